What follows belongs to an exercise in optimizing a design on an open flow for small area; a production flow would make more cautious choices. The RTL was checked by simulation tests, not by an equivalence proof against the original design. Order is by start time. A run may have started before the one above it ended, and the first run may already hold edits. The series may have gaps, and a smaller design here may also do less where the tests do not look. No activity file was given, so power comes from the tool's default toggle rates.

$ cat design/flow/config.mk
export PLATFORM = sky130hd
export DESIGN_NAME = rpi
export DESIGN_NICKNAME = rpi
export VERILOG_FILES = /design/flow/design.v
export SDC_FILE = /design/flow/constraint.sdc
export NUM_CORES = 4
export LEC_CHECK = 0
export CAP_MARGIN = 20
export CORE_MARGIN = 2
export CORE_UTILIZATION = 40
export SLEW_MARGIN = 20
$ cat design/flow/run.sh
#!/bin/bash
# synth_recipe.tcl (not shown) runs the flow's synth.tcl, then flattens the netlist and writes it again
# the make line also repeats each setting of config.mk as NAME=value (left out here)
make -C /OpenROAD-flow-scripts/flow DESIGN_CONFIG=/design/flow/config.mk WORK_HOME=/design/flow/orfs CLKGATE_MAP_FILE= SYNTH_SCRIPT=/design/flow/synth_recipe.tcl finish
$ cat design/flow/constraint.sdc
create_clock -name core_clock -period 10.0 [get_ports {clk_100mhz}]
set_input_delay 2.0000 -clock core_clock [delete_from_list [all_inputs] [get_ports {clk_100mhz}]]
set_output_delay 2.0000 -clock core_clock [all_outputs]
set_load 0.01 [all_outputs]
$ cat design/flow/design.v
module INV (input I, output O);
  assign O = ~I;
endmodule
module AND2 (input I0, input I1, output O);
  assign O = I0 & I1;
endmodule
module AND3 (input I0, input I1, input I2, output O);
  assign O = I0 & I1 & I2;
endmodule
module AND4 (input I0, input I1, input I2, input I3, output O);
  assign O = I0 & I1 & I2 & I3;
endmodule
module OR2 (input I0, input I1, output O);
  assign O = I0 | I1;
endmodule
module OR3 (input I0, input I1, input I2, output O);
  assign O = I0 | I1 | I2;
endmodule
module OR4 (input I0, input I1, input I2, input I3, output O);
  assign O = I0 | I1 | I2 | I3;
endmodule
`timescale 1ns / 1ps
module MC14495_ZJU(D0, 
                   D1, 
                   D2, 
                   D3, 
                   LE, 
                   point, 
                   a, 
                   b, 
                   c, 
                   d, 
                   e, 
                   f, 
                   g, 
                   p);
    input D0;
    input D1;
    input D2;
    input D3;
    input LE;
    input point;
   output a;
   output b;
   output c;
   output d;
   output e;
   output f;
   output g;
   output p;
   wire XLXN_14;
   wire XLXN_24;
   wire XLXN_26;
   wire XLXN_27;
   wire XLXN_28;
   wire XLXN_61;
   wire XLXN_62;
   wire XLXN_72;
   wire XLXN_73;
   wire XLXN_74;
   wire XLXN_75;
   wire XLXN_111;
   wire XLXN_115;
   wire XLXN_119;
   wire XLXN_140;
   wire XLXN_141;
   wire XLXN_170;
   wire XLXN_171;
   wire XLXN_172;
   wire XLXN_184;
   wire XLXN_185;
   wire XLXN_186;
   wire XLXN_200;
   wire XLXN_201;
   wire XLXN_202;
   wire XLXN_208;
   wire XLXN_209;
   wire XLXN_210;
   wire XLXN_211;
   wire XLXN_212;
   wire XLXN_213;
   wire XLXN_214;
   INV  XLXI_1 (.I(D3), 
               .O(XLXN_14));
   INV  XLXI_2 (.I(D2), 
               .O(XLXN_61));
   INV  XLXI_3 (.I(D1), 
               .O(XLXN_62));
   INV  XLXI_4 (.I(D0), 
               .O(XLXN_24));
   AND4  XLXI_5 (.I0(D0), 
                .I1(XLXN_61), 
                .I2(XLXN_62), 
                .I3(XLXN_14), 
                .O(XLXN_119));
   AND4  XLXI_6 (.I0(XLXN_24), 
                .I1(XLXN_62), 
                .I2(D2), 
                .I3(XLXN_14), 
                .O(XLXN_26));
   AND4  XLXI_7 (.I0(D0), 
                .I1(XLXN_62), 
                .I2(D2), 
                .I3(D3), 
                .O(XLXN_27));
   AND4  XLXI_8 (.I0(D0), 
                .I1(D1), 
                .I2(XLXN_61), 
                .I3(D3), 
                .O(XLXN_28));
   OR4  XLXI_17 (.I0(XLXN_28), 
                .I1(XLXN_27), 
                .I2(XLXN_26), 
                .I3(XLXN_119), 
                .O(XLXN_208));
   AND4  XLXI_18 (.I0(D0), 
                 .I1(XLXN_62), 
                 .I2(D2), 
                 .I3(XLXN_14), 
                 .O(XLXN_72));
   AND3  XLXI_19 (.I0(XLXN_24), 
                 .I1(D1), 
                 .I2(D2), 
                 .O(XLXN_73));
   AND3  XLXI_20 (.I0(XLXN_24), 
                 .I1(D2), 
                 .I2(D3), 
                 .O(XLXN_74));
   AND3  XLXI_21 (.I0(D0), 
                 .I1(D1), 
                 .I2(D3), 
                 .O(XLXN_75));
   OR4  XLXI_22 (.I0(XLXN_75), 
                .I1(XLXN_74), 
                .I2(XLXN_73), 
                .I3(XLXN_72), 
                .O(XLXN_209));
   AND4  XLXI_23 (.I0(XLXN_24), 
                 .I1(D1), 
                 .I2(XLXN_61), 
                 .I3(XLXN_14), 
                 .O(XLXN_111));
   AND3  XLXI_24 (.I0(D1), 
                 .I1(D2), 
                 .I2(D3), 
                 .O(XLXN_115));
   OR3  XLXI_26 (.I0(XLXN_115), 
                .I1(XLXN_111), 
                .I2(XLXN_74), 
                .O(XLXN_210));
   AND3  XLXI_27 (.I0(D0), 
                 .I1(D1), 
                 .I2(D2), 
                 .O(XLXN_140));
   AND4  XLXI_28 (.I0(XLXN_24), 
                 .I1(D1), 
                 .I2(XLXN_61), 
                 .I3(D3), 
                 .O(XLXN_141));
   OR4  XLXI_29 (.I0(XLXN_141), 
                .I1(XLXN_140), 
                .I2(XLXN_26), 
                .I3(XLXN_119), 
                .O(XLXN_211));
   AND3  XLXI_30 (.I0(XLXN_62), 
                 .I1(D2), 
                 .I2(XLXN_14), 
                 .O(XLXN_171));
   AND2  XLXI_32 (.I0(D0), 
                 .I1(XLXN_14), 
                 .O(XLXN_170));
   AND3  XLXI_35 (.I0(D0), 
                 .I1(XLXN_62), 
                 .I2(XLXN_61), 
                 .O(XLXN_172));
   OR3  XLXI_36 (.I0(XLXN_172), 
                .I1(XLXN_171), 
                .I2(XLXN_170), 
                .O(XLXN_212));
   AND3  XLXI_37 (.I0(D0), 
                 .I1(XLXN_61), 
                 .I2(XLXN_14), 
                 .O(XLXN_184));
   AND3  XLXI_38 (.I0(D1), 
                 .I1(XLXN_61), 
                 .I2(XLXN_14), 
                 .O(XLXN_185));
   AND3  XLXI_39 (.I0(D0), 
                 .I1(D1), 
                 .I2(XLXN_14), 
                 .O(XLXN_186));
   OR4  XLXI_41 (.I0(XLXN_186), 
                .I1(XLXN_185), 
                .I2(XLXN_184), 
                .I3(XLXN_27), 
                .O(XLXN_213));
   AND3  XLXI_42 (.I0(XLXN_62), 
                 .I1(XLXN_61), 
                 .I2(XLXN_14), 
                 .O(XLXN_200));
   AND4  XLXI_43 (.I0(D0), 
                 .I1(D1), 
                 .I2(D2), 
                 .I3(XLXN_14), 
                 .O(XLXN_201));
   AND4  XLXI_44 (.I0(XLXN_24), 
                 .I1(XLXN_62), 
                 .I2(D2), 
                 .I3(D3), 
                 .O(XLXN_202));
   OR3  XLXI_46 (.I0(XLXN_202), 
                .I1(XLXN_201), 
                .I2(XLXN_200), 
                .O(XLXN_214));
   OR2  XLXI_47 (.I0(LE), 
                .I1(XLXN_208), 
                .O(a));
   OR2  XLXI_48 (.I0(LE), 
                .I1(XLXN_209), 
                .O(b));
   OR2  XLXI_49 (.I0(LE), 
                .I1(XLXN_210), 
                .O(c));
   OR2  XLXI_50 (.I0(LE), 
                .I1(XLXN_211), 
                .O(d));
   OR2  XLXI_51 (.I0(LE), 
                .I1(XLXN_212), 
                .O(e));
   OR2  XLXI_52 (.I0(LE), 
                .I1(XLXN_213), 
                .O(f));
   OR2  XLXI_53 (.I0(LE), 
                .I1(XLXN_214), 
                .O(g));
   INV  XLXI_57 (.I(point), 
                .O(p));
endmodule
`timescale 1ns / 1ps
module  HexTo8SEG(input [31:0] Hexs,		
						input [7:0] points,
						input [7:0] LES,
						input flash,
						output[63:0] SEG_TXT
						);
	Hex2Seg HTS0(Hexs[31:28],LES[7],points[7],flash,SEG_TXT[63:56]);  
	Hex2Seg HTS1(Hexs[27:24],LES[6],points[6],flash,SEG_TXT[55:48]); 
	Hex2Seg HTS2(Hexs[23:20],LES[5],points[5],flash,SEG_TXT[47:40]);  
	Hex2Seg HTS3(Hexs[19:16],LES[4],points[4],flash,SEG_TXT[39:32]);
	Hex2Seg HTS4(Hexs[15:12],LES[3],points[3],flash,SEG_TXT[31:24]);
	Hex2Seg HTS5(Hexs[11:8], LES[2],points[2],flash,SEG_TXT[23:16]);
	Hex2Seg HTS6(Hexs[7:4],  LES[1],points[1],flash,SEG_TXT[15:8]);
	Hex2Seg HTS7(Hexs[3:0],  LES[0],points[0],flash,SEG_TXT[7:0]);
endmodule
module	 Hex2Seg(input[3:0]Hex,
						input LE,
						input point, 
						input flash,
						output[7:0]Segment
						);
		wire en = LE & flash;	
		MC14495_ZJU  MSEG(.D3(Hex[3]),.D2(Hex[2]),.D1(Hex[1]),.D0(Hex[0]),.LE(en),.point(point),
								.a(a),.b(b),.c(c),.d(d),.e(e),.f(f),.g(g),.p(p));
		assign Segment = {p,g,f,e,d,c,b,a};	 
endmodule
`timescale 1ns / 1ps
module SSeg_map(input[63:0]Disp_num, 
                output[63:0]Seg_map
                     );
    assign Seg_map = {
                    Disp_num[30], Disp_num[15], Disp_num[11],Disp_num[23], Disp_num[31], Disp_num[22],  Disp_num[10], Disp_num[3],
                    Disp_num[28], Disp_num[14], Disp_num[9], Disp_num[21], Disp_num[29], Disp_num[20],  Disp_num[8],  Disp_num[2],
                    Disp_num[26], Disp_num[13], Disp_num[7], Disp_num[19], Disp_num[27], Disp_num[18],  Disp_num[6],  Disp_num[1],
                    Disp_num[24], Disp_num[12], Disp_num[5], Disp_num[17], Disp_num[25], Disp_num[16],  Disp_num[4],  Disp_num[0],							 
                    Disp_num[30], Disp_num[15], Disp_num[11],Disp_num[23], Disp_num[31], Disp_num[22],  Disp_num[10], Disp_num[3],
                    Disp_num[28], Disp_num[14], Disp_num[9], Disp_num[21], Disp_num[29], Disp_num[20],  Disp_num[8],  Disp_num[2],
                    Disp_num[26], Disp_num[13], Disp_num[7], Disp_num[19], Disp_num[27], Disp_num[18],  Disp_num[6],  Disp_num[1],
                    Disp_num[24], Disp_num[12], Disp_num[5], Disp_num[17], Disp_num[25], Disp_num[16],  Disp_num[4],  Disp_num[0]};
endmodule
`timescale 1ns / 1ps
module        P2S(input wire clk,						 
						input wire rst,
						input wire Start,
						input wire[DATA_BITS-1:0] PData,
						output wire s_clk,
						output wire s_clrn,
						output wire sout,
						output reg  EN
						);
parameter
	DATA_BITS = 32,  											 
	DATA_COUNT_BITS = 5,										 
	DIR = 0;														 
localparam
		S_IDLE = 0,   
		S_TRAN = 1;   
wire S1,S0,SL,SR;
reg [DATA_BITS:0] Q;
reg sh_clk;
reg [1:0]Go, S, state;
reg       en_n, sh_n;
reg [1:0] s_n, state_n;
reg       s1_n, s0_n;
	assign {SR,SL} = 2'b11;
	assign s_clk = sh_clk;
	assign s_clrn = 1;
	assign sout    = DIR ? Q[0] : Q[DATA_BITS];
	assign {S1,S0} = DIR ? {S[0],S[1]} : S;
	wire finish    = DIR ? &Q[DATA_BITS:2] : &Q[DATA_BITS-2:0];
	always @(posedge clk) begin
		if (rst) Go <= 2'b00;
		else     Go <= {Go[0],Start};
	end
	always @* begin
		en_n = EN; s_n = S; state_n = state; sh_n = sh_clk;
		case(state)
			S_IDLE: if(Go == 2'b01)begin
						  en_n = 0;
						  s_n = 2'b10;
						  state_n = S_TRAN;
						  sh_n = ~sh_clk;
					  end
					  else begin
						  en_n = 1;
						  s_n = 2'b11;
						  sh_n = 0;
						  state_n = S_IDLE;
					  end
			S_TRAN: begin if(finish)begin
								  sh_n = ~sh_clk;
								  en_n = 1;
								  s_n = 2'b11;
								  state_n = S_IDLE;
							  end
							  else begin sh_n = ~sh_clk;
									 state_n = S_TRAN;
							  end
					  end
			default: state_n = S_IDLE;
		endcase
		{s1_n,s0_n} = DIR ? {s_n[0],s_n[1]} : s_n;
	end
	always @(posedge clk) begin
		if (rst) begin
			sh_clk <= 0;
			EN     <= 1;
			S      <= 2'b11;
			state  <= S_IDLE;
			Q      <= 0;
		end
		else begin
			sh_clk <= sh_n;
			EN     <= en_n;
			S      <= s_n;
			state  <= state_n;
			if (sh_clk & ~sh_n)
				case({s1_n,s0_n})
				2'b00: Q <= Q;
				2'b01: Q <= {SR,Q[DATA_BITS:1]};
				2'b10: Q <= {Q[DATA_BITS-1:0],SL};
				2'b11: if(DIR)Q <= {1'b0,PData};
						 else   Q <= {PData,1'b0};
				endcase
		end
	end
endmodule
`timescale 1ns / 1ps
module Display(input clk,
					input rst,
					input Start,
					input Tex,
					input flash,
					input [31:0]Hexs,
					input [7:0]point,
					input [7:0]LES,
					output seg_clk,
					output seg_sout,
					output SEG_PEN,
					output seg_clrn,
					output [63:0] seg64
					);
wire [63:0]a,b,o;
	assign o = Tex ? ~a : ~b;
	assign seg64 = o;
	HexTo8SEG		SM1(.Hexs(Hexs),
							 .points(point),
							 .LES(LES),
							 .flash(flash),
							 .SEG_TXT(a)
							 );
	SSeg_map			SM3(.Disp_num({Hexs,Hexs}),
                      .Seg_map(b)
							 );
	P2S 				#(.DATA_BITS(64),.DATA_COUNT_BITS(6),.DIR(1))
						  P7SEG (.clk(clk),
									.rst(rst),
									.Start(Start),
									.PData(o),
									.s_clk(seg_clk),
									.s_clrn(seg_clrn),
									.sout(seg_sout),
									.EN(SEG_PEN)
									);
endmodule
`timescale 1ns / 1ps
module 		 GPIO(input clk,
						input rst,
						input Start,
						input EN,
						input [15:0] P_Data,
						output wire led_clk,
						output wire led_sout,
						output wire led_clrn,
						output wire LED_PEN,
						output reg[15:0] GPIOf0
						);
	always @(posedge clk)
		if(rst) GPIOf0 <= 16'hFFFF;
		else if(EN)  GPIOf0 <= P_Data;
			  else    GPIOf0 <= GPIOf0;
	P2S 	#(.DATA_BITS(16),.DATA_COUNT_BITS(4),.DIR(1))
		  PLED (.clk(clk),
				.rst(rst),
				.Start(Start),
				.PData(GPIOf0),
				.s_clk(led_clk),
				.s_clrn(led_clrn),
				.sout(led_sout),
				.EN(LED_PEN)
				);
endmodule
`timescale 1ns / 1ps
module  clkdiv(input clk,
					input rst,
					output reg[31:0]clkdiv
					);
	always @ (posedge clk) begin
		if (rst) clkdiv <= 0;
		else clkdiv <= clkdiv + 1'b1;
	end
endmodule
`timescale 1ns / 1ps
module   SAnti_jitter(input wire clk,
							 input wire reset,
							 input wire RSTN,
							 input wire readn,
							 input wire [4:0]Key_y,
							 output reg [4:0] Key_x,
							 input wire [15:0]SW,
							 output reg [4:0] Key_out,
							 output reg      Key_ready,
							 output reg [4:0] pulse_out,
							 output reg [4:0] BTN_OK,
							 output reg [15:0]SW_OK,
							 output reg 	  CR,
							 output reg 	  rst
							);
localparam KEY_DEBOUNCE = 200;    
localparam ROW_DWELL    = 25;     
localparam SW_DEBOUNCE  = 200;    
localparam RST_HOLD     = 1000;   
reg [31:0] counterState;		 
reg [31:0] counter, counter1, rst_counter;
reg [4:0]  btn_temp;
reg [15:0] sw_temp;
reg [2:0]  clk1;
wire [4:0] Keyy;
reg scan, RSTN_temp;
	assign Keyy = ~Key_y;
	always@(posedge clk)
		if (reset) clk1 <= 0;
		else       clk1 <= clk1+1;
	wire tick = (clk1 == 3'b011);
	always @(posedge clk) begin
	if (reset) begin
		btn_temp <= 0; Key_ready <= 0; Key_out <= 0; counter <= 0;
		scan <= 0; counterState <= 0; pulse_out <= 0; BTN_OK <= 0;
		Key_x <= 0;
	end
	else if (tick) begin
		btn_temp <= Keyy;
		if(!readn )begin Key_ready <= 0;	Key_out <= 0;end
		if((btn_temp != Keyy ) && !scan) begin
			counter <= 32'h00000000;
			scan  <= 1;
			end
		else if(counter < KEY_DEBOUNCE)begin
				counter <= counter+1;
				counterState <= 32'b0; 
				end
				else begin
					if(~|Key_x)begin pulse_out <= Keyy; BTN_OK <= Keyy;  end
					if(~|Key_x && ~|Keyy )begin pulse_out <= 0; BTN_OK <= Keyy; end
					if(scan)	begin
						case(Key_x)
							  5'b00000:
											begin
												if(counterState < ROW_DWELL)
													counterState <= counterState + 32'b1;
												else begin
													Key_x <= 5'b11101;
													counterState <= 32'b0;
												end
											end
							  5'b11101: begin
												if(counterState < ROW_DWELL)
													counterState <= counterState + 32'b1;
												else begin
													if(~|Keyy) Key_x <= 5'b11011;
													else begin
													Key_out <= {Keyy[4],3'h0,Keyy[4]}+Keyy_num(Keyy)+0;
													scan <= 0;
													Key_x <= 5'b00000;
													Key_ready <=1;
													end
													counterState <= 32'b0;
												end
											end
							  5'b11011: begin
												if(counterState < ROW_DWELL)
													counterState <= counterState + 32'b1;
												else begin
													if(~|Keyy)Key_x <= 5'b10111;
													else begin
													Key_out <= {1'b0, {3{Keyy[4]}},1'b0}+Keyy_num(Keyy)+4;
													scan <= 0;
													Key_x <= 5'b00000;
													Key_ready <=1;
													end
													counterState <= 32'b0;
												end
											end
							  5'b10111: begin
												if(counterState < ROW_DWELL)
													counterState <= counterState + 32'b1;
												else begin
													if(~|Keyy) Key_x <= 5'b01111;
													else begin
													Key_out <= {1'b0,Keyy[4],1'b0,{2{Keyy[4]}}}+Keyy_num(Keyy)+8;
													scan <= 0;
													Key_x <= 5'b00000;
													Key_ready <=1;
													end
													counterState <= 32'b0;
												end
											end
							  5'b01111: begin
												if(counterState < ROW_DWELL)
													counterState <= counterState + 32'b1;
												else begin
													if(~|Keyy) Key_x <= 5'b11110;
													else begin
													Key_out <= {1'b0, Keyy[4],3'b000}+ Keyy_num(Keyy)+12;
													scan <= 0;
													Key_x <= 5'b00000;
													Key_ready <=1;
													end
													counterState <= 32'b0;
												end
											end
							  5'b11110: begin
												if(counterState < ROW_DWELL)
													counterState <= counterState + 32'b1;
												else begin
													if(~|Keyy) Key_x <= 5'b11111;
													else begin
													Key_out <= Keyy_num(Keyy)+16;
													scan <= 0;
													Key_x <= 5'b00000;
													Key_ready <=1;
													end
													counterState <= 32'b0;
												end
											end
								default: begin Key_out <= Key_out;
											Key_x <= 5'b00000;
											scan <= 0;
											end
						endcase
				end
			end
	 end
	 end
	always @(posedge clk) begin
	if (reset) begin
		RSTN_temp <= 1; sw_temp <= 0; counter1 <= 0; rst_counter <= 0;
		CR <= 0; SW_OK <= 0; rst <= 0;
	end
	else begin
		RSTN_temp <= RSTN;
		sw_temp <= SW;
		if(RSTN_temp !=RSTN || sw_temp !=SW) begin
			counter1 <= 32'h00000000;
			rst_counter<=0;
			end
		else if(counter1<SW_DEBOUNCE)
				counter1<=counter1+1;
				else begin
					CR <= ~RSTN;
					SW_OK <= SW;
					if(!RSTN && rst_counter<RST_HOLD)begin
						rst_counter <= rst_counter + 1;
					end
					else begin
						rst <= ~RSTN;
					end
				end
	 end
	 end
	function [4:0] Keyy_num;
		input [4:0] Keyy;
		begin
		case (Keyy)
				5'b00000 : Keyy_num = 5'b00000;		
				5'b00001 : Keyy_num = 5'b00000;		 
				5'b00010 : Keyy_num = 5'b00001;		 
				5'b00100 : Keyy_num = 5'b00010;		 
				5'b01000 : Keyy_num = 5'b00011;		 
				5'b10000 : Keyy_num = 5'b00100;		 
				default  : Keyy_num = 5'b00000;		 
		endcase
		end
	endfunction
endmodule
`timescale 1ns / 1ps
module ps2(
    input clk,
	input rst,
	input ps2_clk,
	input ps2_data,
	output [9:0] ps2_code,
	output ps2_ready
    );
    reg ps2_clk_flag0, ps2_clk_flag1, ps2_clk_flag2;
    wire negedge_ps2_clk;
	always @ (posedge clk) begin
	   if (rst) begin
            ps2_clk_flag0 <= 1'b0;
			ps2_clk_flag1 <= 1'b0;
			ps2_clk_flag2 <= 1'b0;
		end
		else begin
            ps2_clk_flag0 <= ps2_clk;
			ps2_clk_flag1 <= ps2_clk_flag0;
			ps2_clk_flag2 <= ps2_clk_flag1;
		end
	end
	assign negedge_ps2_clk = !ps2_clk_flag1 & ps2_clk_flag2;
	reg [3:0] num;
	always @ (posedge clk) begin
	    if (rst)
            num <= 4'd0;
		else if (num == 4'd11)
            num <= 4'd0;
		else if (negedge_ps2_clk) begin
            num <= num + 1'b1;
        end
	end
	reg negedge_ps2_clk_shift;
	always @ (posedge clk) begin
	   if (rst) negedge_ps2_clk_shift <= 1'b0;
	   else     negedge_ps2_clk_shift <= negedge_ps2_clk;
	end
	reg [7:0] temp_data;
    always @ (posedge clk) begin
        temp_data <= temp_data;
        if (rst)
		   temp_data <= 8'd0;
		else if (negedge_ps2_clk_shift) begin
		   case (num)
				4'd2 : temp_data[0] <= ps2_data;
				4'd3 : temp_data[1] <= ps2_data;
				4'd4 : temp_data[2] <= ps2_data;
				4'd5 : temp_data[3] <= ps2_data;
				4'd6 : temp_data[4] <= ps2_data;
				4'd7 : temp_data[5] <= ps2_data;
				4'd8 : temp_data[6] <= ps2_data;
				4'd9 : temp_data[7] <= ps2_data;
				default : temp_data <= temp_data;
			endcase
		end
	end
	reg [9:0] data;
	reg data_break, data_done, data_expand;
	always @ (posedge clk) begin
	   if (rst) begin
            data_done <= 1'b0;
            data_expand <= 1'b0;
            data_break <= 1'b0;
			data <= 10'd0;
		end
		else if (num == 4'd11) begin
		   if (temp_data == 8'hE0) begin
			   data_expand <= 1'b1;
			end
			else if(temp_data == 8'hF0) begin
			   data_break <= 1'b1;
			end
			else begin
                data <= {data_expand, data_break, temp_data};
				data_done <= 1'b1;
				data_expand <= 1'b0;
				data_break <= 1'b0;
			end
		end
		else begin
		    data <= data;
			data_done <= 1'b0;
			data_expand <= data_expand;
			data_break <= data_break;
		end
	end
	assign ps2_code = data;
	assign ps2_ready = data_done;
endmodule
`timescale 1ns / 1ps
module dataReader(
    input clk_100mhz,
    input rst,
    input clk,
    input [63:0] seg,
    input [15:0] led,
    output [4:0] data,
    output [3:0] s
    );
    localparam IDLE_LIMIT = 32'd1000;   
    reg [31:0] count;
    reg busy;
    reg [1:0] clk_reg;
    always @(posedge clk_100mhz) begin
        if (rst) clk_reg <= 2'b00;
        else     clk_reg <= {clk_reg[0], clk};
    end
    always @(posedge clk_100mhz) begin
        if (rst) begin
            count <= 32'b0;
            busy  <= 1'b0;
        end else if(clk_reg == 2'b01) begin
            count <= 32'b0;
            busy  <= 1'b1;
        end else begin
            if(count<IDLE_LIMIT)
                count <= count+32'b01;
            else
                busy <= 1'b0;
        end
    end
    reg [63:0] segR;
    reg [15:0] ledR;
    reg [15:0] dataR;
    reg [3:0]  state;
    always @(posedge clk_100mhz) begin
        if (rst) begin
            state <= 4'h0;
            segR  <= 64'b0;
            ledR  <= 16'b0;
            dataR <= 16'b0;
        end else if(clk_reg == 2'b01) begin
            if(busy == 1'b0) begin
                state <= 4'h0;
                segR <= seg;
                ledR <= led;
            end else begin
                dataR <= {segR[63:60], ledR[15:15]};
                segR  <= {segR[59:0], 4'b0};
                ledR  <= {ledR[14:0], 1'b0};
                state <= state + 4'h1;
            end
        end
    end
    assign data = dataR[4:0];
    assign s = state;
endmodule
`timescale 1ns / 1ps
module rpi(
	input clk_100mhz,
	input reset,
	input RSTN,
	input [15:0] SW,
	input [3:0] BTN_IN,
	input ps2_clk,
	input ps2_data,
	output [3:0] BTN_OUT,
	output LEDCLK,
	output LEDDT,
	output LEDEN,
	output SEGCLK,
	output SEGDT,
	output SEGEN,
	input SegLedClk,
	output [4:0] SegLedData
 );
	reg[31:0] data;
	wire[4:0] KCode;
	wire[4:0] K_ROW;
	wire[31:0] clkdiv;
	wire[15:0] SW_OK;
	wire rst_db;
	wire [63:0] seg64;
	wire [15:0] led16;
	wire sub_rst = reset | rst_db;
	assign BTN_OUT = K_ROW[4:1];
	clkdiv M1 (.clk(clk_100mhz),
	           .rst(sub_rst),
			   .clkdiv(clkdiv));
   SAnti_jitter  M2 (.clk(clk_100mhz),
                    .reset(reset),
                    .Key_y({1'b1, BTN_IN}),
                    .readn(1'b1),
                    .RSTN(RSTN),
                    .SW(SW),
                    .BTN_OK(),
                    .CR(),
                    .Key_out(KCode[4:0]),
                    .Key_ready(),
                    .Key_x(K_ROW[4:0]),
                    .pulse_out(),
                    .rst(rst_db),
                    .SW_OK(SW_OK[15:0]));
    wire [9:0] ps2_code;
    wire ps2_ready;
    ps2 M3(.clk(clk_100mhz),
            .rst(reset | SW_OK[0]),
            .ps2_clk(ps2_clk),
            .ps2_data(ps2_data),
            .ps2_code(ps2_code),
            .ps2_ready(ps2_ready));
   Display  M4 (.clk(clk_100mhz),
               .flash(clkdiv[15]),
               .Hexs(data),
               .LES(8'h04),
               .point(data[15:8]),
               .rst(sub_rst),
               .Start(clkdiv[10]),
               .Tex(SW_OK[15]),
               .seg_clk(SEGCLK),
               .seg_clrn(),
               .SEG_PEN(SEGEN),
               .seg_sout(SEGDT),
               .seg64(seg64));
   GPIO  M6 (.clk(clk_100mhz),
            .EN(1'b1),
            .P_Data(data[15:0]),
            .rst(sub_rst),
            .Start(clkdiv[10]),
            .GPIOf0(led16),
            .led_clk(LEDCLK),
            .led_clrn(),
            .LED_PEN(LEDEN),
            .led_sout(LEDDT));
    dataReader M7(
            .clk_100mhz(clk_100mhz),
            .rst(reset),
            .clk(SegLedClk),
            .seg(seg64),
            .led(led16),
            .data(SegLedData),
            .s());
	always @(posedge clk_100mhz) begin
	   if (reset)
			data <= 32'b0;
	   else if(KCode != 5'b0000)
			data <= {KCode[3:0], 2'b0, ps2_code, SW_OK[15:0]};
	end
endmodule
==> results of run 1 <==
-- through the flow --
step,setup slack (ns),util,hold slack [ns],cells
2_1_floorplan,6.42,-,0.399,2558
3_3_place_gp,5.27,0.416,0.409,3113
3_5_place_dp,5.22,0.416,0.413,3113
4_1_cts,5.87,0.451,0.427,3211
5_1_grt,5.68,0.452,0.463,3211
6_report,5.91,0.452,0.424,3211
-- cells in the mapped netlist, types with 6 or more instances --
master and instances:
sky130_fd_sc_hd__dfxtp_1 484, sky130_fd_sc_hd__nand2_1 267, sky130_fd_sc_hd__a21oi_1 249, sky130_fd_sc_hd__nor2_1 217, sky130_fd_sc_hd__clkbuf_1 149, sky130_fd_sc_hd__o21ai_0 144, sky130_fd_sc_hd__and2_1 89, sky130_fd_sc_hd__nand2b_1 67
sky130_fd_sc_hd__mux2i_1 61, sky130_fd_sc_hd__xor2_1 56, sky130_fd_sc_hd__nand3_1 55, sky130_fd_sc_hd__nand4_1 51, sky130_fd_sc_hd__o211ai_1 46, sky130_fd_sc_hd__nor2b_1 40, sky130_fd_sc_hd__a211oi_1 39, sky130_fd_sc_hd__nor4_1 39
sky130_fd_sc_hd__o21a_1 36, sky130_fd_sc_hd__inv_1 32, sky130_fd_sc_hd__a31oi_1 30, sky130_fd_sc_hd__nor3_1 29, sky130_fd_sc_hd__or3_1 27, sky130_fd_sc_hd__a221oi_1 26, sky130_fd_sc_hd__o21ai_1 25, sky130_fd_sc_hd__buf_2 24
sky130_fd_sc_hd__and3_1 22, sky130_fd_sc_hd__a221oi_2 20, sky130_fd_sc_hd__xnor2_1 20, sky130_fd_sc_hd__a222oi_1 15, sky130_fd_sc_hd__a22oi_1 15, sky130_fd_sc_hd__buf_1 15, sky130_fd_sc_hd__ha_1 13, sky130_fd_sc_hd__o22ai_1 13
sky130_fd_sc_hd__buf_4 12, sky130_fd_sc_hd__and4_1 11, sky130_fd_sc_hd__o221ai_1 8, sky130_fd_sc_hd__or2_2 7, sky130_fd_sc_hd__a21o_1 6, sky130_fd_sc_hd__nor3b_1 6, sky130_fd_sc_hd__nor4_2 6, sky130_fd_sc_hd__o31ai_1 6
-- report_power, final --
part,switching (mW),internal [mW]
sequential,0.0263,1.96
combinational,0.0905,0.0579
clock,0.829,1.24
-- critical path, stage by stage --
cell,delay (ns)
sky130_fd_sc_hd__clkdlybuf4s50_1,0.45
sky130_fd_sc_hd__xor2_1,0.18
sky130_fd_sc_hd__nor4_2,0.36
sky130_fd_sc_hd__nand4_2,0.23
sky130_fd_sc_hd__nor3_4,0.87
sky130_fd_sc_hd__or3b_1,0.41
sky130_fd_sc_hd__a21oi_1,0.12
-- final cells by class --
class | count | share of cell area
Timing Repair Buffer | 62 | 0.0234
Inverter | 34 | 0.00526
Tap cell | 696 | 0.0359
Clock inverter | 22 | 0.0120
Sequential cell | 484 | 0.400
Multi-Input combinational cell | 1837 | 0.459
Clock buffer | 76 | 0.0653
-- per-layer routing --
metal	global-route usage	wire (um)	part of all wire
met5	0	0	0
met1	0.278	26900	0.48
met2	0.308	25000	0.44
met4	0.0643	1300	0.023
met3	0.0289	3020	0.054
-- cell families after synthesis --
logic type,after synthesis,synth area share
AO/OA/AOI/OAI,732,0.220
XOR/XNOR,76,0.0306
adder cells (fa/ha/maj),13,0.00749
buffers and inverters,237,0.0455
flip-flops,484,0.446
multiplexers,63,0.0291
AND/OR/NAND/NOR,953,0.221
-- path summary, 6_finish.rpt --
| kind | from | endpoint | slack (ns) | cells after the start |
|---|---|---|---|---|
| max | SW[4] | M2.rst$_SDFFE_PP0P_ | 5.91 | 7 |
| min | M2.clk1[0]$_SDFF_PP0_ | M2.clk1[0]$_SDFF_PP0_ | 0.42 | 1 |
| max reg2reg | M4.P7SEG.Q[49]$_SDFFE_PP0P_ | M4.P7SEG.Q[57]$_SDFFE_PP0P_ | 6.68 | 7 |
| min reg2reg | M2.clk1[0]$_SDFF_PP0_ | M2.clk1[0]$_SDFF_PP0_ | 0.42 | 1 |
==> flow_summary.html, run 1 <==
<table>
<tr><th>Metric</th><th>Value</th></tr>
<tr><th colspan="2">Finish</th></tr>
<tr><td>Leading cell type in the layout, fill and taps excluded</td><td>sky130_fd_sc_hd__dfxtp_1</td></tr>
<tr><td>Largest reg by FF count</td><td>M4.P7SEG.Q</td></tr>
<tr><td>Commonest cells after routing, fill and taps aside</td><td>sky130_fd_sc_hd__dfxtp_1, sky130_fd_sc_hd__nand2_1, sky130_fd_sc_hd__a21oi_1, sky130_fd_sc_hd__nor2_1, sky130_fd_sc_hd__o21ai_0</td></tr>
<tr><td>Largest registers in the final layout</td><td>M4.P7SEG.Q: 65 flops, M7.segR: 64 flops</td></tr>
<tr><td>Share of final-layout standard cells stronger than drive strength 1</td><td>0.0763</td></tr>
<tr><td>Flip-flop count of the largest register, all copies and words added</td><td>65</td></tr>
<tr><td>Syn-to-layout area delta</td><td>11.7%</td></tr>
<tr><td>Storage cell area</td><td>around 9700 sq um</td></tr>
<tr><td>Final-layout fill cell count</td><td>5202</td></tr>
<tr><td>Net total in the final layout</td><td>2512</td></tr>
<tr><td>Area of the multi-input gates</td><td>approximately 11000 sq um</td></tr>
<tr><td>Cell area after layout</td><td>~24000 sq um</td></tr>
<tr><td>Antenna Diode Count</td><td>0</td></tr>
<tr><th colspan="2">GRT</th></tr>
<tr><td>Largest net degree at the start of global routing</td><td>about 110</td></tr>
<tr><td>Combined global-route utilization of all metal layers</td><td>0.197</td></tr>
<tr><td>Number of antenna violations at the first check in global routing</td><td>0</td></tr>
<tr><td>Congestion Overflow GR</td><td>0</td></tr>
<tr><td>Via count of the first global-routing pass</td><td>~17000</td></tr>
<tr><td>First-pass GRT wire length</td><td>about 92000 um</td></tr>
<tr><th colspan="2">Clocking</th></tr>
<tr><td>Count of cells resized by post-cts repair</td><td>0</td></tr>
<tr><td>Clock tree root driver cell</td><td>sky130_fd_sc_hd__clkbuf_16</td></tr>
<tr><td>Level count of the clock H-tree</td><td>2</td></tr>
<tr><td>Number of hold-repair buffers added at the cts stage</td><td>0</td></tr>
<tr><td>Number of clock buffers inserted by TritonCTS</td><td>54</td></tr>
<tr><td>Clock Latency Late Sink</td><td>0.62 ns</td></tr>
<tr><td>Clock tree from TritonCTS</td><td>built</td></tr>
<tr><td>Post-CTS repair timing setup buffer count</td><td>0</td></tr>
<tr><td>Worst-path clk slew</td><td>~0.060 ns</td></tr>
<tr><td>Count of clock tree sinks</td><td>484</td></tr>
<tr><td>CTS Buffer Depth</td><td>3</td></tr>
<tr><th colspan="2">Timing</th></tr>
<tr><td>Tcrit/Tclk final</td><td>0.410</td></tr>
<tr><td>Crit path time final</td><td>about 4.1 ns</td></tr>
<tr><td>Setup violations, final</td><td>0</td></tr>
<tr><td>Upper clock frequency limit</td><td>244 MHz</td></tr>
<tr><td>Fin Clk Skew</td><td>roughly 0.013 ns</td></tr>
<tr><td>Final number of hold-violating endpoints</td><td>0</td></tr>
<tr><td>Relative slew slack</td><td>0.296</td></tr>
<tr><td>Max-slew violation count</td><td>0</td></tr>
<tr><td>Transition time at the pin with the least slew margin</td><td>roughly 1.1 ns</td></tr>
<tr><td>Setup repair after global routing missed its margin</td><td>false</td></tr>
<tr><td>Final total negative setup slack</td><td>0 ns</td></tr>
<tr><th colspan="2">Synthesis</th></tr>
<tr><td>Ys flop type</td><td>sky130_fd_sc_hd__dfxtp_1</td></tr>
<tr><td>Post-Synthesis Cells</td><td>between 2000 and 3000</td></tr>
<tr><td>Cell accounting for the most synthesized area</td><td>sky130_fd_sc_hd__dfxtp_1</td></tr>
<tr><td>Net count after synthesis</td><td>between 2000 and 3000</td></tr>
<tr><td>Netlist area before placement</td><td>about 22000 sq um</td></tr>
<tr><td>Number of library cell types mapped by synthesis</td><td>a little under 90</td></tr>
<tr><td>Yosys warns</td><td>16</td></tr>
<tr><td>Number of enable flip-flop cells after synthesis</td><td>0</td></tr>
<tr><td>Synth area leaders</td><td>sky130_fd_sc_hd__dfxtp_1, sky130_fd_sc_hd__a21oi_1, sky130_fd_sc_hd__nand2_1</td></tr>
<tr><td>Syn avg cell area</td><td>approximately 8.5 sq um</td></tr>
<tr><td>Number of synthesized register bits</td><td>484</td></tr>
<tr><td>Top-area cell type share of the netlist area</td><td>0.446</td></tr>
<tr><td>Sequential-to-total area share from yosys stat</td><td>0.446</td></tr>
<tr><td>Async set-reset flop share out of synthesis</td><td>0</td></tr>
<tr><th colspan="2">Setup path</th></tr>
<tr><td>Crit path capture type</td><td>register</td></tr>
<tr><td>Startpoint type of the worst setup path</td><td>primary input</td></tr>
<tr><td>Required time of the critical path</td><td>10.54 ns</td></tr>
<tr><td>Arrival @ worst endpoint</td><td>between 4 and 5 ns</td></tr>
<tr><td>Max Fanout on Critical Path</td><td>17</td></tr>
<tr><td>Type of the worst setup path</td><td>primary input to register</td></tr>
<tr><th colspan="2">Detailed routing</th></tr>
<tr><td>DRC violations left</td><td>0</td></tr>
<tr><td>Post-route ant nets</td><td>0</td></tr>
<tr><td>Violation count after the first detailed-routing iteration</td><td>1464</td></tr>
<tr><td>Detail-routed via count per cell</td><td>~5.7</td></tr>
<tr><td>Vias</td><td>18400</td></tr>
<tr><td>DR pass1 iterations</td><td>8</td></tr>
<tr><td>Wire length per cell after detailed routing</td><td>roughly 18 um</td></tr>
<tr><td>Final wirelength</td><td>56200 um</td></tr>
<tr><th colspan="2">Die</th></tr>
<tr><td>Area of the core region</td><td>around 54000 sq um</td></tr>
<tr><td>Horizontal die dimension</td><td>237 um</td></tr>
<tr><td>Initial Utilization</td><td>0.404</td></tr>
<tr><td>Core Rows</td><td>between 80 and 90</td></tr>
<tr><td>Die Ht</td><td>about 240 um</td></tr>
<tr><td>Die Area</td><td>around 56000 sq um</td></tr>
<tr><td>I/O Pins</td><td>41</td></tr>
<tr><th colspan="2">Place</th></tr>
<tr><td>RePlAce Congestion</td><td>between 0.8 and 0.9</td></tr>
<tr><td>Detail Placement HPWL</td><td>36000 um</td></tr>
<tr><td>PortBufs</td><td>40</td></tr>
<tr><td>Placed Area</td><td>22400 sq um</td></tr>
<tr><th colspan="2">Power and ir drop</th></tr>
<tr><td>Leakage power</td><td>8.26 nW</td></tr>
<tr><td>Max IR drop VDD</td><td>around 0.15 mV</td></tr>
<tr><td>Total power density per cell area</td><td>173 nW/um^2</td></tr>
<tr><td>Design Power</td><td>4.20 mW</td></tr>
<tr><th colspan="2">Status</th></tr>
<tr><td>Run status</td><td>no timing/DRC/antenna violations</td></tr>
<tr><th colspan="2">Hold path</th></tr>
<tr><td>Class of the tightest hold or removal check</td><td>register to register</td></tr>
<tr><th colspan="2">Flow run</th></tr>
<tr><td>Number of max-cap violations</td><td>0</td></tr>
</table>
==> inputs of run 2 (changes only) <==
==> design/flow/design.v (replaced) <==
`timescale 1ns / 1ps
module rpi(
	input clk_100mhz,
	input reset,
	input RSTN,
	input [15:0] SW,
	input [3:0] BTN_IN,
	input ps2_clk,
	input ps2_data,
	output [3:0] BTN_OUT,
	output LEDCLK,
	output LEDDT,
	output LEDEN,
	output SEGCLK,
	output SEGDT,
	output SEGEN,
	input SegLedClk,
	output [4:0] SegLedData
 );
	wire clk = clk_100mhz;
	function img;
		input [31:0] d;
		input tex;
		input fl;
		input [5:0] k;
		reg [3:0] h;
		reg [6:0] lit;
		reg [4:0] m;
		reg [4:0] src;
		begin
			h = d[{k[5:3], 2'b00} +: 4];
			case (h)
				4'h0: lit = 7'b0111111;
				4'h1: lit = 7'b0000110;
				4'h2: lit = 7'b1011011;
				4'h3: lit = 7'b1001111;
				4'h4: lit = 7'b1100110;
				4'h5: lit = 7'b1101101;
				4'h6: lit = 7'b1111101;
				4'h7: lit = 7'b0000111;
				4'h8: lit = 7'b1111111;
				4'h9: lit = 7'b1101111;
				4'ha: lit = 7'b1110111;
				4'hb: lit = 7'b1111100;
				4'hc: lit = 7'b0111001;
				4'hd: lit = 7'b1011110;
				4'he: lit = 7'b1111001;
				default: lit = 7'b1110001;
			endcase
			m = k[4:0];
			case (m[2:0])
				3'd0: src = {3'b000, m[4:3]};
				3'd1: src = 5'd4  + {m[4:3], 1'b0};
				3'd2: src = 5'd16 + {m[4:3], 1'b0};
				3'd3: src = 5'd25 + {m[4:3], 1'b0};
				3'd4: src = 5'd17 + {m[4:3], 1'b0};
				3'd5: src = 5'd5  + {m[4:3], 1'b0};
				3'd6: src = 5'd12 + {3'b000, m[4:3]};
				default: src = 5'd24 + {m[4:3], 1'b0};
			endcase
			if (tex) begin
				if (k[2:0] == 3'd7) img = d[{2'b01, k[5:3]}];
				else img = lit[k[2:0]] & ~(fl & (k[5:3] == 3'd2));
			end else
				img = ~d[src];
		end
	endfunction
	reg        RSTN_temp;
	reg [15:0] sw_temp;
	reg [10:0] dcnt;       
	reg [15:0] SW_OK;
	reg        rst_db;
	wire chg  = (RSTN_temp != RSTN) || (sw_temp != SW);
	wire d_ok = dcnt >= 11'd200;
	always @(posedge clk) begin
		if (reset) begin
			RSTN_temp <= 1'b1; sw_temp <= 16'd0; dcnt <= 11'd0;
			SW_OK <= 16'd0; rst_db <= 1'b0;
		end else begin
			RSTN_temp <= RSTN;
			sw_temp <= SW;
			if (chg) dcnt <= 11'd0;
			else if (!d_ok) dcnt <= dcnt + 11'd1;
			else begin
				SW_OK <= SW;
				if (!RSTN && dcnt < 11'd1200) dcnt <= dcnt + 11'd1;
				else rst_db <= ~RSTN;
			end
		end
	end
	wire sub_rst = reset | rst_db;
	reg [15:0] cc;
	always @(posedge clk)
		if (sub_rst) cc <= 16'hFFFF;
		else         cc <= cc + 16'd1;
	wire flash_now = cc[15] ^ (&cc[14:0]);           
	localparam [2:0] S_R5 = 3'd4, S_END = 3'd5, S_IDLE = 3'd7;
	reg [2:0] clk1;
	always @(posedge clk)
		if (reset) clk1 <= 3'd0;
		else       clk1 <= clk1 + 3'd1;
	wire tick = clk1 == 3'd3;
	wire [3:0] Keyy = ~BTN_IN;
	reg  [3:0] btn_temp;
	reg        scan, deb;      
	reg  [7:0] kcnt;           
	reg  [2:0] krow;           
	reg  [4:0] Key_out;
	wire [1:0] num = (Keyy == 4'b0010) ? 2'd1 :
	                 (Keyy == 4'b0100) ? 2'd2 :
	                 (Keyy == 4'b1000) ? 2'd3 : 2'd0;
	always @(posedge clk) begin
		if (reset) begin
			btn_temp <= 4'd0; scan <= 1'b0; deb <= 1'b0; kcnt <= 8'd0;
			krow <= S_IDLE; Key_out <= 5'd0;
		end else if (tick) begin
			btn_temp <= Keyy;
			if ((btn_temp != Keyy) && !scan) begin
				kcnt <= 8'd0; deb <= 1'b0; scan <= 1'b1;
			end else if (!deb) begin
				if (kcnt == 8'd199) begin deb <= 1'b1; kcnt <= 8'd0; end
				else kcnt <= kcnt + 8'd1;
			end else if (scan) begin
				if (krow == S_END) begin
					krow <= S_IDLE; scan <= 1'b0;
				end else if (kcnt < 8'd25)
					kcnt <= kcnt + 8'd1;
				else begin
					kcnt <= 8'd0;
					if (krow == S_IDLE || ~|Keyy) krow <= krow + 3'd1;
					else begin
						Key_out <= {krow, num};
						scan <= 1'b0;
						krow <= S_IDLE;
					end
				end
			end
		end
	end
	assign BTN_OUT[0] = (krow != S_IDLE) && (krow != 3'd0);
	assign BTN_OUT[1] = (krow != S_IDLE) && (krow != 3'd1);
	assign BTN_OUT[2] = (krow != S_IDLE) && (krow != 3'd2);
	assign BTN_OUT[3] = (krow != S_IDLE) && (krow != 3'd3);
	wire prst = reset | SW_OK[0];
	reg ps2_clk_flag0, ps2_clk_flag1, ps2_clk_flag2, neg_sh;
	reg [3:0] pnum;
	reg [7:0] temp_data;
	reg [9:0] ps2_code;
	reg data_expand, data_break;
	wire neg = !ps2_clk_flag1 & ps2_clk_flag2;
	always @(posedge clk) begin
		if (prst) begin
			ps2_clk_flag0 <= 1'b0; ps2_clk_flag1 <= 1'b0; ps2_clk_flag2 <= 1'b0;
			neg_sh <= 1'b0; pnum <= 4'd0; ps2_code <= 10'd0;
			data_expand <= 1'b0; data_break <= 1'b0;
		end else begin
			ps2_clk_flag0 <= ps2_clk;
			ps2_clk_flag1 <= ps2_clk_flag0;
			ps2_clk_flag2 <= ps2_clk_flag1;
			neg_sh <= neg;
			if (pnum == 4'd11) pnum <= 4'd0;
			else if (neg) pnum <= pnum + 4'd1;
			if (pnum == 4'd11) begin
				if (temp_data == 8'hE0) data_expand <= 1'b1;
				else if (temp_data == 8'hF0) data_break <= 1'b1;
				else begin
					ps2_code <= {data_expand, data_break, temp_data};
					data_expand <= 1'b0;
					data_break <= 1'b0;
				end
			end
		end
	end
	always @(posedge clk)
		if (neg_sh && pnum >= 4'd2 && pnum <= 4'd9)
			temp_data <= {ps2_data, temp_data[7:1]};
	reg [29:0] data;
	always @(posedge clk)
		if (reset) data <= 30'd0;
		else if (Key_out != 5'd0) data <= {Key_out[3:0], ps2_code, SW_OK};
	wire [31:0] data32 = {data[29:26], 2'b00, data[25:0]};
	wire seg_win = cc[10:7] == 4'b1000;
	wire seg_ld  = seg_win & (&cc[6:0]);
	reg  [29:0] sdata;
	reg         stex, svalid;
	always @(posedge clk) begin
		if (seg_ld) begin sdata <= data; stex <= SW_OK[15]; end
		if (sub_rst) svalid <= 1'b0;
		else if (seg_ld) svalid <= 1'b1;
	end
	wire [5:0] sk = seg_win ? cc[6:1] : 6'd0;
	wire sflash = cc[15] ^ (cc[14:11] == 4'd0);
	assign SEGDT  = svalid & img({sdata[29:26], 2'b00, sdata[25:0]}, stex, sflash, sk);
	assign SEGCLK = seg_win & cc[0];
	assign SEGEN  = ~(seg_win & (|cc[6:0]) & ~(&cc[6:0]));
	wire led_win = cc[10:5] == 6'b100000;
	wire led_ld  = led_win & (cc[4:0] == 5'd30);
	reg [15:0] ldata;
	reg        llast;
	always @(posedge clk) begin
		if (sub_rst) ldata <= 16'd0;
		else if (led_ld) ldata <= data[15:0];
		llast <= ldata[15];
	end
	wire [3:0] lk = led_win ? cc[4:1] : 4'd0;
	assign LEDDT  = (led_win & (&cc[4:0])) ? llast : ldata[lk];
	assign LEDCLK = led_win & cc[0];
	assign LEDEN  = ~(led_win & (|cc[4:0]) & ~(&cc[4:0]));
	reg  [1:0] clk_reg;
	reg  [9:0] rcnt;           
	wire redge = clk_reg == 2'b01;
	wire busy  = ~(&rcnt[9:5] & rcnt[3] & rcnt[0]);
	wire busy_next = ~reset & (redge | (busy & (rcnt != 10'd1000)));
	always @(posedge clk) begin
		if (reset) begin
			clk_reg <= 2'b00;
			rcnt <= 10'd1001;
		end else begin
			clk_reg <= {clk_reg[0], SegLedClk};
			if (redge) rcnt <= 10'd0;
			else if (busy) rcnt <= rcnt + 10'd1;
		end
	end
	reg [15:0] rled;
	reg        rled_ones;
	always @(posedge clk)
		if (!busy_next) begin rled <= data[15:0]; rled_ones <= sub_rst; end
	reg [29:0] rdata;
	reg        rtex, rflash;
	reg [4:0]  ri;
	reg [4:0]  dataR;
	wire [3:0] rk = ~ri[3:0];
	wire [4:0] rout = ri[4] ? 5'd0 : {
		img({rdata[29:26], 2'b00, rdata[25:0]}, rtex, rflash, {rk, 2'd3}),
		img({rdata[29:26], 2'b00, rdata[25:0]}, rtex, rflash, {rk, 2'd2}),
		img({rdata[29:26], 2'b00, rdata[25:0]}, rtex, rflash, {rk, 2'd1}),
		img({rdata[29:26], 2'b00, rdata[25:0]}, rtex, rflash, {rk, 2'd0}),
		rled_ones | rled[rk]};
	always @(posedge clk) begin
		if (reset) dataR <= 5'd0;
		else if (redge & busy) dataR <= rout;
		if (redge) begin
			if (!busy) begin
				rdata <= data; rtex <= SW_OK[15]; rflash <= flash_now;
				ri <= 5'd0;
			end else if (!ri[4])
				ri <= ri + 5'd1;
		end
	end
	assign SegLedData = dataR;
endmodule
==> run 2 against run 1 <==
Net effect:
- still clean on timing, DRC and antenna
- die area is 43% lower
- via count is 53% lower
- clock power is 53% lower
- synthesized cell count is 54% lower
- combinational power is about 70% higher
- non-clock buffer count is 11 lower
- worst setup slack worse by 2.3 ns
- cell count is 50% lower
- sequential power is about 40% lower
- count of clock-buffer cells in the layout is 34 lower
- critical path depth is 6 higher
- final area is 43% lower
- critical path type is now register to output pin
- highest routed layer unchanged
==> flow_summary.html, run 2 <==
<table>
<tr><th>Metric</th><th>Value</th></tr>
<tr><th colspan="2">Finish</th></tr>
<tr><td>Commonest cells after routing, fill and taps aside</td><td>sky130_fd_sc_hd__dfxtp_1, sky130_fd_sc_hd__nand2_1, sky130_fd_sc_hd__nor2_1, sky130_fd_sc_hd__edfxtp_1, sky130_fd_sc_hd__a21oi_1 (was sky130_fd_sc_hd__dfxtp_1, sky130_fd_sc_hd__nand2_1, sky130_fd_sc_hd__a21oi_1, sky130_fd_sc_hd__nor2_1, sky130_fd_sc_hd__o21ai_0)</td></tr>
<tr><td>Share of final-layout standard cells stronger than drive strength 1</td><td>0.0891 (was 0.0763)</td></tr>
<tr><td>Cell area after layout</td><td>13900 sq um (was 24300 sq um)</td></tr>
<tr><td>Largest registers in the final layout</td><td>data: 30 flops, rdata: 30 flops, sdata: 30 flops (was M4.P7SEG.Q: 65 flops, M7.segR: 64 flops)</td></tr>
<tr><td>Antenna Diode Count</td><td>0 (unchanged)</td></tr>
<tr><td>Finished Core Util</td><td>0.455 (was 0.452)</td></tr>
<tr><td>Number of cells in the finished layout apart from fillers</td><td>1619 (was 3211)</td></tr>
<tr><td>Leading cell type in the layout, fill and taps excluded</td><td>sky130_fd_sc_hd__dfxtp_1 (unchanged)</td></tr>
<tr><td>Final-layout fill cell count</td><td>2876 (was 5202)</td></tr>
<tr><td>Syn-to-layout area delta</td><td>12.5% (was 11.7%)</td></tr>
<tr><td>Net total in the final layout</td><td>1261 (was 2512)</td></tr>
<tr><th colspan="2">Synthesis</th></tr>
<tr><td>Net count after synthesis</td><td>1244 (was 2597)</td></tr>
<tr><td>Syn avg cell area</td><td>10.4 sq um (was 8.49 sq um)</td></tr>
<tr><td>Post-Synthesis Cells</td><td>1184 (was 2558)</td></tr>
<tr><td>Number of enable flip-flop cells after synthesis</td><td>93 (was 0)</td></tr>
<tr><td>Synth area leaders</td><td>sky130_fd_sc_hd__dfxtp_1, sky130_fd_sc_hd__edfxtp_1, sky130_fd_sc_hd__mux2i_1 (was sky130_fd_sc_hd__dfxtp_1, sky130_fd_sc_hd__a21oi_1, sky130_fd_sc_hd__nand2_1)</td></tr>
<tr><td>Yosys warns</td><td>1 (was 16)</td></tr>
<tr><td>Number of library cell types mapped by synthesis</td><td>73 (was 89)</td></tr>
<tr><td>Sequential-to-total area share from yosys stat</td><td>0.505 (was 0.446)</td></tr>
<tr><td>Number of synthesized register bits</td><td>264 (was 484)</td></tr>
<tr><td>Netlist area before placement</td><td>12300 sq um (was 21700 sq um)</td></tr>
<tr><td>Async set-reset flop share out of synthesis</td><td>0 (unchanged)</td></tr>
<tr><td>Top-area cell type share of the netlist area</td><td>0.278 (was 0.446)</td></tr>
<tr><td>Cell with the most instances after synthesis</td><td>sky130_fd_sc_hd__dfxtp_1 (unchanged)</td></tr>
<tr><td>Ys flop type</td><td>sky130_fd_sc_hd__dfxtp_1 (unchanged)</td></tr>
<tr><td>Cell accounting for the most synthesized area</td><td>sky130_fd_sc_hd__dfxtp_1 (unchanged)</td></tr>
<tr><td>Commonest cells in the netlist</td><td>sky130_fd_sc_hd__dfxtp_1, sky130_fd_sc_hd__nand2_1, sky130_fd_sc_hd__nor2_1 (was sky130_fd_sc_hd__dfxtp_1, sky130_fd_sc_hd__nand2_1, sky130_fd_sc_hd__a21oi_1)</td></tr>
<tr><th colspan="2">Setup path</th></tr>
<tr><td>Max Fanout on Critical Path</td><td>26 (was 17)</td></tr>
<tr><td>Most frequent CP cell</td><td>sky130_fd_sc_hd__a2111oi_0</td></tr>
<tr><td>Cell family with the largest share of critical-path delay</td><td>compound AO/OA/AOI/OAI gates (was simple AND/OR/NAND/NOR gates)</td></tr>
<tr><td>Startpoint type of the worst setup path</td><td>register (was primary input)</td></tr>
<tr><td>Crit-path cells</td><td>nor4b_4 &gt; buf_4 &gt; nand3_1 &gt; a22o_1 &gt; a311oi_1 &gt; inv_1 &gt; ha_1 &gt; nand2_1 &gt; o211a_1 &gt; a2111oi_0 &gt; a2111oi_0 &gt; o32ai_1 &gt; clkdlybuf4s50_1 (was clkdlybuf4s50_1 &gt; xor2_1 &gt; nor4_2 &gt; nand4_2 &gt; nor3_4 &gt; or3b_1 &gt; a21oi_1)</td></tr>
<tr><td>Delay of the slowest cell on the worst path</td><td>0.69 ns (was 0.87 ns)</td></tr>
<tr><td>Required time of the critical path</td><td>8.00 ns (was 10.54 ns)</td></tr>
<tr><td>Crit-path slowest cell</td><td>sky130_fd_sc_hd__a311oi_1 (was sky130_fd_sc_hd__nor3_4)</td></tr>
<tr><td>Arrival @ worst endpoint</td><td>4.43 ns (was 4.64 ns)</td></tr>
<tr><td>Count of buffering cells on the critical path with inverters included</td><td>3 (was 1)</td></tr>
<tr><td>Type of the worst setup path</td><td>register to output pin (was primary input to register)</td></tr>
<tr><td>Crit path capture type</td><td>output pin (was register)</td></tr>
<tr><th colspan="2">Clocking</th></tr>
<tr><td>Clock tree root driver cell</td><td>sky130_fd_sc_hd__clkbuf_16 (unchanged)</td></tr>
<tr><td>Count of cells resized by post-cts repair</td><td>0 (unchanged)</td></tr>
<tr><td>Count of clock tree sinks</td><td>264 (was 484)</td></tr>
<tr><td>Clock tree from TritonCTS</td><td>built (unchanged)</td></tr>
<tr><td>Post-CTS repair timing setup buffer count</td><td>0 (unchanged)</td></tr>
<tr><td>Number of hold-repair buffers added at the cts stage</td><td>0 (unchanged)</td></tr>
<tr><td>CTS Buffer Depth</td><td>3 (unchanged)</td></tr>
<tr><td>Level count of the clock H-tree</td><td>1 (was 2)</td></tr>
<tr><td>Worst-path clk slew</td><td>0.06 ns (about the same)</td></tr>
<tr><td>Number of clock buffers inserted by TritonCTS</td><td>29 (was 54)</td></tr>
<tr><td>Clock Latency Late Sink</td><td>0.53 ns (was 0.62 ns)</td></tr>
<tr><th colspan="2">Power and ir drop</th></tr>
<tr><td>Max IR drop VDD</td><td>0.122 mV (was 0.154 mV)</td></tr>
<tr><td>Switching share of power</td><td>0.244 (was 0.225)</td></tr>
<tr><td>Design Power</td><td>2.44 mW (was 4.20 mW)</td></tr>
<tr><td>Leakage power</td><td>5.14 nW (was 8.26 nW)</td></tr>
<tr><td>Relative contribution of combinational cells to total power</td><td>0.103 (was 0.035)</td></tr>
<tr><td>Reported net switching power</td><td>0.594 mW (was 0.945 mW)</td></tr>
<tr><td>Share of power burned in the clock network</td><td>0.403 (was 0.491)</td></tr>
<tr><td>Fraction of power consumed by sequential logic</td><td>0.494 (was 0.473)</td></tr>
<tr><td>Internal power of the cells</td><td>1.84 mW (was 3.26 mW)</td></tr>
<tr><td>Total power density per cell area</td><td>176 nW/um^2 (was 173 nW/um^2)</td></tr>
<tr><th colspan="2">Timing</th></tr>
<tr><td>Final total negative setup slack</td><td>0 ns (unchanged)</td></tr>
<tr><td>Setup repair after global routing missed its margin</td><td>false (unchanged)</td></tr>
<tr><td>Fin Clk Skew</td><td>0.0132 ns (was 0.0133 ns)</td></tr>
<tr><td>Relative slew slack</td><td>0.297 (was 0.296)</td></tr>
<tr><td>Final critical-path setup slack</td><td>3.57 ns (was 5.91 ns)</td></tr>
<tr><td>Crit path time final</td><td>6.43 ns (was 4.10 ns)</td></tr>
<tr><td>Max-slew violation count</td><td>0 (unchanged)</td></tr>
<tr><td>Transition time at the pin with the least slew margin</td><td>1.06 ns (about the same)</td></tr>
<tr><td>Upper clock frequency limit</td><td>156 MHz (was 244 MHz)</td></tr>
<tr><td>Tcrit/Tclk final</td><td>0.643 (was 0.410)</td></tr>
<tr><td>Final hold slack</td><td>0.372 ns (was 0.424 ns)</td></tr>
<tr><td>Final number of hold-violating endpoints</td><td>0 (unchanged)</td></tr>
<tr><td>Setup violations, final</td><td>0 (unchanged)</td></tr>
<tr><th colspan="2">Detailed routing</th></tr>
<tr><td>Wire length per cell after detailed routing</td><td>16.5 um (was 17.5 um)</td></tr>
<tr><td>DRC violations left</td><td>0 (unchanged)</td></tr>
<tr><td>Vias</td><td>8631 (was 18400)</td></tr>
<tr><td>DR pass1 iterations</td><td>5 (was 8)</td></tr>
<tr><td>Detail-routed via count per cell</td><td>5.33 (was 5.73)</td></tr>
<tr><td>Violation count after the first detailed-routing iteration</td><td>541 (was 1464)</td></tr>
<tr><td>Final wirelength</td><td>26800 um (was 56200 um)</td></tr>
<tr><td>Post-route ant nets</td><td>0 (unchanged)</td></tr>
<tr><th colspan="2">Die</th></tr>
<tr><td>Die Ht</td><td>179 um (was 237 um)</td></tr>
<tr><td>Horizontal die dimension</td><td>179 um (was 237 um)</td></tr>
<tr><td>Core Rows</td><td>64 (was 85)</td></tr>
<tr><td>Area of the core region</td><td>30400 sq um (was 53700 sq um)</td></tr>
<tr><td>Die Area</td><td>32200 sq um (was 56200 sq um)</td></tr>
<tr><td>I/O Pins</td><td>41 (unchanged)</td></tr>
<tr><td>Initial Utilization</td><td>0.405 (was 0.404)</td></tr>
<tr><th colspan="2">GRT</th></tr>
<tr><td>Combined global-route utilization of all metal layers</td><td>0.164 (was 0.197)</td></tr>
<tr><td>Number of antenna violations at the first check in global routing</td><td>0 (unchanged)</td></tr>
<tr><td>First-pass GRT wire length</td><td>43900 um (was 91800 um)</td></tr>
<tr><td>Largest net degree at the start of global routing</td><td>70 (was 106)</td></tr>
<tr><td>Via count of the first global-routing pass</td><td>8257 (was 17200)</td></tr>
<tr><td>Congestion Overflow GR</td><td>0 (unchanged)</td></tr>
<tr><th colspan="2">Place</th></tr>
<tr><td>Detail Placement HPWL</td><td>18700 um (was 36000 um)</td></tr>
<tr><td>PortBufs</td><td>40 (unchanged)</td></tr>
<tr><td>Placed cell count</td><td>1566 (was 3113)</td></tr>
<tr><td>Post-Place Setup Slack</td><td>4.16 ns (was 5.22 ns)</td></tr>
<tr><td>Placed Area</td><td>13000 sq um (was 22400 sq um)</td></tr>
<tr><td>RePlAce Congestion</td><td>0.874 (was 0.840)</td></tr>
<tr><th colspan="2">Flow run</th></tr>
<tr><td>Number of max-cap violations</td><td>0 (unchanged)</td></tr>
<tr><th colspan="2">Status</th></tr>
<tr><td>Run status</td><td>no timing/DRC/antenna violations (unchanged)</td></tr>
<tr><th colspan="2">Hold path</th></tr>
<tr><td>Class of the tightest hold or removal check</td><td>register to register (unchanged)</td></tr>
</table>
-- run 2: changes by cell type after synthesis, sizes merged, moves of 38 or more --
cell,previous run,this run
dfxtp,484,171
a21oi,252,89
o21ai,170,17
nand2,267,157
nor2,217,109
clkbuf,149,50
edfxtp,0,93
and2,90,13
nand2b,67,14
a221oi,46,4
o211ai,48,7
buf,54,15
nand4,53,15
-- run 2: layout make-up --
class	count	area [sq um]	area share
inverters	33	124	0.00894
multi-input cells	822	5650	0.408
clock buffers	42	805	0.0581
well taps	396	495	0.0358
clock inverters	11	81.3	0.00587
repair buffers	51	480	0.0347
flip-flops and latches	264	6220	0.449
-- run 2: cell families after synthesis --
logic type / synth area share
xor+xnor: 0.0434
mux: 0.108
simple gates: 0.162
buf+inv: 0.0376
compound gates: 0.110
flops: 0.505
fa+ha+maj: 0.0345
-- run 2: power groups by stage --
stage	combinational, mW	clock (mW)	sequential [mW]
after floorplan	0.221	0	1.19
after global placement	0.246	0	1.22
after detailed placement	0.250	0	1.23
after CTS	0.251	1.01	1.20
after global routing	0.282	1.06	1.21
final	0.251	0.982	1.20
-- run 2: path summary, 6_finish.rpt --
check,startpoint,endpoint,slack (ns),cells after the start
max reg2reg,ri[2]$_SDFFCE_PP0P_,dataR[4]$_SDFFE_PP0P_,6.83,9
min,ldata[15]$_SDFFE_PP0P_,llast$_DFF_P_,0.37,0
max,cc[8]$_SDFF_PP1_,SEGDT,3.57,13
min reg2reg,ldata[15]$_SDFFE_PP0P_,llast$_DFF_P_,0.37,0
-- run 2: metal layers --
metal / GRT usage / routed length, um / vias to the layer above
met5: 0 / 0 / -
met4: 0.0377 / 444 / 0
met3: 0.0265 / 1060 / 34
met2: 0.264 / 12500 / 171
met1: 0.232 / 12800 / 4156
li1: - / - / 4270
==> inputs of run 3 (changes only) <==
==> design/flow/flow/run.sh (new file) <==
#!/bin/bash
# Own layout flow: the standard synthesis, then its combinational logic
# re-mapped for area with ABC (the registers are left exactly as synthesised),
# then the standard layout steps with small port buffers and a clock tree
# without dummy loads. Each tool's output goes to a log file in this folder.
set -euo pipefail
W=$(pwd)
R=$W/orfs/results/$FLOW_PLATFORM/rpi/base
LIB=$FLOW_HOME/platforms/$FLOW_PLATFORM/lib/sky130_fd_sc_hd__tt_025C_1v80.lib
YOSYS=$(command -v yosys || true)
[ -n "$YOSYS" ] || YOSYS=$FLOW_HOME/../tools/install/yosys/bin/yosys

bash standard.sh synth > "$W/log_1_standard_synth.log" 2>&1

cp "$R/1_2_yosys.v" "$W/standard_synth.v"
sed -e "s#@LIB@#$LIB#g" -e "s#@IN@#$W/standard_synth.v#g" -e "s#@OUT@#$R/1_2_yosys.v#g" \
    "$W/flow/remap.ys" > "$W/remap.ys"
"$YOSYS" -q -l "$W/log_2_remap.log" "$W/remap.ys" > /dev/null 2>&1
sed -e "s#@LIB@#$LIB#g" -e "s#@OUT@#$R/1_2_yosys.v#g" "$W/flow/check.ys" > "$W/check.ys"
"$YOSYS" -q -l "$W/log_2_check.log" "$W/check.ys" > /dev/null 2>&1
# the registers must be exactly those of the standard synthesis
flops() { grep -oE 'sky130_fd_sc_hd__[a-z]*df[a-z0-9_]* +[^ ]+' "$1" | sort; }
if ! diff <(flops "$W/standard_synth.v") <(flops "$R/1_2_yosys.v") > "$W/log_2_flops.log"; then
    echo "register set changed" >&2; exit 1
fi

bash standard.sh \
    "CTS_ARGS=-sink_clustering_enable -repair_clock_nets -dont_use_dummy_load" \
    "BUFFER_PORTS_ARGS=-buffer_cell sky130_fd_sc_hd__buf_1" \
    finish > "$W/log_3_layout.log" 2>&1
==> design/flow/flow/check.ys (new file) <==
# Sanity check of the re-mapped netlist: every net driven, no loops.
read_liberty -lib @LIB@
read_verilog @OUT@
hierarchy -check -top rpi
check -assert
stat -liberty @LIB@
==> design/flow/flow/remap.ys (new file) <==
# Re-map the combinational logic of the standard synthesis netlist for area.
# Sequential and special cells stay black boxes, so every register keeps its
# name and cell type.
read_liberty -ignore_miss_func @LIB@
blackbox sky130_fd_sc_hd__*df* sky130_fd_sc_hd__*dl* sky130_fd_sc_hd__conb_1 sky130_fd_sc_hd__*tap* sky130_fd_sc_hd__decap* sky130_fd_sc_hd__*lpflow* sky130_fd_sc_hd__*probe* sky130_fd_sc_hd__diode* sky130_fd_sc_hd__macro*
read_verilog @IN@
hierarchy -check -top rpi
flatten
opt_clean
abc -script +strash;dch,-f;amap;strash;dch,-f;amap;strash;dch,-f;amap;topo -liberty @LIB@ -dont_use *lpflow* -dont_use *probe* -dont_use *clk* -dont_use *dly* -dont_use *bleeder*
opt_clean -purge
setundef -zero
splitnets
opt_clean -purge
stat -liberty @LIB@
write_verilog -noattr -noexpr -nohex -nodec @OUT@
==> design/flow/standard.sh (new file) <==
#!/bin/bash
# synth_recipe.tcl (not shown) runs the flow's synth.tcl, then flattens the netlist and writes it again
# the make line also repeats each setting of config.mk as NAME=value (left out here)
make -C /OpenROAD-flow-scripts/flow DESIGN_CONFIG=/design/flow/config.mk WORK_HOME=/design/flow/orfs CLKGATE_MAP_FILE= SYNTH_SCRIPT=/design/flow/synth_recipe.tcl "${@:-finish}"
--- a/design/flow/config.mk
+++ b/design/flow/config.mk
@@ -7,5 +7,5 @@
 export LEC_CHECK = 0
 export CAP_MARGIN = 20
 export CORE_MARGIN = 2
-export CORE_UTILIZATION = 40
+export CORE_UTILIZATION = 70
 export SLEW_MARGIN = 20
removed: design/flow/run.sh
==> run 3 against run 2 <==
Net effect:
- first-iteration DRC count is 130% higher
- sequential share of layout area is 7.4 points higher
- flip-flop and latch count stayed put
- power is 11% lower
- critical endpoint unchanged
- highest routed layer unchanged
==> flow_summary.html, run 3 <==
<table>
<tr><th>Metric</th><th>Value</th></tr>
<tr><th colspan="2">Status</th></tr>
<tr><td>Run status</td><td>no timing/DRC/antenna violations (unchanged)</td></tr>
<tr><th colspan="2">Detailed routing</th></tr>
<tr><td>Wire length per cell after detailed routing</td><td>19.4 um (was 16.5 um)</td></tr>
<tr><td>Detail-routed via count per cell</td><td>6.73 (was 5.33)</td></tr>
<tr><td>DR pass1 iterations</td><td>5 (unchanged)</td></tr>
<tr><td>Vias</td><td>9490 (was 8631)</td></tr>
<tr><td>Post-route ant nets</td><td>0 (unchanged)</td></tr>
<tr><td>Final wirelength</td><td>27400 um (was 26800 um)</td></tr>
<tr><td>DRC violations left</td><td>0 (unchanged)</td></tr>
<tr><td>Violation count after the first detailed-routing iteration</td><td>1244 (was 541)</td></tr>
<tr><th colspan="2">Power and ir drop</th></tr>
<tr><td>Max IR drop VDD</td><td>0.158 mV (was 0.122 mV)</td></tr>
<tr><td>Leakage power</td><td>4.45 nW (was 5.14 nW)</td></tr>
<tr><td>Total power density per cell area</td><td>182 nW/um^2 (was 176 nW/um^2)</td></tr>
<tr><th colspan="2">Setup path</th></tr>
<tr><td>Delay of the slowest cell on the worst path</td><td>0.94 ns (was 0.69 ns)</td></tr>
<tr><td>Total stage count of the critical path</td><td>10 (was 13)</td></tr>
<tr><td>Destination of the worst register-to-register timing path</td><td>ldata[12]$_SDFFE_PP0P_ (was dataR[4]$_SDFFE_PP0P_)</td></tr>
<tr><td>R2R setup slack</td><td>5.93 ns (was 6.83 ns)</td></tr>
<tr><td>Crit-path slowest cell</td><td>sky130_fd_sc_hd__a311oi_1 (unchanged)</td></tr>
<tr><td>Crit-path cells</td><td>nor4_1 &gt; inv_1 &gt; a311oi_1 &gt; inv_1 &gt; a221oi_1 &gt; nor3_1 &gt; nor3_1 &gt; a221oi_1 &gt; o31ai_1 &gt; buf_1 (was nor4b_4 &gt; buf_4 &gt; nand3_1 &gt; a22o_1 &gt; a311oi_1 &gt; inv_1 &gt; ha_1 &gt; nand2_1 &gt; o211a_1 &gt; a2111oi_0 &gt; a2111oi_0 &gt; o32ai_1 &gt; clkdlybuf4s50_1)</td></tr>
<tr><td>Type of the worst setup path</td><td>register to output pin (unchanged)</td></tr>
<tr><td>Worst R2R Start</td><td>cc[8]$_SDFF_PP1_ (was ri[2]$_SDFFCE_PP0P_)</td></tr>
<tr><td>Crit path capture type</td><td>output pin (unchanged)</td></tr>
<tr><td>Arrival @ worst endpoint</td><td>4.90 ns (was 4.43 ns)</td></tr>
<tr><td>Startpoint type of the worst setup path</td><td>register (unchanged)</td></tr>
<tr><td>Launch point of the critical path</td><td>cc[8]$_SDFF_PP1_ (unchanged)</td></tr>
<tr><td>Cell family with the largest share of critical-path delay</td><td>compound AO/OA/AOI/OAI gates (unchanged)</td></tr>
<tr><td>Termination of the worst setup path</td><td>SEGDT (unchanged)</td></tr>
<tr><td>Count of buffering cells on the critical path with inverters included</td><td>3 (unchanged)</td></tr>
<tr><td>Worst Reg2Reg Path Length in Cells</td><td>9 (unchanged)</td></tr>
<tr><td>Max Fanout on Critical Path</td><td>14 (was 26)</td></tr>
<tr><td>Required time of the critical path</td><td>8.00 ns (about the same)</td></tr>
<tr><th colspan="2">Synthesis</th></tr>
<tr><td>Net count after synthesis</td><td>1177 (was 1244)</td></tr>
<tr><td>Netlist area before placement</td><td>10800 sq um (was 12300 sq um)</td></tr>
<tr><td>Yosys warns</td><td>1 (unchanged)</td></tr>
<tr><td>Syn avg cell area</td><td>9.36 sq um (was 10.4 sq um)</td></tr>
<tr><td>Post-Synthesis Cells</td><td>1151 (was 1184)</td></tr>
<tr><th colspan="2">Flow run</th></tr>
<tr><td>Number of max-cap violations</td><td>0 (unchanged)</td></tr>
<tr><th colspan="2">Timing</th></tr>
<tr><td>Final total negative setup slack</td><td>0 ns (unchanged)</td></tr>
<tr><td>Tcrit/Tclk final</td><td>0.690 (was 0.643)</td></tr>
<tr><td>Final hold slack</td><td>0.387 ns (was 0.372 ns)</td></tr>
<tr><td>Max-slew violation count</td><td>0 (unchanged)</td></tr>
<tr><td>Setup repair after global routing missed its margin</td><td>false (unchanged)</td></tr>
<tr><td>Transition time at the pin with the least slew margin</td><td>1.09 ns (was 1.06 ns)</td></tr>
<tr><td>Upper clock frequency limit</td><td>145 MHz (was 156 MHz)</td></tr>
<tr><td>Final number of hold-violating endpoints</td><td>0 (unchanged)</td></tr>
<tr><td>Relative slew slack</td><td>0.267 (was 0.297)</td></tr>
<tr><td>Setup violations, final</td><td>0 (unchanged)</td></tr>
<tr><td>Fin Clk Skew</td><td>0.0346 ns (was 0.0132 ns)</td></tr>
<tr><td>Crit path time final</td><td>6.90 ns (was 6.43 ns)</td></tr>
<tr><th colspan="2">Clocking</th></tr>
<tr><td>Clock tree from TritonCTS</td><td>built (unchanged)</td></tr>
<tr><td>Post-CTS repair timing setup buffer count</td><td>0 (unchanged)</td></tr>
<tr><td>Clock tree root driver cell</td><td>sky130_fd_sc_hd__clkbuf_16 (unchanged)</td></tr>
<tr><td>CTS Buffer Depth</td><td>3 (unchanged)</td></tr>
<tr><td>Clock Latency Late Sink</td><td>0.53 ns (about the same)</td></tr>
<tr><td>Count of cells resized by post-cts repair</td><td>0 (unchanged)</td></tr>
<tr><td>Count of clock tree sinks</td><td>264 (unchanged)</td></tr>
<tr><td>Level count of the clock H-tree</td><td>1 (unchanged)</td></tr>
<tr><td>Worst-path clk slew</td><td>0.06 ns (about the same)</td></tr>
<tr><td>Number of clock buffers inserted by TritonCTS</td><td>27 (was 29)</td></tr>
<tr><td>Number of hold-repair buffers added at the cts stage</td><td>0 (unchanged)</td></tr>
<tr><th colspan="2">Finish</th></tr>
<tr><td>Antenna Diode Count</td><td>0 (unchanged)</td></tr>
<tr><td>Net total in the final layout</td><td>1251 (was 1261)</td></tr>
<tr><td>Leading cell type in the layout, fill and taps excluded</td><td>sky130_fd_sc_hd__nor2_1 (was sky130_fd_sc_hd__dfxtp_1)</td></tr>
<tr><td>Largest registers in the final layout</td><td>data: 30 flops, rdata: 30 flops, sdata: 30 flops (unchanged)</td></tr>
<tr><td>Syn-to-layout area delta</td><td>10.3% (was 12.5%)</td></tr>
<tr><td>Final-layout fill cell count</td><td>990 (was 2876)</td></tr>
<tr><td>Share of final-layout standard cells stronger than drive strength 1</td><td>0.0294 (was 0.0891)</td></tr>
<tr><td>Cell area after layout</td><td>11900 sq um (was 13900 sq um)</td></tr>
<tr><td>Commonest cells after routing, fill and taps aside</td><td>sky130_fd_sc_hd__nor2_1, sky130_fd_sc_hd__dfxtp_1, sky130_fd_sc_hd__inv_1, sky130_fd_sc_hd__edfxtp_1, sky130_fd_sc_hd__a21oi_1 (was sky130_fd_sc_hd__dfxtp_1, sky130_fd_sc_hd__nand2_1, sky130_fd_sc_hd__nor2_1, sky130_fd_sc_hd__edfxtp_1, sky130_fd_sc_hd__a21oi_1)</td></tr>
<tr><td>Number of cells in the finished layout apart from fillers</td><td>1411 (was 1619)</td></tr>
<tr><th colspan="2">GRT</th></tr>
<tr><td>Via count of the first global-routing pass</td><td>8632 (was 8257)</td></tr>
<tr><td>Number of antenna violations at the first check in global routing</td><td>0 (unchanged)</td></tr>
<tr><td>Largest net degree at the start of global routing</td><td>65 (was 70)</td></tr>
<tr><td>First-pass GRT wire length</td><td>43900 um (about the same)</td></tr>
<tr><td>Combined global-route utilization of all metal layers</td><td>0.336 (was 0.164)</td></tr>
<tr><td>Congestion Overflow GR</td><td>0 (unchanged)</td></tr>
<tr><th colspan="2">Die</th></tr>
<tr><td>Horizontal die dimension</td><td>128 um (was 179 um)</td></tr>
<tr><td>Initial Utilization</td><td>0.711 (was 0.405)</td></tr>
<tr><td>Die Area</td><td>16400 sq um (was 32200 sq um)</td></tr>
<tr><td>Area of the core region</td><td>15100 sq um (was 30400 sq um)</td></tr>
<tr><td>I/O Pins</td><td>41 (unchanged)</td></tr>
<tr><td>Core Rows</td><td>45 (was 64)</td></tr>
<tr><td>Die Ht</td><td>128 um (was 179 um)</td></tr>
<tr><th colspan="2">Place</th></tr>
<tr><td>PortBufs</td><td>40 (unchanged)</td></tr>
<tr><td>Detail Placement HPWL</td><td>18200 um (was 18700 um)</td></tr>
<tr><td>RePlAce Congestion</td><td>0.967 (was 0.874)</td></tr>
<tr><td>Placed cell count</td><td>1384 (was 1566)</td></tr>
<tr><td>Placed Area</td><td>11200 sq um (was 13000 sq um)</td></tr>
<tr><th colspan="2">Hold path</th></tr>
<tr><td>Min-Delay Path Depth</td><td>0 (unchanged)</td></tr>
<tr><td>Class of the tightest hold or removal check</td><td>register to register (unchanged)</td></tr>
</table>
==> run 3: per-layer routing <==
layer,vias to the layer above,global-route usage,part of all wire
met3,98,0.0572,0.090
met2,545,0.534,0.46
met4,0,0.133,0.040
met5,-,0,0
met1,4464,0.466,0.41
li1,4383,-,-
==> run 3: power by group <==
part           total, mW  internal (mW)  switching, mW
Clock              0.836          0.470          0.365
Combinational      0.152         0.0484          0.104
Sequential          1.17           1.14         0.0278
Total               2.16           1.66          0.497
==> run 3: worst min-delay path by stage <==
stage | start | to | slack, ns
after CTS | ldata[15]$_SDFFE_PP0P_ | llast$_DFF_P_ | 0.38
after global routing | ldata[15]$_SDFFE_PP0P_ | llast$_DFF_P_ | 0.38
after floorplan | ldata[15]$_SDFFE_PP0P_ | llast$_DFF_P_ | 0.35
after detailed placement | ldata[15]$_SDFFE_PP0P_ | llast$_DFF_P_ | 0.37
final | ldata[15]$_SDFFE_PP0P_ | llast$_DFF_P_ | 0.39
after global placement | ldata[15]$_SDFFE_PP0P_ | llast$_DFF_P_ | 0.37
==> run 3: metrics by stage <==
stage / power [mW] / utilization / setup WS (ns)
after floorplan: 1.29 / - / 4.91
after CTS: 2.16 / 0.784 / 3.32
after global placement: 1.33 / 0.740 / 4.02
after global routing: 2.22 / 0.785 / 2.80
final: 2.16 / 0.785 / 3.10
after detailed placement: 1.34 / 0.740 / 3.94
==> run 3: area by class of cell <==
cell class              count  area, sq um  share of cell area
flip-flops and latches    264         6220               0.523
multi-input cells         775         4150               0.349
clock buffers              27          676              0.0569
well taps                 188          235              0.0198
inverters                 112          420              0.0354
repair buffers             45          189              0.0159
==> inputs of run 4 (changes only) <==
--- a/design/flow/flow/run.sh
+++ b/design/flow/flow/run.sh
@@ -13,9 +13,25 @@
 bash standard.sh synth > "$W/log_1_standard_synth.log" 2>&1
 
 cp "$R/1_2_yosys.v" "$W/standard_synth.v"
-sed -e "s#@LIB@#$LIB#g" -e "s#@IN@#$W/standard_synth.v#g" -e "s#@OUT@#$R/1_2_yosys.v#g" \
-    "$W/flow/remap.ys" > "$W/remap.ys"
-"$YOSYS" -q -l "$W/log_2_remap.log" "$W/remap.ys" > /dev/null 2>&1
+# a few ABC area scripts, run side by side; the smallest result is kept
+R2="balance;rewrite;refactor;balance;rewrite;rewrite,-z;balance;refactor,-z;rewrite,-z;balance"
+AM3="strash;dch,-f;amap;strash;dch,-f;amap;strash;dch,-f;amap"
+SCRIPTS=("$AM3;topo" "strash;dc2;$R2;$AM3;topo" "strash;$R2;dch,-f;amap,-F,3;topo")
+for i in 0 1 2; do
+    sed -e "s#@LIB@#$LIB#g" -e "s#@IN@#$W/standard_synth.v#g" -e "s#@OUT@#$W/remap_$i.v#g" \
+        -e "s#@SCRIPT@#${SCRIPTS[$i]}#g" "$W/flow/remap.ys" > "$W/remap_$i.ys"
+    "$YOSYS" -q -l "$W/log_2_remap_$i.log" "$W/remap_$i.ys" > /dev/null 2>&1 &
+done
+wait
+best=; best_area=
+for i in 0 1 2; do
+    a=$(grep 'Chip area' "$W/log_2_remap_$i.log" | tail -1 | awk '{print $NF}')
+    [ -n "$a" ] || continue
+    if [ -z "$best" ] || awk -v a="$a" -v b="$best_area" 'BEGIN{exit !(a<b)}'; then best=$i; best_area=$a; fi
+done
+[ -n "$best" ] || { echo "no remapped netlist" >&2; exit 1; }
+echo "kept remap_$best.v, area $best_area" > "$W/log_2_remap_choice.log"
+cp "$W/remap_$best.v" "$R/1_2_yosys.v"
 sed -e "s#@LIB@#$LIB#g" -e "s#@OUT@#$R/1_2_yosys.v#g" "$W/flow/check.ys" > "$W/check.ys"
 "$YOSYS" -q -l "$W/log_2_check.log" "$W/check.ys" > /dev/null 2>&1
 # the registers must be exactly those of the standard synthesis
@@ -25,6 +41,6 @@
 fi
 
 bash standard.sh \
-    "CTS_ARGS=-sink_clustering_enable -repair_clock_nets -dont_use_dummy_load" \
+    "CTS_ARGS=-sink_clustering_enable -repair_clock_nets -dont_use_dummy_load -buf_list sky130_fd_sc_hd__clkbuf_4 -sink_clustering_size 8 -sink_clustering_max_diameter 40" \
     "BUFFER_PORTS_ARGS=-buffer_cell sky130_fd_sc_hd__buf_1" \
     finish > "$W/log_3_layout.log" 2>&1
--- a/design/flow/flow/remap.ys
+++ b/design/flow/flow/remap.ys
@@ -7,7 +7,7 @@
 hierarchy -check -top rpi
 flatten
 opt_clean
-abc -script +strash;dch,-f;amap;strash;dch,-f;amap;strash;dch,-f;amap;topo -liberty @LIB@ -dont_use *lpflow* -dont_use *probe* -dont_use *clk* -dont_use *dly* -dont_use *bleeder*
+abc -script +@SCRIPT@ -liberty @LIB@ -dont_use *lpflow* -dont_use *probe* -dont_use *clk* -dont_use *dly* -dont_use *bleeder*
 opt_clean -purge
 setundef -zero
 splitnets
==> run 4 against run 3 <==
Net effect:
- register-to-register slack better by 0.13 ns
- power down 15%
- non-clock buffer count unchanged
- fmax is 0.88% higher
- first-iteration DRC count shrank 12%
- global-route usage fell by 1.6 points
- sequential share of layout area up 1.7 points
- synthesized area did not move
- clock skew rose by 0.045 ns
==> flow_summary.html, run 4 <==
<table>
<tr><th>Metric</th><th>Value</th></tr>
<tr><th colspan="2">Clocking</th></tr>
<tr><td>Worst-path clk slew</td><td>0.08 ns (was 0.06 ns)</td></tr>
<tr><td>Clock tree root driver cell</td><td>sky130_fd_sc_hd__clkbuf_4 (was sky130_fd_sc_hd__clkbuf_16)</td></tr>
<tr><td>Clock Latency Late Sink</td><td>0.66 ns (was 0.53 ns)</td></tr>
<tr><td>CTS Buffer Depth</td><td>3 (unchanged)</td></tr>
<tr><td>Count of cells resized by post-cts repair</td><td>0 (unchanged)</td></tr>
<tr><td>Number of clock buffers inserted by TritonCTS</td><td>40 (was 27)</td></tr>
<tr><td>Number of hold-repair buffers added at the cts stage</td><td>0 (unchanged)</td></tr>
<tr><td>Clock tree from TritonCTS</td><td>built (unchanged)</td></tr>
<tr><td>Post-CTS repair timing setup buffer count</td><td>0 (unchanged)</td></tr>
<tr><td>Level count of the clock H-tree</td><td>2 (was 1)</td></tr>
<tr><td>Count of clock tree sinks</td><td>264 (unchanged)</td></tr>
<tr><th colspan="2">Status</th></tr>
<tr><td>Run status</td><td>no timing/DRC/antenna violations (unchanged)</td></tr>
<tr><th colspan="2">Timing</th></tr>
<tr><td>Final hold slack</td><td>0.406 ns (was 0.387 ns)</td></tr>
<tr><td>Final number of hold-violating endpoints</td><td>0 (unchanged)</td></tr>
<tr><td>Relative slew slack</td><td>0.277 (was 0.267)</td></tr>
<tr><td>Fin Clk Skew</td><td>0.0801 ns (was 0.0346 ns)</td></tr>
<tr><td>Transition time at the pin with the least slew margin</td><td>1.07 ns (was 1.09 ns)</td></tr>
<tr><td>Upper clock frequency limit</td><td>146 MHz (was 145 MHz)</td></tr>
<tr><td>Final total negative setup slack</td><td>0 ns (unchanged)</td></tr>
<tr><td>Crit path time final</td><td>6.84 ns (was 6.90 ns)</td></tr>
<tr><td>Max-slew violation count</td><td>0 (unchanged)</td></tr>
<tr><td>Setup violations, final</td><td>0 (unchanged)</td></tr>
<tr><td>Setup repair after global routing missed its margin</td><td>false (unchanged)</td></tr>
<tr><td>Tcrit/Tclk final</td><td>0.684 (was 0.690)</td></tr>
<tr><th colspan="2">Detailed routing</th></tr>
<tr><td>DRC violations left</td><td>0 (unchanged)</td></tr>
<tr><td>Violation count after the first detailed-routing iteration</td><td>1093 (was 1244)</td></tr>
<tr><td>Detail-routed via count per cell</td><td>6.51 (was 6.73)</td></tr>
<tr><td>DR pass1 iterations</td><td>6 (was 5)</td></tr>
<tr><td>Wire length per cell after detailed routing</td><td>18.2 um (was 19.4 um)</td></tr>
<tr><td>Post-route ant nets</td><td>0 (unchanged)</td></tr>
<tr><td>Final wirelength</td><td>25900 um (was 27400 um)</td></tr>
<tr><td>Vias</td><td>9274 (was 9490)</td></tr>
<tr><th colspan="2">Power and ir drop</th></tr>
<tr><td>Total power density per cell area</td><td>159 nW/um^2 (was 182 nW/um^2)</td></tr>
<tr><td>Switching share of power</td><td>0.251 (was 0.230)</td></tr>
<tr><td>Fraction of power consumed by sequential logic</td><td>0.637 (was 0.542)</td></tr>
<tr><td>Internal power of the cells</td><td>1.37 mW (was 1.66 mW)</td></tr>
<tr><td>Max IR drop VDD</td><td>0.123 mV (was 0.158 mV)</td></tr>
<tr><td>Reported net switching power</td><td>0.460 mW (was 0.497 mW)</td></tr>
<tr><td>Leakage power</td><td>4.30 nW (was 4.45 nW)</td></tr>
<tr><td>Share of power burned in the clock network</td><td>0.280 (was 0.387)</td></tr>
<tr><td>Relative contribution of combinational cells to total power</td><td>0.083 (was 0.071)</td></tr>
<tr><th colspan="2">Finish</th></tr>
<tr><td>Final-layout fill cell count</td><td>1078 (was 990)</td></tr>
<tr><td>Leading cell type in the layout, fill and taps excluded</td><td>sky130_fd_sc_hd__nor2_1 (unchanged)</td></tr>
<tr><td>Storage cell area</td><td>6220 sq um (unchanged)</td></tr>
<tr><td>Net total in the final layout</td><td>1264 (was 1251)</td></tr>
<tr><td>Largest registers in the final layout</td><td>data: 30 flops, rdata: 30 flops, sdata: 30 flops (unchanged)</td></tr>
<tr><td>Commonest cells after routing, fill and taps aside</td><td>sky130_fd_sc_hd__nor2_1, sky130_fd_sc_hd__dfxtp_1, sky130_fd_sc_hd__inv_1, sky130_fd_sc_hd__edfxtp_1, sky130_fd_sc_hd__a21oi_1 (unchanged)</td></tr>
<tr><td>Area of the multi-input gates</td><td>4150 sq um (unchanged)</td></tr>
<tr><td>Share of final-layout standard cells stronger than drive strength 1</td><td>0.0396 (was 0.0294)</td></tr>
<tr><td>Antenna Diode Count</td><td>0 (unchanged)</td></tr>
<tr><td>Syn-to-layout area delta</td><td>6.82% (was 10.3%)</td></tr>
<tr><th colspan="2">Die</th></tr>
<tr><td>Die Ht</td><td>128 um (unchanged)</td></tr>
<tr><td>Core Rows</td><td>45 (unchanged)</td></tr>
<tr><td>Die Area</td><td>16400 sq um (unchanged)</td></tr>
<tr><td>Area of the core region</td><td>15100 sq um (unchanged)</td></tr>
<tr><td>I/O Pins</td><td>41 (unchanged)</td></tr>
<tr><td>Horizontal die dimension</td><td>128 um (unchanged)</td></tr>
<tr><td>Initial Utilization</td><td>0.711 (unchanged)</td></tr>
<tr><th colspan="2">Setup path</th></tr>
<tr><td>Crit-path cells</td><td>nor4_1 &gt; inv_1 &gt; a311oi_1 &gt; inv_1 &gt; a221o_1 &gt; a221oi_1 &gt; a221oi_1 &gt; o31ai_1 &gt; buf_1 (was nor4_1 &gt; inv_1 &gt; a311oi_1 &gt; inv_1 &gt; a221oi_1 &gt; nor3_1 &gt; nor3_1 &gt; a221oi_1 &gt; o31ai_1 &gt; buf_1)</td></tr>
<tr><td>Crit path capture type</td><td>output pin (unchanged)</td></tr>
<tr><td>Arrival @ worst endpoint</td><td>4.84 ns (was 4.90 ns)</td></tr>
<tr><td>Startpoint type of the worst setup path</td><td>register (unchanged)</td></tr>
<tr><td>Count of buffering cells on the critical path with inverters included</td><td>3 (unchanged)</td></tr>
<tr><td>Type of the worst setup path</td><td>register to output pin (unchanged)</td></tr>
<tr><td>Cell family with the largest share of critical-path delay</td><td>compound AO/OA/AOI/OAI gates (unchanged)</td></tr>
<tr><td>Delay of the slowest cell on the worst path</td><td>0.89 ns (was 0.94 ns)</td></tr>
<tr><td>Crit-path slowest cell</td><td>sky130_fd_sc_hd__a311oi_1 (unchanged)</td></tr>
<tr><td>Max Fanout on Critical Path</td><td>14 (unchanged)</td></tr>
<tr><td>Required time of the critical path</td><td>8.00 ns (about the same)</td></tr>
<tr><th colspan="2">Flow run</th></tr>
<tr><td>Number of max-cap violations</td><td>0 (unchanged)</td></tr>
<tr><th colspan="2">Synthesis</th></tr>
<tr><td>Netlist area before placement</td><td>10800 sq um (unchanged)</td></tr>
<tr><td>Syn avg cell area</td><td>9.36 sq um (unchanged)</td></tr>
<tr><td>Post-Synthesis Cells</td><td>1151 (unchanged)</td></tr>
<tr><td>Net count after synthesis</td><td>1177 (unchanged)</td></tr>
<tr><td>Yosys warns</td><td>1 (unchanged)</td></tr>
<tr><th colspan="2">GRT</th></tr>
<tr><td>Largest net degree at the start of global routing</td><td>65 (unchanged)</td></tr>
<tr><td>Combined global-route utilization of all metal layers</td><td>0.320 (was 0.336)</td></tr>
<tr><td>Via count of the first global-routing pass</td><td>8393 (was 8632)</td></tr>
<tr><td>Congestion Overflow GR</td><td>0 (unchanged)</td></tr>
<tr><td>First-pass GRT wire length</td><td>41600 um (was 43900 um)</td></tr>
<tr><td>Number of antenna violations at the first check in global routing</td><td>0 (unchanged)</td></tr>
<tr><th colspan="2">Place</th></tr>
<tr><td>Detail Placement HPWL</td><td>18200 um (unchanged)</td></tr>
<tr><td>PortBufs</td><td>40 (unchanged)</td></tr>
<tr><td>RePlAce Congestion</td><td>0.967 (unchanged)</td></tr>
<tr><th colspan="2">Hold path</th></tr>
<tr><td>Class of the tightest hold or removal check</td><td>register to register (unchanged)</td></tr>
</table>
## run 4: path summary, 6_finish.rpt
check                                       from                     end  slack [ns]  cells after the start
worst max-delay path            cc[9]$_SDFF_PP1_                   SEGDT        3.16                      9
worst min-delay path            cc[0]$_SDFF_PP1_        cc[0]$_SDFF_PP1_        0.41                      1
worst max register to register  cc[9]$_SDFF_PP1_  ldata[13]$_SDFFE_PP0P_        6.06                      9
worst min register to register  cc[0]$_SDFF_PP1_        cc[0]$_SDFF_PP1_        0.41                      1
## run 4: area by class of cell
cell class,count,area share
inverter,112,0.0365
clock buffer,40,0.0261
sequential,264,0.540
tap,188,0.0204
timing repair buffer,45,0.0164
multi-input combinational,775,0.360
## run 4: stage by stage
step | power [mW] | util | setup slack [ns] | instance area (sq um) | instances
finish | 1.83 | 0.760 | 3.16 | 11500 | 1424
floorplan | 1.29 | - | 4.91 | 10800 | 1151
global route | 1.90 | 0.760 | 2.78 | 11500 | 1424
CTS | 1.84 | 0.760 | 3.30 | 11500 | 1424
global placement | 1.33 | 0.740 | 4.02 | 11200 | 1384
detailed placement | 1.34 | 0.740 | 3.94 | 11200 | 1384
## run 4: power groups by stage
stage / clock network [mW] / registers, mW / logic [mW]
after CTS: 0.523 / 1.17 / 0.148
after global routing: 0.566 / 1.17 / 0.169
after global placement: 0 / 1.19 / 0.145
final: 0.514 / 1.17 / 0.151
after detailed placement: 0 / 1.19 / 0.147
after floorplan: 0 / 1.18 / 0.104
## run 4: routing by layer
layer / share of wire / GRT usage / up-vias / wire (um)
li1: - / - / 4418 / -
met1: 0.42 / 0.452 / 4303 / 11000
met2: 0.45 / 0.482 / 464 / 11600
met3: 0.091 / 0.0739 / 89 / 2360
met4: 0.036 / 0.133 / 0 / 930
met5: 0 / 0 / - / 0
==> inputs of run 5 (changes only) <==
--- a/design/flow/design.v
+++ b/design/flow/design.v
@@ -18,73 +18,67 @@
 	output [4:0] SegLedData
  );
 	wire clk = clk_100mhz;
-	function img;
+	function [6:0] hexseg;
+		input [3:0] h;
+		case (h)
+			4'h0: hexseg = 7'b0111111;
+			4'h1: hexseg = 7'b0000110;
+			4'h2: hexseg = 7'b1011011;
+			4'h3: hexseg = 7'b1001111;
+			4'h4: hexseg = 7'b1100110;
+			4'h5: hexseg = 7'b1101101;
+			4'h6: hexseg = 7'b1111101;
+			4'h7: hexseg = 7'b0000111;
+			4'h8: hexseg = 7'b1111111;
+			4'h9: hexseg = 7'b1101111;
+			4'ha: hexseg = 7'b1110111;
+			4'hb: hexseg = 7'b1111100;
+			4'hc: hexseg = 7'b0111001;
+			4'hd: hexseg = 7'b1011110;
+			4'he: hexseg = 7'b1111001;
+			default: hexseg = 7'b1110001;
+		endcase
+	endfunction
+	function [31:0] rawmap;
 		input [31:0] d;
-		input tex;
+		rawmap = {d[30], d[15], d[11], d[23], d[31], d[22], d[10], d[3],
+		          d[28], d[14], d[9],  d[21], d[29], d[20], d[8],  d[2],
+		          d[26], d[13], d[7],  d[19], d[27], d[18], d[6],  d[1],
+		          d[24], d[12], d[5],  d[17], d[25], d[16], d[4],  d[0]};
+	endfunction
+	function [7:0] digit;
+		input [31:0] d;
 		input fl;
-		input [5:0] k;
-		reg [3:0] h;
-		reg [6:0] lit;
-		reg [4:0] m;
-		reg [4:0] src;
-		begin
-			h = d[{k[5:3], 2'b00} +: 4];
-			case (h)
-				4'h0: lit = 7'b0111111;
-				4'h1: lit = 7'b0000110;
-				4'h2: lit = 7'b1011011;
-				4'h3: lit = 7'b1001111;
-				4'h4: lit = 7'b1100110;
-				4'h5: lit = 7'b1101101;
-				4'h6: lit = 7'b1111101;
-				4'h7: lit = 7'b0000111;
-				4'h8: lit = 7'b1111111;
-				4'h9: lit = 7'b1101111;
-				4'ha: lit = 7'b1110111;
-				4'hb: lit = 7'b1111100;
-				4'hc: lit = 7'b0111001;
-				4'hd: lit = 7'b1011110;
-				4'he: lit = 7'b1111001;
-				default: lit = 7'b1110001;
-			endcase
-			m = k[4:0];
-			case (m[2:0])
-				3'd0: src = {3'b000, m[4:3]};
-				3'd1: src = 5'd4  + {m[4:3], 1'b0};
-				3'd2: src = 5'd16 + {m[4:3], 1'b0};
-				3'd3: src = 5'd25 + {m[4:3], 1'b0};
-				3'd4: src = 5'd17 + {m[4:3], 1'b0};
-				3'd5: src = 5'd5  + {m[4:3], 1'b0};
-				3'd6: src = 5'd12 + {3'b000, m[4:3]};
-				default: src = 5'd24 + {m[4:3], 1'b0};
-			endcase
-			if (tex) begin
-				if (k[2:0] == 3'd7) img = d[{2'b01, k[5:3]}];
-				else img = lit[k[2:0]] & ~(fl & (k[5:3] == 3'd2));
-			end else
-				img = ~d[src];
-		end
+		input [2:0] g;
+		digit = {d[{2'b01, g}], hexseg(d[{g, 2'b00} +: 4]) & {7{~(fl & (g == 3'd2))}}};
 	endfunction
+	localparam [10:0] DL_199  = 11'd1251;    
+	localparam [10:0] DL_1199 = 11'd1103;    
 	reg        RSTN_temp;
 	reg [15:0] sw_temp;
-	reg [10:0] dcnt;       
+	reg [10:0] dl;
+	reg        d_ok, d_hold;   
 	reg [15:0] SW_OK;
 	reg        rst_db;
-	wire chg  = (RSTN_temp != RSTN) || (sw_temp != SW);
-	wire d_ok = dcnt >= 11'd200;
-	always @(posedge clk) begin
+	wire chg = (RSTN_temp != RSTN) || (sw_temp != SW);
+	always @(posedge clk) begin
+		if (reset || chg) dl <= 11'd0;
+		else dl <= {dl[9:0], ~(dl[10] ^ dl[8])};
 		if (reset) begin
-			RSTN_temp <= 1'b1; sw_temp <= 16'd0; dcnt <= 11'd0;
+			RSTN_temp <= 1'b1; sw_temp <= 16'd0; d_ok <= 1'b0; d_hold <= 1'b0;
 			SW_OK <= 16'd0; rst_db <= 1'b0;
 		end else begin
 			RSTN_temp <= RSTN;
 			sw_temp <= SW;
-			if (chg) dcnt <= 11'd0;
-			else if (!d_ok) dcnt <= dcnt + 11'd1;
-			else begin
-				SW_OK <= SW;
-				if (!RSTN && dcnt < 11'd1200) dcnt <= dcnt + 11'd1;
-				else rst_db <= ~RSTN;
+			if (chg) begin
+				d_ok <= 1'b0; d_hold <= 1'b0;
+			end else begin
+				if (dl == DL_199) d_ok <= 1'b1;
+				if (dl == DL_1199) d_hold <= 1'b1;
+				if (d_ok) begin
+					SW_OK <= SW;
+					if (RSTN || d_hold) rst_db <= ~RSTN;
+				end
 			end
 		end
 	end
@@ -190,7 +184,10 @@
 	end
 	wire [5:0] sk = seg_win ? cc[6:1] : 6'd0;
 	wire sflash = cc[15] ^ (cc[14:11] == 4'd0);
-	assign SEGDT  = svalid & img({sdata[29:26], 2'b00, sdata[25:0]}, stex, sflash, sk);
+	wire [31:0] sd32 = {sdata[29:26], 2'b00, sdata[25:0]};
+	wire [7:0]  sdig = digit(sd32, sflash, sk[5:3]);
+	wire [31:0] sraw = rawmap(sd32);
+	assign SEGDT  = svalid & (stex ? sdig[sk[2:0]] : ~sraw[sk[4:0]]);
 	assign SEGCLK = seg_win & cc[0];
 	assign SEGEN  = ~(seg_win & (|cc[6:0]) & ~(&cc[6:0]));
 	wire led_win = cc[10:5] == 6'b100000;
@@ -206,19 +203,21 @@
 	assign LEDDT  = (led_win & (&cc[4:0])) ? llast : ldata[lk];
 	assign LEDCLK = led_win & cc[0];
 	assign LEDEN  = ~(led_win & (|cc[4:0]) & ~(&cc[4:0]));
+	localparam [9:0] RL_1000 = 10'd356;      
 	reg  [1:0] clk_reg;
-	reg  [9:0] rcnt;           
+	reg  [9:0] rl;
+	reg        busy;
 	wire redge = clk_reg == 2'b01;
-	wire busy  = ~(&rcnt[9:5] & rcnt[3] & rcnt[0]);
-	wire busy_next = ~reset & (redge | (busy & (rcnt != 10'd1000)));
-	always @(posedge clk) begin
+	wire busy_next = ~reset & (redge | (busy & (rl != RL_1000)));
+	always @(posedge clk) begin
+		if (redge) rl <= 10'd0;
+		else       rl <= {rl[8:0], ~(rl[9] ^ rl[6])};
 		if (reset) begin
 			clk_reg <= 2'b00;
-			rcnt <= 10'd1001;
+			busy <= 1'b0;
 		end else begin
 			clk_reg <= {clk_reg[0], SegLedClk};
-			if (redge) rcnt <= 10'd0;
-			else if (busy) rcnt <= rcnt + 10'd1;
+			busy <= busy_next;
 		end
 	end
 	reg [15:0] rled;
@@ -230,12 +229,11 @@
 	reg [4:0]  ri;
 	reg [4:0]  dataR;
 	wire [3:0] rk = ~ri[3:0];
-	wire [4:0] rout = ri[4] ? 5'd0 : {
-		img({rdata[29:26], 2'b00, rdata[25:0]}, rtex, rflash, {rk, 2'd3}),
-		img({rdata[29:26], 2'b00, rdata[25:0]}, rtex, rflash, {rk, 2'd2}),
-		img({rdata[29:26], 2'b00, rdata[25:0]}, rtex, rflash, {rk, 2'd1}),
-		img({rdata[29:26], 2'b00, rdata[25:0]}, rtex, rflash, {rk, 2'd0}),
-		rled_ones | rled[rk]};
+	wire [31:0] rd32 = {rdata[29:26], 2'b00, rdata[25:0]};
+	wire [7:0]  rdig = digit(rd32, rflash, rk[3:1]);
+	wire [31:0] rraw = rawmap(rd32);
+	wire [3:0]  rnib = rtex ? (rk[0] ? rdig[7:4] : rdig[3:0]) : ~rraw[{rk[2:0], 2'b00} +: 4];
+	wire [4:0] rout = ri[4] ? 5'd0 : {rnib, rled_ones | rled[rk]};
 	always @(posedge clk) begin
 		if (reset) dataR <= 5'd0;
 		else if (redge & busy) dataR <= rout;
==> run 5 against run 4 <==
Net effect:
- still clean
- critical path depth up 3
- clock power about the same
- sequential power about the same
- largest cell class unchanged
- fmax up 9.1%
- first-iteration DRC count up 7.5%
- routed wire length up 1.8%
- via count down 5.4%
- utilization up 1.5 points
- register-to-register slack worse by 0.18 ns
- cell count down 6.5%
- worst setup slack better by 0.57 ns
==> flow_summary.html, run 5 <==
<table>
<tr><th>Metric</th><th>Value</th></tr>
<tr><th colspan="2">Finish</th></tr>
<tr><td>Commonest cells after routing, fill and taps aside</td><td>sky130_fd_sc_hd__nor2_1, sky130_fd_sc_hd__dfxtp_1, sky130_fd_sc_hd__inv_1, sky130_fd_sc_hd__edfxtp_1, sky130_fd_sc_hd__o21ai_0 (was sky130_fd_sc_hd__nor2_1, sky130_fd_sc_hd__dfxtp_1, sky130_fd_sc_hd__inv_1, sky130_fd_sc_hd__edfxtp_1, sky130_fd_sc_hd__a21oi_1)</td></tr>
<tr><td>Area of the multi-input gates</td><td>3790 sq um (was 4150 sq um)</td></tr>
<tr><td>Syn-to-layout area delta</td><td>7.32% (was 6.82%)</td></tr>
<tr><td>Share of final-layout standard cells stronger than drive strength 1</td><td>0.0480 (was 0.0396)</td></tr>
<tr><td>Final-layout fill cell count</td><td>967 (was 1078)</td></tr>
<tr><td>Net total in the final layout</td><td>1174 (was 1264)</td></tr>
<tr><td>Leading cell type in the layout, fill and taps excluded</td><td>sky130_fd_sc_hd__nor2_1 (unchanged)</td></tr>
<tr><td>Storage cell area</td><td>6280 sq um (was 6220 sq um)</td></tr>
<tr><td>Largest registers in the final layout</td><td>data: 30 flops, rdata: 30 flops, sdata: 30 flops (unchanged)</td></tr>
<tr><td>Number of cells in the finished layout apart from fillers</td><td>1331 (was 1424)</td></tr>
<tr><th colspan="2">Detailed routing</th></tr>
<tr><td>Wire length per cell after detailed routing</td><td>19.8 um (was 18.2 um)</td></tr>
<tr><td>Detail-routed via count per cell</td><td>6.59 (was 6.51)</td></tr>
<tr><td>Violation count after the first detailed-routing iteration</td><td>1175 (was 1093)</td></tr>
<tr><td>DR pass1 iterations</td><td>7 (was 6)</td></tr>
<tr><td>DRC violations left</td><td>0 (unchanged)</td></tr>
<tr><td>Vias</td><td>8776 (was 9274)</td></tr>
<tr><td>Final wirelength</td><td>26300 um (was 25900 um)</td></tr>
<tr><td>Post-route ant nets</td><td>0 (unchanged)</td></tr>
<tr><th colspan="2">Clocking</th></tr>
<tr><td>Level count of the clock H-tree</td><td>2 (unchanged)</td></tr>
<tr><td>Number of clock buffers inserted by TritonCTS</td><td>40 (unchanged)</td></tr>
<tr><td>Count of cells resized by post-cts repair</td><td>0 (unchanged)</td></tr>
<tr><td>Worst-path clk slew</td><td>0.08 ns (about the same)</td></tr>
<tr><td>Clock Latency Late Sink</td><td>0.65 ns (was 0.66 ns)</td></tr>
<tr><td>CTS Buffer Depth</td><td>3 (unchanged)</td></tr>
<tr><td>Clock tree root driver cell</td><td>sky130_fd_sc_hd__clkbuf_4 (unchanged)</td></tr>
<tr><td>Count of clock tree sinks</td><td>267 (was 264)</td></tr>
<tr><td>Clock tree from TritonCTS</td><td>built (unchanged)</td></tr>
<tr><td>Number of hold-repair buffers added at the cts stage</td><td>0 (unchanged)</td></tr>
<tr><td>Post-CTS repair timing setup buffer count</td><td>0 (unchanged)</td></tr>
<tr><th colspan="2">Setup path</th></tr>
<tr><td>Arrival @ worst endpoint</td><td>4.27 ns (was 4.84 ns)</td></tr>
<tr><td>Max Fanout on Critical Path</td><td>16 (was 14)</td></tr>
<tr><td>Crit path capture type</td><td>output pin (unchanged)</td></tr>
<tr><td>Type of the worst setup path</td><td>register to output pin (unchanged)</td></tr>
<tr><td>Required time of the critical path</td><td>8.00 ns (about the same)</td></tr>
<tr><td>Startpoint type of the worst setup path</td><td>register (unchanged)</td></tr>
<tr><td>Worst Reg2Reg Path Length in Cells</td><td>16 (was 9)</td></tr>
<tr><th colspan="2">Place</th></tr>
<tr><td>RePlAce Congestion</td><td>1.01 (was 0.967)</td></tr>
<tr><td>Placed cell count</td><td>1290 (was 1384)</td></tr>
<tr><td>PortBufs</td><td>40 (unchanged)</td></tr>
<tr><td>Detail Placement HPWL</td><td>18400 um (was 18200 um)</td></tr>
<tr><th colspan="2">Synthesis</th></tr>
<tr><td>Post-Synthesis Cells</td><td>1058 (was 1151)</td></tr>
<tr><td>Net count after synthesis</td><td>1084 (was 1177)</td></tr>
<tr><td>Yosys warns</td><td>1 (unchanged)</td></tr>
<tr><td>Syn avg cell area</td><td>9.95 sq um (was 9.36 sq um)</td></tr>
<tr><td>Netlist area before placement</td><td>10500 sq um (was 10800 sq um)</td></tr>
<tr><th colspan="2">GRT</th></tr>
<tr><td>Via count of the first global-routing pass</td><td>8387 (was 8393)</td></tr>
<tr><td>First-pass GRT wire length</td><td>42700 um (was 41600 um)</td></tr>
<tr><td>Congestion Overflow GR</td><td>0 (unchanged)</td></tr>
<tr><td>Combined global-route utilization of all metal layers</td><td>0.333 (was 0.320)</td></tr>
<tr><td>Number of antenna violations at the first check in global routing</td><td>1 (was 0)</td></tr>
<tr><td>Largest net degree at the start of global routing</td><td>58 (was 65)</td></tr>
<tr><th colspan="2">Timing</th></tr>
<tr><td>Final number of hold-violating endpoints</td><td>0 (unchanged)</td></tr>
<tr><td>Relative slew slack</td><td>0.412 (was 0.277)</td></tr>
<tr><td>Fin Clk Skew</td><td>0.0957 ns (was 0.0801 ns)</td></tr>
<tr><td>Tcrit/Tclk final</td><td>0.627 (was 0.684)</td></tr>
<tr><td>Crit path time final</td><td>6.27 ns (was 6.84 ns)</td></tr>
<tr><td>Setup repair after global routing missed its margin</td><td>false (unchanged)</td></tr>
<tr><td>Setup violations, final</td><td>0 (unchanged)</td></tr>
<tr><td>Final total negative setup slack</td><td>0 ns (unchanged)</td></tr>
<tr><td>Upper clock frequency limit</td><td>160 MHz (was 146 MHz)</td></tr>
<tr><td>Transition time at the pin with the least slew margin</td><td>0.881 ns (was 1.07 ns)</td></tr>
<tr><td>Final hold slack</td><td>0.402 ns (was 0.406 ns)</td></tr>
<tr><td>Max-slew violation count</td><td>0 (unchanged)</td></tr>
<tr><th colspan="2">Die</th></tr>
<tr><td>Initial Utilization</td><td>0.722 (was 0.711)</td></tr>
<tr><td>Area of the core region</td><td>14600 sq um (was 15100 sq um)</td></tr>
<tr><td>Core Rows</td><td>44 (was 45)</td></tr>
<tr><td>Die Ht</td><td>127 um (was 128 um)</td></tr>
<tr><td>Horizontal die dimension</td><td>127 um (was 128 um)</td></tr>
<tr><td>Die Area</td><td>16000 sq um (was 16400 sq um)</td></tr>
<tr><td>I/O Pins</td><td>41 (unchanged)</td></tr>
<tr><th colspan="2">Power and ir drop</th></tr>
<tr><td>Leakage power</td><td>4.27 nW (was 4.30 nW)</td></tr>
<tr><td>Total power density per cell area</td><td>164 nW/um^2 (was 159 nW/um^2)</td></tr>
<tr><td>Max IR drop VDD</td><td>0.138 mV (was 0.123 mV)</td></tr>
<tr><th colspan="2">Flow run</th></tr>
<tr><td>Number of max-cap violations</td><td>0 (unchanged)</td></tr>
<tr><th colspan="2">Hold path</th></tr>
<tr><td>Min-Delay Path Depth</td><td>0 (was 1)</td></tr>
<tr><td>Class of the tightest hold or removal check</td><td>register to register (unchanged)</td></tr>
<tr><th colspan="2">Status</th></tr>
<tr><td>Run status</td><td>no timing/DRC/antenna violations (unchanged)</td></tr>
</table>
[run 5: stage by stage]
step / instance area [sq um] / worst slack, ns / util / power, mW
floorplan: 10500 / 4.85 / - / 1.30
global placement: 11000 / 4.61 / 0.753 / 1.35
detailed placement: 11000 / 4.56 / 0.753 / 1.36
CTS: 11300 / 3.92 / 0.774 / 1.85
global route: 11300 / 3.43 / 0.775 / 1.92
finish: 11300 / 3.73 / 0.775 / 1.85
[run 5: worst paths after layout]
check | start | endpoint | slack, ns
setup / recovery | cc[4]$_SDFF_PP1_ | SEGDT | 3.73
hold / removal | ldata[15]$_SDFFE_PP0P_ | llast$_DFF_P_ | 0.40
setup reg to reg | cc[1]$_SDFF_PP1_ | cc[15]$_SDFF_PP1_ | 5.88
hold reg to reg | ldata[15]$_SDFFE_PP0P_ | llast$_DFF_P_ | 0.40
[run 5: layout make-up]
type                       count  area share
antenna                        1    0.000221
clock buffer                  40      0.0266
inverter                     130      0.0432
multi-input combinational    661       0.336
sequential                   267       0.555
tap                          184      0.0204
timing repair buffer          48      0.0187
[run 5: worst max-delay path: stages (launching register included)]
cell                       delay (ns)
sky130_fd_sc_hd__dfxtp_1         0.72
sky130_fd_sc_hd__inv_1           0.44
sky130_fd_sc_hd__nor2_1          0.39
sky130_fd_sc_hd__a21oi_1         0.13
sky130_fd_sc_hd__a31oi_1         0.56
sky130_fd_sc_hd__inv_1           0.23
sky130_fd_sc_hd__nand2_1         0.15
sky130_fd_sc_hd__nand2_1         0.06
sky130_fd_sc_hd__a222oi_1        0.33
sky130_fd_sc_hd__nor3_1          0.08
sky130_fd_sc_hd__nor4_1          0.33
sky130_fd_sc_hd__o41ai_1         0.11
sky130_fd_sc_hd__buf_1           0.14
[run 5: per-layer routing]
| metal | track usage | up-vias | wire, um |
|---|---|---|---|
| met2 | 0.533 | 499 | 12100 |
| li1 | - | 4113 | - |
| met4 | 0.110 | 0 | 707 |
| met1 | 0.454 | 4097 | 11000 |
| met5 | 0 | - | 0 |
| met3 | 0.0768 | 67 | 2550 |
[run 5: where the power goes]
group          internal, mW  leakage (nW)  switching (mW)  total (mW)
registers              1.15          2.32          0.0327        1.18
logic                0.0504          1.76           0.103       0.153
clock network         0.184         0.184           0.329       0.514
==> inputs of run 6 (changes only) <==
--- a/design/flow/flow/run.sh
+++ b/design/flow/flow/run.sh
@@ -16,15 +16,15 @@
 # a few ABC area scripts, run side by side; the smallest result is kept
 R2="balance;rewrite;refactor;balance;rewrite;rewrite,-z;balance;refactor,-z;rewrite,-z;balance"
 AM3="strash;dch,-f;amap;strash;dch,-f;amap;strash;dch,-f;amap"
-SCRIPTS=("$AM3;topo" "strash;dc2;$R2;$AM3;topo" "strash;$R2;dch,-f;amap,-F,3;topo")
-for i in 0 1 2; do
+SCRIPTS=("$AM3;topo" "strash;dc2;$R2;$AM3;topo" "strash;$R2;dch,-f;amap,-F,3;topo" "strash;ifraig;$R2;$AM3;topo")
+for i in 0 1 2 3; do
     sed -e "s#@LIB@#$LIB#g" -e "s#@IN@#$W/standard_synth.v#g" -e "s#@OUT@#$W/remap_$i.v#g" \
         -e "s#@SCRIPT@#${SCRIPTS[$i]}#g" "$W/flow/remap.ys" > "$W/remap_$i.ys"
     "$YOSYS" -q -l "$W/log_2_remap_$i.log" "$W/remap_$i.ys" > /dev/null 2>&1 &
 done
 wait
 best=; best_area=
-for i in 0 1 2; do
+for i in 0 1 2 3; do
     a=$(grep 'Chip area' "$W/log_2_remap_$i.log" | tail -1 | awk '{print $NF}')
     [ -n "$a" ] || continue
     if [ -z "$best" ] || awk -v a="$a" -v b="$best_area" 'BEGIN{exit !(a<b)}'; then best=$i; best_area=$a; fi
@@ -41,6 +41,6 @@
 fi
 
 bash standard.sh \
-    "CTS_ARGS=-sink_clustering_enable -repair_clock_nets -dont_use_dummy_load -buf_list sky130_fd_sc_hd__clkbuf_4 -sink_clustering_size 8 -sink_clustering_max_diameter 40" \
+    "CTS_ARGS=-sink_clustering_enable -repair_clock_nets -dont_use_dummy_load -buf_list sky130_fd_sc_hd__clkbuf_4 -sink_clustering_size 10 -sink_clustering_max_diameter 50" \
     "BUFFER_PORTS_ARGS=-buffer_cell sky130_fd_sc_hd__buf_1" \
     finish > "$W/log_3_layout.log" 2>&1
==> run 6 against run 5 <==
Net effect:
- largest power group unchanged
- sequential share of layout area up 0.51 points
- critical path depth up 2
- count of clock-buffer cells in the layout down 9
- via count down 0.10%
==> flow_summary.html, run 6 <==
<table>
<tr><th>Metric</th><th>Value</th></tr>
<tr><th colspan="2">Setup path</th></tr>
<tr><td>Count of buffering cells on the critical path with inverters included</td><td>3 (unchanged)</td></tr>
<tr><td>Required time of the critical path</td><td>8.00 ns (about the same)</td></tr>
<tr><td>Arrival @ worst endpoint</td><td>4.56 ns (was 4.27 ns)</td></tr>
<tr><td>Worst R2R Start</td><td>cc[1]$_SDFF_PP1_ (unchanged)</td></tr>
<tr><td>Crit-path cells</td><td>inv_1 &gt; nor2_1 &gt; a2111oi_0 &gt; nor2_1 &gt; nor2_1 &gt; o21ai_0 &gt; inv_1 &gt; nor2_1 &gt; a2111oi_0 &gt; or4_1 &gt; nand2b_1 &gt; nand3b_1 &gt; o41ai_1 &gt; buf_1 (was inv_1 &gt; nor2_1 &gt; a21oi_1 &gt; a31oi_1 &gt; inv_1 &gt; nand2_1 &gt; nand2_1 &gt; a222oi_1 &gt; nor3_1 &gt; nor4_1 &gt; o41ai_1 &gt; buf_1)</td></tr>
<tr><td>Most frequent CP cell</td><td>sky130_fd_sc_hd__nor2_1</td></tr>
<tr><td>Crit path capture type</td><td>output pin (unchanged)</td></tr>
<tr><td>Cell family with the largest share of critical-path delay</td><td>simple AND/OR/NAND/NOR gates (was compound AO/OA/AOI/OAI gates)</td></tr>
<tr><td>Type of the worst setup path</td><td>register to output pin (unchanged)</td></tr>
<tr><td>Delay of the slowest cell on the worst path</td><td>0.69 ns (was 0.72 ns)</td></tr>
<tr><td>Crit-path slowest cell</td><td>sky130_fd_sc_hd__o21ai_0 (was sky130_fd_sc_hd__dfxtp_1)</td></tr>
<tr><td>Startpoint type of the worst setup path</td><td>register (unchanged)</td></tr>
<tr><td>Launch point of the critical path</td><td>cc[4]$_SDFF_PP1_ (unchanged)</td></tr>
<tr><td>Max Fanout on Critical Path</td><td>19 (was 16)</td></tr>
<tr><th colspan="2">GRT</th></tr>
<tr><td>Congestion Overflow GR</td><td>0 (unchanged)</td></tr>
<tr><td>Gr busiest metal</td><td>met2 (unchanged)</td></tr>
<tr><td>Number of antenna violations at the first check in global routing</td><td>1 (unchanged)</td></tr>
<tr><td>Via count of the first global-routing pass</td><td>8046 (was 8387)</td></tr>
<tr><td>Combined global-route utilization of all metal layers</td><td>0.316 (was 0.333)</td></tr>
<tr><td>First-pass GRT wire length</td><td>40700 um (was 42700 um)</td></tr>
<tr><td>Routing usage on met1</td><td>0.446 (was 0.454)</td></tr>
<tr><td>Met2 global-route usage</td><td>0.497 (was 0.533)</td></tr>
<tr><td>Met3 Usage GRT</td><td>0.0599 (was 0.0768)</td></tr>
<tr><td>Largest net degree at the start of global routing</td><td>44 (was 58)</td></tr>
<tr><th colspan="2">Synthesis</th></tr>
<tr><td>Post-Synthesis Cells</td><td>1083 (was 1058)</td></tr>
<tr><td>Yosys warns</td><td>1 (unchanged)</td></tr>
<tr><td>Netlist area before placement</td><td>10500 sq um (about the same)</td></tr>
<tr><td>Net count after synthesis</td><td>1109 (was 1084)</td></tr>
<tr><td>Syn avg cell area</td><td>9.71 sq um (was 9.95 sq um)</td></tr>
<tr><th colspan="2">Power and ir drop</th></tr>
<tr><td>Total power density per cell area</td><td>159 nW/um^2 (was 164 nW/um^2)</td></tr>
<tr><td>Leakage power</td><td>4.14 nW (was 4.27 nW)</td></tr>
<tr><td>Max IR drop VDD</td><td>0.109 mV (was 0.138 mV)</td></tr>
<tr><th colspan="2">Timing</th></tr>
<tr><td>Setup repair after global routing missed its margin</td><td>false (unchanged)</td></tr>
<tr><td>Setup violations, final</td><td>0 (unchanged)</td></tr>
<tr><td>Fin Clk Skew</td><td>0.0548 ns (was 0.0957 ns)</td></tr>
<tr><td>Upper clock frequency limit</td><td>152 MHz (was 160 MHz)</td></tr>
<tr><td>Final total negative setup slack</td><td>0 ns (unchanged)</td></tr>
<tr><td>Final critical-path setup slack</td><td>3.44 ns (was 3.73 ns)</td></tr>
<tr><td>Transition time at the pin with the least slew margin</td><td>0.957 ns (was 0.881 ns)</td></tr>
<tr><td>Final number of hold-violating endpoints</td><td>0 (unchanged)</td></tr>
<tr><td>Max-slew violation count</td><td>0 (unchanged)</td></tr>
<tr><td>Relative slew slack</td><td>0.360 (was 0.412)</td></tr>
<tr><td>Crit path time final</td><td>6.56 ns (was 6.27 ns)</td></tr>
<tr><td>Tcrit/Tclk final</td><td>0.656 (was 0.627)</td></tr>
<tr><th colspan="2">Clocking</th></tr>
<tr><td>Clock tree from TritonCTS</td><td>built (unchanged)</td></tr>
<tr><td>Clock Latency Late Sink</td><td>0.69 ns (was 0.65 ns)</td></tr>
<tr><td>CTS Buffer Depth</td><td>3 (unchanged)</td></tr>
<tr><td>Count of cells resized by post-cts repair</td><td>0 (unchanged)</td></tr>
<tr><td>Number of clock buffers inserted by TritonCTS</td><td>31 (was 40)</td></tr>
<tr><td>Post-CTS repair timing setup buffer count</td><td>0 (unchanged)</td></tr>
<tr><td>Worst-path clk slew</td><td>0.10 ns (was 0.08 ns)</td></tr>
<tr><td>Count of clock tree sinks</td><td>267 (unchanged)</td></tr>
<tr><td>Clock tree root driver cell</td><td>sky130_fd_sc_hd__clkbuf_4 (unchanged)</td></tr>
<tr><td>Level count of the clock H-tree</td><td>1 (was 2)</td></tr>
<tr><td>Number of hold-repair buffers added at the cts stage</td><td>0 (unchanged)</td></tr>
<tr><th colspan="2">Die</th></tr>
<tr><td>Die Area</td><td>16000 sq um (about the same)</td></tr>
<tr><td>Horizontal die dimension</td><td>127 um (about the same)</td></tr>
<tr><td>Area of the core region</td><td>14600 sq um (unchanged)</td></tr>
<tr><td>I/O Pins</td><td>41 (unchanged)</td></tr>
<tr><td>Initial Utilization</td><td>0.721 (was 0.722)</td></tr>
<tr><td>Die Ht</td><td>127 um (about the same)</td></tr>
<tr><td>Core Rows</td><td>44 (unchanged)</td></tr>
<tr><th colspan="2">Hold path</th></tr>
<tr><td>Origin of the worst min-delay path</td><td>ldata[15]$_SDFFE_PP0P_ (unchanged)</td></tr>
<tr><td>Class of the tightest hold or removal check</td><td>register to register (unchanged)</td></tr>
<tr><th colspan="2">Place</th></tr>
<tr><td>RePlAce Congestion</td><td>1.00 (was 1.01)</td></tr>
<tr><td>Post-Place Setup Slack</td><td>4.26 ns (was 4.56 ns)</td></tr>
<tr><td>PortBufs</td><td>40 (unchanged)</td></tr>
<tr><td>Detail Placement HPWL</td><td>18300 um (was 18400 um)</td></tr>
<tr><th colspan="2">Detailed routing</th></tr>
<tr><td>Final wirelength</td><td>25400 um (was 26300 um)</td></tr>
<tr><td>Post-route ant nets</td><td>0 (unchanged)</td></tr>
<tr><td>Vias</td><td>8767 (was 8776)</td></tr>
<tr><td>Violation count after the first detailed-routing iteration</td><td>1093 (was 1175)</td></tr>
<tr><td>DRC violations left</td><td>0 (unchanged)</td></tr>
<tr><td>Detail-routed via count per cell</td><td>6.51 (was 6.59)</td></tr>
<tr><td>Wire length per cell after detailed routing</td><td>18.9 um (was 19.8 um)</td></tr>
<tr><td>DR pass1 iterations</td><td>8 (was 7)</td></tr>
<tr><th colspan="2">Status</th></tr>
<tr><td>Run status</td><td>no timing/DRC/antenna violations (unchanged)</td></tr>
<tr><th colspan="2">Finish</th></tr>
<tr><td>Final-layout fill cell count</td><td>987 (was 967)</td></tr>
<tr><td>Largest registers in the final layout</td><td>data: 30 flops, rdata: 30 flops, sdata: 30 flops (unchanged)</td></tr>
<tr><td>Syn-to-layout area delta</td><td>6.47% (was 7.32%)</td></tr>
<tr><td>Commonest cells after routing, fill and taps aside</td><td>sky130_fd_sc_hd__nor2_1, sky130_fd_sc_hd__dfxtp_1, sky130_fd_sc_hd__inv_1, sky130_fd_sc_hd__edfxtp_1, sky130_fd_sc_hd__o21ai_0 (unchanged)</td></tr>
<tr><td>Net total in the final layout</td><td>1189 (was 1174)</td></tr>
<tr><td>Leading cell type in the layout, fill and taps excluded</td><td>sky130_fd_sc_hd__nor2_1 (unchanged)</td></tr>
<tr><td>Share of final-layout standard cells stronger than drive strength 1</td><td>0.0362 (was 0.0480)</td></tr>
<tr><th colspan="2">Flow run</th></tr>
<tr><td>Number of max-cap violations</td><td>0 (unchanged)</td></tr>
</table>
## run 6: power by group
part           internal, mW  switching, mW
Sequential             1.15         0.0323
Clock                 0.142          0.310
Combinational        0.0471         0.0971
## run 6: worst paths after layout
| path | to | slack (ns) | cells past startpoint |
|---|---|---|---|
| setup / recovery | SEGDT | 3.44 | 14 |
| hold / removal | llast$_DFF_P_ | 0.38 | 0 |
| hold reg to reg | llast$_DFF_P_ | 0.38 | 0 |
| setup reg to reg | rflash$_DFFE_PP_ | 5.88 | 16 |
## run 6: area by class of cell
| type | instances | area [sq um] | area share |
|---|---|---|---|
| well taps | 184 | 230 | 0.0206 |
| flip-flops and latches | 267 | 6280 | 0.560 |
| multi-input cells | 704 | 3830 | 0.342 |
| diodes | 1 | 2.50 | 0.000223 |
| clock buffers | 31 | 233 | 0.0208 |
| inverters | 112 | 420 | 0.0375 |
| repair buffers | 47 | 204 | 0.0182 |
## run 6: routing by layer
layer | wire (um) | vias up
met5 | 0 | -
met4 | 759 | 0
met3 | 2430 | 63
met2 | 11600 | 487
met1 | 10600 | 4079
li1 | - | 4138
## run 6: metrics by stage
stage | total power [mW] | area, sq um | hold WS, ns | utilization | instances
finish | 1.78 | 11200 | 0.382 | 0.768 | 1346
global route | 1.85 | 11200 | 0.392 | 0.768 | 1346
CTS | 1.78 | 11200 | 0.381 | 0.767 | 1345
detailed placement | 1.35 | 11000 | 0.367 | 0.751 | 1314
global placement | 1.34 | 11000 | 0.360 | 0.751 | 1314
floorplan | 1.29 | 10500 | 0.351 | - | 1083
## run 6: worst register-to-register path, stage by stage (launching register included)
cell and delay (ns):
sky130_fd_sc_hd__dfxtp_1 0.73, sky130_fd_sc_hd__inv_1 0.46, sky130_fd_sc_hd__nor2_1 0.33, sky130_fd_sc_hd__nand2_1 0.11
sky130_fd_sc_hd__nor2_1 0.19, sky130_fd_sc_hd__nand2_1 0.11, sky130_fd_sc_hd__nor2_1 0.25, sky130_fd_sc_hd__nand2_1 0.16
sky130_fd_sc_hd__inv_1 0.13, sky130_fd_sc_hd__and3_1 0.20, sky130_fd_sc_hd__nand2_1 0.08, sky130_fd_sc_hd__inv_1 0.08
sky130_fd_sc_hd__and3_1 0.22, sky130_fd_sc_hd__and2_0 0.22, sky130_fd_sc_hd__and3_1 0.21, sky130_fd_sc_hd__nor2_1 0.05
sky130_fd_sc_hd__a21oi_1 0.35
==> inputs of run 7 (changes only) <==
--- a/design/flow/design.v
+++ b/design/flow/design.v
@@ -88,7 +88,7 @@
 		if (sub_rst) cc <= 16'hFFFF;
 		else         cc <= cc + 16'd1;
 	wire flash_now = cc[15] ^ (&cc[14:0]);           
-	localparam [2:0] S_R5 = 3'd4, S_END = 3'd5, S_IDLE = 3'd7;
+	localparam [2:0] S_END = 3'd5, S_IDLE = 3'd7;
 	reg [2:0] clk1;
 	always @(posedge clk)
 		if (reset) clk1 <= 3'd0;
@@ -96,8 +96,9 @@
 	wire tick = clk1 == 3'd3;
 	wire [3:0] Keyy = ~BTN_IN;
 	reg  [3:0] btn_temp;
-	reg        scan, deb;      
+	reg        scan;
 	reg  [7:0] kcnt;           
+	wire       deb = kcnt[7] & kcnt[6] & (|kcnt[5:3]);    
 	reg  [2:0] krow;           
 	reg  [4:0] Key_out;
 	wire [1:0] num = (Keyy == 4'b0010) ? 2'd1 :
@@ -105,22 +106,21 @@
 	                 (Keyy == 4'b1000) ? 2'd3 : 2'd0;
 	always @(posedge clk) begin
 		if (reset) begin
-			btn_temp <= 4'd0; scan <= 1'b0; deb <= 1'b0; kcnt <= 8'd0;
+			btn_temp <= 4'd0; scan <= 1'b0; kcnt <= 8'd0;
 			krow <= S_IDLE; Key_out <= 5'd0;
 		end else if (tick) begin
 			btn_temp <= Keyy;
 			if ((btn_temp != Keyy) && !scan) begin
-				kcnt <= 8'd0; deb <= 1'b0; scan <= 1'b1;
-			end else if (!deb) begin
-				if (kcnt == 8'd199) begin deb <= 1'b1; kcnt <= 8'd0; end
-				else kcnt <= kcnt + 8'd1;
-			end else if (scan) begin
+				kcnt <= 8'd0; scan <= 1'b1;
+			end else if (!deb)
+				kcnt <= kcnt + 8'd1;
+			else if (scan) begin
 				if (krow == S_END) begin
 					krow <= S_IDLE; scan <= 1'b0;
-				end else if (kcnt < 8'd25)
+				end else if (kcnt < 8'd225)
 					kcnt <= kcnt + 8'd1;
 				else begin
-					kcnt <= 8'd0;
+					kcnt <= 8'd200;
 					if (krow == S_IDLE || ~|Keyy) krow <= krow + 3'd1;
 					else begin
 						Key_out <= {krow, num};
@@ -172,7 +172,6 @@
 	always @(posedge clk)
 		if (reset) data <= 30'd0;
 		else if (Key_out != 5'd0) data <= {Key_out[3:0], ps2_code, SW_OK};
-	wire [31:0] data32 = {data[29:26], 2'b00, data[25:0]};
 	wire seg_win = cc[10:7] == 4'b1000;
 	wire seg_ld  = seg_win & (&cc[6:0]);
 	reg  [29:0] sdata;
==> run 7 against run 6 <==
Net effect:
- utilization fell by 0.10 points
- fmax shrank 7.1%
- combinational power fell by 5%
- final area rose by 0.25%
- worst hold slack better by 0.020 ns
- routed wire length is 1.2% higher
- count of clock-buffer cells in the layout stayed put
- clock skew up 0.028 ns
- critical path depth up 3
- largest cell class unchanged
==> flow_summary.html, run 7 <==
<table>
<tr><th>Metric</th><th>Value</th></tr>
<tr><th colspan="2">Status</th></tr>
<tr><td>Run status</td><td>no timing/DRC/antenna violations (unchanged)</td></tr>
<tr><th colspan="2">Setup path</th></tr>
<tr><td>Arrival @ worst endpoint</td><td>5.06 ns (was 4.56 ns)</td></tr>
<tr><td>Worst R2R Start</td><td>cc[1]$_SDFF_PP1_ (unchanged)</td></tr>
<tr><td>Type of the worst setup path</td><td>register to output pin (unchanged)</td></tr>
<tr><td>Destination of the worst register-to-register timing path</td><td>cc[15]$_SDFF_PP1_ (was rflash$_DFFE_PP_)</td></tr>
<tr><td>R2R setup slack</td><td>6.37 ns (was 5.88 ns)</td></tr>
<tr><td>Startpoint type of the worst setup path</td><td>register (unchanged)</td></tr>
<tr><td>Max Fanout on Critical Path</td><td>10 (was 19)</td></tr>
<tr><td>Worst Reg2Reg Path Length in Cells</td><td>16 (unchanged)</td></tr>
<tr><td>Required time of the critical path</td><td>8.00 ns (about the same)</td></tr>
<tr><td>Crit path capture type</td><td>output pin (unchanged)</td></tr>
<tr><th colspan="2">GRT</th></tr>
<tr><td>First-pass GRT wire length</td><td>41600 um (was 40700 um)</td></tr>
<tr><td>Congestion Overflow GR</td><td>0 (unchanged)</td></tr>
<tr><td>Via count of the first global-routing pass</td><td>8044 (was 8046)</td></tr>
<tr><td>Number of antenna violations at the first check in global routing</td><td>0 (was 1)</td></tr>
<tr><td>Largest net degree at the start of global routing</td><td>76 (was 44)</td></tr>
<tr><td>Combined global-route utilization of all metal layers</td><td>0.322 (was 0.316)</td></tr>
<tr><th colspan="2">Timing</th></tr>
<tr><td>Final hold slack</td><td>0.402 ns (was 0.382 ns)</td></tr>
<tr><td>Final critical-path setup slack</td><td>2.94 ns (was 3.44 ns)</td></tr>
<tr><td>Setup violations, final</td><td>0 (unchanged)</td></tr>
<tr><td>Final number of hold-violating endpoints</td><td>0 (unchanged)</td></tr>
<tr><td>Crit path time final</td><td>7.06 ns (was 6.56 ns)</td></tr>
<tr><td>Setup repair after global routing missed its margin</td><td>false (unchanged)</td></tr>
<tr><td>Fin Clk Skew</td><td>0.0831 ns (was 0.0548 ns)</td></tr>
<tr><td>Max-slew violation count</td><td>0 (unchanged)</td></tr>
<tr><td>Final total negative setup slack</td><td>0 ns (unchanged)</td></tr>
<tr><td>Tcrit/Tclk final</td><td>0.706 (was 0.656)</td></tr>
<tr><td>Relative slew slack</td><td>0.269 (was 0.360)</td></tr>
<tr><td>Upper clock frequency limit</td><td>142 MHz (was 152 MHz)</td></tr>
<tr><td>Transition time at the pin with the least slew margin</td><td>1.09 ns (was 0.957 ns)</td></tr>
<tr><th colspan="2">Finish</th></tr>
<tr><td>Antenna Diode Count</td><td>0 (was 1)</td></tr>
<tr><td>Syn-to-layout area delta</td><td>6.25% (was 6.47%)</td></tr>
<tr><td>Largest registers in the final layout</td><td>data: 30 flops, rdata: 30 flops, sdata: 30 flops (unchanged)</td></tr>
<tr><td>Net total in the final layout</td><td>1205 (was 1189)</td></tr>
<tr><td>Commonest cells after routing, fill and taps aside</td><td>sky130_fd_sc_hd__nor2_1, sky130_fd_sc_hd__dfxtp_1, sky130_fd_sc_hd__inv_1, sky130_fd_sc_hd__edfxtp_1, sky130_fd_sc_hd__o21ai_0 (unchanged)</td></tr>
<tr><td>Leading cell type in the layout, fill and taps excluded</td><td>sky130_fd_sc_hd__nor2_1 (unchanged)</td></tr>
<tr><td>Share of final-layout standard cells stronger than drive strength 1</td><td>0.0340 (was 0.0362)</td></tr>
<tr><td>Finished Core Util</td><td>0.767 (was 0.768)</td></tr>
<tr><th colspan="2">Hold path</th></tr>
<tr><td>Min-Delay Path Depth</td><td>0 (unchanged)</td></tr>
<tr><td>Origin of the worst min-delay path</td><td>ldata[15]$_SDFFE_PP0P_ (unchanged)</td></tr>
<tr><td>Class of the tightest hold or removal check</td><td>register to register (unchanged)</td></tr>
<tr><td>Worst Hold Endpoint</td><td>llast$_DFF_P_ (unchanged)</td></tr>
<tr><th colspan="2">Flow run</th></tr>
<tr><td>Number of max-cap violations</td><td>0 (unchanged)</td></tr>
<tr><th colspan="2">Die</th></tr>
<tr><td>Initial Utilization</td><td>0.722 (was 0.721)</td></tr>
<tr><td>Core Rows</td><td>44 (unchanged)</td></tr>
<tr><td>I/O Pins</td><td>41 (unchanged)</td></tr>
<tr><td>Die Area</td><td>16100 sq um (was 16000 sq um)</td></tr>
<tr><td>Horizontal die dimension</td><td>127 um (about the same)</td></tr>
<tr><td>Area of the core region</td><td>14600 sq um (about the same)</td></tr>
<tr><td>Die Ht</td><td>127 um (about the same)</td></tr>
<tr><th colspan="2">Power and ir drop</th></tr>
<tr><td>Total power density per cell area</td><td>158 nW/um^2 (was 159 nW/um^2)</td></tr>
<tr><td>Max IR drop VDD</td><td>0.130 mV (was 0.109 mV)</td></tr>
<tr><td>Design Power</td><td>1.77 mW (was 1.78 mW)</td></tr>
<tr><td>Leakage power</td><td>4.14 nW (about the same)</td></tr>
<tr><th colspan="2">Clocking</th></tr>
<tr><td>Clock Latency Late Sink</td><td>0.72 ns (was 0.69 ns)</td></tr>
<tr><td>Level count of the clock H-tree</td><td>1 (unchanged)</td></tr>
<tr><td>Clock tree root driver cell</td><td>sky130_fd_sc_hd__clkbuf_4 (unchanged)</td></tr>
<tr><td>Clock tree from TritonCTS</td><td>built (unchanged)</td></tr>
<tr><td>Count of cells resized by post-cts repair</td><td>0 (unchanged)</td></tr>
<tr><td>Number of hold-repair buffers added at the cts stage</td><td>0 (unchanged)</td></tr>
<tr><td>Post-CTS repair timing setup buffer count</td><td>0 (unchanged)</td></tr>
<tr><td>CTS Buffer Depth</td><td>3 (unchanged)</td></tr>
<tr><td>Number of clock buffers inserted by TritonCTS</td><td>31 (unchanged)</td></tr>
<tr><td>Worst-path clk slew</td><td>0.10 ns (about the same)</td></tr>
<tr><td>Count of clock tree sinks</td><td>266 (was 267)</td></tr>
<tr><th colspan="2">Place</th></tr>
<tr><td>Detail Placement HPWL</td><td>18100 um (was 18300 um)</td></tr>
<tr><td>PortBufs</td><td>40 (unchanged)</td></tr>
<tr><td>RePlAce Congestion</td><td>0.981 (was 1.00)</td></tr>
<tr><td>Post-Place Setup Slack</td><td>3.62 ns (was 4.26 ns)</td></tr>
<tr><th colspan="2">Detailed routing</th></tr>
<tr><td>Violation count after the first detailed-routing iteration</td><td>1147 (was 1093)</td></tr>
<tr><td>Post-route ant nets</td><td>0 (unchanged)</td></tr>
<tr><td>Final wirelength</td><td>25700 um (was 25400 um)</td></tr>
<tr><td>DR pass1 iterations</td><td>6 (was 8)</td></tr>
<tr><td>Vias</td><td>8809 (was 8767)</td></tr>
<tr><td>Detail-routed via count per cell</td><td>6.47 (was 6.51)</td></tr>
<tr><td>DRC violations left</td><td>0 (unchanged)</td></tr>
<tr><td>Wire length per cell after detailed routing</td><td>18.9 um (about the same)</td></tr>
<tr><th colspan="2">Synthesis</th></tr>
<tr><td>Net count after synthesis</td><td>1128 (was 1109)</td></tr>
<tr><td>Post-Synthesis Cells</td><td>1102 (was 1083)</td></tr>
<tr><td>Netlist area before placement</td><td>10600 sq um (was 10500 sq um)</td></tr>
<tr><td>Syn avg cell area</td><td>9.59 sq um (was 9.71 sq um)</td></tr>
<tr><td>Yosys warns</td><td>1 (unchanged)</td></tr>
</table>
[run 7: cell count changes in the layout (fill, tap and decap cells not counted), sizes merged, moves of 6 or more]
cell	change
a221oi	+7
inv	+9
nand2	-6
nor2	+10
o22ai	+10
[run 7: where the power goes]
group          internal [mW]  switching, mW  leakage (nW)  total [mW]
registers               1.15         0.0264          2.31        1.17
logic                 0.0455         0.0918          1.68       0.137
clock network          0.142          0.317         0.143       0.459
[run 7: worst max path at each step]
stage                           from    end  slack (ns)  depth (start not counted)
finish              cc[8]$_SDFF_PP1_  SEGDT        2.94                         17
floorplan           cc[8]$_SDFF_PP1_  SEGDT        4.58                         15
detailed placement  cc[8]$_SDFF_PP1_  SEGDT        3.62                         16
CTS                 cc[8]$_SDFF_PP1_  SEGDT        2.91                         16
global placement    cc[8]$_SDFF_PP1_  SEGDT        3.83                         16
global route        cc[8]$_SDFF_PP1_  SEGDT        2.42                         16
[run 7: cell type report]
cell class              instances  area, sq um
fillers                       988         3420
inverters                     121          454
repair buffers                 44          181
multi-input cells             715         3870
well taps                     184          230
flip-flops and latches        266         6260
clock buffers                  31          233
[run 7: stage by stage]
step                instance area (sq um)  instances
CTS                                 11200       1361
global placement                    11000       1330
global route                        11200       1361
detailed placement                  11000       1330
finish                              11200       1361
floorplan                           10600       1102
[run 7: metal layers]
metal,GRT usage,vias up,share of wire
li1,-,4185,-
met1,0.457,4090,0.42
met2,0.520,464,0.46
met3,0.0523,70,0.088
met4,0.0931,0,0.032
met5,0,-,0
[run 7: worst max-delay path, stage by stage (launching register included)]
cell and delay [ns]:
sky130_fd_sc_hd__dfxtp_1 0.33, sky130_fd_sc_hd__nor4_1 0.73, sky130_fd_sc_hd__inv_1 0.38, sky130_fd_sc_hd__nor2_1 0.50
sky130_fd_sc_hd__nand2_1 0.20, sky130_fd_sc_hd__or2_0 0.24, sky130_fd_sc_hd__a32oi_1 0.36, sky130_fd_sc_hd__nor2_1 0.14
sky130_fd_sc_hd__nor3_1 0.24, sky130_fd_sc_hd__nor2_1 0.09, sky130_fd_sc_hd__nor2_1 0.14, sky130_fd_sc_hd__a31oi_1 0.05
sky130_fd_sc_hd__a2111oi_0 0.43, sky130_fd_sc_hd__a222oi_1 0.17, sky130_fd_sc_hd__nand2_1 0.10, sky130_fd_sc_hd__nor3_1 0.05
sky130_fd_sc_hd__o2bb2ai_1 0.13, sky130_fd_sc_hd__buf_1 0.13
==> inputs of run 8 (changes only) <==
--- a/design/flow/design.v
+++ b/design/flow/design.v
@@ -88,7 +88,7 @@
 		if (sub_rst) cc <= 16'hFFFF;
 		else         cc <= cc + 16'd1;
 	wire flash_now = cc[15] ^ (&cc[14:0]);           
-	localparam [2:0] S_END = 3'd5, S_IDLE = 3'd7;
+	localparam [2:0] S_R5 = 3'd4, S_END = 3'd5, S_IDLE = 3'd7;
 	reg [2:0] clk1;
 	always @(posedge clk)
 		if (reset) clk1 <= 3'd0;
@@ -96,9 +96,8 @@
 	wire tick = clk1 == 3'd3;
 	wire [3:0] Keyy = ~BTN_IN;
 	reg  [3:0] btn_temp;
-	reg        scan;
+	reg        scan, deb;      
 	reg  [7:0] kcnt;           
-	wire       deb = kcnt[7] & kcnt[6] & (|kcnt[5:3]);    
 	reg  [2:0] krow;           
 	reg  [4:0] Key_out;
 	wire [1:0] num = (Keyy == 4'b0010) ? 2'd1 :
@@ -106,21 +105,22 @@
 	                 (Keyy == 4'b1000) ? 2'd3 : 2'd0;
 	always @(posedge clk) begin
 		if (reset) begin
-			btn_temp <= 4'd0; scan <= 1'b0; kcnt <= 8'd0;
+			btn_temp <= 4'd0; scan <= 1'b0; deb <= 1'b0; kcnt <= 8'd0;
 			krow <= S_IDLE; Key_out <= 5'd0;
 		end else if (tick) begin
 			btn_temp <= Keyy;
 			if ((btn_temp != Keyy) && !scan) begin
-				kcnt <= 8'd0; scan <= 1'b1;
-			end else if (!deb)
-				kcnt <= kcnt + 8'd1;
-			else if (scan) begin
+				kcnt <= 8'd0; deb <= 1'b0; scan <= 1'b1;
+			end else if (!deb) begin
+				if (kcnt == 8'd199) begin deb <= 1'b1; kcnt <= 8'd0; end
+				else kcnt <= kcnt + 8'd1;
+			end else if (scan) begin
 				if (krow == S_END) begin
 					krow <= S_IDLE; scan <= 1'b0;
-				end else if (kcnt < 8'd225)
+				end else if (kcnt < 8'd25)
 					kcnt <= kcnt + 8'd1;
 				else begin
-					kcnt <= 8'd200;
+					kcnt <= 8'd0;
 					if (krow == S_IDLE || ~|Keyy) krow <= krow + 3'd1;
 					else begin
 						Key_out <= {krow, num};
@@ -172,6 +172,7 @@
 	always @(posedge clk)
 		if (reset) data <= 30'd0;
 		else if (Key_out != 5'd0) data <= {Key_out[3:0], ps2_code, SW_OK};
+	wire [31:0] data32 = {data[29:26], 2'b00, data[25:0]};
 	wire seg_win = cc[10:7] == 4'b1000;
 	wire seg_ld  = seg_win & (&cc[6:0]);
 	reg  [29:0] sdata;
--- a/design/flow/flow/run.sh
+++ b/design/flow/flow/run.sh
@@ -13,23 +13,40 @@
 bash standard.sh synth > "$W/log_1_standard_synth.log" 2>&1
 
 cp "$R/1_2_yosys.v" "$W/standard_synth.v"
-# a few ABC area scripts, run side by side; the smallest result is kept
+# ABC area scripts, four at a time; the smallest result is kept, then
+# re-mapped once more from its own structure
 R2="balance;rewrite;refactor;balance;rewrite;rewrite,-z;balance;refactor,-z;rewrite,-z;balance"
-AM3="strash;dch,-f;amap;strash;dch,-f;amap;strash;dch,-f;amap"
-SCRIPTS=("$AM3;topo" "strash;dc2;$R2;$AM3;topo" "strash;$R2;dch,-f;amap,-F,3;topo" "strash;ifraig;$R2;$AM3;topo")
-for i in 0 1 2 3; do
-    sed -e "s#@LIB@#$LIB#g" -e "s#@IN@#$W/standard_synth.v#g" -e "s#@OUT@#$W/remap_$i.v#g" \
-        -e "s#@SCRIPT@#${SCRIPTS[$i]}#g" "$W/flow/remap.ys" > "$W/remap_$i.ys"
-    "$YOSYS" -q -l "$W/log_2_remap_$i.log" "$W/remap_$i.ys" > /dev/null 2>&1 &
-done
+AM="strash;dch,-f;amap"
+AM3="$AM;$AM;$AM"
+AME="$AM,-E,0.01;$AM,-E,0.01;$AM,-E,0.01"
+SCRIPTS=("$AM3;topo" "strash;dc2;$R2;$AM3;topo" "strash;$R2;dch,-f;amap,-F,3;topo"
+         "strash;ifraig;$R2;$AM3;topo" "$AME;topo" "$AM,-x;$AM,-x;$AM,-x;topo"
+         "$AM,-E,0.01,-A,8;$AM,-E,0.01,-A,8;$AM,-E,0.01,-A,8;topo" "strash;dc2;dc2;$AM3;topo")
+remap() {  # remap INPUT TAG SCRIPT
+    sed -e "s#@LIB@#$LIB#g" -e "s#@IN@#$1#g" -e "s#@OUT@#$W/remap_$2.v#g" \
+        -e "s#@SCRIPT@#$3#g" "$W/flow/remap.ys" > "$W/remap_$2.ys"
+    "$YOSYS" -q -l "$W/log_2_remap_$2.log" "$W/remap_$2.ys" > /dev/null 2>&1 || true
+}
+area() { grep 'Chip area' "$W/log_2_remap_$1.log" 2>/dev/null | tail -1 | awk '{print $NF}'; }
+best=; best_area=
+pick() {
+    for t in "$@"; do
+        a=$(area "$t")
+        [ -n "$a" ] || continue
+        if [ -z "$best" ] || awk -v a="$a" -v b="$best_area" 'BEGIN{exit !(a<b)}'; then
+            best=$t; best_area=$a
+        fi
+    done
+}
+for i in 0 1 2 3; do remap "$W/standard_synth.v" "$i" "${SCRIPTS[$i]}" & done; wait
+for i in 4 5 6 7; do remap "$W/standard_synth.v" "$i" "${SCRIPTS[$i]}" & done; wait
+pick 0 1 2 3 4 5 6 7
+[ -n "$best" ] || { echo "no remapped netlist" >&2; exit 1; }
+first=$best
+remap "$W/remap_$first.v" "${first}_a" "${SCRIPTS[0]}" &
+remap "$W/remap_$first.v" "${first}_b" "${SCRIPTS[4]}" &
 wait
-best=; best_area=
-for i in 0 1 2 3; do
-    a=$(grep 'Chip area' "$W/log_2_remap_$i.log" | tail -1 | awk '{print $NF}')
-    [ -n "$a" ] || continue
-    if [ -z "$best" ] || awk -v a="$a" -v b="$best_area" 'BEGIN{exit !(a<b)}'; then best=$i; best_area=$a; fi
-done
-[ -n "$best" ] || { echo "no remapped netlist" >&2; exit 1; }
+pick "${first}_a" "${first}_b"
 echo "kept remap_$best.v, area $best_area" > "$W/log_2_remap_choice.log"
 cp "$W/remap_$best.v" "$R/1_2_yosys.v"
 sed -e "s#@LIB@#$LIB#g" -e "s#@OUT@#$R/1_2_yosys.v#g" "$W/flow/check.ys" > "$W/check.ys"
==> run 8 against run 7 <==
Net effect:
- still clean on timing, DRC and antenna
- clock skew fell by 0.014 ns
- global-route usage rose by 0.62 points
- utilization barely moved
- critical path depth rose by 3
- cell count fell by 1.2%
- final area fell by 0.31%
- worst setup slack improved by 0.17 ns
- synthesized area fell by 0.88%
- critical endpoint unchanged
- largest power group unchanged
==> flow_summary.html, run 8 <==
<table>
<tr><th>Metric</th><th>Value</th></tr>
<tr><th colspan="2">Detailed routing</th></tr>
<tr><td>DR pass1 iterations</td><td>10 (was 6)</td></tr>
<tr><td>Wire length per cell after detailed routing</td><td>19.5 um (was 18.9 um)</td></tr>
<tr><td>DRC violations left</td><td>0 (unchanged)</td></tr>
<tr><td>Vias</td><td>8815 (was 8809)</td></tr>
<tr><td>Violation count after the first detailed-routing iteration</td><td>1192 (was 1147)</td></tr>
<tr><td>Detail-routed via count per cell</td><td>6.55 (was 6.47)</td></tr>
<tr><td>Final wirelength</td><td>26200 um (was 25700 um)</td></tr>
<tr><td>Post-route ant nets</td><td>0 (unchanged)</td></tr>
<tr><th colspan="2">Hold path</th></tr>
<tr><td>Class of the tightest hold or removal check</td><td>register to register (unchanged)</td></tr>
<tr><th colspan="2">Finish</th></tr>
<tr><td>Share of final-layout standard cells stronger than drive strength 1</td><td>0.0405 (was 0.0340)</td></tr>
<tr><td>Number of cells in the finished layout apart from fillers</td><td>1345 (was 1361)</td></tr>
<tr><td>Storage cell area</td><td>6280 sq um (was 6260 sq um)</td></tr>
<tr><td>Cell area after layout</td><td>11200 sq um (about the same)</td></tr>
<tr><td>Final-layout fill cell count</td><td>1010 (was 988)</td></tr>
<tr><td>Area of the multi-input gates</td><td>3780 sq um (was 3870 sq um)</td></tr>
<tr><td>Syn-to-layout area delta</td><td>6.86% (was 6.25%)</td></tr>
<tr><td>Commonest cells after routing, fill and taps aside</td><td>sky130_fd_sc_hd__nor2_1, sky130_fd_sc_hd__dfxtp_1, sky130_fd_sc_hd__inv_1, sky130_fd_sc_hd__edfxtp_1, sky130_fd_sc_hd__nand2_1 (was sky130_fd_sc_hd__nor2_1, sky130_fd_sc_hd__dfxtp_1, sky130_fd_sc_hd__inv_1, sky130_fd_sc_hd__edfxtp_1, sky130_fd_sc_hd__o21ai_0)</td></tr>
<tr><td>Largest registers in the final layout</td><td>data: 30 flops, rdata: 30 flops, sdata: 30 flops (unchanged)</td></tr>
<tr><td>Leading cell type in the layout, fill and taps excluded</td><td>sky130_fd_sc_hd__nor2_1 (unchanged)</td></tr>
<tr><td>Net total in the final layout</td><td>1188 (was 1205)</td></tr>
<tr><th colspan="2">Clocking</th></tr>
<tr><td>Post-CTS repair timing setup buffer count</td><td>0 (unchanged)</td></tr>
<tr><td>Number of hold-repair buffers added at the cts stage</td><td>0 (unchanged)</td></tr>
<tr><td>Clock tree from TritonCTS</td><td>built (unchanged)</td></tr>
<tr><td>Level count of the clock H-tree</td><td>2 (was 1)</td></tr>
<tr><td>Count of clock tree sinks</td><td>267 (was 266)</td></tr>
<tr><td>Clock tree root driver cell</td><td>sky130_fd_sc_hd__clkbuf_4 (unchanged)</td></tr>
<tr><td>CTS Buffer Depth</td><td>3 (unchanged)</td></tr>
<tr><td>Clock Latency Late Sink</td><td>0.66 ns (was 0.72 ns)</td></tr>
<tr><td>Worst-path clk slew</td><td>0.10 ns (about the same)</td></tr>
<tr><td>Number of clock buffers inserted by TritonCTS</td><td>34 (was 31)</td></tr>
<tr><td>Count of cells resized by post-cts repair</td><td>0 (unchanged)</td></tr>
<tr><th colspan="2">Timing</th></tr>
<tr><td>Final critical-path setup slack</td><td>3.11 ns (was 2.94 ns)</td></tr>
<tr><td>Setup repair after global routing missed its margin</td><td>false (unchanged)</td></tr>
<tr><td>Relative slew slack</td><td>0.345 (was 0.269)</td></tr>
<tr><td>Max-slew violation count</td><td>0 (unchanged)</td></tr>
<tr><td>Fin Clk Skew</td><td>0.0695 ns (was 0.0831 ns)</td></tr>
<tr><td>Final total negative setup slack</td><td>0 ns (unchanged)</td></tr>
<tr><td>Setup violations, final</td><td>0 (unchanged)</td></tr>
<tr><td>Tcrit/Tclk final</td><td>0.689 (was 0.706)</td></tr>
<tr><td>Final number of hold-violating endpoints</td><td>0 (unchanged)</td></tr>
<tr><td>Transition time at the pin with the least slew margin</td><td>0.980 ns (was 1.09 ns)</td></tr>
<tr><td>Crit path time final</td><td>6.89 ns (was 7.06 ns)</td></tr>
<tr><td>Upper clock frequency limit</td><td>145 MHz (was 142 MHz)</td></tr>
<tr><th colspan="2">Die</th></tr>
<tr><td>Die Ht</td><td>126 um (was 127 um)</td></tr>
<tr><td>Area of the core region</td><td>14600 sq um (about the same)</td></tr>
<tr><td>Horizontal die dimension</td><td>126 um (was 127 um)</td></tr>
<tr><td>Core Rows</td><td>44 (unchanged)</td></tr>
<tr><td>Die Area</td><td>16000 sq um (was 16100 sq um)</td></tr>
<tr><td>I/O Pins</td><td>41 (unchanged)</td></tr>
<tr><td>Initial Utilization</td><td>0.718 (was 0.722)</td></tr>
<tr><th colspan="2">Setup path</th></tr>
<tr><td>Startpoint type of the worst setup path</td><td>register (unchanged)</td></tr>
<tr><td>Crit-path slowest cell</td><td>sky130_fd_sc_hd__nor4_2 (was sky130_fd_sc_hd__nor4_1)</td></tr>
<tr><td>Cell family with the largest share of critical-path delay</td><td>simple AND/OR/NAND/NOR gates (unchanged)</td></tr>
<tr><td>Delay of the slowest cell on the worst path</td><td>0.51 ns (was 0.73 ns)</td></tr>
<tr><td>Crit path capture type</td><td>output pin (unchanged)</td></tr>
<tr><td>Count of buffering cells on the critical path with inverters included</td><td>6 (was 2)</td></tr>
<tr><td>Arrival @ worst endpoint</td><td>4.89 ns (was 5.06 ns)</td></tr>
<tr><td>Most frequent CP cell</td><td>sky130_fd_sc_hd__inv_1 (was sky130_fd_sc_hd__nor2_1)</td></tr>
<tr><td>Type of the worst setup path</td><td>register to output pin (unchanged)</td></tr>
<tr><td>Crit-path cells</td><td>inv_1 &gt; nor4_2 &gt; inv_1 &gt; nor2_1 &gt; inv_1 &gt; nor2_1 &gt; nand2_1 &gt; a32o_1 &gt; o21ai_0 &gt; inv_1 &gt; nor2_1 &gt; inv_1 &gt; o22ai_1 &gt; a2111oi_0 &gt; o32ai_1 &gt; nand3_1 &gt; and2_0 &gt; nor2b_1 &gt; nor2_1 &gt; buf_1 (was nor4_1 &gt; inv_1 &gt; nor2_1 &gt; nand2_1 &gt; or2_0 &gt; a32oi_1 &gt; nor2_1 &gt; nor3_1 &gt; nor2_1 &gt; nor2_1 &gt; a31oi_1 &gt; a2111oi_0 &gt; a222oi_1 &gt; nand2_1 &gt; nor3_1 &gt; o2bb2ai_1 &gt; buf_1)</td></tr>
<tr><td>Required time of the critical path</td><td>8.00 ns (about the same)</td></tr>
<tr><td>Max Fanout on Critical Path</td><td>13 (was 10)</td></tr>
<tr><th colspan="2">GRT</th></tr>
<tr><td>Via count of the first global-routing pass</td><td>8185 (was 8044)</td></tr>
<tr><td>Combined global-route utilization of all metal layers</td><td>0.328 (was 0.322)</td></tr>
<tr><td>Congestion Overflow GR</td><td>0 (unchanged)</td></tr>
<tr><td>First-pass GRT wire length</td><td>42000 um (was 41600 um)</td></tr>
<tr><td>Number of antenna violations at the first check in global routing</td><td>1 (was 0)</td></tr>
<tr><td>Largest net degree at the start of global routing</td><td>58 (was 76)</td></tr>
<tr><th colspan="2">Flow run</th></tr>
<tr><td>Number of max-cap violations</td><td>0 (unchanged)</td></tr>
<tr><th colspan="2">Place</th></tr>
<tr><td>PortBufs</td><td>40 (unchanged)</td></tr>
<tr><td>Placed Area</td><td>10900 sq um (was 11000 sq um)</td></tr>
<tr><td>Detail Placement HPWL</td><td>18400 um (was 18100 um)</td></tr>
<tr><td>Post-Place Setup Slack</td><td>3.52 ns (was 3.62 ns)</td></tr>
<tr><td>RePlAce Congestion</td><td>0.979 (was 0.981)</td></tr>
<tr><td>Placed cell count</td><td>1309 (was 1330)</td></tr>
<tr><th colspan="2">Synthesis</th></tr>
<tr><td>Netlist area before placement</td><td>10500 sq um (was 10600 sq um)</td></tr>
<tr><td>Net count after synthesis</td><td>1104 (was 1128)</td></tr>
<tr><td>Syn avg cell area</td><td>9.72 sq um (was 9.59 sq um)</td></tr>
<tr><td>Post-Synthesis Cells</td><td>1078 (was 1102)</td></tr>
<tr><td>Yosys warns</td><td>1 (unchanged)</td></tr>
<tr><th colspan="2">Power and ir drop</th></tr>
<tr><td>Leakage power</td><td>4.13 nW (was 4.14 nW)</td></tr>
<tr><td>Total power density per cell area</td><td>162 nW/um^2 (was 158 nW/um^2)</td></tr>
<tr><td>Max IR drop VDD</td><td>0.147 mV (was 0.130 mV)</td></tr>
<tr><th colspan="2">Status</th></tr>
<tr><td>Run status</td><td>no timing/DRC/antenna violations (unchanged)</td></tr>
</table>
==> run 8: final timing paths <==
check	depth (start not counted)	startpoint	endpoint	slack (ns)
worst min register to register	1	cc[0]$_SDFF_PP1_	cc[0]$_SDFF_PP1_	0.41
worst max register to register	16	cc[1]$_SDFF_PP1_	rflash$_DFFE_PP_	5.90
worst min-delay path	1	cc[0]$_SDFF_PP1_	cc[0]$_SDFF_PP1_	0.41
worst max-delay path	20	cc[10]$_SDFF_PP1_	SEGDT	3.11
==> run 8: per-layer routing <==
layer  global-route usage  routed length (um)  up-vias
met1                0.455               10700     4098
met5                    0                   0        -
met3               0.0578                2400       84
li1                     -                   -     4135
met4                0.135                 782        0
met2                0.520               12300      498
==> run 8: layout make-up <==
| cell class | count | share of cell area |
|---|---|---|
| repair buffers | 48 | 0.0189 |
| clock buffers | 34 | 0.0228 |
| flip-flops and latches | 267 | 0.561 |
| inverters | 116 | 0.0389 |
| diodes | 1 | 0.000224 |
| well taps | 184 | 0.0206 |
| multi-input cells | 695 | 0.338 |
==> run 8: per-stage QoR <==
stage / hold WS [ns] / utilization / power, mW
global placement: 0.382 / 0.748 / 1.33
finish: 0.406 / 0.767 / 1.81
CTS: 0.410 / 0.766 / 1.80
floorplan: 0.351 / - / 1.29
detailed placement: 0.388 / 0.748 / 1.34
global route: 0.432 / 0.767 / 1.87
==> run 8: power breakdown <==
part | internal [mW] | switching [mW] | leakage (nW)
logic | 0.0446 | 0.0920 | 1.65
registers | 1.15 | 0.0307 | 2.32
clock network | 0.158 | 0.331 | 0.156

what the ideal ports hide:
The flow's constraints put no driver on any port. The routed layouts listed below were extracted and timed again, unchanged, in two steps.
Step 1, drivers: a clkbuf_16 drives clk_100mhz and a buf_2 each remaining input, both assumed.
Step 2 also shifts input and output timing later by t, the mid clock arrival at the registers, as if the neighbouring blocks saw the same clock.
Three values: ideal ports, drivers, drivers and shift; two values: the first two.
run | t (ns) | setup slack, ns | clock arrival spread, ns | worst register clock-pin slew, ns
run 1 | 0.671 | 5.905 / 5.941 / 5.270 | 0.015 / 0.015 | 0.06 / 0.06
run 2 | 0.573 | 3.570 / 3.520 / 4.093 | 0.015 / 0.014 | 0.06 / 0.06
run 3 | 0.555 | 3.104 / 3.061 / 3.616 | 0.036 / 0.036 | 0.06 / 0.06
run 4 | 0.658 | 3.164 / 3.128 / 3.786 | 0.088 / 0.088 | 0.10 / 0.10
run 5 | 0.641 | 3.733 / 3.697 / 4.338 | 0.102 / 0.102 | 0.10 / 0.10
run 6 | 0.700 | 3.441 / 3.404 / 4.104 | 0.056 / 0.056 | 0.11 / 0.11
run 7 | 0.716 | 2.936 / 2.900 / 3.616 | 0.088 / 0.088 | 0.11 / 0.11
run 8 | 0.661 | 3.109 / 3.069 / 3.730 | 0.070 / 0.070 | 0.11 / 0.11
After both steps setup and hold are still met in every run listed. For run 1, which loses most, drivers alone change the setup slack by +0.036 ns; drivers and shift together by -0.635 ns.
